From an optimization exercise on the open Yosys and OpenROAD flow, aimed at small area, a short achievable clock period and few clock cycles; shortcuts taken in it are not production practice. RTL that was checked went through simulation tests only; none was proved equivalent to the original. Order is by start time. A run may have started before the one above it ended, and the first run may already hold edits. The series may have gaps, and a smaller design here may also do less where the tests do not look. Only the layout flow was run in run 2; the RTL was not checked for function there. No activity file was given, so power comes from the tool's default toggle rates.

### design.v
module vDFF(clk,D,Q);
  parameter n=1;
  input clk;
  input [n-1:0] D;
  output [n-1:0] Q;
  reg [n-1:0] Q;
  always @(posedge clk)
    Q <= D;
endmodule
module ALU(Ain,Bin,ALUop,out,Z,N,V);
input [15:0] Ain, Bin;
input [1:0] ALUop;
output [15:0] out;
output reg Z,N,V;
reg [15:0] out;
always@(*) begin
	case(ALUop)
		{2'b00}: out = Ain + Bin;
		{2'b01}: out = Ain - Bin;
 		{2'b10}: out = Ain & Bin;
		{2'b11}: out = ~Bin;
		default: out = {16{1'bx}};
	endcase
if (out == 16'b0000000000000000)begin
Z =1'b1;
end
else begin
Z=1'b0;
end
if(out[15]==1'b1) begin
N=1'b1;
end
else begin
N=1'b0;
end
if(ALUop===2'b00&Ain[15]===1'b0&Bin[15]===1'b0&out[15]===1'b1) begin
V=1'b1;
end 
else if(ALUop===2'b00&Ain[15]===1'b1&Bin[15]===1'b1&out[15]===1'b0) begin
V=1'b1;
end 
else if (ALUop===2'b01&Ain[15]===1'b0&Bin[15]===1'b1&out[15]===1'b1) begin
V=1'b1;
end
else if(ALUop===2'b01&Ain[15]===1'b1&Bin[15]===1'b0&out[15]===1'b0) begin
V=1'b1;
end 
else begin
V=1'b0;
end
end
endmodule
module shifter(in,shift,sout);
input [15:0] in;
input [1:0] shift;
output [15:0] sout;
reg [15:0] sout;
always@(*) begin
	case(shift)
		{2'b01}: {sout}={in[14:0], 1'b0};
		{2'b10}: {sout}={1'b0, in[15:1]};
		{2'b11}: {sout}={in[15], in[15:1]};
		{2'b00}: sout = in;
		default: sout = {16{1'bx}};
	endcase
end
endmodule
module regfile(data_in,writenum,write,readnum,clk,data_out);
input [15:0] data_in;
input [2:0] writenum, readnum;
input write, clk;
output [15:0] data_out;
wire[7:0] one_hot_write_adress,load_enables,mux_select;
wire [15:0] R0,R1,R2,R3,R4,R5,R6,R7;
DEC writing_adress_decoder(writenum,one_hot_write_adress);
DEC reading_adress_decoder(readnum,mux_select);
assign load_enables=one_hot_write_adress&{write,write,write,write,write,write,write,write};
REG #(16) reg0(clk,load_enables[0],data_in,R0);
REG #(16)reg1(clk,load_enables[1],data_in,R1);
REG #(16)reg2(clk,load_enables[2],data_in,R2);
REG #(16)reg3(clk,load_enables[3],data_in,R3);
REG #(16)reg4(clk,load_enables[4],data_in,R4);
REG #(16)reg5(clk,load_enables[5],data_in,R5);
REG #(16)reg6(clk,load_enables[6],data_in,R6);
REG #(16)reg7(clk,load_enables[7],data_in,R7);
MUX8 #(16)outputMUX(mux_select,R0,R1,R2,R3,R4,R5,R6,R7,data_out);
endmodule
module datapath(vsel,writenum,write,readnum,clk,loada,loadb,shift,asel,bsel,ALUop,loadc,loads,Z_out,N_out,V_out,datapath_out,sximm5,sximm8,PC,mdata);
input write,clk,loada,loadb,asel,bsel,loads,loadc;
input [1:0] shift,ALUop,vsel;
input [2:0] writenum,readnum;
input [8:0] PC;
input [15:0] sximm5,sximm8,mdata;
output Z_out,N_out,V_out;
output [15:0] datapath_out;
wire Z,N,V;
wire [15:0] data_in,data_out,regA_out,regB_out,Ain,Bin,sout,out;
MUX4 #(16) inputMux(vsel,datapath_out,{7'b0000000,PC},sximm8,mdata,data_in);
regfile REGFILE(data_in,writenum,write,readnum,clk,data_out);
REG #(16) regA(clk,loada,data_out,regA_out);
REG #(16) regB(clk,loadb,data_out,regB_out);
shifter shifter(regB_out,shift,sout);
MUX #(16) AinMux(asel,regA_out,16'b0,Ain);
MUX #(16) BinMux(bsel,sout,sximm5,Bin);
ALU ALU(Ain,Bin,ALUop,out,Z,N,V);
REG #(16)regC(clk,loadc,out,datapath_out);
REG regSZ(clk,loads,Z,Z_out);
REG regSN(clk,loads,N,N_out);
REG regSV(clk,loads,V,V_out);
endmodule
module DEC(in,out);
input[2:0] in;
output reg [7:0] out;
always@(in) begin
case(in)
3'b000:out=8'b00000001;
3'b001:out=8'b00000010;
3'b010:out=8'b00000100;
3'b011:out=8'b00001000;
3'b100:out=8'b00010000;
3'b101:out=8'b00100000;
3'b110:out=8'b01000000;
3'b111:out=8'b10000000;
default: out=8'bx;
endcase
end
endmodule
module REG(clk,load,in,out);
parameter n=1;
input clk,load;
input [n-1:0] in;
output reg [n-1:0] out;
wire [n-1:0] D;
wire [n-1:0] Q;
MUX #(.n(n)) LoadEnable(load,out,in,D);
vDFF #(.n(n)) RegisterFlipFlop(clk,D,Q);
always@(Q) begin
out=Q;
end
endmodule
module MUX4(sel,in0,in1,in2,in3,out);
parameter n=1;
input [1:0]sel;
input [n-1:0] in0,in1,in2,in3;
output reg [n-1:0] out;
always@(sel,in0,in1,in2,in3) begin
case(sel)
2'b00:out=in0;
2'b01:out=in1;
2'b10:out=in2;
2'b11:out=in3;
default: out=1'bx;
endcase
end
endmodule
module MUX(sel,in0,in1,out);
parameter n=1;
input sel;
input [n-1:0] in0,in1;
output reg [n-1:0] out;
always@(sel,in0,in1) begin
case(sel)
1'b1:out=in1;
1'b0:out=in0;
default: out=1'bx;
endcase
end
endmodule
module MUX8(sel,in0,in1,in2,in3,in4,in5,in6,in7,out);
parameter n=1;
input [7:0] sel;
input [n-1:0] in0,in1,in2,in3,in4,in5,in6,in7;
output reg [n-1:0] out;
always@(sel,in0,in1,in2,in3,in4,in5,in6,in7) begin
if(sel[0]==1'b1)
out=in0;
else if(sel[1]==1'b1)
out=in1;
else if(sel[2]==1'b1)
out=in2;
else if(sel[3]==1'b1)
out=in3;
else if(sel[4]==1'b1)
out=in4;
else if(sel[5]==1'b1)
out=in5;
else if(sel[6]==1'b1)
out=in6;
else if(sel[7]==1'b1)
out=in7;
else
out=16'bx;
end
endmodule
module instruction_register(load,clk,in,out);
input load,clk;
input [15:0] in;
output reg [15:0] out;
always@(posedge clk) begin
if(load==1'b1) begin
out<=in;
end
end
endmodule
module instruct_dec(instructreg, nsel, opcode, op, ALUop, sximm5, sximm8, shift, readnum, writenum);
input [15:0] instructreg;
input [2:0] nsel;
output [2:0] opcode;
output [1:0] op;
output [1:0] ALUop;
output reg [15:0] sximm5;
output reg [15:0] sximm8;
output [1:0] shift;
output [2:0] readnum;
output [2:0] writenum;
wire [4:0] imm5;
wire [7:0] imm8;
wire [2:0] Rn, Rd, Rm;
wire [2:0] mux_out;
assign shift = ((opcode==3'b011)|(opcode==3'b100))? 2'b00 :instructreg[4:3] ; 
assign Rn = instructreg[10:8];
assign Rd = instructreg[7:5];
assign Rm = instructreg[2:0];
MUX3 outputMUX(nsel, Rn, Rd, Rm, mux_out);
assign readnum=mux_out;
assign writenum = mux_out;
assign imm5 = instructreg[4:0];
assign imm8 = instructreg[7:0];
assign opcode = instructreg[15:13];
assign op = instructreg[12:11];	
assign ALUop = instructreg[12:11];
always@* begin
	if(imm5[4]== 1'b0)begin
		sximm5 = {{11{1'b0}},imm5};
	end
	else if(imm5[4]== 1'b1) begin
		sximm5 = {{11{1'b1}},imm5};
	end
	else begin
		sximm5 = {16{1'bx}};
	end
end
always @* begin 
	if(imm8[7] == 1'b0) begin
		sximm8 = {{8{1'b0}},imm8};
	end
	else if (imm8[7] == 1'b1)begin
		sximm8 = {{8{1'b1}},imm8};
	end
	else begin
	sximm8 = {16{1'bx}};
	end
end
endmodule
module MUX3(sel,in0,in1,in2,out);
input [2:0] sel;
input [2:0] in0,in1,in2;
output reg [2:0] out;
always@(sel,in0,in1,in2) begin
if(sel[0]==1'b1)
out=in0;
else if(sel[1]==1'b1)
out=in1;
else if(sel[2]==1'b1)
out=in2;
else begin
out=3'bx;
end
end
endmodule
module FSMcontroller(reset,clk,opcode,op,nsel,asel,bsel,vsel,loada,loadb,loadc,loads,write_regfile,load_pc,reset_pc,load_addr,addr_sel,mem_cmd,load_ir);
input  reset,clk;
input [2:0] opcode;
input [1:0] op;
output reg  asel,bsel,loada,loadb,loadc,loads,write_regfile,load_pc,reset_pc,load_addr,addr_sel,load_ir;
output reg [1:0] vsel,mem_cmd;
output reg [2:0] nsel;
reg[3:0] state;
reg[3:0] next_state;
always@(*) begin
case(state)
4'b1001:next_state=4'b1001;
4'b0000 : next_state = 4'b0110;
4'b0110 :next_state = 4'b0111;
4'b0111 : next_state=4'b1000;
4'b1000: next_state=4'b0001;
4'b0001: begin
if({opcode,op}==5'b11010) begin 
next_state=4'b0101;
end 
else if(opcode==3'b111) begin
next_state=4'b1001;
end
else if(({opcode,op}==5'b10111)|({opcode,op}==5'b11000)) begin
next_state=4'b0011;
end
else if( ({opcode,op}==5'b10100) | ({opcode,op}==5'b10101) | ({opcode,op}==5'b10110)|({opcode,op}==5'b01100)|({opcode,op}==5'b10000) ) begin
next_state=4'b0010;
end
else begin
next_state=4'b0000;
end
end
4'b0010:begin 
if(({opcode,op}==5'b01100)|({opcode,op}==5'b10000)) begin
next_state=4'b0100;
end
else begin
next_state=4'b0011;
end
end
4'b0011: begin 
if({opcode,op}==5'b10000) begin
next_state=4'b1100;
end
else begin
next_state=4'b0100;
end
end
4'b0100:begin
if({opcode,op}==5'b10101)  begin
next_state=4'b0110;
end
else if(({opcode,op}==5'b01100)|({opcode,op}==5'b10000)) begin
next_state=4'b1010;
end
else begin
next_state=4'b0101;
end
end
4'b0101: begin next_state=4'b0110;
end
4'b1010: begin
if({opcode,op}==5'b01100) begin
next_state=4'b1011;
end
else begin
next_state=4'b0011;
end
end
4'b1011: begin
next_state=4'b0101;
end
4'b1100: begin
next_state=4'b1101;
end
4'b1101: begin 
next_state=4'b0110;
end
default:next_state=4'bxxxx;
endcase
end
always@(posedge clk) begin
if(reset==1'b1) begin
state<=4'b0000;
end
else begin
state<=next_state;
end 
end
always@(*) begin
case(state)
4'b0000:begin
{load_pc,reset_pc,load_addr,addr_sel,mem_cmd,load_ir}={2'b11,5'b00000};
{asel,bsel,vsel,loada,loadb,loadc,loads,write_regfile,nsel}={12'b000000000000};
end
4'b1001: begin
{load_pc,reset_pc,load_addr,addr_sel,mem_cmd,load_ir}={2'b00,5'b00000};
{asel,bsel,vsel,loada,loadb,loadc,loads,write_regfile,nsel}={12'b000000000000};
end
4'b0110: begin
{asel,bsel,vsel,loada,loadb,loadc,loads,write_regfile,nsel}={12'b000000000000};
{load_pc,reset_pc,load_addr,addr_sel,mem_cmd,load_ir}={3'b000,1'b1,2'b01,1'b0};
end
4'b0111: begin
{asel,bsel,vsel,loada,loadb,loadc,loads,write_regfile,nsel}={12'b000000000000};
{load_pc,reset_pc,load_addr,addr_sel,mem_cmd,load_ir}={3'b000,1'b1,2'b01,1'b1};
end
4'b1000: begin
{asel,bsel,vsel,loada,loadb,loadc,loads,write_regfile,nsel}={12'b000000000000};
{load_pc,reset_pc,load_addr,addr_sel,mem_cmd,load_ir}={1'b1,2'b00,1'b1,2'b00,1'b0};
end
4'b0001:begin {asel,bsel,vsel,loada,loadb,loadc,loads,write_regfile,nsel}={12'b000000000000};
{load_pc,reset_pc,load_addr,addr_sel,mem_cmd,load_ir}={7'b0000000};
end
4'b0010: begin{asel,bsel,vsel,loada,loadb,loadc,loads,write_regfile,nsel}={4'b0000,1'b1,4'b0000,3'b001};
{load_pc,reset_pc,load_addr,addr_sel,mem_cmd,load_ir}=7'b0000000;
end
4'b0011:begin{asel,bsel,vsel,loada,loadb,loadc,loads,write_regfile}={5'b00000,1'b1,3'b000};
{load_pc,reset_pc,load_addr,addr_sel,mem_cmd,load_ir}=7'b0000000;
if({opcode,op}==5'b10000) begin
nsel=3'b010;
end else begin
nsel=3'b100;
end
end
4'b0100: begin {vsel,loada,loadb,loadc,write_regfile,nsel}={4'b0000,1'b1,4'b0000};
{load_pc,reset_pc,load_addr,addr_sel,mem_cmd,load_ir}=7'b0000000;
if({opcode,op}==5'b11000) begin
asel=1'b1;
loads=1'b0;
bsel=1'b0;
end
else if({opcode,op}==5'b10101)  begin
loads=1'b1;
asel=1'b0;
bsel=1'b0;
end else if(({opcode,op}==5'b01100)|({opcode,op}==5'b10000))  begin
loads=1'b0;
asel=1'b0;
bsel=1'b1;
end
else begin
asel=1'b0;
loads=1'b0;
bsel=1'b0;
end
end
4'b0101:begin {asel,bsel,loada,loadb,loadc,loads,write_regfile}={2'b00,4'b0000,1'b1};
{load_pc,reset_pc,load_addr,addr_sel,load_ir}={4'b0000,1'b0};
if({opcode,op}==5'b11010) begin
vsel=2'b10;
nsel=3'b001;
mem_cmd=2'b00;
end
else if({opcode,op}==5'b01100) begin
vsel=2'b11;
nsel=3'b010;
mem_cmd=2'b01;
end else 
begin
vsel=2'b00;
nsel=3'b010;
mem_cmd=2'b00;
end
end
4'b1010: begin
{asel,bsel,vsel,loada,loadb,loadc,loads,write_regfile,nsel}={12'b000000000000};
{load_pc,reset_pc,load_addr,addr_sel,mem_cmd,load_ir}={2'b00,2'b11,3'b000};
end
4'b1011: begin
{asel,bsel,vsel,loada,loadb,loadc,loads,write_regfile,nsel}={12'b000000000000};
{load_pc,reset_pc,load_addr,addr_sel,mem_cmd,load_ir}={4'b0000,2'b01,1'b0};
end
4'b1100: begin
{load_pc,reset_pc,load_addr,addr_sel,mem_cmd,load_ir}={2'b00,5'b00000};
{asel,bsel,vsel,loada,loadb,loadc,loads,write_regfile,nsel}={1'b1,5'b00000,1'b1,5'b00000};
end
4'b1101: begin
{load_pc,reset_pc,load_addr,addr_sel,mem_cmd,load_ir}={2'b00,2'b00,2'b10,1'b0};
{asel,bsel,vsel,loada,loadb,loadc,loads,write_regfile,nsel}={12'b000000000000};
end
default:begin {asel,bsel,vsel,loada,loadb,loadc,loads,write_regfile,nsel}={12'bxxxxxxxxxxxx};
{load_pc,reset_pc,load_addr,addr_sel,mem_cmd,load_ir}=7'bxxxxxxx;
end
endcase
end
endmodule
module cpu(clk,reset,read_data,out,N,V,Z,mem_cmd,mem_addr);
input clk, reset;
input [15:0] read_data;
output [1:0] mem_cmd;
output [8:0] mem_addr;
output [15:0] out;
output N, V, Z;
wire asel,bsel,loada,loadb,loadc,loads,write_regfile, load_ir,load_pc,reset_pc,addr_sel,load_addr;
wire [2:0] opcode,readnum,writenum,nsel;
wire[1:0] op,vsel,ALUop,shift;
wire [8:0] PC,next_pc, count_plusone, addr_out;
wire[15:0] instruction,sximm5,sximm8;
instruction_register IRREG(load_ir,clk,read_data,instruction);
instruct_dec dec(instruction, nsel, opcode, op, ALUop, sximm5, sximm8, shift, readnum, writenum);
FSMcontroller FSM(reset,clk,opcode,op,nsel,asel,bsel,vsel,loada,loadb,loadc,loads,write_regfile,load_pc,reset_pc,load_addr,addr_sel,mem_cmd,load_ir);
datapath DP(vsel,writenum,write_regfile,readnum,clk,loada,loadb,shift,asel,bsel,ALUop,loadc,loads,Z,N,V,out,sximm5,sximm8,PC,read_data);
assign count_plusone = PC + 9'b000000001;
 MUX #(9) ADDONE(reset_pc,count_plusone, 9'b000000000,  next_pc);
REG #(9) Program_Counter(clk,load_pc, next_pc, PC);
REG #(9) DATA(clk,load_addr ,out[8:0], addr_out);
MUX #(9) MEM(addr_sel, addr_out, PC, mem_addr);
endmodule
### run.sh
#!/bin/bash
# synth_recipe.tcl (not shown) runs the flow's synth.tcl, then flattens the netlist and writes it again
# the make line also repeats each setting of config.mk as NAME=value (left out here)
make -C /OpenROAD-flow-scripts/flow DESIGN_CONFIG=/design/flow/config.mk WORK_HOME=/design/flow/orfs CLKGATE_MAP_FILE= SYNTH_SCRIPT=/design/flow/synth_recipe.tcl finish
### config.mk
export PLATFORM = sky130hd
export DESIGN_NAME = cpu
export DESIGN_NICKNAME = cpu
export VERILOG_FILES = /design/flow/design.v
export SDC_FILE = /design/flow/constraint.sdc
export NUM_CORES = 4
export LEC_CHECK = 0
export CAP_MARGIN = 20
export CORE_MARGIN = 2
export CORE_UTILIZATION = 40
export SLEW_MARGIN = 20
### constraint.sdc
create_clock -name core_clock -period 6.0 [get_ports {clk}]
set_input_delay 1.2000 -clock core_clock [delete_from_list [all_inputs] [get_ports {clk}]]
set_output_delay 1.2000 -clock core_clock [all_outputs]
set_load 0.01 [all_outputs]
==> results of run 1 <==
[per-stage QoR]
step	total power [mW]	hold WS, ps	util [%]	instance area, µm²
final	5.82	477	47.3	12800
after global routing	6.14	492	47.3	12800
after floorplan	3.69	520	-	11100
after global placement	4.44	471	44.6	12100
after detailed placement	4.46	469	44.6	12100
after CTS	5.84	480	47.2	12800
[kinds of logic after synthesis]
| logic type | Yosys count | synth area share, % |
|---|---|---|
| DFF | 217 | 58.5 |
| and+or+nand+nor | 286 | 13.0 |
| AOI/OAI and AO/OA | 271 | 16.4 |
| buffers and inverters | 74 | 2.72 |
| muxes | 45 | 4.80 |
| adders and majority gates | 19 | 2.21 |
| xor gates and xnor gates | 29 | 2.42 |
[what timing repair did]
item,4_1_cts,5_1_grt
gates resized for setup,0,3
endpoints found under the setup margin,0,3
setup buffers,0,0
[critical path, delay by kind of cell (launching register included)]
| family | cells | cell delay, ps |
|---|---|---|
| adders and majority gates | 2 | 540 |
| and+or+nand+nor | 8 | 2380 |
| AOI/OAI and AO/OA | 9 | 1830 |
| DFF | 1 | 630 |
[flip-flops by register name, summed over array words and instances (netlist names), 4 cells and up]
register and count:
FSM.state 4, DP.REGFILE.reg5.RegisterFlipFlop.Q 16, DP.REGFILE.reg7.RegisterFlipFlop.Q 16, DP.REGFILE.reg4.RegisterFlipFlop.Q 16, DP.regB.RegisterFlipFlop.Q 16, DP.REGFILE.reg1.RegisterFlipFlop.Q 16, DATA.RegisterFlipFlop.Q 9, IRREG.out 16
DP.REGFILE.reg0.RegisterFlipFlop.Q 16, Program_Counter.RegisterFlipFlop.Q 9, DP.REGFILE.reg3.RegisterFlipFlop.Q 16, DP.regA.RegisterFlipFlop.Q 16, DP.REGFILE.reg6.RegisterFlipFlop.Q 16, DP.REGFILE.reg2.RegisterFlipFlop.Q 16, DP.regC.RegisterFlipFlop.Q 16
[metal layers]
layer / vias to the layer above / share of wire, % / track usage, %
met5: - / 0 / 0
met4: 0 / 2.2 / 5.39
met3: 37 / 6.5 / 3.12
met2: 275 / 46 / 33.8
met1: 4046 / 46 / 30.8
li1: 3741 / - / -
[cell usage in the layout, fill, tap and decap left out, types with 5 or more instances in the layout]
| cell | Yosys | routed |
|---|---|---|
| nand2_1 | 88 | 88 |
| a221o_1 | 12 | 12 |
| o22ai_1 | 19 | 19 |
| a22oi_1 | 8 | 8 |
| buf_4 | 0 | 33 |
| nor4_1 | 9 | 5 |
| clkinv_2 | 0 | 5 |
| ha_1 | 18 | 18 |
| xnor2_1 | 10 | 10 |
| a221oi_1 | 14 | 14 |
| clkbuf_1 | 46 | 6 |
| a21o_1 | 11 | 11 |
| o21ai_0 | 41 | 40 |
| mux2_2 | 17 | 17 |
| o21a_1 | 10 | 9 |
| nor3_1 | 21 | 18 |
| a21oi_1 | 63 | 63 |
| a211oi_1 | 15 | 15 |
| nor2b_1 | 10 | 10 |
| clkbuf_16 | 0 | 25 |
| xor2_1 | 18 | 18 |
| a31oi_1 | 21 | 21 |
| o211ai_1 | 5 | 5 |
| nand3_1 | 19 | 19 |
| nor2_1 | 66 | 66 |
| mux2i_1 | 16 | 16 |
| edfxtp_1 | 213 | 213 |
| nand2b_1 | 9 | 9 |
| and2_1 | 17 | 17 |
| nor4_2 | 1 | 5 |
| nand3b_1 | 5 | 5 |
| a41oi_1 | 5 | 5 |
| mux2_1 | 8 | 8 |
| o21ai_1 | 9 | 8 |
| inv_1 | 14 | 14 |
| clkdlybuf4s50_1 | 0 | 47 |
| and3_1 | 10 | 10 |
[power groups by stage]
stage	clock, mW	combinational [mW]	sequential [mW]
finish	1.37	2.23	2.22
CTS	1.39	2.23	2.22
global placement	0	2.20	2.24
detailed placement	0	2.22	2.24
global route	1.46	2.45	2.23
floorplan	0	1.51	2.18
[final timing paths]
kind                                                 from                                    end  depth (start not counted)
setup reg to reg                  IRREG.out[14]$_DFFE_PN_  DP.regSZ.RegisterFlipFlop.Q$_DFFE_PP_                         19
hold reg to reg   DP.regC.RegisterFlipFlop.Q[2]$_DFFE_PP_   DATA.RegisterFlipFlop.Q[2]$_DFFE_PP_                          0
setup / recovery                  IRREG.out[14]$_DFFE_PN_  DP.regSZ.RegisterFlipFlop.Q$_DFFE_PP_                         19
hold / removal    DP.regC.RegisterFlipFlop.Q[2]$_DFFE_PP_   DATA.RegisterFlipFlop.Q[2]$_DFFE_PP_                          0
[cell type report]
cell class / count / area, µm²
sequential: 217 / 6480
multi-input combinational: 650 / 4380
tap: 372 / 465
inverter: 17 / 63.8
clock inverter: 9 / 71.3
timing repair buffer: 80 / 718
fill: 2467 / 14300
clock buffer: 31 / 648
==> impl_metrics.yaml, run 1 <==
status:
  status: "timing/DRC/antenna clean"
power:
  intPower_mw: 3.71
  clock_power_share_pct: 23.6
  p_leak_nw: 4.36
  power.density_mw_per_mm2: 454
  p_switching_mw: 2.11
  vdd_ir_drop_max_v: 0.000210
  p_comb_share_pct: 38.3
  power.share.switching_pct: 36.2
  pwr-share-seq_pct: 38.1
timing:
  drv_slew: 0
  tightest_slew_ps: 955
  fin_setup_tns_ps: 0
  finClkSkew_ps: 14.0
  rsz0062_at_grt: "no"
  setup_viol_count_final: 0
  fmax_mhz: 181
  period_share_pct: 92.2
  setup_slack_ps: 469
  hold_viol: 0
  finalCriticalPeriod_ps: 5530
  slew-limit-headroom_pct: 36.0
route:
  drtPass1Iterations: 6
  vias: 8099
  wirelength_um: 30800
  routedWlPerCell_um: 22.4
  ant_nets: 0
  initialDrtViolationCount: 905
  drcViolationCount: 0
  viasPerCell: 5.89
yosys:
  yosysMostFrequentCell: "edfxtp_1"
  async_flop_share_pct: 0
  synthCells: 941
  synth-edff-count: 213
  ys_warn_count: 18
  synth_area_per_cell_um2: 11.8
  ys_top_cells_by_area: "edfxtp_1 58%, nand2_1 3.0%, a21oi_1 2.8%, nor2_1 2.2%, ha_1 2.0%"
  synth.distinct_cells: 79
  synth_area_leader_cell: "edfxtp_1"
  synth_ff_type: "edfxtp_1"
  synth_seq_cells: 217
  syn_nets: 978
  synthesis.area_mm2: 0.0111
  seq_area_frac_synth_pct: 58.5
  synthTopCellsByCount: "213 x edfxtp_1, 88 x nand2_1, 66 x nor2_1"
  synth_top_area_share_pct: 57.7
cts:
  hold_buffers: 0
  cts.reportedPaths.clkPinSlew_ps: 60
  cts_sinks: 217
  tritoncts: "yes"
  cts_root_buf: "clkbuf_16"
  cts_max_level: 1
  clk_latency_ps: 520
  cts_made_buffers: 24
  clk_path_buf_depth: 3
worst_setup_path:
  slowest_stage: "edfxtp_1"
  max_stage_delay_ps: 630
  cp.arrival_ps: 5920
  crit_fanout: 14
  cp_cell_sequence: "and3b_1 > o21ai_4 > or2_4 > o21ai_0 > ha_1 > and3_1 > nand3_1 > a211oi_1 > nor2_1 > ha_1 > a21oi_1 > o21ai_0 > o21a_1 > a311o_1 > a21oi_1 > a31oi_1 > or4b_1 > nor4_2 > and3_1"
  required_ps: 6390
  reg2reg_slack_ps: 470
  critPathLaunchType: "flip-flop"
  crit_type: "reg2reg"
  cp-end-kind: "flip-flop"
placed_design:
  numPortBuffers: 47
  dp_hpwl_um: 21800
  gp_congestion: 0.883
  dp_slack_ps: 218
  dp.cells: 1336
final_layout:
  nets: 1027
  drive_gt1_share_pct: 11.5
  final_cell_count_no_fill: 1376
  area_delta_synth_final_pct: 15.8
  antennaDiodeCount: 0
die:
  die_w_um: 170
  start_util_pct: 40.9
  core-area_mm2: 0.0271
  dieArea_mm2: 0.0290
  fp-row-count: 60
  io_pins: 48
  die_y_um: 170
global_routing:
  grt_pass1_vias: 7662
  antenna_found_initial: 1
  grt_remaining_overflow: 0
  grt_pass1_wl_um: 46800
  grt_max_degree: 43
  track_usage_pct: 21.3
flow_run:
  drv_cap: 0
worst_hold_path:
  holdCritPathClass: "reg2reg"
Testbench counts, summed over its fixed seeds: cycles 73,109.
==> run 2, diff against run 1 <==
==> design.v (replaced) <==
module cpu(clk,reset,read_data,out,N,V,Z,mem_cmd,mem_addr);
input clk, reset;
input [15:0] read_data;
output reg [1:0] mem_cmd;
output reg [8:0] mem_addr;
output reg [15:0] out;
output reg N, V, Z;
reg        c_fetch;    
reg        d_valid;    
reg        i_valid;    
reg [15:0] ir;
reg        halted;
reg  [8:0] fpc;        
reg  [8:0] xpc;        
reg        smc;        
reg        ld1_v, ld2_v, ld3_v;
reg  [2:0] ld1_rd, ld2_rd, ld3_rd;
wire is_mem  = ~ir[15] | ~(ir[14] | ir[13]);    
wire is_ldr  = ~ir[15];
wire is_str  = ir[15] & ~ir[14] & ~ir[13];
wire is_halt = ir[15] & ir[14] & ir[13];
wire is_mov  = ir[15] & ir[14] & ~ir[13];       
wire is_alu  = ir[15] & ~ir[14] & ir[13];       
wire is_cmp  = is_alu & ~ir[12] & ir[11];
wire wr_reg  = is_mov | (is_alu & ~is_cmp);
wire use_rn  = is_mem | (is_alu & ~(ir[12] & ir[11]));
wire use_rm  = (is_mov & ~ir[12]) | is_alu;
wire [2:0] rn = ir[10:8], rd = ir[7:5], rm = ir[2:0];
wire [2:0] wa = (is_mov & ir[12]) ? rn : rd;
function pend;
  input [2:0] r;
  pend = (ld1_v & (ld1_rd == r)) | (ld2_v & (ld2_rd == r));
endfunction
wire hazard = (use_rn & pend(rn)) | (use_rm & pend(rm)) | (is_str & pend(rd));
wire flush  = (i_valid & hazard) | smc;
wire exec   = i_valid & ~flush & ~halted;
reg  [15:0] rf [0:7];
wire [2:0]  rb = is_str ? rd : rm;
wire [15:0] a  = rf[rn];
wire [15:0] b  = rf[rb];
reg [15:0] sb;
always @(*) begin
  case (ir[4:3])
    2'b00: sb = b;
    2'b01: sb = {b[14:0], 1'b0};
    2'b10: sb = {1'b0, b[15:1]};
    default: sb = {b[15], b[15:1]};
  endcase
end
wire        sub = ~ir[12] & ir[11];
wire [15:0] sum = a + (sb ^ {16{sub}}) + {15'b0, sub};
wire  [8:0] ea  = a[8:0] + {{4{ir[4]}}, ir[4:0]};
reg [15:0] res;
always @(*) begin
  if (is_mov) res = ir[12] ? {{8{ir[7]}}, ir[7:0]} : sb;
  else case (ir[12:11])
    2'b10: res = a & sb;
    2'b11: res = ~sb;
    default: res = sum;
  endcase
end
wire        we_x = exec & wr_reg;
wire        we   = we_x | ld3_v;
wire  [2:0] wsel = ld3_v ? ld3_rd : wa;
wire [15:0] wd   = ld3_v ? ir : res;
integer k;
always @(posedge clk)
  for (k = 0; k < 8; k = k + 1)
    if (we && wsel == k) rf[k] <= wd;
always @(posedge clk) begin
  if (exec & is_cmp) begin
    Z <= (a == sb);
    N <= sum[15];
    V <= (a[15] ^ sb[15]) & (sum[15] ^ a[15]);
  end
end
wire [8:0] xpc1 = xpc + 9'd1;
wire [8:0] xpc2 = xpc + 9'd2;
wire       mem_x = exec & is_mem;
always @(posedge clk) out <= b;
always @(posedge clk) begin
  if (reset) begin
    mem_cmd <= 2'b01; mem_addr <= 9'd0; c_fetch <= 1'b1;
    fpc <= 9'd1; xpc <= 9'd0;
    d_valid <= 1'b0; i_valid <= 1'b0; halted <= 1'b0; smc <= 1'b0;
    ld1_v <= 1'b0; ld2_v <= 1'b0; ld3_v <= 1'b0;
  end else begin
    d_valid <= c_fetch & ~flush;
    i_valid <= d_valid & ~flush;
    smc     <= mem_x & is_str & ((ea == xpc1) | (ea == xpc2));
    if (exec) xpc <= xpc1;
    ld1_v <= mem_x & is_ldr;
    ld2_v <= ld1_v & ~(we_x & (wa == ld1_rd));
    ld3_v <= ld2_v & ~(we_x & (wa == ld2_rd));
    if (halted | (exec & is_halt)) begin
      halted <= 1'b1; mem_cmd <= 2'b00; c_fetch <= 1'b0;
    end else if (flush) begin
      mem_cmd <= 2'b01; mem_addr <= xpc; c_fetch <= 1'b1; fpc <= xpc1;
    end else if (mem_x) begin
      mem_cmd <= is_str ? 2'b10 : 2'b01; mem_addr <= ea; c_fetch <= 1'b0;
    end else begin
      mem_cmd <= 2'b01; mem_addr <= fpc; c_fetch <= 1'b1; fpc <= fpc + 9'd1;
    end
  end
end
always @(posedge clk) begin
  ir <= read_data;
  ld1_rd <= rd; ld2_rd <= ld1_rd; ld3_rd <= ld2_rd;
end
endmodule
==> run 2 against run 1 <==
Worst hold slack got worse by 20 ps. Combinational power fell by 55%. Critical path type unchanged. Critical endpoint is now rf[1][12]$_DFFE_PP_. Cell count rose by 27%. Critical path depth rose by 2. Clock skew rose by 5.0 ps. Global-route usage rose by 2.5 points. Wire length rose by 28%. Worst setup slack got worse by 150 ps.
==> impl_metrics.yaml, run 2 <==
status:
  status: "timing/DRC/antenna clean"
global_routing:
  grt_pass1_vias: 10100
  track_usage_pct: 23.8
  grt_remaining_overflow: 0
  grt_pass1_wl_um: 60900
  antenna_found_initial: 0
  grt_max_degree: 32
final_layout:
  finish.utilization_pct: 47.2
  drive_gt1_share_pct: 12.4
  nets: 1393
  multi_input_area_mm2: 0.00651
  antennaDiodeCount: 0
  reg.largest.list: "rf: 128 flops, ir: 16 flops, out: 16 flops"
  largest_register_ffs: 128
  nFillCells: 2900
  area_delta_synth_final_pct: 16.1
  regMostFlops: "rf"
  final_common_cell: "edfxtp_1"
  mostFrequentLayoutCells: "131 x edfxtp_1, 129 x nor2_1, 87 x nand2_1, 76 x dfxtp_1, 70 x buf_4"
  seq_area_mm2: 0.00550
route:
  vias: 10600
  ant_nets: 0
  initialDrtViolationCount: 1111
  wirelength_um: 39600
  drtPass1Iterations: 5
  routedWlPerCell_um: 22.7
  viasPerCell: 6.05
  drcViolationCount: 0
power:
  p_total_mw: 4.11
  vdd_ir_drop_max_v: 0.000274
  power.density_mw_per_mm2: 284
  p_leak_nw: 5.41
worst_setup_path:
  timing.rr.start: "ir[13]$_DFF_P_"
  crit_type: "reg2reg"
  required_ps: 6250
  cp-end-kind: "flip-flop"
  cp.arrival_ps: 5930
  critPathLaunchType: "flip-flop"
  critPathLaunch: "ir[13]$_DFF_P_"
  crit_fanout: 17
cts:
  cts.reportedPaths.clkPinSlew_ps: 60
  clk_latency_ps: 540
  tritoncts: "yes"
  cts_max_level: 1
  cts_sinks: 209
  cts_made_buffers: 24
  cts_root_buf: "clkbuf_16"
  clk_path_buf_depth: 3
  hold_buffers: 0
yosys:
  synth_seq_cells: 209
  seq_area_frac_synth_pct: 44.1
  synth_area_per_cell_um2: 9.81
  synthCells: 1270
  ys_top_cells_by_area: "edfxtp_1 32%, dfxtp_1 13%, mux2i_1 4.7%, ha_1 4.1%, xnor2_1 4.0%"
  synth-edff-count: 131
  ys_warn_count: 2
  synth_ff_type: "edfxtp_1"
  synth.distinct_cells: 88
  synthTopCellsByCount: "131 x edfxtp_1, 130 x nor2_1, 87 x nand2_1"
  synth_area_leader_cell: "edfxtp_1"
  synthesis.area_mm2: 0.0125
  async_flop_share_pct: 0
  synth_top_area_share_pct: 31.6
  yosysMostFrequentCell: "edfxtp_1"
  syn_nets: 1331
timing:
  rsz0062_at_grt: "no"
  finClkSkew_ps: 19.0
  hold_viol: 0
  drv_slew: 0
  tightest_slew_ps: 1020
  finalCriticalPeriod_ps: 5680
  setup_viol_count_final: 0
  period_share_pct: 94.7
  fin_setup_tns_ps: 0
  fmax_mhz: 176
  slew-limit-headroom_pct: 31.7
die:
  start_util_pct: 40.6
  io_pins: 48
  dieArea_mm2: 0.0326
  core-area_mm2: 0.0307
  die_w_um: 180
  die_y_um: 180
  fp-row-count: 64
placed_design:
  dp_hpwl_um: 29200
  gp_congestion: 0.967
  numPortBuffers: 47
worst_hold_path:
  holdCritPathClass: "reg2reg"
  hp-start: "d_valid$_SDFF_PP0_"
flow_run:
  drv_cap: 0
run 2: cell types whose count changed after synthesis, moves of 42 or more:
cell	change
nor2_1	+64
edfxtp_1	-82
xnor2_1	+47
mux2i_1	+42
dfxtp_1	+74
run 2: logic make-up (layout without fill, tap and decap cells):
family,Yosys count,after routing,synth area share [%]
AOI/OAI and AO/OA,340,340,19.0
xor gates and xnor gates,87,87,6.18
adders and majority gates,43,43,4.44
buffers and inverters,126,206,4.06
DFF,209,209,44.1
muxes,86,86,7.73
and+or+nand+nor,379,379,14.5
run 2: repair_timing:
item | CTS | global route
setup endpoints to repair | 0 | 21
resized for setup | 0 | 4
buffers inserted | 0 | 2
run 2: final timing paths:
check	to	slack (ps)	cells past startpoint
hold / removal	i_valid$_SDFF_PP0_	460	1
hold reg to reg	i_valid$_SDFF_PP0_	460	1
setup / recovery	rf[1][12]$_DFFE_PP_	320	21
setup reg to reg	rf[1][12]$_DFFE_PP_	320	21
run 2: critical path, stage by stage (launching register included):
cell	delay [ps]
dfxtp_1	400
or3b_1	480
buf_4	260
a21oi_4	190
buf_4	250
o211ai_1	130
nand4_1	160
o211ai_1	170
and2_1	230
inv_1	100
mux2_2	350
fa_1	400
a21o_1	200
a21oi_1	290
o21ai_0	160
a31o_2	250
a21o_1	210
a21oi_1	170
nor2_1	50
or3_1	320
a32o_1	290
o31a_1	350
run 2: metrics by stage:
stage / setup WS (ps) / std cells / cell area, µm² / hold WS (ps)
floorplan: 627 / 1270 / 12500 / 329
global placement: 289 / 1700 / 13600 / 447
detailed placement: 180 / 1700 / 13600 / 453
CTS: 153 / 1744 / 14400 / 460
global route: 40.3 / 1746 / 14500 / 475
finish: 321 / 1746 / 14500 / 457
run 2: cell type report:
| cell class | count | area share [%] |
|---|---|---|
| clock inverters | 10 | 0.718 |
| clock buffers | 34 | 4.56 |
| flip-flops and latches | 209 | 38.0 |
| well taps | 396 | 3.43 |
| inverters | 43 | 1.12 |
| multi-input cells | 935 | 45.0 |
| repair buffers | 119 | 7.16 |
run 2: per-layer routing:
layer | vias up | part of all wire, % | track usage (%)
met4 | 0 | 4.1 | 9.61
li1 | 4874 | - | -
met1 | 5104 | 43 | 32.4
met2 | 491 | 45 | 38.4
met5 | - | 0 | 0
met3 | 86 | 7.7 | 3.11
run 2: where the power goes:
group	switching [mW]	internal [mW]	total [mW]
clock network	0.596	0.817	1.41
registers	0.0454	1.63	1.68
logic	0.609	0.404	1.01
==> run 3, diff against run 2 <==
--- a/design.v
+++ b/design.v
@@ -9,6 +9,7 @@
 reg        d_valid;    
 reg        i_valid;    
 reg [15:0] ir;
+reg  [2:0] ir_rb;      
 reg        halted;
 reg  [8:0] fpc;        
 reg  [8:0] xpc;        
@@ -35,9 +36,8 @@
 wire flush  = (i_valid & hazard) | smc;
 wire exec   = i_valid & ~flush & ~halted;
 reg  [15:0] rf [0:7];
-wire [2:0]  rb = is_str ? rd : rm;
 wire [15:0] a  = rf[rn];
-wire [15:0] b  = rf[rb];
+wire [15:0] b  = rf[ir_rb];
 reg [15:0] sb;
 always @(*) begin
   case (ir[4:3])
@@ -105,6 +105,7 @@
 end
 always @(posedge clk) begin
   ir <= read_data;
+  ir_rb <= (read_data[15] & ~read_data[14] & ~read_data[13]) ? read_data[7:5] : read_data[2:0];
   ld1_rd <= rd; ld2_rd <= ld1_rd; ld3_rd <= ld2_rd;
 end
 endmodule
--- a/config.mk
+++ b/config.mk
@@ -8,4 +8,5 @@
 export CAP_MARGIN = 20
 export CORE_MARGIN = 2
 export CORE_UTILIZATION = 40
+export SETUP_SLACK_MARGIN = 1.5
 export SLEW_MARGIN = 20
==> run 3 against run 2 <==
Still clean on timing, DRC and antenna. First-iteration DRC count shrank 8.6%. Worst setup slack improved by 1300 ps. Sequential power about the same. Synthesized cell count decreased by 4.9%. Sequential cell count is 3 higher. Core utilization increased by 0.84 points. Fmax grew 31%. Via count fell by 7.2%. Sequential share of layout area grew 1.1 points. Clock-buffer cell count shrank 10. Wire length down 6.2%.
==> impl_metrics.yaml, run 3 <==
status:
  status: "timing/DRC/antenna clean"
timing:
  finClkSkew_ps: 22.0
  slew-limit-headroom_pct: 36.6
  rsz0062_at_grt: "no"
  hold_viol: 0
  hold_ws_ps: 455
  period_share_pct: 72.2
  setup_viol_count_final: 0
  finalCriticalPeriod_ps: 4330
  fmax_mhz: 231
  drv_slew: 0
  tightest_slew_ps: 941
  fin_setup_tns_ps: 0
yosys:
  synthesis.area_mm2: 0.0121
  synthCells: 1208
  synth_top_area_share_pct: 32.5
  ys_warn_count: 2
  synth_area_leader_cell: "edfxtp_1"
  synth_top_family_by_area: "compound AO/OA/AOI/OAI gates"
  synth.distinct_cells: 80
  synth_ff_type: "edfxtp_1"
  synth_compound_area_share_pct: 17.6
  ys_top_cells_by_area: "edfxtp_1 32%, dfxtp_1 13%, xnor2_1 5.5%, mux2i_1 5.0%, ha_1 4.2%"
  synthTopCellsByCount: "131 x edfxtp_1, 126 x nor2_1, 89 x nand2_1"
  synth_area_per_cell_um2: 10.0
  synth-xor-area-share_pct: 7.30
  synth-edff-count: 131
  synth_adder_area_share_pct: 4.56
  syn_nets: 1269
  yosysMostFrequentCell: "edfxtp_1"
  async_flop_share_pct: 0
  seq_area_frac_synth_pct: 45.8
  yosys.area_share.simple_pct: 13.2
  synth_seq_cells: 212
  synth_mux_area_share_pct: 7.47
global_routing:
  grt_max_degree: 36
  antenna_found_initial: 1
  grt_pass1_wl_um: 56200
  grt_pass1_vias: 9422
  grt_remaining_overflow: 0
  track_usage_pct: 23.4
power:
  pwr-share-seq_pct: 40.6
  p_comb_share_pct: 23.6
  power.density_mw_per_mm2: 295
  intPower_mw: 2.96
  clock_power_share_pct: 35.8
  p_switching_mw: 1.25
  power.share.switching_pct: 29.6
  vdd_ir_drop_max_v: 0.000161
  p_leak_nw: 5.27
route:
  vias: 9791
  routedWlPerCell_um: 22.3
  wirelength_um: 37100
  ant_nets: 0
  initialDrtViolationCount: 1016
  drtPass1Iterations: 6
  viasPerCell: 5.89
  drcViolationCount: 0
worst_setup_path:
  crit_fanout: 8
  reg2reg_depth: 18
  slowest_stage: "dfxtp_4"
  cpMostUsedCell: "buf_4"
  critPathTopFamily: "compound AO/OA/AOI/OAI gates"
  max_stage_delay_ps: 390
  required_ps: 6280
  cp.depth: 18
  cp-end-kind: "flip-flop"
  crit_type: "reg2reg"
  cp_cell_sequence: "buf_4 > nor2b_4 > a22oi_2 > nor2_1 > o32a_1 > mux2_2 > mux2i_4 > xnor2_1 > ha_1 > buf_4 > nand3_1 > and3b_1 > or3_1 > a41oi_2 > xnor2_1 > a2111oi_2 > a211oi_2 > buf_4"
  cp_num_buf_inv: 3
  critPathLaunchType: "flip-flop"
  cp.arrival_ps: 4610
die:
  dieArea_mm2: 0.0317
  start_util_pct: 40.8
  die_y_um: 178
  fp-row-count: 63
  core-area_mm2: 0.0297
  die_w_um: 178
  io_pins: 48
final_layout:
  area_delta_synth_final_pct: 17.7
  reg.largest.list: "rf: 128 flops, ir: 16 flops, out: 16 flops"
  largest_register_ffs: 128
  mostFrequentLayoutCells: "131 x edfxtp_1, 122 x nor2_1, 87 x nand2_1, 75 x dfxtp_1, 74 x xnor2_1"
  nets: 1317
  antennaDiodeCount: 0
  drive_gt1_share_pct: 14.5
  nFillCells: 2724
  final_common_cell: "edfxtp_1"
  regMostFlops: "rf"
worst_hold_path:
  hold_depth: 2
  holdCritPathClass: "reg2reg"
placed_design:
  dp_hpwl_um: 25700
  gp_congestion: 0.937
  numPortBuffers: 47
cts:
  tritoncts: "yes"
  cts.reportedPaths.clkPinSlew_ps: 60
  clk_path_buf_depth: 3
  cts_made_buffers: 23
  cts_root_buf: "clkbuf_16"
  cts_max_level: 1
  clk_latency_ps: 550
  cts_sinks: 212
flow_run:
  drv_cap: 0
==> run 3: changes by cell type after synthesis, sizes merged, moves of 12 or more <==
cell    before  now
o22ai       10   22
xnor2       57   77
nand3       44   24
clkbuf      61   46
a31oi       26   11
o21ai       74   60
==> run 3: worst min-delay path: stages (launching register included) <==
cell     delay, ps
dfxtp_1        310
nand2_1         50
a21oi_1         50
==> run 3: power by group through the flow <==
stage / logic [mW] / clock network [mW] / registers (mW)
floorplan: 0.636 / 0 / 1.72
detailed placement: 0.876 / 0 / 1.75
CTS: 0.918 / 1.53 / 1.71
finish: 0.993 / 1.51 / 1.71
global placement: 0.869 / 0 / 1.75
global route: 1.08 / 1.59 / 1.71
==> run 3: cells by family (layout without fill, tap and decap cells) <==
group | after synthesis | in the layout
simple gates | 344 | 344
compound gates | 314 | 314
fa+ha+maj | 43 | 43
xor+xnor | 98 | 98
flops | 212 | 212
mux | 82 | 82
buf+inv | 115 | 180
==> run 3: path summary, 6_finish.rpt <==
check / slack (ps) / to / from
max reg2reg: 1670 / rf[4][7]$_DFFE_PP_ / ir_rb[2]$_DFF_P_
min: 450 / mem_addr[4]$_SDFFE_PP0P_ / mem_addr[4]$_SDFFE_PP0P_
max: 1670 / rf[4][7]$_DFFE_PP_ / ir_rb[2]$_DFF_P_
min reg2reg: 450 / mem_addr[4]$_SDFFE_PP0P_ / mem_addr[4]$_SDFFE_PP0P_
==> run 3: cell type report <==
class	instances	area, µm²	share of cell area, %
multi-input combinational	881	6370	44.7
sequential	212	5580	39.1
timing repair buffer	97	876	6.14
clock buffer	24	579	4.06
tap	390	488	3.42
clock inverter	18	220	1.54
inverter	41	158	1.11
==> run 3: per-layer routing <==
metal / vias up / track usage, % / part of all wire [%]
met1: 4728 / 33.1 / 44
met2: 405 / 36.9 / 45
met4: 2 / 6.73 / 2.7
met5: - / 0 / 0.035
li1: 4571 / - / -
met3: 85 / 3.82 / 7.9
==> run 3: metrics by stage <==
stage / setup slack (ps) / util, % / total power, mW / cell area [µm²] / std cells
floorplan: 1740 / - / 2.36 / 12100 / 1208
global placement: 809 / 43.7 / 2.62 / 13000 / 1602
detailed placement: 603 / 43.7 / 2.62 / 13000 / 1602
CTS: 1510 / 47.1 / 4.16 / 14000 / 1657
global route: 1450 / 48.0 / 4.38 / 14300 / 1663
finish: 1670 / 48.0 / 4.21 / 14300 / 1663
==> run 3: timing repair <==
action | in CTS | in global routing
setup endpoints to repair | 107 | 91
setup buffers | 13 | 6
pin swaps | 4 | 11
hold buffers | 0 | 0
gates resized for setup | 27 | 47
Testbench counts for the RTL of run 3, summed over its fixed seeds: cycles 13,003.
==> run 4, diff against run 3 <==
==> design.v (replaced) <==
module cpu(clk,reset,read_data,out,N,V,Z,mem_cmd,mem_addr);
input clk, reset;
input [15:0] read_data;
output reg [1:0] mem_cmd;
output reg [8:0] mem_addr;
output reg [15:0] out;
output reg N, V, Z;
reg        c_fetch;    
reg        d_valid;    
reg        halted;
reg  [8:0] fpc;        
reg  [8:0] xpc;        
reg        smc;        
reg        ld1_v, ld2_v;
reg  [2:0] ld1_rd, ld2_rd;
reg        e_valid;    
reg        e_haz;      
reg        e_ldw;      
reg        e_wr;       
reg  [2:0] e_wa;
reg        e_pass;     
reg  [1:0] e_op;       
reg        e_cmp, e_ldr, e_str, e_halt;
reg  [4:0] e_imm5;
reg [15:0] a, b;
wire flush = (e_valid & e_haz) | smc;
wire exec  = e_valid & ~flush & ~halted;
wire [15:0] sum = a + (b ^ {16{e_op[0]}}) + {15'b0, e_op[0]};
reg  [15:0] res;
always @(*) begin
  if (e_pass) res = b;
  else case (e_op)
    2'b10: res = a & b;
    2'b11: res = ~b;
    default: res = sum;
  endcase
end
wire [8:0] ea = a[8:0] + {{4{e_imm5[4]}}, e_imm5};
wire       we_x = exec & e_wr;
wire       we   = we_x | e_ldw;
wire       mem_x = exec & (e_ldr | e_str);
reg  [15:0] rf [0:7];
integer k;
always @(posedge clk)
  for (k = 0; k < 8; k = k + 1)
    if (we && e_wa == k) rf[k] <= res;
always @(posedge clk) begin
  if (exec & e_cmp) begin
    Z <= (a == b);
    N <= sum[15];
    V <= (a[15] ^ b[15]) & (sum[15] ^ a[15]);
  end
end
wire [15:0] ir = read_data;
wire is_mem  = ~ir[15] | ~(ir[14] | ir[13]);    
wire is_ldr  = ~ir[15];
wire is_str  = ir[15] & ~ir[14] & ~ir[13];
wire is_halt = ir[15] & ir[14] & ir[13];
wire is_mov  = ir[15] & ir[14] & ~ir[13];       
wire is_alu  = ir[15] & ~ir[14] & ir[13];       
wire is_movi = is_mov & ir[12];
wire use_rn  = is_mem | (is_alu & ~(ir[12] & ir[11]));
wire use_rm  = (is_mov & ~ir[12]) | is_alu;
wire [2:0] rn = ir[10:8], rd = ir[7:5], rm = ir[2:0];
wire [2:0] rb = is_str ? rd : rm;
wire [1:0] sh = is_mem ? 2'b00 : ir[4:3];
function [15:0] shf;
  input [15:0] x;
  input [1:0] s;
  case (s)
    2'b00: shf = x;
    2'b01: shf = {x[14:0], 1'b0};
    2'b10: shf = {1'b0, x[15:1]};
    default: shf = {x[15], x[15:1]};
  endcase
endfunction
function pend;
  input [2:0] r;
  pend = (e_valid & e_ldr & (e_wa == r)) | (ld1_v & (ld1_rd == r));
endfunction
wire haz_d = (use_rn & pend(rn)) | (use_rm & pend(rm)) | (is_str & pend(rd));
wire fwd_a = we & (e_wa == rn);
wire fwd_b = we & (e_wa == rb);
wire [15:0] a_d = fwd_a ? res : rf[rn];
wire [15:0] b_early = ld2_v ? read_data : is_movi ? {{8{ir[7]}}, ir[7:0]} : shf(rf[rb], sh);
wire [15:0] b_d = (fwd_b & ~ld2_v & ~is_movi) ? shf(res, sh) : b_early;
always @(posedge clk) begin
  a <= a_d;
  b <= b_d;
  e_haz  <= haz_d;
  e_wr   <= is_mov | (is_alu & ~(~ir[12] & ir[11]));
  e_wa   <= ld2_v ? ld2_rd : is_movi ? rn : rd;
  e_pass <= ld2_v | is_mov;
  e_op   <= ir[12:11];
  e_cmp  <= is_alu & ~ir[12] & ir[11];
  e_ldr  <= is_ldr;
  e_str  <= is_str;
  e_halt <= is_halt;
  e_imm5 <= ir[4:0];
  ld1_rd <= e_wa; ld2_rd <= ld1_rd;
end
wire [8:0] xpc1 = xpc + 9'd1;
wire [8:0] xpc2 = xpc + 9'd2;
always @(posedge clk) out <= b;
always @(posedge clk) begin
  if (reset) begin
    mem_cmd <= 2'b01; mem_addr <= 9'd0; c_fetch <= 1'b1;
    fpc <= 9'd1; xpc <= 9'd0;
    d_valid <= 1'b0; e_valid <= 1'b0; e_ldw <= 1'b0; halted <= 1'b0; smc <= 1'b0;
    ld1_v <= 1'b0; ld2_v <= 1'b0;
  end else begin
    d_valid <= c_fetch & ~flush;
    e_valid <= d_valid & ~flush;
    smc     <= mem_x & e_str & ((ea == xpc1) | (ea == xpc2));
    if (exec) xpc <= xpc1;
    ld1_v <= mem_x & e_ldr;
    ld2_v <= ld1_v & ~(we_x & (e_wa == ld1_rd));
    e_ldw <= ld2_v & ~(we_x & (e_wa == ld2_rd));
    if (halted | (exec & e_halt)) begin
      halted <= 1'b1; mem_cmd <= 2'b00; c_fetch <= 1'b0;
    end else if (flush) begin
      mem_cmd <= 2'b01; mem_addr <= xpc; c_fetch <= 1'b1; fpc <= xpc1;
    end else if (mem_x) begin
      mem_cmd <= e_str ? 2'b10 : 2'b01; mem_addr <= ea; c_fetch <= 1'b0;
    end else begin
      mem_cmd <= 2'b01; mem_addr <= fpc; c_fetch <= 1'b1; fpc <= fpc + 9'd1;
    end
  end
end
endmodule
--- a/config.mk
+++ b/config.mk
@@ -5,8 +5,9 @@
 export SDC_FILE = /design/flow/constraint.sdc
 export NUM_CORES = 4
 export LEC_CHECK = 0
+export ABC_AREA = 1
 export CAP_MARGIN = 20
 export CORE_MARGIN = 2
 export CORE_UTILIZATION = 40
-export SETUP_SLACK_MARGIN = 1.5
+export SETUP_SLACK_MARGIN = 3.4
 export SLEW_MARGIN = 20
==> run 4 against run 3 <==
Combinational power increased by 45%. Critical endpoint is now b[14]$_DFF_P_. Highest routed layer is now met4. Via count increased by 36%. Critical path depth decreased by 4. Fmax increased by 64%. Core utilization increased by 2.8 points.
==> impl_metrics.yaml, run 4 <==
power:
  power.density_mw_per_mm2: 294
  p_comb_share_pct: 28.0
  intPower_mw: 3.42
  vdd_ir_drop_max_v: 0.000201
  pwr-share-seq_pct: 38.7
  clock_power_share_pct: 33.3
  p_leak_nw: 7.64
  p_switching_mw: 1.72
  power.share.switching_pct: 33.5
yosys:
  synth_area_per_cell_um2: 7.86
  seq_area_frac_synth_pct: 43.9
  syn_nets: 1826
  synth_seq_cells: 239
  yosysMostFrequentCell: "nand2_1"
  synth-edff-count: 131
  synthTopCellsByCount: "366 x nand2_1, 258 x inv_1, 139 x nand3_1"
  synth.distinct_cells: 52
  synth_ff_type: "edfxtp_1"
  synth_area_leader_cell: "edfxtp_1"
  async_flop_share_pct: 0
  ys_warn_count: 2
  synth_top_area_share_pct: 28.4
  ys_top_cells_by_area: "edfxtp_1 28%, dfxtp_1 16%, nand2_1 9.9%, inv_1 7.0%, nand3_1 5.0%"
  synthesis.area_mm2: 0.0139
  synthCells: 1764
status:
  status: "timing/DRC/antenna clean"
die:
  io_pins: 48
  core-area_mm2: 0.0344
  die_y_um: 190
  die_w_um: 190
  dieArea_mm2: 0.0362
  start_util_pct: 40.4
  fp-row-count: 68
cts:
  clk_path_buf_depth: 3
  hold_buffers: 0
  tritoncts: "yes"
  cts.reportedPaths.clkPinSlew_ps: 60
  cts_root_buf: "clkbuf_16"
  cts_max_level: 1
  clk_latency_ps: 560
  cts_sinks: 239
  cts_made_buffers: 27
final_layout:
  finish.utilization_pct: 50.8
  regMostFlops: "rf"
  nets: 1931
  drive_gt1_share_pct: 18.5
  antennaDiodeCount: 0
  final_common_cell: "nand2_1"
  stdcell_area_mm2: 0.0175
  nFillCells: 3250
  mostFrequentLayoutCells: "321 x nand2_1, 245 x inv_1, 131 x edfxtp_1, 108 x nor2_1, 102 x nand3_1"
  largest_register_ffs: 128
  area_delta_synth_final_pct: 26.0
timing:
  finClkSkew_ps: 20.8
  fmax_mhz: 379
  hold_viol: 0
  setup_viol_count_final: 0
  finalCriticalPeriod_ps: 2640
  period_share_pct: 44.0
  slew-limit-headroom_pct: 44.5
  tightest_slew_ps: 833
  rsz0062_at_grt: "yes"
  fin_setup_tns_ps: 0
  drv_slew: 0
worst_setup_path:
  cp_num_buf_inv: 3
  crit_fanout: 7
  max_stage_delay_ps: 250
  cp-end-kind: "flip-flop"
  required_ps: 6490
  cp_cell_sequence: "buf_12 > nor2_4 > buf_6 > buf_6 > nand3_4 > nand2_8 > nand3_4 > o21ai_0 > nor2_1 > nand2_1 > nand3_1 > nand3_2 > nand2_2 > a21oi_2"
  critPathTopFamily: "simple AND/OR/NAND/NOR gates"
  cp.arrival_ps: 3130
  critPathLaunchType: "input pin"
  slowest_stage: "nor2_4"
  crit_type: "in2reg"
placed_design:
  numPortBuffers: 47
  gp_congestion: 0.904
  place_area_mm2: 0.0147
  dp_hpwl_um: 29900
global_routing:
  grt_pass1_wl_um: 70200
  track_usage_pct: 24.9
  grt_pass1_vias: 12400
  antenna_found_initial: 0
  grt_max_degree: 42
  grt_remaining_overflow: 0
route:
  initialDrtViolationCount: 1618
  vias: 13300
  routedWlPerCell_um: 20.0
  viasPerCell: 5.67
  ant_nets: 0
  drtPass1Iterations: 9
  wirelength_um: 47000
  drcViolationCount: 0
worst_hold_path:
  holdCritPathClass: "reg2reg"
flow_run:
  drv_cap: 0
## run 4: cell types whose count changed in the layout (fill, tap and decap cells not counted), moves of 35 or more
cell             change
nand2_1            +234
inv_1              +207
nand3_1             +78
nand4_1             +64
xnor2_1             -61
mux2i_1             -58
clkdlybuf4s50_1     -45
o22ai_1             +37
nand2_2             +35
## run 4: metrics by stage
step	hold WS, ps	setup slack [ps]	std cells	total power [mW]
floorplan	329	2900	1764	2.76
global placement	414	1700	2212	3.12
detailed placement	414	1670	2212	3.14
CTS	421	3390	2304	4.95
global route	438	3320	2345	5.38
finish	424	3360	2345	5.14
## run 4: final cells by class
cell class                      instances  area [µm²]  share of cell area (%)
Inverter                              265        1030                    5.87
Clock buffer                           33         739                    4.23
Tap cell                              455         569                    3.26
Clock inverter                         17         175                    1.00
Multi-Input combinational cell       1200        7420                    42.5
Timing Repair inverter                  1        7.51                  0.0430
Sequential cell                       239        6110                    35.0
Timing Repair Buffer                  135        1430                    8.18
## run 4: power groups by stage
stage | sequential, mW | combinational, mW | clock (mW)
2_1_floorplan | 1.99 | 0.773 | 0
3_3_place_gp | 2.02 | 1.10 | 0
3_5_place_dp | 2.03 | 1.11 | 0
4_1_cts | 1.99 | 1.22 | 1.74
5_1_grt | 2.00 | 1.57 | 1.81
6_report | 1.99 | 1.44 | 1.71
## run 4: worst paths after layout
check | cells after the start | slack, ps | start | endpoint
worst max-delay path | 14 | 3360 | read_data[13] | b[14]$_DFF_P_
worst min register to register | 2 | 420 | c_fetch$_SDFF_PP1_ | d_valid$_SDFF_PP0_
worst min-delay path | 2 | 420 | c_fetch$_SDFF_PP1_ | d_valid$_SDFF_PP0_
worst max register to register | 13 | 3380 | e_op[0]$_DFF_P_ | b[3]$_DFF_P_
## run 4: repair_timing
| action | 4_1_cts | 5_1_grt |
|---|---|---|
| buffers inserted | 29 | 37 |
| resized for setup | 165 | 187 |
| endpoints found under the setup margin | 327 | 201 |
| pin swaps | 16 | 77 |
| cloned | 13 | 4 |
## run 4: worst min-delay path: stages, from the launching register on
cell and delay (ps):
dfxtp_1 290, nand2_1 50, nor2_1 40
## run 4: metal layers
metal,global-route usage [%],wire length (µm),up-vias
met5,0,0,-
met1,33.6,19600,6305
met2,41.1,21900,631
li1,-,-,6237
met4,8.94,1770,0
met3,3.29,3680,130
## run 4: logic make-up (layout without fill, tap and decap cells)
logic type / Yosys count / after routing / synth area share, %
AO/OA/AOI/OAI: 314 / 314 / 13.4
XOR/XNOR: 60 / 60 / 3.79
adder cells (fa/ha/maj): 44 / 44 / 4.08
buffers and inverters: 337 / 451 / 10.0
flip-flops: 239 / 239 / 43.9
multiplexers: 1 / 1 / 0.0812
AND/OR/NAND/NOR: 769 / 781 / 24.6
Testbench counts for the RTL of run 4, summed over its fixed seeds: cycles 13,053.
==> run 5, diff against run 4 <==
--- a/design.v
+++ b/design.v
@@ -46,18 +46,18 @@
     if (we && e_wa == k) rf[k] <= res;
 always @(posedge clk) begin
   if (exec & e_cmp) begin
-    Z <= (a == b);
+    Z <= (sum == 16'b0);
     N <= sum[15];
     V <= (a[15] ^ b[15]) & (sum[15] ^ a[15]);
   end
 end
 wire [15:0] ir = read_data;
-wire is_mem  = ~ir[15] | ~(ir[14] | ir[13]);    
-wire is_ldr  = ~ir[15];
-wire is_str  = ir[15] & ~ir[14] & ~ir[13];
-wire is_halt = ir[15] & ir[14] & ir[13];
-wire is_mov  = ir[15] & ir[14] & ~ir[13];       
-wire is_alu  = ir[15] & ~ir[14] & ir[13];       
+wire is_ldr  = ~ir[15];                         
+wire is_str  = ~(ir[14] | ir[13]);              
+wire is_mem  = is_ldr | is_str;
+wire is_halt = ir[15] & ir[14] & ir[13];        
+wire is_mov  = ir[14] & ~ir[13];                
+wire is_alu  = ~ir[14] & ir[13];                
 wire is_movi = is_mov & ir[12];
 wire use_rn  = is_mem | (is_alu & ~(ir[12] & ir[11]));
 wire use_rm  = (is_mov & ~ir[12]) | is_alu;
@@ -82,8 +82,8 @@
 wire fwd_a = we & (e_wa == rn);
 wire fwd_b = we & (e_wa == rb);
 wire [15:0] a_d = fwd_a ? res : rf[rn];
-wire [15:0] b_early = ld2_v ? read_data : is_movi ? {{8{ir[7]}}, ir[7:0]} : shf(rf[rb], sh);
-wire [15:0] b_d = (fwd_b & ~ld2_v & ~is_movi) ? shf(res, sh) : b_early;
+wire [15:0] b_sh = shf(fwd_b ? res : rf[rb], sh);
+wire [15:0] b_d = ld2_v ? read_data : is_movi ? {{8{ir[7]}}, ir[7:0]} : b_sh;
 always @(posedge clk) begin
   a <= a_d;
   b <= b_d;
@@ -100,7 +100,6 @@
   ld1_rd <= e_wa; ld2_rd <= ld1_rd;
 end
 wire [8:0] xpc1 = xpc + 9'd1;
-wire [8:0] xpc2 = xpc + 9'd2;
 always @(posedge clk) out <= b;
 always @(posedge clk) begin
   if (reset) begin
@@ -111,7 +110,7 @@
   end else begin
     d_valid <= c_fetch & ~flush;
     e_valid <= d_valid & ~flush;
-    smc     <= mem_x & e_str & ((ea == xpc1) | (ea == xpc2));
+    smc     <= mem_x & e_str & ((ea[8:6] == xpc[8:6]) | (&xpc[5:1] & (ea[8:6] == xpc[8:6] + 3'd1)));
     if (exec) xpc <= xpc1;
     ld1_v <= mem_x & e_ldr;
     ld2_v <= ld1_v & ~(we_x & (e_wa == ld1_rd));
==> run 5 against run 4 <==
Still clean. Wire length down 9.0%. Via count down 12%. Synthesized cell count down 12%. Sequential share of layout area up 2.3 points. Non-clock buffer count up 14. Core utilization up 1.0 points. Die area down 7.6%. Cell area down 6.4%.
==> impl_metrics.yaml, run 5 <==
status:
  status: "timing/DRC/antenna clean"
timing:
  finalCriticalPeriod_ps: 2820
  tightest_slew_ps: 975
  rsz0062_at_grt: "yes"
  fmax_mhz: 355
  setup_viol_count_final: 0
  slew-limit-headroom_pct: 34.7
  hold_viol: 0
  drv_slew: 0
  finClkSkew_ps: 14.1
  fin_setup_tns_ps: 0
  period_share_pct: 47.0
placed_design:
  dp.cells: 1962
  numPortBuffers: 47
  dp_hpwl_um: 26100
  gp_congestion: 0.927
final_layout:
  seq_area_mm2: 0.00610
  mostFrequentLayoutCells: "272 x nand2_1, 201 x inv_1, 143 x nor2_1, 131 x edfxtp_1, 107 x dfxtp_1"
  multi_input_area_mm2: 0.00643
  largest_register_ffs: 128
  antennaDiodeCount: 0
  nFillCells: 2875
  final_common_cell: "nand2_1"
  area_delta_synth_final_pct: 27.8
  nets: 1730
  regMostFlops: "rf"
  drive_gt1_share_pct: 20.1
  final_cell_count_no_fill: 2102
worst_setup_path:
  reg2reg_to: "a[11]$_DFF_P_"
  timing.rr.start: "e_op[0]$_DFF_P_"
  cp-end-kind: "flip-flop"
  reg2reg_slack_ps: 3320
  cp_num_buf_inv: 8
  crit_type: "in2reg"
  crit_fanout: 7
  required_ps: 6420
  max_stage_delay_ps: 220
  cp_cell_sequence: "buf_8 > nor2_4 > buf_12 > buf_12 > inv_8 > nand2_8 > nand2_8 > buf_6 > nand3_4 > buf_12 > buf_6 > buf_4 > o22ai_2 > nor2_1 > nand4_1 > nand3_1 > nand2_1 > nand2_1 > nand2_1"
  cp.arrival_ps: 3240
  reg2reg_depth: 12
  slowest_stage: "nand4_1"
  critPathTopFamily: "simple AND/OR/NAND/NOR gates"
  critPathLaunchType: "input pin"
global_routing:
  track_usage_pct: 25.2
  antenna_found_initial: 0
  grt_pass1_vias: 11300
  grt_max_degree: 31
  grt_remaining_overflow: 0
  grt_pass1_wl_um: 64700
yosys:
  synth_top_area_share_pct: 30.7
  synth.distinct_cells: 56
  synthCells: 1556
  async_flop_share_pct: 0
  synth-edff-count: 131
  synth_area_per_cell_um2: 8.23
  synth_seq_cells: 239
  synth_ff_type: "edfxtp_1"
  syn_nets: 1604
  synthesis.area_mm2: 0.0128
  ys_top_cells_by_area: "edfxtp_1 31%, dfxtp_1 17%, nand2_1 9.1%, inv_1 6.3%, nor2_1 4.5%"
  synthTopCellsByCount: "310 x nand2_1, 215 x inv_1, 152 x nor2_1"
  seq_area_frac_synth_pct: 47.6
  synth_area_leader_cell: "edfxtp_1"
  ys_warn_count: 2
  yosysMostFrequentCell: "nand2_1"
route:
  ant_nets: 0
  routedWlPerCell_um: 20.3
  viasPerCell: 5.59
  wirelength_um: 42700
  drtPass1Iterations: 6
  drcViolationCount: 0
  vias: 11800
  initialDrtViolationCount: 1293
power:
  p_leak_nw: 7.04
  power.density_mw_per_mm2: 300
  vdd_ir_drop_max_v: 0.000181
cts:
  hold_buffers: 0
  cts_root_buf: "clkbuf_16"
  cts_sinks: 239
  clk_path_buf_depth: 3
  cts.reportedPaths.clkPinSlew_ps: 70
  tritoncts: "yes"
  clk_latency_ps: 550
  cts_max_level: 1
  cts_made_buffers: 26
worst_hold_path:
  hp-start: "b[13]$_DFF_P_"
  min_to: "out[13]$_DFF_P_"
  holdCritPathClass: "reg2reg"
  hold_depth: 0
die:
  start_util_pct: 40.6
  dieArea_mm2: 0.0334
  die_w_um: 183
  core-area_mm2: 0.0316
  io_pins: 48
  die_y_um: 183
  fp-row-count: 65
flow_run:
  drv_cap: 0
-- run 5: cell count changes in the layout (fill, tap and decap cells not counted), moves of 10 or more --
| cell | previous run | this run |
|---|---|---|
| dlygate4sd2_1 | 27 | 17 |
| nand3_2 | 27 | 16 |
| nand4_1 | 74 | 13 |
| a221oi_1 | 10 | 0 |
| nor2_2 | 18 | 6 |
| clkdlybuf4s50_1 | 2 | 13 |
| nand2_1 | 321 | 272 |
| nand3_1 | 102 | 67 |
| nor2_1 | 108 | 143 |
| buf_4 | 51 | 65 |
| ha_1 | 40 | 23 |
| inv_1 | 245 | 201 |
-- run 5: final cells by class --
type,count,area share [%]
clock buffers,30,4.20
clock inverters,16,0.765
inverters,225,5.40
multi-input cells,1038,39.3
flip-flops and latches,239,37.3
well taps,402,3.07
repair buffers,149,9.84
repair inverters,3,0.138
-- run 5: per-stage QoR --
stage,power (mW),hold WS [ps],worst slack (ps),util (%),area [µm²]
5_1_grt,5.12,391,3140,51.8,16400
3_5_place_dp,3.08,387,1750,43.5,13700
6_report,4.90,371,3180,51.8,16400
3_3_place_gp,3.07,389,1810,43.5,13700
2_1_floorplan,2.72,329,2880,-,12900
4_1_cts,4.78,379,3320,50.3,15900
-- run 5: worst reg2reg max path: stages (launching register included) --
cell,delay [ps]
dfxtp_4,370
clkbuf_16,190
xor2_1,180
ha_1,370
nand2_1,160
nor2_2,190
nand3_1,170
nand4_1,140
nand3_1,130
a21boi_1,200
buf_4,200
nor2_1,70
a41oi_2,220
-- run 5: worst max-delay path by stage --
stage	endpoint	slack, ps	start	cells past startpoint
global placement	b[11]$_DFF_P_	1810	read_data[13]	15
detailed placement	b[11]$_DFF_P_	1750	read_data[13]	15
finish	b[14]$_DFF_P_	3180	read_data[13]	19
global route	b[0]$_DFF_P_	3140	read_data[13]	20
CTS	b[13]$_DFF_P_	3320	read_data[14]	18
floorplan	rf[1][0]$_DFFE_PP_	2880	e_valid$_SDFF_PP0_	9
-- run 5: cells by family (layout without fill, tap and decap cells) --
family,Yosys count,in the layout,share of synthesized area (%)
flops,239,239,47.6
simple gates,624,629,21.2
fa+ha+maj,30,30,3.05
buf+inv,284,423,8.98
compound gates,319,319,15.1
xor+xnor,60,60,4.11
-- run 5: routing by layer --
metal  global-route usage, %  part of all wire, %  vias to the layer above
met1                    31.9                   40                     5473
met3                    4.98                  8.9                      160
met2                    41.3                   46                      604
met5                       0                    0                        -
li1                        -                    -                     5522
met4                    12.0                  5.0                        0
-- run 5: report_power, final --
group	switching [mW]	internal [mW]
Clock	0.664	0.897
Combinational	0.848	0.512
Sequential	0.0895	1.89
Total	1.60	3.30
-- run 5: timing repair --
| action | in CTS | in global routing |
|---|---|---|
| setup buffers | 59 | 20 |
| endpoints found under the setup margin | 156 | 130 |
| gates cloned | 14 | 1 |
| resized for setup | 183 | 87 |
| pin swaps | 57 | 39 |
| endpoints found under the hold margin | 0 | 0 |
Testbench counts for the RTL of run 5, summed over its fixed seeds: cycles 13,053.
==> run 6, diff against run 5 <==
--- a/config.mk
+++ b/config.mk
@@ -8,6 +8,7 @@
 export ABC_AREA = 1
 export CAP_MARGIN = 20
 export CORE_MARGIN = 2
-export CORE_UTILIZATION = 40
-export SETUP_SLACK_MARGIN = 3.4
+export CORE_UTILIZATION = 65
+export PLACE_DENSITY = 0.75
+export SETUP_SLACK_MARGIN = 3.5
 export SLEW_MARGIN = 20
==> run 6 against run 5 <==
Global-route usage grew 16 points. Still clean on timing, DRC and antenna. Core utilization grew 33 points. Largest power group unchanged. Sequential cell count unchanged. Non-clock buffer count down 8. Synthesized area did not move. Die area shrank 38%. Register-to-register slack got worse by 170 ps. Cell area increased by 1.1%. Via count rose by 12%. Critical path depth did not move. Critical path type unchanged.
==> impl_metrics.yaml, run 6 <==
timing:
  finClkSkew_ps: 14.8
  finalCriticalPeriod_ps: 2970
  hold_ws_ps: 432
  fin_setup_tns_ps: 0
  setup_viol_count_final: 0
  tightest_slew_ps: 942
  hold_viol: 0
  drv_slew: 0
  slew-limit-headroom_pct: 37.1
  rsz0062_at_grt: "yes"
  fmax_mhz: 337
  period_share_pct: 49.4
yosys:
  async_flop_share_pct: 0
  synth.distinct_cells: 56
  synth_adder_area_share_pct: 3.05
  synth_ff_type: "edfxtp_1"
  synthCells: 1556
  ys_top_cells_by_area: "edfxtp_1 31%, dfxtp_1 17%, nand2_1 9.1%, inv_1 6.3%, nor2_1 4.5%"
  seq_area_frac_synth_pct: 47.6
  synth-edff-count: 131
  synthTopCellsByCount: "310 x nand2_1, 215 x inv_1, 152 x nor2_1"
  synth_area_leader_cell: "edfxtp_1"
  syn_nets: 1604
  synth_seq_cells: 239
  synth_top_family_by_area: "simple AND/OR/NAND/NOR gates"
  synthesis.area_mm2: 0.0128
  yosysMostFrequentCell: "nand2_1"
  ys_warn_count: 2
  synth_compound_area_share_pct: 15.1
  synth_area_per_cell_um2: 8.23
  yosys.area_share.simple_pct: 21.2
  synth_mux_area_share_pct: 0
  synth-xor-area-share_pct: 4.11
  synth_top_area_share_pct: 30.7
final_layout:
  mostFrequentLayoutCells: "252 x nand2_1, 201 x inv_1, 141 x nor2_1, 131 x edfxtp_1, 105 x dfxtp_1"
  area_delta_synth_final_pct: 29.2
  final_common_cell: "nand2_1"
  largest_register_ffs: 128
  nets: 1721
  drive_gt1_share_pct: 23.1
  regMostFlops: "rf"
  antennaDiodeCount: 0
  final_cell_count_no_fill: 1955
die:
  core-area_mm2: 0.0194
  dieArea_mm2: 0.0208
  die_y_um: 144
  io_pins: 48
  die_w_um: 144
  fp-row-count: 51
  start_util_pct: 66.0
worst_setup_path:
  cp-end-kind: "flip-flop"
  timing.rr.start: "e_op[0]$_DFF_P_"
  cp.arrival_ps: 3430
  reg2reg_slack_ps: 3150
  critPathLaunchType: "input pin"
  critPathLaunch: "read_data[13]"
  crit_type: "in2reg"
  reg2reg_depth: 20
  crit_fanout: 13
  reg2reg_to: "b[14]$_DFF_P_"
  required_ps: 6470
worst_hold_path:
  holdCritPathClass: "reg2reg"
  hold_depth: 0
  min_to: "out[0]$_DFF_P_"
  hp-start: "b[0]$_DFF_P_"
cts:
  cts.reportedPaths.clkPinSlew_ps: 60
  cts_root_buf: "clkbuf_16"
  cts_max_level: 1
  tritoncts: "yes"
  clk_latency_ps: 530
  clk_path_buf_depth: 3
  hold_buffers: 0
  cts_sinks: 239
  cts_made_buffers: 25
status:
  status: "timing/DRC/antenna clean"
route:
  drcViolationCount: 0
  viasPerCell: 6.73
  wirelength_um: 47300
  drtPass1Iterations: 12
  routedWlPerCell_um: 24.2
  vias: 13200
  initialDrtViolationCount: 1992
  ant_nets: 0
global_routing:
  track_usage_pct: 41.2
  antenna_found_initial: 0
  grt_remaining_overflow: 0
  grt_pass1_wl_um: 64500
  grt_pass1_vias: 11700
  grt_max_degree: 31
power:
  power.density_mw_per_mm2: 314
  vdd_ir_drop_max_v: 0.000305
  p_total_mw: 5.20
  p_leak_nw: 7.03
flow_run:
  drv_cap: 0
placed_design:
  numPortBuffers: 47
  dp_hpwl_um: 26200
  dp.cells: 1825
  gp_congestion: 1.01
==> run 6: cell counts after synthesis <==
No cell type changed its count.
==> run 6: metal layers <==
metal	vias up	track usage, %	share of wire (%)
met3	427	10.4	13
li1	5482	-	-
met2	1268	65.0	44
met1	5979	50.9	34
met4	0	25.9	9.0
met5	-	0	0
==> run 6: area by class of cell <==
type                            instances  area, µm²
Clock buffer                           32        682
Clock inverter                         12        134
Fill cell                            1063       2860
Inverter                              225        886
Multi-Input combinational cell       1038       6890
Sequential cell                       239       6100
Tap cell                              265        332
Timing Repair Buffer                  141       1500
Timing Repair inverter                  3       18.8
==> run 6: per-stage QoR <==
step                      setup WS, ps  util (%)  instance area (µm²)
after floorplan                   2880         -                12900
after global placement            1920      69.9                13600
after detailed placement          1880      69.9                13600
after CTS                         3360      80.9                15700
after global routing              2990      85.2                16500
final                             3030      85.2                16500
==> run 6: kinds of logic after synthesis <==
logic type	count (synthesis)
compound gates	319
flops	239
simple gates	624
fa+ha+maj	30
xor+xnor	60
buf+inv	284
==> run 6: repair_timing <==
item	4_1_cts	5_1_grt
gates resized for setup	188	156
pin swaps	38	49
setup endpoints to repair	240	202
setup buffers	61	12
gates cloned	12	1
==> run 6: worst max-delay path by stage <==
| stage | slack, ps | endpoint |
|---|---|---|
| global placement | 1920 | b[14]$_DFF_P_ |
| finish | 3030 | b[14]$_DFF_P_ |
| CTS | 3360 | b[1]$_DFF_P_ |
| floorplan | 2880 | rf[1][0]$_DFFE_PP_ |
| detailed placement | 1880 | b[11]$_DFF_P_ |
| global route | 2990 | b[4]$_DFF_P_ |
==> run 6: worst max-delay path, stage by stage <==
cell,delay (ps)
buf_8,100
nor2_4,160
buf_12,130
buf_16,130
nand2_2,90
o21ai_4,120
buf_4,170
nand3_4,190
o21ai_0,320
nor2_1,110
nand2_1,180
nand3_4,110
nand2_4,80
nand2_2,40
nand2_1,80
nand2_1,50
nand2_1,60
nand2_1,50
nand2_1,60
==> run 6: power breakdown <==
part | switching [mW] | total [mW] | internal, mW
logic | 1.02 | 1.62 | 0.598
clock network | 0.643 | 1.57 | 0.926
registers | 0.120 | 2.01 | 1.89
total | 1.78 | 5.20 | 3.42
==> run 7, diff against run 6 <==
--- a/config.mk
+++ b/config.mk
@@ -8,7 +8,7 @@
 export ABC_AREA = 1
 export CAP_MARGIN = 20
 export CORE_MARGIN = 2
-export CORE_UTILIZATION = 65
-export PLACE_DENSITY = 0.75
+export CORE_UTILIZATION = 55
+export PLACE_DENSITY = 0.65
 export SETUP_SLACK_MARGIN = 3.5
 export SLEW_MARGIN = 20
==> run 7 against run 6 <==
Still clean on timing, DRC and antenna. Critical path depth shrank 3. Cell area hardly changed. Worst hold slack lost 21 ps. Critical path type unchanged. First-iteration DRC count is 38% lower. Global-route usage fell by 7.1 points. Fmax increased by 11%. Highest routed layer unchanged. Non-clock buffer count rose by 6. Cell count grew 1.6%.
==> impl_metrics.yaml, run 7 <==
yosys:
  yosysMostFrequentCell: "nand2_1"
  synth_ff_type: "edfxtp_1"
  ys_warn_count: 2
  synth_area_per_cell_um2: 8.23
  synth_seq_cells: 239
  synth.distinct_cells: 56
  synth-edff-count: 131
  ys_top_cells_by_area: "edfxtp_1 31%, dfxtp_1 17%, nand2_1 9.1%, inv_1 6.3%, nor2_1 4.5%"
  synth_top_area_share_pct: 30.7
  synthesis.area_mm2: 0.0128
  syn_nets: 1604
  synthTopCellsByCount: "310 x nand2_1, 215 x inv_1, 152 x nor2_1"
  async_flop_share_pct: 0
  synth_area_leader_cell: "edfxtp_1"
  synthCells: 1556
  seq_area_frac_synth_pct: 47.6
power:
  p_leak_nw: 7.00
  p_total_mw: 5.04
  vdd_ir_drop_max_v: 0.000317
  power.density_mw_per_mm2: 305
route:
  initialDrtViolationCount: 1228
  routedWlPerCell_um: 21.7
  vias: 12100
  wirelength_um: 43100
  drcViolationCount: 0
  ant_nets: 0
  viasPerCell: 6.07
  drtPass1Iterations: 5
worst_setup_path:
  crit_type: "in2reg"
  cp_cell_sequence: "buf_8 > nor2_4 > buf_12 > buf_4 > o21ai_4 > buf_4 > nand3_4 > clkinvlp_4 > a21oi_1 > nand3_1 > o21bai_1 > nand2_1 > nand2_1 > nand3_1 > nand2_1 > nand2_1"
  timing.rr.start: "e_op[0]$_DFF_P_"
  crit_fanout: 6
  reg2reg_slack_ps: 3440
  reg2reg_depth: 21
  cp-end-kind: "flip-flop"
  cpMostUsedCell: "nand2_1"
  required_ps: 6430
  cp.arrival_ps: 3110
  critPathTopFamily: "simple AND/OR/NAND/NOR gates"
  critPathLaunchType: "input pin"
  max_stage_delay_ps: 220
  reg2reg_to: "b[14]$_DFF_P_"
  slowest_stage: "a21oi_1"
  cp_num_buf_inv: 5
die:
  core-area_mm2: 0.0227
  die_y_um: 157
  die_w_um: 157
  fp-row-count: 55
  io_pins: 48
  start_util_pct: 56.4
  dieArea_mm2: 0.0245
placed_design:
  numPortBuffers: 47
  gp_congestion: 0.962
  dp_hpwl_um: 27400
timing:
  finClkSkew_ps: 22.7
  setup_viol_count_final: 0
  fmax_mhz: 373
  finalCriticalPeriod_ps: 2680
  hold_viol: 0
  tightest_slew_ps: 893
  period_share_pct: 44.7
  drv_slew: 0
  rsz0062_at_grt: "yes"
  fin_setup_tns_ps: 0
  slew-limit-headroom_pct: 40.4
  hold_ws_ps: 412
worst_hold_path:
  hp-start: "b[12]$_DFF_P_"
  hold_depth: 0
  holdCritPathClass: "reg2reg"
  min_to: "out[12]$_DFF_P_"
final_layout:
  largest_register_ffs: 128
  mostFrequentLayoutCells: "242 x nand2_1, 200 x inv_1, 135 x nor2_1, 131 x edfxtp_1, 106 x dfxtp_1"
  regMostFlops: "rf"
  antennaDiodeCount: 0
  nets: 1729
  drive_gt1_share_pct: 24.3
  finish.utilization_pct: 72.8
  area_delta_synth_final_pct: 29.2
  final_common_cell: "nand2_1"
cts:
  clk_latency_ps: 550
  cts_sinks: 239
  clk_path_buf_depth: 3
  tritoncts: "yes"
  hold_buffers: 0
  cts_made_buffers: 27
  cts_max_level: 1
  cts.reportedPaths.clkPinSlew_ps: 70
  cts_root_buf: "clkbuf_16"
status:
  status: "timing/DRC/antenna clean"
global_routing:
  grt_remaining_overflow: 0
  grt_pass1_vias: 11000
  track_usage_pct: 34.1
  antenna_found_initial: 0
  grt_max_degree: 31
  grt_pass1_wl_um: 63600
flow_run:
  drv_cap: 0
run 7: kinds of logic (layout without fill, tap and decap cells):
group,count (synthesis),after routing,share of synthesized area [%]
simple gates,624,628,21.2
compound gates,319,319,15.1
buf+inv,284,425,8.98
flops,239,239,47.6
xor+xnor,60,60,4.11
fa+ha+maj,30,30,3.05
run 7: routing by layer:
layer	up-vias	GRT usage, %	part of all wire, %
met4	0	14.1	5.1
met5	-	0	0
met2	710	54.2	45
met3	189	5.57	9.5
li1	5514	-	-
met1	5650	46.5	40
run 7: final cells by class:
type	instances	area, µm²
repair buffers	147	1490
clock buffers	33	708
repair inverters	4	26.3
flip-flops and latches	239	6100
well taps	285	357
inverters	225	892
multi-input cells	1037	6880
fillers	1719	6170
clock inverters	16	88.8
run 7: where the power goes:
part | total [mW] | switching [mW] | leakage [nW] | internal, mW
logic | 1.53 | 0.934 | 4.55 | 0.592
registers | 2.00 | 0.111 | 2.08 | 1.89
clock network | 1.51 | 0.676 | 0.369 | 0.836
run 7: how the worst max path moves through the flow:
stage	from	to	slack [ps]	cells past startpoint
final	read_data[13]	b[11]$_DFF_P_	3320	16
after global routing	read_data[13]	b[5]$_DFF_P_	3220	18
after CTS	read_data[14]	b[14]$_DFF_P_	3380	20
after detailed placement	read_data[13]	b[2]$_DFF_P_	1850	15
after global placement	read_data[13]	b[14]$_DFF_P_	1950	18
after floorplan	e_valid$_SDFF_PP0_	rf[1][0]$_DFFE_PP_	2880	9
run 7: stage by stage:
step                      cells  worst slack (ps)  area, µm²
after floorplan            1556              2880      12900
after global placement     1844              1950      13600
after detailed placement   1844              1850      13600
after CTS                  1963              3380      15700
after global routing       1986              3220      16500
final                      1986              3320      16500
run 7: timing repair:
action,in CTS,in global routing
endpoints found under the setup margin,287,273
resized for setup,219,152
gates cloned,10,2
pin swaps,63,68
buffers inserted,60,21
run 7: worst reg2reg max path: cells and delay by family (launching register included):
kind / cells / cell delay, ps
flip-flops: 1 / 390
XOR/XNOR: 1 / 180
AO/OA/AOI/OAI: 1 / 170
AND/OR/NAND/NOR: 15 / 1140
adder cells (fa/ha/maj): 1 / 260
buffers and inverters: 3 / 390
==> run 8, diff against run 7 <==
--- a/design.v
+++ b/design.v
@@ -10,7 +10,6 @@
 reg        halted;
 reg  [8:0] fpc;        
 reg  [8:0] xpc;        
-reg        smc;        
 reg        ld1_v, ld2_v;
 reg  [2:0] ld1_rd, ld2_rd;
 reg        e_valid;    
@@ -23,9 +22,33 @@
 reg        e_cmp, e_ldr, e_str, e_halt;
 reg  [4:0] e_imm5;
 reg [15:0] a, b;
+wire smc   = mem_cmd[1] & ((mem_addr[8:6] == xpc[8:6]) | (&xpc[5:0] & (mem_addr[8:6] == xpc[8:6] + 3'd1)));
 wire flush = (e_valid & e_haz) | smc;
 wire exec  = e_valid & ~flush & ~halted;
-wire [15:0] sum = a + (b ^ {16{e_op[0]}}) + {15'b0, e_op[0]};
+function [15:0] add16;
+  input [15:0] x, y;
+  input cin;
+  reg [15:0] g, p, G, P, G2, P2;
+  integer l, i, j;
+  begin
+    g = x & y;
+    p = x ^ y;
+    G = g; P = p;
+    G[0] = g[0] | (p[0] & cin);
+    for (l = 0; l < 4; l = l + 1) begin
+      G2 = G; P2 = P;
+      for (i = 0; i < 16; i = i + 1)
+        if (i[l]) begin
+          j = ((i >> l) << l) - 1;
+          G2[i] = G[i] | (P[i] & G[j]);
+          P2[i] = P[i] & P[j];
+        end
+      G = G2; P = P2;
+    end
+    add16 = p ^ {G[14:0], cin};
+  end
+endfunction
+wire [15:0] sum = add16(a, b ^ {16{e_op[0]}}, e_op[0]);
 reg  [15:0] res;
 always @(*) begin
   if (e_pass) res = b;
@@ -46,7 +69,7 @@
     if (we && e_wa == k) rf[k] <= res;
 always @(posedge clk) begin
   if (exec & e_cmp) begin
-    Z <= (sum == 16'b0);
+    Z <= (a == b);
     N <= sum[15];
     V <= (a[15] ^ b[15]) & (sum[15] ^ a[15]);
   end
@@ -105,12 +128,11 @@
   if (reset) begin
     mem_cmd <= 2'b01; mem_addr <= 9'd0; c_fetch <= 1'b1;
     fpc <= 9'd1; xpc <= 9'd0;
-    d_valid <= 1'b0; e_valid <= 1'b0; e_ldw <= 1'b0; halted <= 1'b0; smc <= 1'b0;
+    d_valid <= 1'b0; e_valid <= 1'b0; e_ldw <= 1'b0; halted <= 1'b0;
     ld1_v <= 1'b0; ld2_v <= 1'b0;
   end else begin
     d_valid <= c_fetch & ~flush;
     e_valid <= d_valid & ~flush;
-    smc     <= mem_x & e_str & ((ea[8:6] == xpc[8:6]) | (&xpc[5:1] & (ea[8:6] == xpc[8:6] + 3'd1)));
     if (exec) xpc <= xpc1;
     ld1_v <= mem_x & e_ldr;
     ld2_v <= ld1_v & ~(we_x & (e_wa == ld1_rd));
--- a/config.mk
+++ b/config.mk
@@ -8,7 +8,6 @@
 export ABC_AREA = 1
 export CAP_MARGIN = 20
 export CORE_MARGIN = 2
-export CORE_UTILIZATION = 55
-export PLACE_DENSITY = 0.65
+export CORE_UTILIZATION = 40
 export SETUP_SLACK_MARGIN = 3.5
 export SLEW_MARGIN = 20
==> run 8 against run 7 <==
Sequential share of layout area is 0.50 points lower. Clock skew is 4.6 ps higher. Cell area is 1.4% higher. Worst hold slack hardly changed. Combinational power is 16% lower. Synthesized area is 2.6% lower. Synthesized cell count is 8.0% lower. Clock power is 9% higher. Clock-buffer cell count is 4 higher. Critical path type unchanged. Critical endpoint is now b[4]$_DFF_P_. Largest power group unchanged.
==> impl_metrics.yaml, run 8 <==
status:
  status: "timing/DRC/antenna clean"
worst_setup_path:
  critPathLaunchType: "input pin"
  critPathLaunch: "read_data[5]"
  required_ps: 6430
  crit_type: "in2reg"
  reg2reg_slack_ps: 3250
  reg2reg_depth: 17
  reg2reg_to: "b[10]$_DFF_P_"
  cp-end-kind: "flip-flop"
  timing.rr.start: "e_op[0]$_DFF_P_"
  crit_fanout: 8
  cp.arrival_ps: 3250
final_layout:
  drive_gt1_share_pct: 26.8
  regMostFlops: "rf"
  area_delta_synth_final_pct: 34.4
  nets: 1654
  final_cell_count_no_fill: 2008
  nFillCells: 2648
  final_common_cell: "inv_1"
  finish.utilization_pct: 54.7
  largest_register_ffs: 128
  mostFrequentLayoutCells: "169 x inv_1, 168 x nand2_1, 131 x edfxtp_1, 107 x nor2_1, 96 x dfxtp_1"
timing:
  setup_slack_ps: 3170
  finClkSkew_ps: 27.3
  finalCriticalPeriod_ps: 2830
  rsz0062_at_grt: "yes"
  drv_slew: 0
  hold_viol: 0
  period_share_pct: 47.1
  fin_setup_tns_ps: 0
  fmax_mhz: 354
  slew-limit-headroom_pct: 43.2
  setup_viol_count_final: 0
  tightest_slew_ps: 851
power:
  p_comb_share_pct: 26.1
  power.density_mw_per_mm2: 294
  p_switching_mw: 1.54
  p_leak_nw: 6.99
  p_total_mw: 4.93
  intPower_mw: 3.38
  clock_power_share_pct: 33.4
  pwr-share-seq_pct: 40.5
  power.share.switching_pct: 31.4
  vdd_ir_drop_max_v: 0.000247
route:
  drtPass1Iterations: 6
  wirelength_um: 42300
  routedWlPerCell_um: 21.0
  drcViolationCount: 0
  initialDrtViolationCount: 1314
  viasPerCell: 5.68
  ant_nets: 0
  vias: 11400
global_routing:
  gr-usage-met1_pct: 31.5
  grt_use_met3_pct: 4.77
  grt_pass1_vias: 10800
  grt_use_met2_pct: 39.7
  busiest_layer: "met2"
  antenna_found_initial: 1
  grt_max_degree: 25
  grt_pass1_wl_um: 62100
  grt_remaining_overflow: 0
  track_usage_pct: 24.3
yosys:
  synth_area_per_cell_um2: 8.71
  ys_top_cells_by_area: "edfxtp_1 32%, dfxtp_1 17%, nand2_1 6.4%, inv_1 5.9%, nand3_1 4.4%"
  yosysMostFrequentCell: "nand2_1"
  synthTopCellsByCount: "213 x nand2_1, 196 x inv_1, 131 x edfxtp_1"
  async_flop_share_pct: 0
  synth_ff_type: "edfxtp_1"
  synthesis.area_mm2: 0.0125
  syn_nets: 1495
  synth_seq_cells: 238
  synth_top_area_share_pct: 31.5
  synth.distinct_cells: 58
  ys_warn_count: 2
  synth-edff-count: 131
  seq_area_frac_synth_pct: 48.7
  synth_area_leader_cell: "edfxtp_1"
  synthCells: 1432
cts:
  cts_made_buffers: 27
  cts_root_buf: "clkbuf_16"
  clk_latency_ps: 560
  clk_path_buf_depth: 3
  cts.reportedPaths.clkPinSlew_ps: 60
  cts_sinks: 238
  tritoncts: "yes"
  cts_max_level: 1
placed_design:
  dp.cells: 1835
  gp_congestion: 0.917
  dp_slack_ps: 1710
  dp_hpwl_um: 25300
  numPortBuffers: 47
flow_run:
  drv_cap: 0
worst_hold_path:
  hp-start: "b[3]$_DFF_P_"
  holdCritPathClass: "reg2reg"
  hold_depth: 0
  min_to: "out[3]$_DFF_P_"
die:
  die_y_um: 181
  core-area_mm2: 0.0307
  dieArea_mm2: 0.0326
  start_util_pct: 40.7
  io_pins: 48
  fp-row-count: 64
  die_w_um: 181
[run 8: power by group through the flow]
stage / combinational [mW] / clock, mW / sequential [mW]
6_report: 1.29 / 1.65 / 1.99
5_1_grt: 1.39 / 1.73 / 2.00
4_1_cts: 1.09 / 1.66 / 1.98
3_5_place_dp: 0.913 / 0 / 2.02
3_3_place_gp: 0.898 / 0 / 2.02
2_1_floorplan: 0.628 / 0 / 1.99
[run 8: worst max path at each step]
stage                         end  slack, ps  cells past startpoint
detailed placement  b[15]$_DFF_P_       1710                     12
CTS                 b[14]$_DFF_P_       3280                     15
global placement    b[15]$_DFF_P_       1750                     12
global route        b[10]$_DFF_P_       3110                     17
finish               b[4]$_DFF_P_       3170                     16
floorplan            b[0]$_DFF_P_       3200                     14
[run 8: what timing repair did]
action | CTS | global route
setup buffers | 76 | 32
gates resized for setup | 270 | 141
endpoints found under the setup margin | 326 | 276
hold buffers | 0 | 0
pin swaps | 77 | 73
gates cloned | 11 | 4
[run 8: layer usage]
metal | routed length, µm | part of all wire, % | vias up
li1 | - | - | 5300
met1 | 17200 | 41 | 5423
met2 | 19700 | 47 | 551
met3 | 3540 | 8.4 | 132
met4 | 1820 | 4.3 | 0
met5 | 0 | 0 | -
[run 8: critical path: stages]
cell and delay [ps]:
clkdlybuf4s18_2 270, inv_1 110, nand2_4 80, o21ai_4 60, buf_12 140, buf_6 110, nand3_4 260, inv_8 80
a21oi_2 150, nand3_1 90, o22ai_2 210, nand2_2 130, nand3_1 120, nand2_1 90, nor2_1 90, nor2_1 40
[run 8: logic make-up (layout without fill, tap and decap cells)]
logic type | Yosys count | in the layout | share of synthesized area, %
AOI/OAI and AO/OA | 338 | 338 | 16.3
buffers and inverters | 260 | 435 | 8.38
other | 0 | 1 | 0
DFF | 238 | 238 | 48.7
adders and majority gates | 45 | 45 | 4.82
and+or+nand+nor | 492 | 496 | 17.5
xor gates and xnor gates | 59 | 59 | 4.20
[run 8: area by class of cell]
| cell class | instances | area [µm²] | area share, % |
|---|---|---|---|
| antenna | 1 | 2.50 | 0.0149 |
| clock buffer | 37 | 733 | 4.37 |
| clock inverter | 12 | 145 | 0.866 |
| inverter | 206 | 842 | 5.02 |
| multi-input combinational | 938 | 6530 | 38.9 |
| sequential | 238 | 6100 | 36.4 |
| tap | 396 | 495 | 2.96 |
| timing repair buffer | 174 | 1880 | 11.2 |
| timing repair inverter | 6 | 43.8 | 0.261 |
[run 8: through the flow]
| stage | cell area (µm²) | hold WS, ps |
|---|---|---|
| 6_report | 16800 | 411 |
| 5_1_grt | 16800 | 420 |
| 4_1_cts | 15900 | 418 |
| 3_5_place_dp | 13500 | 411 |
| 3_3_place_gp | 13500 | 416 |
| 2_1_floorplan | 12700 | 326 |
Testbench counts for the RTL of run 8, summed over its fixed seeds: cycles 13,053.
==> run 9, diff against run 8 <==
--- a/design.v
+++ b/design.v
@@ -8,7 +8,6 @@
 reg        c_fetch;    
 reg        d_valid;    
 reg        halted;
-reg  [8:0] fpc;        
 reg  [8:0] xpc;        
 reg        ld1_v, ld2_v;
 reg  [2:0] ld1_rd, ld2_rd;
@@ -123,11 +122,13 @@
   ld1_rd <= e_wa; ld2_rd <= ld1_rd;
 end
 wire [8:0] xpc1 = xpc + 9'd1;
+wire [1:0] inflight = {1'b0, e_valid} + {1'b0, d_valid} + {1'b0, c_fetch};
+wire [8:0] nfa = xpc + {7'b0, inflight};
 always @(posedge clk) out <= b;
 always @(posedge clk) begin
   if (reset) begin
     mem_cmd <= 2'b01; mem_addr <= 9'd0; c_fetch <= 1'b1;
-    fpc <= 9'd1; xpc <= 9'd0;
+    xpc <= 9'd0;
     d_valid <= 1'b0; e_valid <= 1'b0; e_ldw <= 1'b0; halted <= 1'b0;
     ld1_v <= 1'b0; ld2_v <= 1'b0;
   end else begin
@@ -140,11 +141,11 @@
     if (halted | (exec & e_halt)) begin
       halted <= 1'b1; mem_cmd <= 2'b00; c_fetch <= 1'b0;
     end else if (flush) begin
-      mem_cmd <= 2'b01; mem_addr <= xpc; c_fetch <= 1'b1; fpc <= xpc1;
+      mem_cmd <= 2'b01; mem_addr <= xpc; c_fetch <= 1'b1;
     end else if (mem_x) begin
       mem_cmd <= e_str ? 2'b10 : 2'b01; mem_addr <= ea; c_fetch <= 1'b0;
     end else begin
-      mem_cmd <= 2'b01; mem_addr <= fpc; c_fetch <= 1'b1; fpc <= fpc + 9'd1;
+      mem_cmd <= 2'b01; mem_addr <= nfa; c_fetch <= 1'b1;
     end
   end
 end
--- a/config.mk
+++ b/config.mk
@@ -8,6 +8,7 @@
 export ABC_AREA = 1
 export CAP_MARGIN = 20
 export CORE_MARGIN = 2
-export CORE_UTILIZATION = 40
+export CORE_UTILIZATION = 55
+export PLACE_DENSITY = 0.65
 export SETUP_SLACK_MARGIN = 3.5
 export SLEW_MARGIN = 20
==> run 9 against run 8 <==
Fmax fell by 5.1%. Synthesized area fell by 3.0%. Non-clock buffer count fell by 5. Combinational power barely moved. Wire length fell by 6.6%. Register-to-register slack got worse by 100 ps. Sequential share of layout area rose by 0.51 points. Power fell by 4.4%. Core utilization rose by 19 points. First-iteration DRC count fell by 13%. Largest power group unchanged. Clock-buffer cell count fell by 4. Sequential power fell by 4%. Critical endpoint unchanged.
==> impl_metrics.yaml, run 9 <==
status:
  status: "timing/DRC/antenna clean"
worst_setup_path:
  slowest_stage: "o21ai_2"
  crit_type: "in2reg"
  max_stage_delay_ps: 270
  cp-end-kind: "flip-flop"
  crit_fanout: 8
  cp_num_buf_inv: 5
  critPathTopFamily: "simple AND/OR/NAND/NOR gates"
  cp_cell_sequence: "buf_8 > nor2_4 > buf_12 > buf_8 > nand2_2 > o21ai_4 > nand3_2 > buf_6 > clkinvlp_4 > a21oi_1 > nand3_1 > o21ai_2 > nand2_1 > nand3_2 > nand2_2 > a21oi_2 > nor2_1"
  critPathLaunchType: "input pin"
  required_ps: 6420
  cp.arrival_ps: 3400
  reg2reg_slack_ps: 3150
yosys:
  seq_area_frac_synth_pct: 48.8
  synthTopCellsByCount: "217 x nand2_1, 204 x inv_1, 131 x edfxtp_1"
  synth_area_per_cell_um2: 8.64
  synth-edff-count: 131
  synth_seq_cells: 229
  synth_top_area_share_pct: 32.5
  synth.distinct_cells: 53
  synthCells: 1400
  syn_nets: 1466
  synth_ff_type: "edfxtp_1"
  synthesis.area_mm2: 0.0121
  synth_area_leader_cell: "edfxtp_1"
  yosysMostFrequentCell: "nand2_1"
  ys_top_cells_by_area: "edfxtp_1 33%, dfxtp_1 16%, nand2_1 6.7%, inv_1 6.3%, nand3_1 4.8%"
  async_flop_share_pct: 0
  ys_warn_count: 2
cts:
  tritoncts: "yes"
  cts_max_level: 1
  cts_made_buffers: 25
  hold_buffers: 0
  cts.reportedPaths.clkPinSlew_ps: 60
  clk_path_buf_depth: 3
  clk_latency_ps: 540
  cts_sinks: 229
  cts_root_buf: "clkbuf_16"
global_routing:
  grt_pass1_vias: 10400
  grt_pass1_wl_um: 58200
  track_usage_pct: 32.2
  grt_max_degree: 33
  antenna_found_initial: 1
  grt_remaining_overflow: 0
worst_hold_path:
  holdCritPathClass: "reg2reg"
die:
  fp-row-count: 54
  die_w_um: 152
  dieArea_mm2: 0.0232
  core-area_mm2: 0.0217
  die_y_um: 152
  start_util_pct: 55.8
  io_pins: 48
power:
  p_switching_mw: 1.48
  clock_power_share_pct: 32.0
  pwr-share-seq_pct: 40.5
  intPower_mw: 3.22
  power.density_mw_per_mm2: 294
  power.share.switching_pct: 31.5
  p_comb_share_pct: 27.5
  vdd_ir_drop_max_v: 0.000269
  p_leak_nw: 6.69
final_layout:
  drive_gt1_share_pct: 25.9
  largest_register_ffs: 128
  antennaDiodeCount: 0
  area_delta_synth_final_pct: 32.6
  regMostFlops: "rf"
  final_common_cell: "inv_1"
  nets: 1617
  mostFrequentLayoutCells: "182 x inv_1, 178 x nand2_1, 131 x edfxtp_1, 113 x nor2_1, 88 x dfxtp_1"
route:
  routedWlPerCell_um: 21.4
  drcViolationCount: 0
  wirelength_um: 39500
  vias: 11200
  viasPerCell: 6.04
  initialDrtViolationCount: 1137
  ant_nets: 0
  drtPass1Iterations: 6
timing:
  fin_setup_tns_ps: 0
  rsz0062_at_grt: "yes"
  setup_slack_ps: 3020
  slew-limit-headroom_pct: 47.1
  tightest_slew_ps: 785
  drv_slew: 0
  finClkSkew_ps: 24.8
  hold_viol: 0
  setup_viol_count_final: 0
  finalCriticalPeriod_ps: 2980
  fmax_mhz: 336
  period_share_pct: 49.7
placed_design:
  numPortBuffers: 47
  dp_slack_ps: 1750
  gp_congestion: 0.917
  dp_hpwl_um: 24800
flow_run:
  drv_cap: 0
run 9: changes by cell type after synthesis, sizes merged, moves of 8 or more:
cell / before / now
a21oi: 103 / 72
xor2: 54 / 35
o21ai: 78 / 90
o22ai: 74 / 66
dfxtp: 107 / 98
run 9: metal layers:
metal  track usage [%]  wire length, µm  vias up
li1                  -                -     5134
met4              13.6             1790        0
met1              41.3            15500     5250
met2              52.8            18400      636
met5                 0                0        -
met3              7.31             3790      150
run 9: cell families (layout without fill, tap and decap cells):
group / after synthesis / count (layout) / synth area share, %
AO/OA/AOI/OAI: 310 / 310 / 15.6
adder cells (fa/ha/maj): 48 / 48 / 5.40
flip-flops: 229 / 229 / 48.8
XOR/XNOR: 45 / 45 / 3.26
AND/OR/NAND/NOR: 506 / 508 / 18.4
buffers and inverters: 262 / 429 / 8.55
run 9: repair_timing:
item	CTS	global route
cloned	6	1
setup buffers	65	37
gates resized for setup	273	118
setup endpoints to repair	312	284
pin swaps	62	45
run 9: final cells by class:
cell class	count	area, µm²
repair inverters	2	15.0
repair buffers	169	1760
inverters	213	885
flip-flops and latches	229	5920
multi-input cells	911	6320
clock buffers	33	677
clock inverters	12	116
fillers	1586	5650
well taps	280	350
run 9: worst reg2reg max path, cell delays in order (launching register included):
cell      delay, ps
dfxtp_4         370
buf_12          150
xor2_1          160
ha_1            300
or2_4           250
and2_4          160
fa_2            530
a21oi_2          60
o211ai_1        130
o21a_2          220
inv_2            60
nand3_4         100
nand3_2          80
nand2_2          70
a21oi_2          40
nor2_1           90
run 9: path summary, 6_finish.rpt:
kind | startpoint | endpoint | depth (start not counted)
setup reg to reg | e_op[0]$_DFF_P_ | b[3]$_DFF_P_ | 15
hold reg to reg | b[0]$_DFF_P_ | out[0]$_DFF_P_ | 0
hold / removal | b[0]$_DFF_P_ | out[0]$_DFF_P_ | 0
setup / recovery | read_data[13] | b[4]$_DFF_P_ | 17
run 9: per-stage QoR:
| stage | hold WS (ps) | utilization [%] | area [µm²] | total power, mW | instances |
|---|---|---|---|---|---|
| 2_1_floorplan | 326 | - | 12400 | 2.52 | 1400 |
| 3_3_place_gp | 418 | 60.3 | 13100 | 2.81 | 1695 |
| 3_5_place_dp | 416 | 60.3 | 13100 | 2.83 | 1695 |
| 4_1_cts | 421 | 70.4 | 15300 | 4.52 | 1811 |
| 5_1_grt | 410 | 73.9 | 16000 | 4.90 | 1849 |
| 6_report | 410 | 73.9 | 16000 | 4.71 | 1849 |
run 9: power groups by stage:
stage                     registers (mW)  clock network [mW]  logic [mW]
after floorplan                     1.91                   0       0.614
after global routing                1.92                1.58        1.40
after global placement              1.93                   0       0.879
after CTS                           1.90                1.52        1.10
final                               1.91                1.51        1.30
after detailed placement            1.93                   0       0.891
Testbench counts for the RTL of run 9, summed over its fixed seeds: cycles 13,053.
==> run 10, diff against run 9 <==
--- a/design.v
+++ b/design.v
@@ -16,7 +16,6 @@
 reg        e_ldw;      
 reg        e_wr;       
 reg  [2:0] e_wa;
-reg        e_pass;     
 reg  [1:0] e_op;       
 reg        e_cmp, e_ldr, e_str, e_halt;
 reg  [4:0] e_imm5;
@@ -24,34 +23,10 @@
 wire smc   = mem_cmd[1] & ((mem_addr[8:6] == xpc[8:6]) | (&xpc[5:0] & (mem_addr[8:6] == xpc[8:6] + 3'd1)));
 wire flush = (e_valid & e_haz) | smc;
 wire exec  = e_valid & ~flush & ~halted;
-function [15:0] add16;
-  input [15:0] x, y;
-  input cin;
-  reg [15:0] g, p, G, P, G2, P2;
-  integer l, i, j;
-  begin
-    g = x & y;
-    p = x ^ y;
-    G = g; P = p;
-    G[0] = g[0] | (p[0] & cin);
-    for (l = 0; l < 4; l = l + 1) begin
-      G2 = G; P2 = P;
-      for (i = 0; i < 16; i = i + 1)
-        if (i[l]) begin
-          j = ((i >> l) << l) - 1;
-          G2[i] = G[i] | (P[i] & G[j]);
-          P2[i] = P[i] & P[j];
-        end
-      G = G2; P = P2;
-    end
-    add16 = p ^ {G[14:0], cin};
-  end
-endfunction
-wire [15:0] sum = add16(a, b ^ {16{e_op[0]}}, e_op[0]);
+wire [15:0] sum = a + (b ^ {16{e_op[0]}}) + {15'b0, e_op[0]};
 reg  [15:0] res;
 always @(*) begin
-  if (e_pass) res = b;
-  else case (e_op)
+  case (e_op)
     2'b10: res = a & b;
     2'b11: res = ~b;
     default: res = sum;
@@ -103,7 +78,8 @@
 wire haz_d = (use_rn & pend(rn)) | (use_rm & pend(rm)) | (is_str & pend(rd));
 wire fwd_a = we & (e_wa == rn);
 wire fwd_b = we & (e_wa == rb);
-wire [15:0] a_d = fwd_a ? res : rf[rn];
+wire        pass = ld2_v | is_mov;
+wire [15:0] a_d = pass ? 16'b0 : fwd_a ? res : rf[rn];
 wire [15:0] b_sh = shf(fwd_b ? res : rf[rb], sh);
 wire [15:0] b_d = ld2_v ? read_data : is_movi ? {{8{ir[7]}}, ir[7:0]} : b_sh;
 always @(posedge clk) begin
@@ -112,8 +88,7 @@
   e_haz  <= haz_d;
   e_wr   <= is_mov | (is_alu & ~(~ir[12] & ir[11]));
   e_wa   <= ld2_v ? ld2_rd : is_movi ? rn : rd;
-  e_pass <= ld2_v | is_mov;
-  e_op   <= ir[12:11];
+  e_op   <= pass ? 2'b00 : ir[12:11];
   e_cmp  <= is_alu & ~ir[12] & ir[11];
   e_ldr  <= is_ldr;
   e_str  <= is_str;
==> run 10 against run 9 <==
Core utilization rose by 4.0 points. Sequential power hardly changed. Via count is 7.1% higher. Wire length up 16%. Fmax is 3.2% higher. Register-to-register slack improved by 130 ps. Die area shrank 0.34%. Cell area grew 5.5%. Global-route usage increased by 2.9 points. Sequential cell count shrank 1. Synthesized cell count rose by 0.36%. Largest power group unchanged. Highest routed layer unchanged.
==> impl_metrics.yaml, run 10 <==
die:
  fp-row-count: 54
  die_y_um: 152
  die_w_um: 152
  dieArea_mm2: 0.0231
  start_util_pct: 55.6
  io_pins: 48
  core-area_mm2: 0.0217
worst_setup_path:
  cpMostUsedCell: "nand3_1"
  reg2reg_depth: 16
  reg2reg_slack_ps: 3280
  timing.rr.start: "e_op[0]$_SDFF_PP0_"
  cp.arrival_ps: 3310
  crit_type: "in2reg"
  reg2reg_to: "b[14]$_DFF_P_"
  max_stage_delay_ps: 230
  crit_fanout: 7
  cp_cell_sequence: "buf_8 > nor2_4 > buf_6 > nand2_4 > o21ai_4 > buf_12 > buf_12 > nor3_4 > buf_6 > clkbuf_16 > a21oi_2 > nand3_1 > o21bai_1 > nand2_1 > nand3_1 > nand3_1 > nor2_1 > nor2_1"
  required_ps: 6420
  critPathLaunchType: "input pin"
  critPathLaunch: "read_data[14]"
  cp-end-kind: "flip-flop"
  slowest_stage: "o21bai_1"
yosys:
  synth_seq_cells: 228
  async_flop_share_pct: 0
  synthTopCellsByCount: "240 x nand2_1, 181 x inv_1, 131 x edfxtp_1, 131 x nor2_1, 121 x nand3_1"
  seq_area_frac_synth_pct: 48.8
  synthesis.area_mm2: 0.0120
  syn_nets: 1469
  ys_top_cells_by_area: "edfxtp_1 33%, dfxtp_1 16%, nand2_1 7.5%, inv_1 5.6%, nand3_1 5.0%"
  synth_area_leader_cell: "edfxtp_1"
  synth_top_area_share_pct: 32.6
  synth-edff-count: 131
  synth_ff_type: "edfxtp_1"
  yosysMostFrequentCell: "nand2_1"
  synth.distinct_cells: 52
  ys_warn_count: 2
  synth_area_per_cell_um2: 8.58
  synthCells: 1405
status:
  status: "timing/DRC/antenna clean"
cts:
  cts_made_buffers: 25
  cts_sinks: 228
  clk_latency_ps: 540
  cts.reportedPaths.clkPinSlew_ps: 70
  cts_max_level: 1
  hold_buffers: 0
  clk_path_buf_depth: 3
  cts_root_buf: "clkbuf_16"
  tritoncts: "yes"
route:
  vias: 12000
  wl_met3_um: 4950
  wl_met2_um: 21200
  wirelength_um: 45800
  initialDrtViolationCount: 1412
  ant_nets: 0
  viasPerCell: 6.31
  drtPass1Iterations: 6
  wl_met1_um: 16700
  top_layer: "met4"
  drcViolationCount: 0
  routedWlPerCell_um: 24.1
final_layout:
  finish.utilization_pct: 78.0
  largest_register_ffs: 128
  mostFrequentLayoutCells: "181 x nand2_1, 139 x inv_1, 131 x edfxtp_1, 107 x nor2_1, 105 x buf_4"
  drive_gt1_share_pct: 32.2
  area_delta_synth_final_pct: 40.4
  final_common_cell: "nand2_1"
  stdcell_area_mm2: 0.0169
  regMostFlops: "rf"
  nets: 1662
timing:
  drv_slew: 0
  finClkSkew_ps: 11.4
  fin_setup_tns_ps: 0
  finalCriticalPeriod_ps: 2890
  fmax_mhz: 346
  tightest_slew_ps: 717
  setup_viol_count_final: 0
  hold_viol: 0
  rsz0062_at_grt: "yes"
  slew-limit-headroom_pct: 52.1
  period_share_pct: 48.1
placed_design:
  gp_congestion: 0.977
  place_area_mm2: 0.0131
  numPortBuffers: 47
  dp_hpwl_um: 26100
worst_hold_path:
  holdCritPathClass: "reg2reg"
  hp-start: "b[8]$_DFF_P_"
  min_to: "out[8]$_DFF_P_"
  hold_depth: 0
flow_run:
  drv_cap: 0
global_routing:
  grt_pass1_wl_um: 63200
  grt_remaining_overflow: 0
  antenna_found_initial: 0
  grt_max_degree: 18
  track_usage_pct: 35.1
  grt_pass1_vias: 11100
power:
  p_leak_nw: 7.00
  power.density_mw_per_mm2: 302
  vdd_ir_drop_max_v: 0.000320
## run 10: cell types whose count changed after synthesis, sizes merged, moves of 9 or more
| cell | before | now |
|---|---|---|
| nand2 | 224 | 241 |
| a21oi | 72 | 84 |
| o21bai | 2 | 11 |
| inv | 211 | 186 |
| o22ai | 66 | 36 |
| a31oi | 19 | 9 |
| a221oi | 2 | 21 |
| o221ai | 16 | 0 |
## run 10: kinds of logic (layout without fill, tap and decap cells)
logic type      Yosys count  count (layout)  synth area share, %
compound gates          304             304                 15.6
xor+xnor                 46              46                 3.34
fa+ha+maj                46              46                 5.03
buf+inv                 237             446                 7.75
other cells               0               1                    0
flops                   228             228                 48.8
simple gates            544             546                 19.5
## run 10: metal layers
layer / up-vias / global-route usage, %
met1: 5607 / 44.9
met5: - / 0
li1: 5243 / -
met2: 859 / 57.6
met4: 0 / 18.3
met3: 254 / 5.82
## run 10: worst max path at each step
stage / end / slack (ps) / cells past startpoint
2_1_floorplan: rf[0][0]$_DFFE_PP_ / 3130 / 13
3_3_place_gp: a[14]$_SDFF_PP0_ / 1700 / 6
3_5_place_dp: b[3]$_DFF_P_ / 1590 / 14
4_1_cts: b[5]$_DFF_P_ / 3250 / 17
5_1_grt: b[2]$_DFF_P_ / 3070 / 18
6_report: b[5]$_DFF_P_ / 3110 / 18
## run 10: repair_timing
action / 4_1_cts / 5_1_grt
pin swaps: 58 / 103
gates resized for setup: 274 / 205
cloned: 7 / 8
hold endpoints to repair: 0 / 0
endpoints found under the setup margin: 316 / 253
setup buffers: 86 / 53
## run 10: area by class of cell
cell class,instances,area [µm²]
sequential,228,5900
fill,1390,4770
timing repair inverter,2,15.0
timing repair buffer,212,2260
inverter,187,797
antenna,1,2.50
tap,280,350
clock inverter,13,97.6
clock buffer,32,746
multi-input combinational,942,6750
## run 10: per-stage QoR
stage	hold slack [ps]	std cells	total power, mW	setup slack, ps
final	420	1897	5.10	3110
after detailed placement	398	1697	2.93	1590
after global routing	419	1896	5.27	3070
after CTS	406	1835	4.76	3250
after global placement	403	1697	2.92	1700
after floorplan	326	1405	2.58	3130
## run 10: worst max-delay path: cells and delay by family
kind | cells | cell delay (ps)
AOI/OAI and AO/OA | 3 | 430
buffers and inverters | 6 | 790
and+or+nand+nor | 9 | 870
## run 10: report_power, final
| group | leakage, nW | switching, mW | internal [mW] |
|---|---|---|---|
| Sequential | 1.99 | 0.0997 | 1.83 |
| Combinational | 4.59 | 0.966 | 0.648 |
| Clock | 0.414 | 0.643 | 0.919 |
| Total | 7.00 | 1.71 | 3.39 |
Testbench counts for the RTL of run 10, summed over its fixed seeds: cycles 13,053.
==> run 11, diff against run 10 <==
--- a/design.v
+++ b/design.v
@@ -9,6 +9,7 @@
 reg        d_valid;    
 reg        halted;
 reg  [8:0] xpc;        
+reg        smc;        
 reg        ld1_v, ld2_v;
 reg  [2:0] ld1_rd, ld2_rd;
 reg        e_valid;    
@@ -16,17 +17,18 @@
 reg        e_ldw;      
 reg        e_wr;       
 reg  [2:0] e_wa;
+reg        e_pass;     
 reg  [1:0] e_op;       
 reg        e_cmp, e_ldr, e_str, e_halt;
 reg  [4:0] e_imm5;
 reg [15:0] a, b;
-wire smc   = mem_cmd[1] & ((mem_addr[8:6] == xpc[8:6]) | (&xpc[5:0] & (mem_addr[8:6] == xpc[8:6] + 3'd1)));
 wire flush = (e_valid & e_haz) | smc;
 wire exec  = e_valid & ~flush & ~halted;
 wire [15:0] sum = a + (b ^ {16{e_op[0]}}) + {15'b0, e_op[0]};
 reg  [15:0] res;
 always @(*) begin
-  case (e_op)
+  if (e_pass) res = b;
+  else case (e_op)
     2'b10: res = a & b;
     2'b11: res = ~b;
     default: res = sum;
@@ -43,7 +45,7 @@
     if (we && e_wa == k) rf[k] <= res;
 always @(posedge clk) begin
   if (exec & e_cmp) begin
-    Z <= (a == b);
+    Z <= (sum == 16'b0);
     N <= sum[15];
     V <= (a[15] ^ b[15]) & (sum[15] ^ a[15]);
   end
@@ -78,8 +80,7 @@
 wire haz_d = (use_rn & pend(rn)) | (use_rm & pend(rm)) | (is_str & pend(rd));
 wire fwd_a = we & (e_wa == rn);
 wire fwd_b = we & (e_wa == rb);
-wire        pass = ld2_v | is_mov;
-wire [15:0] a_d = pass ? 16'b0 : fwd_a ? res : rf[rn];
+wire [15:0] a_d = fwd_a ? res : rf[rn];
 wire [15:0] b_sh = shf(fwd_b ? res : rf[rb], sh);
 wire [15:0] b_d = ld2_v ? read_data : is_movi ? {{8{ir[7]}}, ir[7:0]} : b_sh;
 always @(posedge clk) begin
@@ -88,7 +89,8 @@
   e_haz  <= haz_d;
   e_wr   <= is_mov | (is_alu & ~(~ir[12] & ir[11]));
   e_wa   <= ld2_v ? ld2_rd : is_movi ? rn : rd;
-  e_op   <= pass ? 2'b00 : ir[12:11];
+  e_pass <= ld2_v | is_mov;
+  e_op   <= ir[12:11];
   e_cmp  <= is_alu & ~ir[12] & ir[11];
   e_ldr  <= is_ldr;
   e_str  <= is_str;
@@ -104,11 +106,12 @@
   if (reset) begin
     mem_cmd <= 2'b01; mem_addr <= 9'd0; c_fetch <= 1'b1;
     xpc <= 9'd0;
-    d_valid <= 1'b0; e_valid <= 1'b0; e_ldw <= 1'b0; halted <= 1'b0;
+    d_valid <= 1'b0; e_valid <= 1'b0; e_ldw <= 1'b0; halted <= 1'b0; smc <= 1'b0;
     ld1_v <= 1'b0; ld2_v <= 1'b0;
   end else begin
     d_valid <= c_fetch & ~flush;
     e_valid <= d_valid & ~flush;
+    smc     <= mem_x & e_str & ((ea[8:6] == xpc[8:6]) | (&xpc[5:1] & (ea[8:6] == xpc[8:6] + 3'd1)));
     if (exec) xpc <= xpc1;
     ld1_v <= mem_x & e_ldr;
     ld2_v <= ld1_v & ~(we_x & (e_wa == ld1_rd));
==> run 11 against run 10 <==
Cell area grew 0.22%. Combinational power grew 8%. Sequential share of layout area grew 0.10 points. Sequential cell count grew 2. Via count shrank 0.69%. Clock skew grew 1.1 ps. Critical endpoint is now b[11]$_DFF_P_. Largest power group unchanged. Die area grew 3.8%. Synthesized area grew 3.9%. First-iteration DRC count shrank 6.2%. Global-route usage shrank 1.1 points.
==> impl_metrics.yaml, run 11 <==
status:
  status: "timing/DRC/antenna clean"
power:
  vdd_ir_drop_max_v: 0.000360
  p_leak_nw: 7.15
  power.density_mw_per_mm2: 309
yosys:
  synth.distinct_cells: 58
  synth_ff_type: "edfxtp_1"
  synth_top_area_share_pct: 31.4
  synth_area_leader_cell: "edfxtp_1"
  seq_area_frac_synth_pct: 47.3
  synthCells: 1499
  syn_nets: 1550
  yosysMostFrequentCell: "nand2_1"
  synth_area_per_cell_um2: 8.35
  synth_seq_cells: 230
  ys_warn_count: 2
  async_flop_share_pct: 0
  synthTopCellsByCount: "298 x nand2_1, 206 x inv_1, 137 x nor2_1"
  synthesis.area_mm2: 0.0125
  synth-edff-count: 131
  ys_top_cells_by_area: "edfxtp_1 31%, dfxtp_1 16%, nand2_1 8.9%, inv_1 6.2%, nor2_1 4.1%"
global_routing:
  grt_max_degree: 33
  grt_pass1_vias: 11000
  track_usage_pct: 34.0
  antenna_found_initial: 1
  grt_pass1_wl_um: 62100
  grt_remaining_overflow: 0
final_layout:
  seq_area_mm2: 0.00593
  nets: 1703
  antennaDiodeCount: 0
  area_delta_synth_final_pct: 35.4
  mostFrequentLayoutCells: "225 x nand2_1, 183 x inv_1, 131 x edfxtp_1, 122 x nor2_1, 92 x dfxtp_1"
  final_common_cell: "nand2_1"
  largest_register_ffs: 128
  multi_input_area_mm2: 0.00705
  drive_gt1_share_pct: 27.8
  regMostFlops: "rf"
  nFillCells: 1560
cts:
  tritoncts: "yes"
  cts_sinks: 230
  clk_path_buf_depth: 3
  cts_made_buffers: 26
  hold_buffers: 0
  cts_max_level: 1
  clk_latency_ps: 550
  cts.reportedPaths.clkPinSlew_ps: 60
  cts_root_buf: "clkbuf_16"
worst_hold_path:
  min_to: "out[14]$_DFF_P_"
  hp-start: "b[14]$_DFF_P_"
  hold_depth: 0
  holdCritPathClass: "reg2reg"
worst_setup_path:
  cpMostUsedCell: "buf_12"
  slowest_stage: "buf_12"
  reg2reg_slack_ps: 3330
  required_ps: 6430
  cp_num_buf_inv: 7
  cp.arrival_ps: 3150
  crit_type: "in2reg"
  crit_fanout: 8
  critPathLaunchType: "input pin"
  cp-end-kind: "flip-flop"
  reg2reg_to: "b[1]$_DFF_P_"
  critPathTopFamily: "simple AND/OR/NAND/NOR gates"
  reg2reg_depth: 9
  max_stage_delay_ps: 150
  cp_cell_sequence: "buf_8 > nor2_4 > buf_12 > buf_12 > nand2_4 > o21ai_4 > buf_12 > buf_6 > nor2_4 > buf_12 > buf_16 > nand2_4 > o21ai_2 > nor2_1 > nand3_1 > nand3_2 > nand2_2 > nand2_1 > nand3_1 > nand2_1 > nand2_1"
  timing.rr.start: "e_op[1]$_DFF_P_"
timing:
  rsz0062_at_grt: "yes"
  tightest_slew_ps: 1070
  setup_viol_count_final: 0
  hold_viol: 0
  hold_ws_ps: 408
  finClkSkew_ps: 12.5
  slew-limit-headroom_pct: 28.6
  period_share_pct: 45.3
  fin_setup_tns_ps: 0
  fmax_mhz: 368
  drv_slew: 0
  finalCriticalPeriod_ps: 2720
route:
  ant_nets: 0
  drtPass1Iterations: 6
  routedWlPerCell_um: 22.5
  vias: 11900
  drcViolationCount: 0
  wirelength_um: 43900
  viasPerCell: 6.08
  initialDrtViolationCount: 1325
die:
  core-area_mm2: 0.0225
  die_y_um: 155
  fp-row-count: 55
  start_util_pct: 55.6
  dieArea_mm2: 0.0240
  io_pins: 48
  die_w_um: 155
flow_run:
  drv_cap: 0
placed_design:
  numPortBuffers: 47
  gp_congestion: 0.921
  dp_hpwl_um: 25800
[run 11: how the worst max path moves through the flow]
stage	slack, ps	endpoint	startpoint	depth (start not counted)
after floorplan	3180	b[10]$_DFF_P_	read_data[14]	17
after global placement	1570	b[14]$_DFF_P_	read_data[14]	18
after detailed placement	1520	b[14]$_DFF_P_	read_data[14]	18
after CTS	3340	b[10]$_DFF_P_	read_data[13]	21
after global routing	3170	b[10]$_DFF_P_	read_data[14]	21
final	3280	b[11]$_DFF_P_	read_data[14]	21
[run 11: worst reg2reg max path: stages, from the launching register on]
cell,delay (ps)
dfxtp_1,440
inv_1,840
a21oi_1,190
a21oi_2,570
nand2_1,140
nand2_2,110
nand2_1,50
nand2_1,80
nand2_1,60
a21oi_2,140
[run 11: layer usage]
metal / vias to the layer above / wire [µm] / track usage, %
li1: 5398 / - / -
met1: 5606 / 16700 / 43.3
met2: 708 / 20800 / 56.4
met3: 168 / 4140 / 5.40
met4: 0 / 2370 / 17.5
met5: - / 0 / 0
[run 11: power by group]
part	internal [mW]	switching [mW]
Sequential	1.82	0.117
Combinational	0.709	1.03
Clock	0.910	0.644
[run 11: cell type report]
| type | instances | share of cell area [%] |
|---|---|---|
| Clock buffer | 34 | 4.13 |
| Clock inverter | 12 | 0.812 |
| Inverter | 213 | 5.06 |
| Multi-Input combinational cell | 1002 | 41.6 |
| Sequential cell | 230 | 35.0 |
| Tap cell | 285 | 2.10 |
| Timing Repair Buffer | 172 | 11.0 |
| Timing Repair inverter | 7 | 0.280 |
[run 11: per-stage QoR]
step / cell area [µm²] / instances / total power, mW / setup slack (ps) / util [%]
after floorplan: 12600 / 1499 / 2.64 / 3180 / -
after global placement: 13300 / 1788 / 2.98 / 1570 / 59.0
after detailed placement: 13300 / 1788 / 2.99 / 1520 / 59.0
after CTS: 15800 / 1917 / 4.79 / 3340 / 70.2
after global routing: 17000 / 1955 / 5.42 / 3170 / 75.3
final: 17000 / 1955 / 5.23 / 3280 / 75.3
[run 11: kinds of logic after synthesis]
family / share of synthesized area [%]
xor+xnor: 3.64
fa+ha+maj: 3.54
buf+inv: 8.98
flops: 47.3
compound gates: 15.4
simple gates: 21.2
[run 11: repair_timing]
| action | in CTS | in global routing |
|---|---|---|
| setup buffers | 71 | 33 |
| cloned | 12 | 5 |
| pin swaps | 63 | 76 |
| endpoints found under the setup margin | 315 | 241 |
| gates resized for setup | 255 | 200 |
Testbench counts for the RTL of run 11, summed over its fixed seeds: cycles 13,053.
==> run 12, diff against run 11 <==
--- a/config.mk
+++ b/config.mk
@@ -8,7 +8,7 @@
 export ABC_AREA = 1
 export CAP_MARGIN = 20
 export CORE_MARGIN = 2
-export CORE_UTILIZATION = 55
-export PLACE_DENSITY = 0.65
+export CORE_UTILIZATION = 45
+export PLACE_DENSITY = 0.6
 export SETUP_SLACK_MARGIN = 3.5
 export SLEW_MARGIN = 20
==> run 12 against run 11 <==
Still clean. Clock skew up 6.7 ps. Clock power up 8%. Sequential power about the same. Wire length down 1.3%. Worst hold slack better by 7.1 ps.
==> impl_metrics.yaml, run 12 <==
placed_design:
  numPortBuffers: 47
  gp_congestion: 0.913
  dp_slack_ps: 1590
  dp_hpwl_um: 26300
cts:
  cts_max_level: 1
  cts_root_buf: "clkbuf_16"
  clk_path_buf_depth: 3
  hold_buffers: 0
  clk_latency_ps: 570
  cts_sinks: 230
  cts_made_buffers: 27
  cts.reportedPaths.clkPinSlew_ps: 60
  tritoncts: "yes"
global_routing:
  grt_pass1_wl_um: 63800
  busiest_layer: "met2"
  grt_max_degree: 33
  grt_pass1_vias: 11100
  track_usage_pct: 28.9
  antenna_found_initial: 0
  grt_use_met2_pct: 47.7
  grt_use_met3_pct: 5.76
  gr-usage-met1_pct: 36.3
  grt_remaining_overflow: 0
final_layout:
  antennaDiodeCount: 0
  mostFrequentLayoutCells: "225 x nand2_1, 184 x inv_1, 131 x edfxtp_1, 122 x nor2_1, 93 x dfxtp_1"
  regMostFlops: "rf"
  largest_register_ffs: 128
  area_delta_synth_final_pct: 36.5
  drive_gt1_share_pct: 28.4
  multi_input_area_mm2: 0.00695
  seq_area_mm2: 0.00593
  nFillCells: 2249
  final_common_cell: "nand2_1"
  nets: 1714
yosys:
  synth_area_leader_cell: "edfxtp_1"
  ys_top_cells_by_area: "edfxtp_1 31%, dfxtp_1 16%, nand2_1 8.9%, inv_1 6.2%, nor2_1 4.1%"
  synth_area_per_cell_um2: 8.35
  synthTopCellsByCount: "298 x nand2_1, 206 x inv_1, 137 x nor2_1"
  synth-edff-count: 131
  synthesis.area_mm2: 0.0125
  async_flop_share_pct: 0
  synth.distinct_cells: 58
  syn_nets: 1550
  ys_warn_count: 2
  seq_area_frac_synth_pct: 47.3
  synth_ff_type: "edfxtp_1"
  synth_top_area_share_pct: 31.4
  synthCells: 1499
  synth_seq_cells: 230
  yosysMostFrequentCell: "nand2_1"
power:
  vdd_ir_drop_max_v: 0.000207
  power.density_mw_per_mm2: 308
  p_leak_nw: 7.16
worst_setup_path:
  cp_cell_sequence: "buf_8 > nor2_4 > buf_12 > buf_12 > o21ai_4 > buf_12 > nand2_4 > nand2_4 > nor2_4 > nand3_4 > buf_12 > buf_12 > buf_4 > nand3_4 > nand2_2 > nand2_1 > nand3_2 > nand2_1 > nand2_1"
  reg2reg_to: "b[8]$_DFF_P_"
  reg2reg_depth: 17
  reg2reg_slack_ps: 3330
  cp_num_buf_inv: 7
  critPathLaunchType: "input pin"
  slowest_stage: "nor2_4"
  required_ps: 6440
  cp.arrival_ps: 3170
  crit_type: "in2reg"
  crit_fanout: 8
  cp-end-kind: "flip-flop"
  timing.rr.start: "e_op[0]$_DFF_P_"
  max_stage_delay_ps: 160
  critPathTopFamily: "buffers and inverters"
  cpMostUsedCell: "buf_12"
die:
  core-area_mm2: 0.0276
  die_w_um: 171
  io_pins: 48
  fp-row-count: 61
  start_util_pct: 45.4
  die_y_um: 171
  dieArea_mm2: 0.0292
timing:
  drv_slew: 0
  setup_slack_ps: 3270
  fin_setup_tns_ps: 0
  rsz0062_at_grt: "yes"
  fmax_mhz: 367
  setup_viol_count_final: 0
  tightest_slew_ps: 866
  finClkSkew_ps: 19.2
  slew-limit-headroom_pct: 42.2
  hold_viol: 0
  finalCriticalPeriod_ps: 2730
  period_share_pct: 45.4
route:
  ant_nets: 0
  wirelength_um: 43400
  viasPerCell: 5.73
  routedWlPerCell_um: 21.0
  drcViolationCount: 0
  initialDrtViolationCount: 1342
  drtPass1Iterations: 7
  vias: 11800
status:
  status: "timing/DRC/antenna clean"
worst_hold_path:
  holdCritPathClass: "reg2reg"
  min_to: "out[11]$_DFF_P_"
  hp-start: "b[11]$_DFF_P_"
  hold_depth: 0
flow_run:
  drv_cap: 0
-- run 12: cell counts after synthesis --
No cell type changed its count.
-- run 12: final cells by class --
type	instances	area share, %
sequential	230	34.7
clock buffer	29	4.00
inverter	213	4.98
timing repair buffer	183	11.4
clock inverter	21	1.27
timing repair inverter	6	0.242
tap	378	2.77
multi-input combinational	1002	40.7
-- run 12: per-layer routing --
layer | part of all wire [%] | vias up
met1 | 39 | 5545
li1 | - | 5429
met2 | 47 | 660
met3 | 8.7 | 174
met4 | 5.7 | 0
met5 | 0 | -
-- run 12: worst max path at each step --
stage | start | endpoint | depth (start not counted)
floorplan | read_data[14] | b[10]$_DFF_P_ | 17
global placement | read_data[14] | b[14]$_DFF_P_ | 18
detailed placement | read_data[14] | b[14]$_DFF_P_ | 18
CTS | read_data[13] | b[12]$_DFF_P_ | 19
global route | read_data[13] | b[5]$_DFF_P_ | 20
finish | read_data[13] | b[8]$_DFF_P_ | 19
-- run 12: where the power goes --
part	switching [mW]	internal (mW)	total (mW)
Clock	0.702	0.963	1.67
Combinational	0.975	0.692	1.67
Sequential	0.112	1.82	1.93
Total	1.79	3.48	5.27
-- run 12: kinds of logic after synthesis --
| family | Yosys count | synth area share [%] |
|---|---|---|
| buffers and inverters | 271 | 8.98 |
| adders and majority gates | 33 | 3.54 |
| and+or+nand+nor | 602 | 21.2 |
| AOI/OAI and AO/OA | 311 | 15.4 |
| xor gates and xnor gates | 52 | 3.64 |
| DFF | 230 | 47.3 |
-- run 12: what timing repair did --
| action | in CTS | in global routing |
|---|---|---|
| gates resized for setup | 247 | 170 |
| buffers inserted | 77 | 40 |
| setup endpoints to repair | 324 | 256 |
| pin swaps | 61 | 65 |
| cloned | 13 | 1 |
-- run 12: metrics by stage --
stage | instances | cell area (µm²) | utilization [%] | power, mW | hold slack (ps)
after floorplan | 1499 | 12600 | - | 2.64 | 329
after global placement | 1881 | 13400 | 48.7 | 2.98 | 380
after detailed placement | 1881 | 13400 | 48.7 | 2.99 | 382
after CTS | 2021 | 16000 | 58.1 | 4.89 | 389
after global routing | 2062 | 17100 | 62.0 | 5.47 | 415
final | 2062 | 17100 | 62.0 | 5.27 | 416
==> run 13, diff against run 12 <==
--- a/config.mk
+++ b/config.mk
@@ -8,7 +8,9 @@
 export ABC_AREA = 1
 export CAP_MARGIN = 20
 export CORE_MARGIN = 2
-export CORE_UTILIZATION = 45
-export PLACE_DENSITY = 0.6
-export SETUP_SLACK_MARGIN = 3.5
+export CORE_UTILIZATION = 55
+export CTS_CLUSTER_DIAMETER = 100
+export CTS_CLUSTER_SIZE = 25
+export PLACE_DENSITY = 0.65
+export SETUP_SLACK_MARGIN = 3.2
 export SLEW_MARGIN = 20
==> run 13 against run 12 <==
Still clean. Worst setup slack got worse by 61 ps. Critical path depth shrank 1. Non-clock buffer count is 58 lower. Power down 22%. Cell count shrank 9.0%. Worst hold slack got worse by 8.0 ps. Wire length decreased by 11%. Combinational power decreased by 25%. Critical path type unchanged. Highest routed layer unchanged.
==> impl_metrics.yaml, run 13 <==
status:
  status: "timing/DRC/antenna clean"
final_layout:
  drive_gt1_share_pct: 17.1
  final_common_cell: "nand2_1"
  largest_register_ffs: 128
  antennaDiodeCount: 0
  seq_area_mm2: 0.00592
  nFillCells: 1883
  finish.utilization_pct: 66.3
  nets: 1637
  area_delta_synth_final_pct: 19.2
  stdcell_area_mm2: 0.0149
  regMostFlops: "rf"
  multi_input_area_mm2: 0.00610
  mostFrequentLayoutCells: "270 x nand2_1, 193 x inv_1, 131 x edfxtp_1, 131 x nor2_1, 98 x dfxtp_1"
worst_hold_path:
  min_to: "out[2]$_DFF_P_"
  hp-start: "b[2]$_DFF_P_"
  hold_depth: 0
  holdCritPathClass: "reg2reg"
flow_run:
  drv_cap: 0
yosys:
  synth_area_per_cell_um2: 8.35
  synth_area_leader_cell: "edfxtp_1"
  synth_top_area_share_pct: 31.4
  synthTopCellsByCount: "298 x nand2_1, 206 x inv_1, 137 x nor2_1"
  synthCells: 1499
  syn_nets: 1550
  synth_ff_type: "edfxtp_1"
  synth.distinct_cells: 58
  ys_top_cells_by_area: "edfxtp_1 31%, dfxtp_1 16%, nand2_1 8.9%, inv_1 6.2%, nor2_1 4.1%"
  seq_area_frac_synth_pct: 47.3
  synthesis.area_mm2: 0.0125
  synth-edff-count: 131
  async_flop_share_pct: 0
  ys_warn_count: 2
  synth_seq_cells: 230
  yosysMostFrequentCell: "nand2_1"
timing:
  setup_viol_count_final: 0
  period_share_pct: 46.5
  slew-limit-headroom_pct: 46.6
  tightest_slew_ps: 798
  drv_slew: 0
  fmax_mhz: 359
  hold_viol: 0
  fin_setup_tns_ps: 0
  finClkSkew_ps: 19.8
  finalCriticalPeriod_ps: 2790
  rsz0062_at_grt: "yes"
cts:
  hold_buffers: 0
  cts_max_level: 1
  tritoncts: "yes"
  clk_latency_ps: 490
  clk_path_buf_depth: 3
  cts_made_buffers: 13
  cts_sinks: 230
  cts_root_buf: "clkbuf_16"
  cts.reportedPaths.clkPinSlew_ps: 100
worst_setup_path:
  timing.rr.start: "e_op[0]$_DFF_P_"
  cp-end-kind: "flip-flop"
  reg2reg_depth: 17
  cp.arrival_ps: 3160
  reg2reg_to: "a[14]$_DFF_P_"
  crit_fanout: 8
  crit_type: "in2reg"
  required_ps: 6370
  critPathLaunchType: "input pin"
  reg2reg_slack_ps: 3300
placed_design:
  numPortBuffers: 47
  place_area_mm2: 0.0132
  gp_congestion: 0.912
  dp_hpwl_um: 25800
die:
  start_util_pct: 55.6
  core-area_mm2: 0.0225
  fp-row-count: 55
  die_w_um: 155
  die_y_um: 155
  dieArea_mm2: 0.0240
  io_pins: 48
route:
  ant_nets: 0
  wirelength_um: 38600
  drtPass1Iterations: 5
  routedWlPerCell_um: 20.6
  viasPerCell: 5.89
  initialDrtViolationCount: 1093
  drcViolationCount: 0
  vias: 11000
global_routing:
  grt_remaining_overflow: 0
  grt_pass1_vias: 10300
  grt_pass1_wl_um: 58600
  antenna_found_initial: 0
  track_usage_pct: 31.7
  grt_max_degree: 27
power:
  p_leak_nw: 6.26
  vdd_ir_drop_max_v: 0.000288
  power.density_mw_per_mm2: 276
==> run 13: layout make-up <==
| cell class | instances | area share [%] |
|---|---|---|
| Multi-Input combinational cell | 1000 | 40.9 |
| Sequential cell | 230 | 39.7 |
| Inverter | 213 | 5.63 |
| Tap cell | 285 | 2.39 |
| Clock inverter | 3 | 0.168 |
| Clock buffer | 17 | 2.42 |
| Timing Repair inverter | 3 | 0.134 |
| Timing Repair Buffer | 125 | 8.73 |
==> run 13: power breakdown <==
group | switching, mW | total (mW) | internal [mW]
Clock | 0.516 | 0.952 | 0.436
Combinational | 0.793 | 1.26 | 0.470
Sequential | 0.0889 | 1.91 | 1.82
==> run 13: repair_timing <==
action / CTS / global route
pin swaps: 15 / 23
cloned: 6 / 2
setup buffers: 35 / 21
setup endpoints to repair: 275 / 123
resized for setup: 94 / 110
==> run 13: cells by family (layout without fill, tap and decap cells) <==
kind of cell             count (synthesis)  count (layout)  share of synthesized area (%)
buffers and inverters                  271             361                           8.98
XOR/XNOR                                52              52                           3.64
flip-flops                             230             230                           47.3
adder cells (fa/ha/maj)                 33              33                           3.54
AND/OR/NAND/NOR                        602             604                           21.2
AO/OA/AOI/OAI                          311             311                           15.4
==> run 13: how the worst max path moves through the flow <==
stage | startpoint | to | cells after the start
after global placement | read_data[13] | b[14]$_DFF_P_ | 18
after global routing | read_data[13] | b[14]$_DFF_P_ | 21
after detailed placement | read_data[13] | b[14]$_DFF_P_ | 18
final | read_data[13] | b[14]$_DFF_P_ | 18
after floorplan | e_valid$_SDFF_PP0_ | rf[1][0]$_DFFE_PP_ | 9
after CTS | e_op[0]$_DFF_P_ | b[8]$_DFF_P_ | 18
==> run 13: per-layer routing <==
layer | track usage, % | up-vias | wire length [µm]
met5 | 0 | - | 0
met4 | 12.7 | 0 | 1570
met3 | 4.74 | 101 | 3020
met2 | 52.6 | 478 | 18400
met1 | 42.1 | 5221 | 15600
li1 | - | 5243 | -
==> run 13: critical path, cell delays in order <==
cell and delay (ps):
buf_8 100, nor2_4 130, buf_12 140, buf_8 120, o21ai_4 70, buf_6 150
nand3_2 220, nor2_1 70, nor3_1 260, nand2_1 110, nand2_1 150, nand2_1 110
nand2_1 80, nand2_1 50, nand2_1 50, nand2_1 50, nand2_1 50, nand2_1 50
==> run 13: per-stage QoR <==
step / power [mW] / hold WS [ps] / std cells / worst slack (ps)
after floorplan: 2.63 / 329 / 1499 / 2800
after global placement: 2.98 / 387 / 1792 / 1730
after detailed placement: 2.99 / 387 / 1792 / 1700
after CTS: 4.00 / 401 / 1853 / 3190
after global routing: 4.32 / 415 / 1876 / 3110
final: 4.12 / 408 / 1876 / 3210
==> run 14, diff against run 13 <==
--- a/design.v
+++ b/design.v
@@ -8,6 +8,7 @@
 reg        c_fetch;    
 reg        d_valid;    
 reg        halted;
+reg  [8:0] fpc;        
 reg  [8:0] xpc;        
 reg        smc;        
 reg        ld1_v, ld2_v;
@@ -99,13 +100,11 @@
   ld1_rd <= e_wa; ld2_rd <= ld1_rd;
 end
 wire [8:0] xpc1 = xpc + 9'd1;
-wire [1:0] inflight = {1'b0, e_valid} + {1'b0, d_valid} + {1'b0, c_fetch};
-wire [8:0] nfa = xpc + {7'b0, inflight};
 always @(posedge clk) out <= b;
 always @(posedge clk) begin
   if (reset) begin
     mem_cmd <= 2'b01; mem_addr <= 9'd0; c_fetch <= 1'b1;
-    xpc <= 9'd0;
+    fpc <= 9'd1; xpc <= 9'd0;
     d_valid <= 1'b0; e_valid <= 1'b0; e_ldw <= 1'b0; halted <= 1'b0; smc <= 1'b0;
     ld1_v <= 1'b0; ld2_v <= 1'b0;
   end else begin
@@ -119,11 +118,11 @@
     if (halted | (exec & e_halt)) begin
       halted <= 1'b1; mem_cmd <= 2'b00; c_fetch <= 1'b0;
     end else if (flush) begin
-      mem_cmd <= 2'b01; mem_addr <= xpc; c_fetch <= 1'b1;
+      mem_cmd <= 2'b01; mem_addr <= xpc; c_fetch <= 1'b1; fpc <= xpc1;
     end else if (mem_x) begin
       mem_cmd <= e_str ? 2'b10 : 2'b01; mem_addr <= ea; c_fetch <= 1'b0;
     end else begin
-      mem_cmd <= 2'b01; mem_addr <= nfa; c_fetch <= 1'b1;
+      mem_cmd <= 2'b01; mem_addr <= fpc; c_fetch <= 1'b1; fpc <= fpc + 9'd1;
     end
   end
 end
--- a/config.mk
+++ b/config.mk
@@ -12,5 +12,5 @@
 export CTS_CLUSTER_DIAMETER = 100
 export CTS_CLUSTER_SIZE = 25
 export PLACE_DENSITY = 0.65
-export SETUP_SLACK_MARGIN = 3.2
+export SETUP_SLACK_MARGIN = 3.5
 export SLEW_MARGIN = 20
==> run 14 against run 13 <==
Clock power increased by 0.9%. Sequential cell count increased by 9. Fmax increased by 1.6%. Critical endpoint is now b[2]$_DFF_P_. Highest routed layer unchanged.
==> impl_metrics.yaml, run 14 <==
route:
  vias: 12000
  wirelength_um: 43900
  drcViolationCount: 0
  viasPerCell: 6.13
  ant_nets: 0
  initialDrtViolationCount: 1337
  drtPass1Iterations: 6
  routedWlPerCell_um: 22.4
die:
  fp-row-count: 55
  core-area_mm2: 0.0227
  start_util_pct: 56.4
  die_w_um: 157
  die_y_um: 157
  io_pins: 48
  dieArea_mm2: 0.0245
timing:
  slew-limit-headroom_pct: 34.9
  fin_setup_tns_ps: 0
  setup_viol_count_final: 0
  setup_slack_ps: 3260
  fmax_mhz: 364
  finClkSkew_ps: 36.3
  hold_viol: 0
  finalCriticalPeriod_ps: 2740
  period_share_pct: 45.7
  drv_slew: 0
  rsz0062_at_grt: "yes"
  tightest_slew_ps: 975
global_routing:
  antenna_found_initial: 0
  grt_remaining_overflow: 0
  track_usage_pct: 34.4
  grt_max_degree: 31
  grt_pass1_vias: 11000
  grt_pass1_wl_um: 63900
worst_setup_path:
  crit_fanout: 7
  slowest_stage: "nand3_4"
  cp-end-kind: "flip-flop"
  cp_cell_sequence: "buf_8 > nor2_4 > buf_12 > buf_6 > o21ai_4 > buf_12 > nand2_4 > nand2_4 > nor2_4 > buf_6 > nand3_4 > o21ai_2 > inv_1 > nand2_2 > nand2_2 > nand2_1 > nand2_1 > nor2_1 > nor2_1"
  max_stage_delay_ps: 200
  crit_type: "in2reg"
  required_ps: 6400
  critPathLaunchType: "input pin"
  cp.arrival_ps: 3150
flow_run:
  drv_cap: 0
yosys:
  synth-edff-count: 131
  synth_ff_type: "edfxtp_1"
  synth_seq_cells: 239
  ys_warn_count: 2
  synthCells: 1556
  ys_top_cells_by_area: "edfxtp_1 31%, dfxtp_1 17%, nand2_1 9.1%, inv_1 6.3%, nor2_1 4.5%"
  synth_top_area_share_pct: 30.7
  synth.distinct_cells: 56
  synthTopCellsByCount: "310 x nand2_1, 215 x inv_1, 152 x nor2_1"
  async_flop_share_pct: 0
  syn_nets: 1604
  yosysMostFrequentCell: "nand2_1"
  seq_area_frac_synth_pct: 47.6
  synthesis.area_mm2: 0.0128
  synth_area_leader_cell: "edfxtp_1"
  synth_area_per_cell_um2: 8.23
power:
  power.density_mw_per_mm2: 280
  pwr-share-seq_pct: 43.6
  clock_power_share_pct: 20.9
  p_total_mw: 4.60
  vdd_ir_drop_max_v: 0.000307
  p_switching_mw: 1.65
  power.share.switching_pct: 36.0
  intPower_mw: 2.95
  p_comb_share_pct: 35.5
  p_leak_nw: 6.84
cts:
  cts_made_buffers: 13
  cts_root_buf: "clkbuf_16"
  cts_max_level: 1
  cts.reportedPaths.clkPinSlew_ps: 100
  hold_buffers: 0
  cts_sinks: 239
  clk_latency_ps: 510
  clk_path_buf_depth: 3
  tritoncts: "yes"
final_layout:
  area_delta_synth_final_pct: 28.2
  antennaDiodeCount: 0
  regMostFlops: "rf"
  drive_gt1_share_pct: 24.9
  final_cell_count_no_fill: 1965
  nets: 1722
  finish.utilization_pct: 72.2
  largest_register_ffs: 128
  mostFrequentLayoutCells: "234 x nand2_1, 198 x inv_1, 134 x nor2_1, 131 x edfxtp_1, 106 x dfxtp_1"
  final_common_cell: "nand2_1"
placed_design:
  numPortBuffers: 47
  gp_congestion: 0.962
  dp.cells: 1844
  dp_slack_ps: 1850
  dp_hpwl_um: 27400
worst_hold_path:
  holdCritPathClass: "reg2reg"
status:
  status: "timing/DRC/antenna clean"
[run 14: cell count changes after synthesis, sizes merged, moves of 12 or more]
cell / previous run / this run
o22ai: 49 / 73
a221oi: 15 / 1
nor2: 143 / 157
inv: 210 / 222
[run 14: power groups by stage]
stage | Sequential, mW | Clock, mW | Combinational [mW]
after floorplan | 1.99 | 0 | 0.734
after global placement | 2.02 | 0 | 1.06
after detailed placement | 2.02 | 0 | 1.06
after CTS | 1.99 | 0.972 | 1.30
after global routing | 2.01 | 1.02 | 1.74
final | 2.00 | 0.961 | 1.63
[run 14: per-layer routing]
layer | part of all wire, % | vias up | GRT usage, %
met5 | 0 | - | 0
met3 | 8.8 | 184 | 4.93
met4 | 5.6 | 0 | 15.9
met2 | 46 | 712 | 55.3
met1 | 40 | 5647 | 46.2
li1 | - | 5496 | -
[run 14: logic make-up (layout without fill, tap and decap cells)]
| family | after synthesis | count (layout) | share of synthesized area [%] |
|---|---|---|---|
| AOI/OAI and AO/OA | 319 | 319 | 15.1 |
| xor gates and xnor gates | 60 | 60 | 4.11 |
| adders and majority gates | 30 | 30 | 3.05 |
| buffers and inverters | 284 | 400 | 8.98 |
| DFF | 239 | 239 | 47.6 |
| and+or+nand+nor | 624 | 632 | 21.2 |
[run 14: final timing paths]
| kind | startpoint | to | slack [ps] | cells after the start |
|---|---|---|---|---|
| max | read_data[13] | b[2]$_DFF_P_ | 3260 | 19 |
| min | d_valid$_SDFF_PP0_ | e_valid$_SDFF_PP0_ | 430 | 2 |
| max reg2reg | e_op[0]$_DFF_P_ | b[14]$_DFF_P_ | 3380 | 20 |
| min reg2reg | d_valid$_SDFF_PP0_ | e_valid$_SDFF_PP0_ | 430 | 2 |
[run 14: area by class of cell]
cell class	count	area [µm²]
Multi-Input combinational cell	1041	7150
Fill cell	1716	6300
Sequential cell	239	6100
Timing Repair Buffer	150	1490
Inverter	225	906
Tap cell	285	357
Clock buffer	19	348
Clock inverter	2	25.0
Timing Repair inverter	4	23.8
[run 14: critical path, delay by kind of cell]
| kind | cells | cell delay (ps) |
|---|---|---|
| AND/OR/NAND/NOR | 11 | 1050 |
| buffers and inverters | 6 | 680 |
| AO/OA/AOI/OAI | 2 | 190 |
[run 14: per-stage QoR]
step                area (µm²)  hold slack, ps
global placement         13600             389
floorplan                12900             329
detailed placement       13600             385
finish                   16400             429
global route             16400             443
CTS                      15400             401
[run 14: timing repair]
action	CTS	global route
buffers inserted	63	21
resized for setup	252	162
setup endpoints to repair	281	134
pin swaps	53	76
cloned	14	2
Testbench counts for the RTL of run 14, summed over its fixed seeds: cycles 13,053.
==> run 15, diff against run 14 <==
--- a/design.v
+++ b/design.v
@@ -8,7 +8,6 @@
 reg        c_fetch;    
 reg        d_valid;    
 reg        halted;
-reg  [8:0] fpc;        
 reg  [8:0] xpc;        
 reg        smc;        
 reg        ld1_v, ld2_v;
@@ -100,11 +99,13 @@
   ld1_rd <= e_wa; ld2_rd <= ld1_rd;
 end
 wire [8:0] xpc1 = xpc + 9'd1;
+wire [1:0] inflight = {1'b0, e_valid} + {1'b0, d_valid} + {1'b0, c_fetch};
+wire [8:0] nfa = xpc + {7'b0, inflight};
 always @(posedge clk) out <= b;
 always @(posedge clk) begin
   if (reset) begin
     mem_cmd <= 2'b01; mem_addr <= 9'd0; c_fetch <= 1'b1;
-    fpc <= 9'd1; xpc <= 9'd0;
+    xpc <= 9'd0;
     d_valid <= 1'b0; e_valid <= 1'b0; e_ldw <= 1'b0; halted <= 1'b0; smc <= 1'b0;
     ld1_v <= 1'b0; ld2_v <= 1'b0;
   end else begin
@@ -118,11 +119,11 @@
     if (halted | (exec & e_halt)) begin
       halted <= 1'b1; mem_cmd <= 2'b00; c_fetch <= 1'b0;
     end else if (flush) begin
-      mem_cmd <= 2'b01; mem_addr <= xpc; c_fetch <= 1'b1; fpc <= xpc1;
+      mem_cmd <= 2'b01; mem_addr <= xpc; c_fetch <= 1'b1;
     end else if (mem_x) begin
       mem_cmd <= e_str ? 2'b10 : 2'b01; mem_addr <= ea; c_fetch <= 1'b0;
     end else begin
-      mem_cmd <= 2'b01; mem_addr <= fpc; c_fetch <= 1'b1; fpc <= fpc + 9'd1;
+      mem_cmd <= 2'b01; mem_addr <= nfa; c_fetch <= 1'b1;
     end
   end
 end
--- a/config.mk
+++ b/config.mk
@@ -12,5 +12,5 @@
 export CTS_CLUSTER_DIAMETER = 100
 export CTS_CLUSTER_SIZE = 25
 export PLACE_DENSITY = 0.65
-export SETUP_SLACK_MARGIN = 3.5
+export SETUP_SLACK_MARGIN = 2.9
 export SLEW_MARGIN = 20
==> run 15 against run 14 <==
Sequential cell count shrank 9. Sequential share of layout area increased by 4.6 points. Critical endpoint is now a[13]$_DFF_P_. Worst setup slack got worse by 260 ps. Cell count decreased by 5.6%.
==> impl_metrics.yaml, run 15 <==
status:
  status: "timing/DRC/antenna clean"
global_routing:
  grt_max_degree: 30
  track_usage_pct: 31.6
  grt_pass1_vias: 10200
  antenna_found_initial: 0
  grt_remaining_overflow: 0
  grt_pass1_wl_um: 58100
placed_design:
  dp_hpwl_um: 26100
  dp.cells: 1789
  gp_congestion: 0.915
  numPortBuffers: 47
yosys:
  synth_area_per_cell_um2: 8.35
  synth-edff-count: 131
  synth_area_leader_cell: "edfxtp_1"
  synthesis.area_mm2: 0.0125
  synth_ff_type: "edfxtp_1"
  synth_seq_cells: 230
  synth_adder_area_share_pct: 3.54
  synth-xor-area-share_pct: 3.64
  synth_mux_area_share_pct: 0
  async_flop_share_pct: 0
  seq_area_frac_synth_pct: 47.3
  yosys.area_share.simple_pct: 21.2
  synth_compound_area_share_pct: 15.4
  synthTopCellsByCount: "298 x nand2_1, 206 x inv_1, 137 x nor2_1"
  ys_top_cells_by_area: "edfxtp_1 31%, dfxtp_1 16%, nand2_1 8.9%, inv_1 6.2%, nor2_1 4.1%"
  synth.distinct_cells: 58
  synth_top_family_by_area: "simple AND/OR/NAND/NOR gates"
  yosysMostFrequentCell: "nand2_1"
  synthCells: 1499
  ys_warn_count: 2
  synth_top_area_share_pct: 31.4
  syn_nets: 1550
route:
  initialDrtViolationCount: 1126
  viasPerCell: 5.86
  drtPass1Iterations: 5
  ant_nets: 0
  vias: 10900
  routedWlPerCell_um: 20.7
  drcViolationCount: 0
  wirelength_um: 38300
timing:
  finClkSkew_ps: 34.8
  setup_viol_count_final: 0
  slew-limit-headroom_pct: 22.6
  hold_viol: 0
  period_share_pct: 50.1
  fin_setup_tns_ps: 0
  rsz0062_at_grt: "yes"
  drv_slew: 0
  finalCriticalPeriod_ps: 3010
  tightest_slew_ps: 1160
  fmax_mhz: 333
worst_setup_path:
  critPathLaunchType: "input pin"
  cp.arrival_ps: 3420
  crit_type: "in2reg"
  reg2reg_slack_ps: 3080
  required_ps: 6410
  cp-end-kind: "flip-flop"
  crit_fanout: 25
final_layout:
  largest_register_ffs: 128
  final_common_cell: "nand2_1"
  nets: 1615
  area_delta_synth_final_pct: 13.3
  antennaDiodeCount: 0
  drive_gt1_share_pct: 10.4
  mostFrequentLayoutCells: "296 x nand2_1, 200 x inv_1, 133 x nor2_1, 131 x edfxtp_1, 97 x dfxtp_1"
  final_cell_count_no_fill: 1855
  regMostFlops: "rf"
die:
  start_util_pct: 55.6
  io_pins: 48
  dieArea_mm2: 0.0240
  die_y_um: 155
  die_w_um: 155
  fp-row-count: 55
  core-area_mm2: 0.0225
power:
  intPower_mw: 2.63
  pwr-share-seq_pct: 48.1
  p_leak_nw: 6.01
  power.share.switching_pct: 34.1
  p_switching_mw: 1.36
  p_comb_share_pct: 28.2
  vdd_ir_drop_max_v: 0.000269
  clock_power_share_pct: 23.7
  power.density_mw_per_mm2: 281
cts:
  cts_root_buf: "clkbuf_16"
  cts_sinks: 230
  clk_latency_ps: 500
  clk_path_buf_depth: 3
  tritoncts: "yes"
  cts_max_level: 1
  cts.reportedPaths.clkPinSlew_ps: 110
  cts_made_buffers: 13
flow_run:
  drv_cap: 0
worst_hold_path:
  holdCritPathClass: "reg2reg"
run 15: cell count changes after synthesis, moves of 5 or more:
cell / delta
xor2_1: -9
dfxtp_1: -9
o211ai_1: -5
inv_1: -9
a41oi_1: +6
nor3_1: +7
o22ai_1: -24
a221oi_1: +14
o32ai_1: -5
o221ai_1: -5
nand2_1: -12
nor2_1: -15
run 15: cell families (layout without fill, tap and decap cells):
logic type / count (synthesis) / in the layout
AO/OA/AOI/OAI: 311 / 311
flip-flops: 230 / 230
AND/OR/NAND/NOR: 602 / 604
buffers and inverters: 271 / 340
XOR/XNOR: 52 / 52
adder cells (fa/ha/maj): 33 / 33
run 15: cell type report:
| cell class | instances | area [µm²] |
|---|---|---|
| fillers | 1959 | 8320 |
| flip-flops and latches | 230 | 5920 |
| multi-input cells | 1000 | 5710 |
| repair buffers | 104 | 991 |
| inverters | 213 | 820 |
| well taps | 285 | 357 |
| clock buffers | 19 | 348 |
| clock inverters | 2 | 23.8 |
| repair inverters | 2 | 12.5 |
run 15: stage by stage:
step	instance area, µm²	power [mW]	util (%)	setup WS (ps)	hold slack (ps)
after floorplan	12500	2.63	-	2800	329
after global placement	13200	2.97	58.7	1670	377
after detailed placement	13200	2.99	58.7	1630	372
after CTS	14000	3.95	62.1	2900	388
after global routing	14200	4.17	63.0	2860	395
final	14200	3.98	63.0	2990	383
run 15: power groups by stage:
stage          Sequential, mW  Combinational, mW  Clock, mW
6_report                 1.91               1.12      0.946
5_1_grt                  1.92               1.24       1.00
4_1_cts                  1.91               1.08      0.958
3_5_place_dp             1.95               1.04          0
3_3_place_gp             1.95               1.02          0
2_1_floorplan            1.91              0.716          0
run 15: metal layers:
metal | up-vias | track usage (%) | wire length (µm)
met5 | - | 0 | 0
met4 | 0 | 11.2 | 1350
met3 | 103 | 3.87 | 2870
met2 | 471 | 53.1 | 18100
met1 | 5097 | 42.6 | 16000
li1 | 5205 | - | -
run 15: critical path: stages:
cell and delay (ps):
clkdlybuf4s50_1 450, buf_4 350, clkinvlp_4 300, nor3_4 440
buf_4 300, a221oi_1 110, a41oi_1 240
run 15: what timing repair did:
action                                  CTS  global route
endpoints found under the setup margin  139            57
pin swaps                                10             6
setup buffers                            27            13
resized for setup                        32            28
hold buffers                              0             0
gates cloned                              3             2
run 15: final timing paths:
path / startpoint / endpoint / depth (start not counted)
min reg2reg: b[11]$_DFF_P_ / out[11]$_DFF_P_ / 0
max: read_data[8] / a[13]$_DFF_P_ / 7
max reg2reg: e_op[0]$_DFF_P_ / b[6]$_DFF_P_ / 18
min: b[11]$_DFF_P_ / out[11]$_DFF_P_ / 0
Testbench counts for the RTL of run 15, summed over its fixed seeds: cycles 13,053.
==> run 16, diff against run 15 <==
--- a/design.v
+++ b/design.v
@@ -8,6 +8,7 @@
 reg        c_fetch;    
 reg        d_valid;    
 reg        halted;
+reg  [8:0] fpc;        
 reg  [8:0] xpc;        
 reg        smc;        
 reg        ld1_v, ld2_v;
@@ -99,13 +100,11 @@
   ld1_rd <= e_wa; ld2_rd <= ld1_rd;
 end
 wire [8:0] xpc1 = xpc + 9'd1;
-wire [1:0] inflight = {1'b0, e_valid} + {1'b0, d_valid} + {1'b0, c_fetch};
-wire [8:0] nfa = xpc + {7'b0, inflight};
 always @(posedge clk) out <= b;
 always @(posedge clk) begin
   if (reset) begin
     mem_cmd <= 2'b01; mem_addr <= 9'd0; c_fetch <= 1'b1;
-    xpc <= 9'd0;
+    fpc <= 9'd1; xpc <= 9'd0;
     d_valid <= 1'b0; e_valid <= 1'b0; e_ldw <= 1'b0; halted <= 1'b0; smc <= 1'b0;
     ld1_v <= 1'b0; ld2_v <= 1'b0;
   end else begin
@@ -119,11 +118,11 @@
     if (halted | (exec & e_halt)) begin
       halted <= 1'b1; mem_cmd <= 2'b00; c_fetch <= 1'b0;
     end else if (flush) begin
-      mem_cmd <= 2'b01; mem_addr <= xpc; c_fetch <= 1'b1;
+      mem_cmd <= 2'b01; mem_addr <= xpc; c_fetch <= 1'b1; fpc <= xpc1;
     end else if (mem_x) begin
       mem_cmd <= e_str ? 2'b10 : 2'b01; mem_addr <= ea; c_fetch <= 1'b0;
     end else begin
-      mem_cmd <= 2'b01; mem_addr <= nfa; c_fetch <= 1'b1;
+      mem_cmd <= 2'b01; mem_addr <= fpc; c_fetch <= 1'b1; fpc <= fpc + 9'd1;
     end
   end
 end
--- a/config.mk
+++ b/config.mk
@@ -12,5 +12,5 @@
 export CTS_CLUSTER_DIAMETER = 100
 export CTS_CLUSTER_SIZE = 25
 export PLACE_DENSITY = 0.65
-export SETUP_SLACK_MARGIN = 2.9
+export SETUP_SLACK_MARGIN = 3.2
 export SLEW_MARGIN = 20
==> run 16 against run 15 <==
Sequential power increased by 4%. Combinational power up 13%. Cell area up 6.3%. Clock-buffer cell count did not move. Core utilization increased by 3.4 points. First-iteration DRC count increased by 13%. Die area is 2.2% higher. Via count up 6.1%.
==> impl_metrics.yaml, run 16 <==
status:
  status: "timing/DRC/antenna clean"
route:
  drcViolationCount: 0
  routedWlPerCell_um: 21.0
  vias: 11500
  viasPerCell: 5.97
  initialDrtViolationCount: 1268
  ant_nets: 0
  wirelength_um: 40500
  drtPass1Iterations: 6
yosys:
  synth_area_per_cell_um2: 8.23
  synth_area_leader_cell: "edfxtp_1"
  yosysMostFrequentCell: "nand2_1"
  seq_area_frac_synth_pct: 47.6
  synth-edff-count: 131
  synthCells: 1556
  synthesis.area_mm2: 0.0128
  async_flop_share_pct: 0
  synthTopCellsByCount: "310 x nand2_1, 215 x inv_1, 152 x nor2_1"
  synth_ff_type: "edfxtp_1"
  synth_top_area_share_pct: 30.7
  ys_top_cells_by_area: "edfxtp_1 31%, dfxtp_1 17%, nand2_1 9.1%, inv_1 6.3%, nor2_1 4.5%"
  syn_nets: 1604
  synth_seq_cells: 239
  synth.distinct_cells: 56
  ys_warn_count: 2
die:
  die_y_um: 157
  die_w_um: 157
  core-area_mm2: 0.0227
  io_pins: 48
  fp-row-count: 55
  start_util_pct: 56.4
  dieArea_mm2: 0.0245
timing:
  setup_viol_count_final: 0
  tightest_slew_ps: 949
  period_share_pct: 46.2
  slew-limit-headroom_pct: 36.5
  fmax_mhz: 361
  finalCriticalPeriod_ps: 2770
  drv_slew: 0
  finClkSkew_ps: 21.0
  hold_viol: 0
  rsz0062_at_grt: "yes"
  fin_setup_tns_ps: 0
worst_setup_path:
  reg2reg_slack_ps: 3320
  critPathLaunch: "read_data[14]"
  cp-end-kind: "flip-flop"
  critPathLaunchType: "input pin"
  reg2reg_to: "a[14]$_DFF_P_"
  crit_end: "b[4]$_DFF_P_"
  timing.rr.start: "e_valid$_SDFF_PP0_"
  cp.arrival_ps: 3160
  required_ps: 6390
  crit_fanout: 5
  crit_type: "in2reg"
  reg2reg_depth: 12
cts:
  cts_max_level: 1
  cts_root_buf: "clkbuf_16"
  tritoncts: "yes"
  cts.reportedPaths.clkPinSlew_ps: 100
  clk_latency_ps: 490
  clk_path_buf_depth: 3
  cts_sinks: 239
  hold_buffers: 0
  cts_made_buffers: 13
final_layout:
  area_delta_synth_final_pct: 17.8
  final_cell_count_no_fill: 1932
  largest_register_ffs: 128
  drive_gt1_share_pct: 14.6
  final_common_cell: "nand2_1"
  antennaDiodeCount: 0
  nets: 1689
  regMostFlops: "rf"
  mostFrequentLayoutCells: "289 x nand2_1, 205 x inv_1, 148 x nor2_1, 131 x edfxtp_1, 106 x dfxtp_1"
power:
  p_comb_share_pct: 30.1
  p_total_mw: 4.20
  power.share.switching_pct: 33.8
  intPower_mw: 2.78
  p_switching_mw: 1.42
  clock_power_share_pct: 22.6
  vdd_ir_drop_max_v: 0.000292
  power.density_mw_per_mm2: 278
  p_leak_nw: 6.42
  pwr-share-seq_pct: 47.3
global_routing:
  antenna_found_initial: 2
  grt_max_degree: 31
  grt_pass1_wl_um: 59900
  grt_remaining_overflow: 0
  track_usage_pct: 31.9
  grt_pass1_vias: 10400
placed_design:
  numPortBuffers: 47
  gp_congestion: 0.973
  dp.cells: 1845
  dp_hpwl_um: 26600
worst_hold_path:
  holdCritPathClass: "reg2reg"
flow_run:
  drv_cap: 0
-- run 16: layer usage --
| metal | global-route usage [%] | vias up | share of wire [%] |
|---|---|---|---|
| li1 | - | 5408 | - |
| met2 | 51.4 | 628 | 46 |
| met3 | 4.18 | 124 | 9.0 |
| met4 | 11.2 | 0 | 3.9 |
| met5 | 0 | - | 0 |
| met1 | 44.5 | 5374 | 41 |
-- run 16: cell families (layout without fill, tap and decap cells) --
group / count (synthesis) / in the layout / synth area share [%]
fa+ha+maj: 30 / 30 / 3.05
buf+inv: 284 / 372 / 8.98
simple gates: 624 / 627 / 21.2
compound gates: 319 / 319 / 15.1
flops: 239 / 239 / 47.6
xor+xnor: 60 / 60 / 4.11
-- run 16: worst min-delay path by stage --
stage / cells past startpoint / start / endpoint
finish: 0 / b[12]$_DFF_P_ / out[12]$_DFF_P_
global route: 0 / b[12]$_DFF_P_ / out[12]$_DFF_P_
CTS: 0 / b[3]$_DFF_P_ / out[3]$_DFF_P_
detailed placement: 0 / b[12]$_DFF_P_ / out[12]$_DFF_P_
global placement: 0 / b[12]$_DFF_P_ / out[12]$_DFF_P_
floorplan: 0 / e_wa[1]$_DFF_P_ / ld1_rd[1]$_DFF_P_
-- run 16: through the flow --
step / instance area, µm² / setup slack, ps / hold WS [ps] / utilization, %
after floorplan: 12800 / 2880 / 329 / -
after global placement: 13500 / 1820 / 390 / 59.4
after detailed placement: 13500 / 1770 / 387 / 59.4
after CTS: 14400 / 3180 / 396 / 63.5
after global routing: 15100 / 3120 / 404 / 66.4
final: 15100 / 3230 / 398 / 66.4
-- run 16: critical path, stage by stage --
cell and delay [ps]:
buf_8 100, nor2_4 170, buf_6 170, buf_6 110
o21ai_4 100, buf_6 140, nand3_4 90, clkinvlp_4 200
buf_4 190, a21oi_1 130, nand2_1 90, nand2_2 110
nand2_2 80, nand2_1 60, nand2_1 60, nor2_1 100
nor2_1 50
-- run 16: power groups by stage --
stage	registers, mW	logic [mW]	clock network [mW]
2_1_floorplan	1.99	0.722	0
4_1_cts	1.98	1.12	0.961
6_report	1.99	1.26	0.948
3_5_place_dp	2.02	1.05	0
3_3_place_gp	2.02	1.04	0
5_1_grt	2.00	1.38	1.01
-- run 16: area by class of cell --
class,count,area (µm²)
clock buffers,19,358
clock inverters,2,12.5
fillers,1900,7630
inverters,225,883
multi-input cells,1036,6100
flip-flops and latches,239,6100
well taps,285,357
repair buffers,123,1250
repair inverters,3,21.3
-- run 16: repair_timing --
item	4_1_cts	5_1_grt
hold endpoints to repair	0	0
gates cloned	2	5
pin swaps	11	26
setup endpoints to repair	165	68
resized for setup	80	112
buffers inserted	31	28
Testbench counts for the RTL of run 16, summed over its fixed seeds: cycles 13,053.
==> run 17, diff against run 16 <==
--- a/design.v
+++ b/design.v
@@ -8,7 +8,6 @@
 reg        c_fetch;    
 reg        d_valid;    
 reg        halted;
-reg  [8:0] fpc;        
 reg  [8:0] xpc;        
 reg        smc;        
 reg        ld1_v, ld2_v;
@@ -100,11 +99,13 @@
   ld1_rd <= e_wa; ld2_rd <= ld1_rd;
 end
 wire [8:0] xpc1 = xpc + 9'd1;
+wire [1:0] inflight = {1'b0, e_valid} + {1'b0, d_valid} + {1'b0, c_fetch};
+wire [8:0] nfa = xpc + {7'b0, inflight};
 always @(posedge clk) out <= b;
 always @(posedge clk) begin
   if (reset) begin
     mem_cmd <= 2'b01; mem_addr <= 9'd0; c_fetch <= 1'b1;
-    fpc <= 9'd1; xpc <= 9'd0;
+    xpc <= 9'd0;
     d_valid <= 1'b0; e_valid <= 1'b0; e_ldw <= 1'b0; halted <= 1'b0; smc <= 1'b0;
     ld1_v <= 1'b0; ld2_v <= 1'b0;
   end else begin
@@ -118,11 +119,11 @@
     if (halted | (exec & e_halt)) begin
       halted <= 1'b1; mem_cmd <= 2'b00; c_fetch <= 1'b0;
     end else if (flush) begin
-      mem_cmd <= 2'b01; mem_addr <= xpc; c_fetch <= 1'b1; fpc <= xpc1;
+      mem_cmd <= 2'b01; mem_addr <= xpc; c_fetch <= 1'b1;
     end else if (mem_x) begin
       mem_cmd <= e_str ? 2'b10 : 2'b01; mem_addr <= ea; c_fetch <= 1'b0;
     end else begin
-      mem_cmd <= 2'b01; mem_addr <= fpc; c_fetch <= 1'b1; fpc <= fpc + 9'd1;
+      mem_cmd <= 2'b01; mem_addr <= nfa; c_fetch <= 1'b1;
     end
   end
 end
--- a/config.mk
+++ b/config.mk
@@ -12,5 +12,6 @@
 export CTS_CLUSTER_DIAMETER = 100
 export CTS_CLUSTER_SIZE = 25
 export PLACE_DENSITY = 0.65
-export SETUP_SLACK_MARGIN = 3.2
+export SETUP_SLACK_MARGIN = 3.3
 export SLEW_MARGIN = 20
+export TNS_END_PERCENT = 30
==> run 17 against run 16 <==
Clock power about the same. Clock skew grew 10 ps. Worst setup slack got worse by 8.9 ps. Core utilization rose by 2.2 points. Fmax down 0.32%. Synthesized cell count is 3.7% lower. Register-to-register slack gained 30 ps. Power rose by 1.5%.
==> impl_metrics.yaml, run 17 <==
placed_design:
  gp_congestion: 0.915
  numPortBuffers: 47
  dp_hpwl_um: 26100
  dp_slack_ps: 1630
worst_setup_path:
  crit_fanout: 8
  cpMostUsedCell: "buf_12"
  cp-end-kind: "flip-flop"
  slowest_stage: "o21ai_2"
  crit_type: "in2reg"
  critPathTopFamily: "simple AND/OR/NAND/NOR gates"
  max_stage_delay_ps: 230
  cp_num_buf_inv: 5
  cp_cell_sequence: "buf_8 > nor2_4 > buf_12 > o21ai_4 > buf_12 > buf_12 > nand3_4 > inv_1 > a21oi_2 > nand3_1 > o21ai_2 > nand2_2 > nand2_1 > nand3_1 > nor2_1 > nor2_1"
  cp.arrival_ps: 3180
  required_ps: 6400
  critPathLaunchType: "input pin"
yosys:
  async_flop_share_pct: 0
  ys_warn_count: 2
  synth_area_per_cell_um2: 8.35
  synthesis.area_mm2: 0.0125
  synthTopCellsByCount: "298 x nand2_1, 206 x inv_1, 137 x nor2_1"
  synth_ff_type: "edfxtp_1"
  synthCells: 1499
  synth_seq_cells: 230
  synth_top_area_share_pct: 31.4
  synth.distinct_cells: 58
  ys_top_cells_by_area: "edfxtp_1 31%, dfxtp_1 16%, nand2_1 8.9%, inv_1 6.2%, nor2_1 4.1%"
  synth-edff-count: 131
  synth_area_leader_cell: "edfxtp_1"
  seq_area_frac_synth_pct: 47.3
  yosysMostFrequentCell: "nand2_1"
  syn_nets: 1550
timing:
  fmax_mhz: 360
  fin_setup_tns_ps: 0
  tightest_slew_ps: 821
  drv_slew: 0
  hold_ws_ps: 385
  finalCriticalPeriod_ps: 2780
  finClkSkew_ps: 31.1
  period_share_pct: 46.3
  slew-limit-headroom_pct: 45.2
  rsz0062_at_grt: "yes"
  setup_slack_ps: 3220
  setup_viol_count_final: 0
  hold_viol: 0
final_layout:
  largest_register_ffs: 128
  area_delta_synth_final_pct: 23.3
  regMostFlops: "rf"
  mostFrequentLayoutCells: "248 x nand2_1, 192 x inv_1, 131 x edfxtp_1, 129 x nor2_1, 95 x dfxtp_1"
  drive_gt1_share_pct: 21.5
  antennaDiodeCount: 0
  nets: 1673
  final_common_cell: "nand2_1"
  nFillCells: 1781
cts:
  tritoncts: "yes"
  cts.reportedPaths.clkPinSlew_ps: 110
  clk_path_buf_depth: 3
  cts_made_buffers: 13
  cts_sinks: 230
  clk_latency_ps: 500
  cts_max_level: 1
  cts_root_buf: "clkbuf_16"
route:
  viasPerCell: 6.04
  routedWlPerCell_um: 22.0
  initialDrtViolationCount: 1341
  drtPass1Iterations: 7
  wirelength_um: 42000
  ant_nets: 0
  vias: 11600
  drcViolationCount: 0
global_routing:
  grt_pass1_vias: 10600
  grt_pass1_wl_um: 60300
  track_usage_pct: 32.9
  grt_max_degree: 27
  antenna_found_initial: 0
  grt_remaining_overflow: 0
worst_hold_path:
  holdCritPathClass: "reg2reg"
power:
  p_comb_share_pct: 32.8
  power.density_mw_per_mm2: 276
  power.share.switching_pct: 34.8
  pwr-share-seq_pct: 45.1
  clock_power_share_pct: 22.2
  intPower_mw: 2.78
  p_switching_mw: 1.48
  vdd_ir_drop_max_v: 0.000270
  p_leak_nw: 6.48
die:
  die_y_um: 155
  start_util_pct: 55.6
  core-area_mm2: 0.0225
  io_pins: 48
  dieArea_mm2: 0.0240
  die_w_um: 155
  fp-row-count: 55
flow_run:
  drv_cap: 0
status:
  status: "timing/DRC/antenna clean"
## run 17: changes by cell type after synthesis, moves of 12 or more
cell / before / now
nand2_1: 310 / 298
a221oi_1: 1 / 15
nor2_1: 152 / 137
o22ai_1: 73 / 49
## run 17: power groups by stage
stage | clock network, mW | logic (mW) | registers (mW)
after floorplan | 0 | 0.716 | 1.91
after global placement | 0 | 1.02 | 1.95
after detailed placement | 0 | 1.04 | 1.95
after CTS | 0.958 | 1.13 | 1.91
after global routing | 1.00 | 1.51 | 1.93
final | 0.945 | 1.40 | 1.92
## run 17: metrics by stage
stage | std cells | power [mW] | util, % | instance area [µm²]
CTS | 1867 | 4.00 | 64.1 | 14400
detailed placement | 1789 | 2.99 | 58.7 | 13200
global route | 1913 | 4.44 | 68.6 | 15400
global placement | 1789 | 2.97 | 58.7 | 13200
floorplan | 1499 | 2.63 | - | 12500
finish | 1913 | 4.26 | 68.6 | 15400
## run 17: final cells by class
class                      instances  area [µm²]  share of cell area, %
multi-input combinational       1006        6360                   41.2
sequential                       230        5920                   38.4
timing repair buffer             153        1550                   10.1
inverter                         213         838                   5.43
tap                              285         357                   2.31
clock buffer                      19         348                   2.25
timing repair inverter             5        36.3                  0.235
clock inverter                     2        23.8                  0.154
## run 17: path summary, 6_finish.rpt
kind                        start              end  slack (ps)  depth (start not counted)
hold / removal      b[11]$_DFF_P_  out[11]$_DFF_P_         380                          0
setup reg to reg  e_op[0]$_DFF_P_      Z$_DFFE_PP_        3350                         15
hold reg to reg     b[11]$_DFF_P_  out[11]$_DFF_P_         380                          0
setup / recovery    read_data[14]     b[2]$_DFF_P_        3220                         16
## run 17: cells by family after synthesis
kind of cell	after synthesis	share of synthesized area, %
XOR/XNOR	52	3.64
AND/OR/NAND/NOR	602	21.2
flip-flops	230	47.3
AO/OA/AOI/OAI	311	15.4
buffers and inverters	271	8.98
adder cells (fa/ha/maj)	33	3.54
## run 17: layer usage
| layer | track usage, % | vias up | wire [µm] |
|---|---|---|---|
| li1 | - | 5332 | - |
| met3 | 4.99 | 185 | 3860 |
| met2 | 54.2 | 666 | 19300 |
| met5 | 0 | - | 0 |
| met4 | 15.8 | 0 | 2310 |
| met1 | 42.8 | 5378 | 16600 |
## run 17: timing repair
item,4_1_cts,5_1_grt
pin swaps,27,66
setup endpoints to repair,285,230
hold buffers,0,0
buffers inserted,49,38
gates resized for setup,114,159
cloned,8,8
Testbench counts for the RTL of run 17, summed over its fixed seeds: cycles 13,053.
==> run 18, diff against run 17 <==
--- a/design.v
+++ b/design.v
@@ -24,7 +24,30 @@
 reg [15:0] a, b;
 wire flush = (e_valid & e_haz) | smc;
 wire exec  = e_valid & ~flush & ~halted;
-wire [15:0] sum = a + (b ^ {16{e_op[0]}}) + {15'b0, e_op[0]};
+function [15:0] add16;
+  input [15:0] x, y;
+  input cin;
+  reg [15:0] g, p, G, P, G2, P2;
+  integer l, i, j;
+  begin
+    g = x & y;
+    p = x ^ y;
+    G = g; P = p;
+    G[0] = g[0] | (p[0] & cin);
+    for (l = 0; l < 4; l = l + 1) begin
+      G2 = G; P2 = P;
+      for (i = 0; i < 16; i = i + 1)
+        if (i[l]) begin
+          j = ((i >> l) << l) - 1;
+          G2[i] = G[i] | (P[i] & G[j]);
+          P2[i] = P[i] & P[j];
+        end
+      G = G2; P = P2;
+    end
+    add16 = p ^ {G[14:0], cin};
+  end
+endfunction
+wire [15:0] sum = add16(a, b ^ {16{e_op[0]}}, e_op[0]);
 reg  [15:0] res;
 always @(*) begin
   if (e_pass) res = b;
--- a/config.mk
+++ b/config.mk
@@ -12,6 +12,5 @@
 export CTS_CLUSTER_DIAMETER = 100
 export CTS_CLUSTER_SIZE = 25
 export PLACE_DENSITY = 0.65
-export SETUP_SLACK_MARGIN = 3.3
+export SETUP_SLACK_MARGIN = 3.2
 export SLEW_MARGIN = 20
-export TNS_END_PERCENT = 30
==> run 18 against run 17 <==
First-iteration DRC count down 4.2%. Die area fell by 3.0%. Core utilization grew 0.78 points. Sequential cell count did not move. Clock-buffer cell count down 4. Cell area decreased by 2.2%. Synthesized area is 3.1% lower. Fmax decreased by 12%. Worst setup slack worse by 370 ps. Critical path type is now reg2reg.
==> impl_metrics.yaml, run 18 <==
status:
  status: "timing/DRC/antenna clean"
yosys:
  synth.distinct_cells: 53
  synth_top_area_share_pct: 32.4
  synth_ff_type: "edfxtp_1"
  seq_area_frac_synth_pct: 48.8
  synthesis.area_mm2: 0.0121
  ys_top_cells_by_area: "edfxtp_1 32%, dfxtp_1 16%, nand2_1 8.0%, inv_1 6.0%, nor2_1 4.9%"
  synthCells: 1426
  syn_nets: 1478
  synth_area_leader_cell: "edfxtp_1"
  synth_seq_cells: 230
  ys_warn_count: 2
  synth_area_per_cell_um2: 8.51
  yosysMostFrequentCell: "nand2_1"
  synth-edff-count: 131
  async_flop_share_pct: 0
  synthTopCellsByCount: "259 x nand2_1, 193 x inv_1, 159 x nor2_1"
global_routing:
  grt_max_degree: 26
  grt_remaining_overflow: 0
  antenna_found_initial: 0
  grt_pass1_vias: 10300
  grt_pass1_wl_um: 58100
  track_usage_pct: 32.0
die:
  fp-row-count: 54
  core-area_mm2: 0.0218
  dieArea_mm2: 0.0233
  die_w_um: 153
  die_y_um: 153
  io_pins: 48
  start_util_pct: 55.8
worst_setup_path:
  slowest_stage: "fa_2"
  max_stage_delay_ps: 440
  crit_type: "reg2reg"
  required_ps: 6300
  cp.arrival_ps: 3450
  cp_cell_sequence: "buf_4 > xor2_4 > ha_2 > nand2_1 > nor2_2 > nand3_2 > nand2_4 > fa_2 > or3_4 > nor4_4 > nand4_1 > a2111oi_2"
  critPathLaunchType: "flip-flop"
  cp-end-kind: "flip-flop"
  crit_fanout: 6
route:
  routedWlPerCell_um: 21.5
  wirelength_um: 39400
  viasPerCell: 6.00
  drtPass1Iterations: 6
  ant_nets: 0
  drcViolationCount: 0
  vias: 11000
  initialDrtViolationCount: 1285
final_layout:
  final_cell_count_no_fill: 1832
  final_common_cell: "nand2_1"
  antennaDiodeCount: 0
  nets: 1601
  drive_gt1_share_pct: 20.8
  stdcell_area_mm2: 0.0151
  mostFrequentLayoutCells: "224 x nand2_1, 185 x inv_1, 148 x nor2_1, 131 x edfxtp_1, 98 x dfxtp_1"
  largest_register_ffs: 128
  regMostFlops: "rf"
  finish.utilization_pct: 69.4
  area_delta_synth_final_pct: 24.4
timing:
  setup_viol_count_final: 0
  setup_slack_ps: 2850
  slew-limit-headroom_pct: 48.2
  finClkSkew_ps: 23.7
  drv_slew: 0
  finalCriticalPeriod_ps: 3150
  rsz0062_at_grt: "yes"
  hold_ws_ps: 383
  tightest_slew_ps: 777
  hold_viol: 0
  fin_setup_tns_ps: 0
  period_share_pct: 52.5
  fmax_mhz: 317
cts:
  cts.reportedPaths.clkPinSlew_ps: 100
  cts_max_level: 1
  cts_made_buffers: 13
  hold_buffers: 0
  cts_sinks: 230
  clk_path_buf_depth: 3
  tritoncts: "yes"
  clk_latency_ps: 500
  cts_root_buf: "clkbuf_16"
power:
  power.density_mw_per_mm2: 283
  p_leak_nw: 6.26
  p_total_mw: 4.27
  vdd_ir_drop_max_v: 0.000231
placed_design:
  place_area_mm2: 0.0129
  dp.cells: 1720
  dp_slack_ps: 1660
  gp_congestion: 0.932
  numPortBuffers: 47
  dp_hpwl_um: 24400
worst_hold_path:
  holdCritPathClass: "reg2reg"
flow_run:
  drv_cap: 0
[run 18: final timing paths]
kind	start	end	slack, ps	depth (start not counted)
worst max-delay path	e_op[0]$_DFF_P_	Z$_DFFE_PP_	2850	12
worst min-delay path	b[11]$_DFF_P_	out[11]$_DFF_P_	380	0
worst max register to register	e_op[0]$_DFF_P_	Z$_DFFE_PP_	2850	12
worst min register to register	b[11]$_DFF_P_	out[11]$_DFF_P_	380	0
[run 18: logic make-up after synthesis]
family,after synthesis,synth area share [%]
adder cells (fa/ha/maj),34,3.94
buffers and inverters,256,8.62
flip-flops,230,48.8
XOR/XNOR,49,3.54
AO/OA/AOI/OAI,303,15.5
AND/OR/NAND/NOR,554,19.6
[run 18: layout make-up]
| type | count | area, µm² |
|---|---|---|
| tap | 280 | 350 |
| sequential | 230 | 5920 |
| fill | 1649 | 6660 |
| clock inverter | 3 | 28.8 |
| clock buffer | 15 | 343 |
| timing repair buffer | 155 | 1530 |
| inverter | 205 | 798 |
| multi-input combinational | 942 | 6110 |
| timing repair inverter | 2 | 13.8 |
[run 18: routing by layer]
metal / GRT usage, % / wire (µm)
met5: 0 / 0
met4: 13.8 / 1940
met3: 4.89 / 3580
met2: 51.7 / 18300
met1: 43.1 / 15600
[run 18: power breakdown]
part           total (mW)  internal, mW  switching [mW]
combinational        1.40         0.587           0.809
sequential           1.92          1.82          0.0997
clock               0.945         0.420           0.525
[run 18: critical path: cells and delay by family (launching register included)]
family,cells,cell delay (ps)
AOI/OAI and AO/OA,1,280
xor gates and xnor gates,1,190
adders and majority gates,2,780
buffers and inverters,1,170
DFF,1,400
and+or+nand+nor,7,1130
[run 18: repair_timing]
action	in CTS	in global routing
gates cloned	5	1
resized for setup	120	141
buffers inserted	56	32
pin swaps	39	54
setup endpoints to repair	258	95
Testbench counts for the RTL of run 18, summed over its fixed seeds: cycles 13,053.
==> run 19, diff against run 18 <==
--- a/design.v
+++ b/design.v
@@ -8,6 +8,7 @@
 reg        c_fetch;    
 reg        d_valid;    
 reg        halted;
+reg  [8:0] fpc;        
 reg  [8:0] xpc;        
 reg        smc;        
 reg        ld1_v, ld2_v;
@@ -24,30 +25,7 @@
 reg [15:0] a, b;
 wire flush = (e_valid & e_haz) | smc;
 wire exec  = e_valid & ~flush & ~halted;
-function [15:0] add16;
-  input [15:0] x, y;
-  input cin;
-  reg [15:0] g, p, G, P, G2, P2;
-  integer l, i, j;
-  begin
-    g = x & y;
-    p = x ^ y;
-    G = g; P = p;
-    G[0] = g[0] | (p[0] & cin);
-    for (l = 0; l < 4; l = l + 1) begin
-      G2 = G; P2 = P;
-      for (i = 0; i < 16; i = i + 1)
-        if (i[l]) begin
-          j = ((i >> l) << l) - 1;
-          G2[i] = G[i] | (P[i] & G[j]);
-          P2[i] = P[i] & P[j];
-        end
-      G = G2; P = P2;
-    end
-    add16 = p ^ {G[14:0], cin};
-  end
-endfunction
-wire [15:0] sum = add16(a, b ^ {16{e_op[0]}}, e_op[0]);
+wire [15:0] sum = a + (b ^ {16{e_op[0]}}) + {15'b0, e_op[0]};
 reg  [15:0] res;
 always @(*) begin
   if (e_pass) res = b;
@@ -122,13 +100,11 @@
   ld1_rd <= e_wa; ld2_rd <= ld1_rd;
 end
 wire [8:0] xpc1 = xpc + 9'd1;
-wire [1:0] inflight = {1'b0, e_valid} + {1'b0, d_valid} + {1'b0, c_fetch};
-wire [8:0] nfa = xpc + {7'b0, inflight};
 always @(posedge clk) out <= b;
 always @(posedge clk) begin
   if (reset) begin
     mem_cmd <= 2'b01; mem_addr <= 9'd0; c_fetch <= 1'b1;
-    xpc <= 9'd0;
+    fpc <= 9'd1; xpc <= 9'd0;
     d_valid <= 1'b0; e_valid <= 1'b0; e_ldw <= 1'b0; halted <= 1'b0; smc <= 1'b0;
     ld1_v <= 1'b0; ld2_v <= 1'b0;
   end else begin
@@ -142,11 +118,11 @@
     if (halted | (exec & e_halt)) begin
       halted <= 1'b1; mem_cmd <= 2'b00; c_fetch <= 1'b0;
     end else if (flush) begin
-      mem_cmd <= 2'b01; mem_addr <= xpc; c_fetch <= 1'b1;
+      mem_cmd <= 2'b01; mem_addr <= xpc; c_fetch <= 1'b1; fpc <= xpc1;
     end else if (mem_x) begin
       mem_cmd <= e_str ? 2'b10 : 2'b01; mem_addr <= ea; c_fetch <= 1'b0;
     end else begin
-      mem_cmd <= 2'b01; mem_addr <= nfa; c_fetch <= 1'b1;
+      mem_cmd <= 2'b01; mem_addr <= fpc; c_fetch <= 1'b1; fpc <= fpc + 9'd1;
     end
   end
 end
--- a/config.mk
+++ b/config.mk
@@ -12,5 +12,5 @@
 export CTS_CLUSTER_DIAMETER = 100
 export CTS_CLUSTER_SIZE = 25
 export PLACE_DENSITY = 0.65
-export SETUP_SLACK_MARGIN = 3.2
+export SETUP_SLACK_MARGIN = 3.1
 export SLEW_MARGIN = 20
==> run 19 against run 18 <==
Fmax is 8.8% higher. Global-route usage is 0.24 points higher. Still clean on timing, DRC and antenna. Sequential cell count is 9 higher. Highest routed layer is now met5. Register-to-register slack better by 370 ps. Cell area is 1.7% lower. Die area is 5.4% higher. Largest power group unchanged. Sequential share of layout area is 1.9 points higher. First-iteration DRC count is 5.6% higher.
==> impl_metrics.yaml, run 19 <==
placed_design:
  place_area_mm2: 0.0135
  dp.cells: 1845
  dp_slack_ps: 1770
  gp_congestion: 0.973
  dp_hpwl_um: 26600
  numPortBuffers: 47
final_layout:
  regMostFlops: "rf"
  area_delta_synth_final_pct: 16.0
  final_common_cell: "nand2_1"
  stdcell_area_mm2: 0.0148
  mostFrequentLayoutCells: "293 x nand2_1, 206 x inv_1, 148 x nor2_1, 131 x edfxtp_1, 106 x dfxtp_1"
  largest_register_ffs: 128
  drive_gt1_share_pct: 13.2
  final_cell_count_no_fill: 1925
  nets: 1681
status:
  status: "timing/DRC/antenna clean"
yosys:
  synth_compound_area_share_pct: 15.1
  seq_area_frac_synth_pct: 47.6
  synth-edff-count: 131
  synth_ff_type: "edfxtp_1"
  synth_area_leader_cell: "edfxtp_1"
  yosys.area_share.simple_pct: 21.2
  yosysMostFrequentCell: "nand2_1"
  ys_top_cells_by_area: "edfxtp_1 31%, dfxtp_1 17%, nand2_1 9.1%, inv_1 6.3%, nor2_1 4.5%"
  synth_top_family_by_area: "simple AND/OR/NAND/NOR gates"
  synth_mux_area_share_pct: 0
  syn_nets: 1604
  synth_adder_area_share_pct: 3.05
  ys_warn_count: 2
  synthTopCellsByCount: "310 x nand2_1, 215 x inv_1, 152 x nor2_1"
  synth.distinct_cells: 56
  async_flop_share_pct: 0
  synth_seq_cells: 239
  synthCells: 1556
  synth-xor-area-share_pct: 4.11
  synth_top_area_share_pct: 30.7
  synthesis.area_mm2: 0.0128
  synth_area_per_cell_um2: 8.23
global_routing:
  grt_pass1_vias: 10500
  grt_remaining_overflow: 0
  grt_pass1_wl_um: 60400
  antenna_found_initial: 3
  grt_max_degree: 31
  track_usage_pct: 32.2
worst_setup_path:
  cp_cell_sequence: "clkdlybuf4s15_2 > inv_1 > o21ai_4 > buf_4 > nand3_4 > o21ai_0 > nor2_1 > nand2_1 > nand3_1 > nand2_1 > nand2_1 > nand2_1 > nand2_1 > nand2_1 > nand2_1 > nand2_1"
  cpMostUsedCell: "nand2_1"
  cp_num_buf_inv: 3
  slowest_stage: "clkdlybuf4s15_2"
  cp-end-kind: "flip-flop"
  crit_fanout: 7
  critPathTopFamily: "simple AND/OR/NAND/NOR gates"
  critPathLaunchType: "input pin"
  crit_type: "in2reg"
  max_stage_delay_ps: 340
  required_ps: 6430
  cp.arrival_ps: 3330
die:
  core-area_mm2: 0.0227
  start_util_pct: 56.4
  die_w_um: 157
  dieArea_mm2: 0.0245
  die_y_um: 157
  fp-row-count: 55
  io_pins: 48
route:
  drcViolationCount: 0
  viasPerCell: 5.99
  wirelength_um: 40600
  wl_met2_um: 18600
  wl_met3_um: 3670
  vias: 11500
  ant_nets: 0
  top_layer: "met5"
  wl_met1_um: 16800
  routedWlPerCell_um: 21.1
  drtPass1Iterations: 5
  initialDrtViolationCount: 1357
cts:
  cts_root_buf: "clkbuf_16"
  cts_sinks: 239
  tritoncts: "yes"
  hold_buffers: 0
  cts_made_buffers: 13
  clk_latency_ps: 490
  clk_path_buf_depth: 3
  cts.reportedPaths.clkPinSlew_ps: 100
  cts_max_level: 1
timing:
  setup_viol_count_final: 0
  rsz0062_at_grt: "yes"
  hold_viol: 0
  tightest_slew_ps: 908
  slew-limit-headroom_pct: 39.2
  setup_slack_ps: 3100
  period_share_pct: 48.3
  finClkSkew_ps: 21.3
  fmax_mhz: 345
  finalCriticalPeriod_ps: 2900
  drv_slew: 0
  fin_setup_tns_ps: 0
power:
  vdd_ir_drop_max_v: 0.000296
  power.density_mw_per_mm2: 280
  p_leak_nw: 6.35
flow_run:
  drv_cap: 0
worst_hold_path:
  holdCritPathClass: "reg2reg"
[run 19: cell count changes in the layout (fill, tap and decap cells not counted), moves of 8 or more]
cell      before  now
nand2_1      224  293
o22ai_1       43   71
buf_4         73   47
xor2_1        22   45
inv_1        185  206
nand3_1       60   81
a221oi_1      13    1
nand2_2       31   20
buf_6         21   11
o21ai_0       56   65
dfxtp_1       98  106
ha_1          19   27
[run 19: routing by layer]
layer / up-vias / GRT usage, %
met5: - / 0
met4: 2 / 11.8
met3: 138 / 4.60
met2: 645 / 51.5
met1: 5337 / 44.8
li1: 5401 / -
[run 19: kinds of logic after synthesis]
logic type               Yosys count
AO/OA/AOI/OAI                    319
flip-flops                       239
AND/OR/NAND/NOR                  624
XOR/XNOR                          60
adder cells (fa/ha/maj)           30
buffers and inverters            284
[run 19: worst paths after layout]
check | startpoint | depth (start not counted) | slack (ps) | end
hold / removal | b[12]$_DFF_P_ | 0 | 410 | out[12]$_DFF_P_
setup reg to reg | e_op[0]$_DFF_P_ | 14 | 3220 | a[8]$_DFF_P_
hold reg to reg | b[12]$_DFF_P_ | 0 | 410 | out[12]$_DFF_P_
setup / recovery | read_data[1] | 16 | 3100 | b[14]$_DFF_P_
[run 19: metrics by stage]
| step | total power, mW | utilization [%] | hold slack (ps) |
|---|---|---|---|
| final | 4.16 | 65.4 | 405 |
| after global routing | 4.34 | 65.4 | 404 |
| after CTS | 4.05 | 63.2 | 396 |
| after detailed placement | 3.07 | 59.4 | 387 |
| after global placement | 3.06 | 59.4 | 390 |
| after floorplan | 2.71 | - | 329 |
[run 19: cell type report]
class,count,area (µm²)
timing repair buffer,115,1120
clock buffer,19,358
multi-input combinational,1037,6000
sequential,239,6100
fill,1929,7870
timing repair inverter,2,16.3
inverter,225,877
tap,285,357
clock inverter,2,12.5
antenna,1,2.50
[run 19: what timing repair did]
item / CTS / global route
setup endpoints to repair: 125 / 72
buffers inserted: 25 / 25
cloned: 3 / 5
resized for setup: 65 / 86
pin swaps: 10 / 19
[run 19: where the power goes]
part           internal, mW  leakage [nW]  switching [mW]  total [mW]
Clock                 0.422         0.182           0.531       0.953
Sequential             1.89          2.08          0.0931        1.98
Combinational         0.441          4.09           0.783        1.22
Total                  2.75          6.35            1.41        4.16
Testbench counts for the RTL of run 19, summed over its fixed seeds: cycles 13,053.
==> run 20, diff against run 19 <==
--- a/design.v
+++ b/design.v
@@ -46,18 +46,18 @@
     if (we && e_wa == k) rf[k] <= res;
 always @(posedge clk) begin
   if (exec & e_cmp) begin
-    Z <= (sum == 16'b0);
+    Z <= (a == b);
     N <= sum[15];
     V <= (a[15] ^ b[15]) & (sum[15] ^ a[15]);
   end
 end
 wire [15:0] ir = read_data;
-wire is_ldr  = ~ir[15];                         
-wire is_str  = ~(ir[14] | ir[13]);              
-wire is_mem  = is_ldr | is_str;
-wire is_halt = ir[15] & ir[14] & ir[13];        
-wire is_mov  = ir[14] & ~ir[13];                
-wire is_alu  = ~ir[14] & ir[13];                
+wire is_mem  = ~ir[15] | ~(ir[14] | ir[13]);    
+wire is_ldr  = ~ir[15];
+wire is_str  = ir[15] & ~ir[14] & ~ir[13];
+wire is_halt = ir[15] & ir[14] & ir[13];
+wire is_mov  = ir[15] & ir[14] & ~ir[13];       
+wire is_alu  = ir[15] & ~ir[14] & ir[13];       
 wire is_movi = is_mov & ir[12];
 wire use_rn  = is_mem | (is_alu & ~(ir[12] & ir[11]));
 wire use_rm  = (is_mov & ~ir[12]) | is_alu;
@@ -82,8 +82,8 @@
 wire fwd_a = we & (e_wa == rn);
 wire fwd_b = we & (e_wa == rb);
 wire [15:0] a_d = fwd_a ? res : rf[rn];
-wire [15:0] b_sh = shf(fwd_b ? res : rf[rb], sh);
-wire [15:0] b_d = ld2_v ? read_data : is_movi ? {{8{ir[7]}}, ir[7:0]} : b_sh;
+wire [15:0] b_early = ld2_v ? read_data : is_movi ? {{8{ir[7]}}, ir[7:0]} : shf(rf[rb], sh);
+wire [15:0] b_d = (fwd_b & ~ld2_v & ~is_movi) ? shf(res, sh) : b_early;
 always @(posedge clk) begin
   a <= a_d;
   b <= b_d;
@@ -100,6 +100,7 @@
   ld1_rd <= e_wa; ld2_rd <= ld1_rd;
 end
 wire [8:0] xpc1 = xpc + 9'd1;
+wire [8:0] xpc2 = xpc + 9'd2;
 always @(posedge clk) out <= b;
 always @(posedge clk) begin
   if (reset) begin
@@ -110,7 +111,7 @@
   end else begin
     d_valid <= c_fetch & ~flush;
     e_valid <= d_valid & ~flush;
-    smc     <= mem_x & e_str & ((ea[8:6] == xpc[8:6]) | (&xpc[5:1] & (ea[8:6] == xpc[8:6] + 3'd1)));
+    smc     <= mem_x & e_str & ((ea == xpc1) | (ea == xpc2));
     if (exec) xpc <= xpc1;
     ld1_v <= mem_x & e_ldr;
     ld2_v <= ld1_v & ~(we_x & (e_wa == ld1_rd));
--- a/config.mk
+++ b/config.mk
@@ -12,5 +12,5 @@
 export CTS_CLUSTER_DIAMETER = 100
 export CTS_CLUSTER_SIZE = 25
 export PLACE_DENSITY = 0.65
-export SETUP_SLACK_MARGIN = 3.1
+export SETUP_SLACK_MARGIN = 3.2
 export SLEW_MARGIN = 20
==> run 20 against run 19 <==
Non-clock buffer count up 1. Still clean. Synthesized area up 8.4%. Clock skew up 10 ps. Worst setup slack better by 150 ps. Sequential power about the same. Worst hold slack better by 23 ps. Core utilization down 0.54 points. Fmax up 5.5%. First-iteration DRC count up 22%.
==> impl_metrics.yaml, run 20 <==
status:
  status: "timing/DRC/antenna clean"
final_layout:
  mostFrequentLayoutCells: "341 x nand2_1, 247 x inv_1, 131 x edfxtp_1, 126 x nand3_1, 119 x nor2_1"
  area_delta_synth_final_pct: 16.6
  antennaDiodeCount: 0
  nets: 1902
  final_common_cell: "nand2_1"
  nFillCells: 2151
  largest_register_ffs: 128
  final_cell_count_no_fill: 2178
  finish.utilization_pct: 64.8
  regMostFlops: "rf"
  seq_area_mm2: 0.00610
  multi_input_area_mm2: 0.00707
  drive_gt1_share_pct: 12.0
  stdcell_area_mm2: 0.0162
yosys:
  synthesis.area_mm2: 0.0139
  ys_warn_count: 2
  synthTopCellsByCount: "366 x nand2_1, 258 x inv_1, 139 x nand3_1"
  synth-xor-area-share_pct: 3.79
  synth_adder_area_share_pct: 4.08
  async_flop_share_pct: 0
  yosysMostFrequentCell: "nand2_1"
  synth_area_leader_cell: "edfxtp_1"
  synth_ff_type: "edfxtp_1"
  syn_nets: 1826
  synth_area_per_cell_um2: 7.86
  synth-edff-count: 131
  synth_compound_area_share_pct: 13.4
  synth_mux_area_share_pct: 0.0812
  synth_top_area_share_pct: 28.4
  synth_top_family_by_area: "simple AND/OR/NAND/NOR gates"
  synthCells: 1764
  seq_area_frac_synth_pct: 43.9
  yosys.area_share.simple_pct: 24.6
  synth.distinct_cells: 52
  ys_top_cells_by_area: "edfxtp_1 28%, dfxtp_1 16%, nand2_1 9.9%, inv_1 7.0%, nand3_1 5.0%"
  synth_seq_cells: 239
cts:
  cts_root_buf: "clkbuf_16"
  cts_made_buffers: 14
  clk_latency_ps: 510
  cts_max_level: 1
  clk_path_buf_depth: 3
  cts.reportedPaths.clkPinSlew_ps: 100
  cts_sinks: 239
  tritoncts: "yes"
timing:
  period_share_pct: 45.8
  tightest_slew_ps: 777
  hold_viol: 0
  drv_slew: 0
  finalCriticalPeriod_ps: 2750
  rsz0062_at_grt: "yes"
  fmax_mhz: 364
  slew-limit-headroom_pct: 48.1
  hold_ws_ps: 428
  setup_viol_count_final: 0
  finClkSkew_ps: 31.5
  fin_setup_tns_ps: 0
flow_run:
  drv_cap: 0
global_routing:
  antenna_found_initial: 0
  track_usage_pct: 33.5
  grt_max_degree: 32
  grt_remaining_overflow: 0
  grt_pass1_vias: 12000
  grt_pass1_wl_um: 68800
die:
  die_w_um: 163
  start_util_pct: 55.6
  fp-row-count: 58
  io_pins: 48
  core-area_mm2: 0.0250
  die_y_um: 163
  dieArea_mm2: 0.0265
worst_setup_path:
  critPathLaunchType: "input pin"
  cp.arrival_ps: 3160
  crit_fanout: 15
  crit_type: "in2reg"
  required_ps: 6410
  cp-end-kind: "flip-flop"
route:
  routedWlPerCell_um: 20.7
  initialDrtViolationCount: 1651
  drtPass1Iterations: 6
  drcViolationCount: 0
  viasPerCell: 6.04
  vias: 13200
  wirelength_um: 45100
  ant_nets: 0
worst_hold_path:
  holdCritPathClass: "reg2reg"
placed_design:
  place_area_mm2: 0.0145
  gp_congestion: 0.943
  dp_hpwl_um: 29400
  dp.cells: 2087
  numPortBuffers: 47
power:
  vdd_ir_drop_max_v: 0.000312
  power.density_mw_per_mm2: 269
  p_leak_nw: 7.05
## run 20: cell type report
| class | instances | area share, % |
|---|---|---|
| multi-input cells | 1203 | 43.7 |
| flip-flops and latches | 239 | 37.7 |
| repair buffers | 116 | 6.89 |
| inverters | 265 | 6.33 |
| well taps | 330 | 2.55 |
| clock buffers | 21 | 2.52 |
| clock inverters | 3 | 0.255 |
| repair inverters | 1 | 0.0309 |
## run 20: layer usage
metal / vias up / part of all wire [%] / global-route usage, %
met5: - / 0 / 0
met4: 0 / 4.8 / 14.0
met3: 159 / 8.8 / 4.84
met2: 717 / 46 / 54.6
met1: 6105 / 41 / 44.9
li1: 6173 / - / -
## run 20: critical path, cell delays in order
cell      delay (ps)
clkbuf_4         280
inv_2            100
nor3_2           270
nand2_4          120
nand2_2          210
inv_4            130
nand3_2          160
nor2_4            80
inv_2             70
nand2_2          120
a21oi_1          220
nand2_1           80
nand2_1           60
inv_1             30
## run 20: worst paths after layout
check	startpoint	endpoint	slack [ps]	cells after the start
worst max-delay path	read_data[15]	b[15]$_DFF_P_	3250	14
worst min-delay path	d_valid$_SDFF_PP0_	e_valid$_SDFF_PP0_	430	2
worst max register to register	b[2]$_DFF_P_	a[15]$_DFF_P_	3320	16
worst min register to register	d_valid$_SDFF_PP0_	e_valid$_SDFF_PP0_	430	2
## run 20: timing repair
| item | CTS | global route |
|---|---|---|
| pin swaps | 15 | 11 |
| setup endpoints to repair | 146 | 239 |
| resized for setup | 103 | 64 |
| hold buffers | 0 | 0 |
| setup buffers | 32 | 19 |
| gates cloned | 13 | 3 |
## run 20: logic make-up (layout without fill, tap and decap cells)
family,count (synthesis),count (layout)
AOI/OAI and AO/OA,314,319
xor gates and xnor gates,60,60
adders and majority gates,44,44
buffers and inverters,337,406
DFF,239,239
muxes,1,1
and+or+nand+nor,769,779
## run 20: where the power goes
group | switching (mW) | leakage [nW] | total, mW | internal (mW)
combinational | 0.846 | 4.75 | 1.31 | 0.463
sequential | 0.107 | 2.08 | 1.99 | 1.88
clock | 0.568 | 0.219 | 1.06 | 0.491
total | 1.52 | 7.05 | 4.36 | 2.84
## run 20: per-stage QoR
step / power [mW] / setup WS (ps)
floorplan: 2.76 / 2900
global placement: 3.12 / 1500
detailed placement: 3.14 / 1460
CTS: 4.26 / 3170
global route: 4.56 / 3150
finish: 4.36 / 3250
Testbench counts for the RTL of run 20, summed over its fixed seeds: cycles 13,053.
==> run 21, diff against run 20 <==
--- a/design.v
+++ b/design.v
@@ -46,18 +46,18 @@
     if (we && e_wa == k) rf[k] <= res;
 always @(posedge clk) begin
   if (exec & e_cmp) begin
-    Z <= (a == b);
+    Z <= (sum == 16'b0);
     N <= sum[15];
     V <= (a[15] ^ b[15]) & (sum[15] ^ a[15]);
   end
 end
 wire [15:0] ir = read_data;
-wire is_mem  = ~ir[15] | ~(ir[14] | ir[13]);    
-wire is_ldr  = ~ir[15];
-wire is_str  = ir[15] & ~ir[14] & ~ir[13];
-wire is_halt = ir[15] & ir[14] & ir[13];
-wire is_mov  = ir[15] & ir[14] & ~ir[13];       
-wire is_alu  = ir[15] & ~ir[14] & ir[13];       
+wire is_ldr  = ~ir[15];                         
+wire is_str  = ~(ir[14] | ir[13]);              
+wire is_mem  = is_ldr | is_str;
+wire is_halt = ir[15] & ir[14] & ir[13];        
+wire is_mov  = ir[14] & ~ir[13];                
+wire is_alu  = ~ir[14] & ir[13];                
 wire is_movi = is_mov & ir[12];
 wire use_rn  = is_mem | (is_alu & ~(ir[12] & ir[11]));
 wire use_rm  = (is_mov & ~ir[12]) | is_alu;
@@ -82,8 +82,8 @@
 wire fwd_a = we & (e_wa == rn);
 wire fwd_b = we & (e_wa == rb);
 wire [15:0] a_d = fwd_a ? res : rf[rn];
-wire [15:0] b_early = ld2_v ? read_data : is_movi ? {{8{ir[7]}}, ir[7:0]} : shf(rf[rb], sh);
-wire [15:0] b_d = (fwd_b & ~ld2_v & ~is_movi) ? shf(res, sh) : b_early;
+wire [15:0] b_sh = shf(fwd_b ? res : rf[rb], sh);
+wire [15:0] b_d = ld2_v ? read_data : is_movi ? {{8{ir[7]}}, ir[7:0]} : b_sh;
 always @(posedge clk) begin
   a <= a_d;
   b <= b_d;
@@ -100,7 +100,6 @@
   ld1_rd <= e_wa; ld2_rd <= ld1_rd;
 end
 wire [8:0] xpc1 = xpc + 9'd1;
-wire [8:0] xpc2 = xpc + 9'd2;
 always @(posedge clk) out <= b;
 always @(posedge clk) begin
   if (reset) begin
@@ -111,7 +110,7 @@
   end else begin
     d_valid <= c_fetch & ~flush;
     e_valid <= d_valid & ~flush;
-    smc     <= mem_x & e_str & ((ea == xpc1) | (ea == xpc2));
+    smc     <= mem_x & e_str & ((ea[8:6] == xpc[8:6]) | (&xpc[5:1] & (ea[8:6] == xpc[8:6] + 3'd1)));
     if (exec) xpc <= xpc1;
     ld1_v <= mem_x & e_ldr;
     ld2_v <= ld1_v & ~(we_x & (e_wa == ld1_rd));
--- a/config.mk
+++ b/config.mk
@@ -8,9 +8,9 @@
 export ABC_AREA = 1
 export CAP_MARGIN = 20
 export CORE_MARGIN = 2
-export CORE_UTILIZATION = 55
+export CORE_UTILIZATION = 50
 export CTS_CLUSTER_DIAMETER = 100
 export CTS_CLUSTER_SIZE = 25
-export PLACE_DENSITY = 0.65
-export SETUP_SLACK_MARGIN = 3.2
+export PLACE_DENSITY = 0.62
+export SETUP_SLACK_MARGIN = 3.25
 export SLEW_MARGIN = 20
==> run 21 against run 20 <==
Still clean. Via count fell by 13%. Sequential cell count did not move. Global-route usage fell by 4.9 points. Sequential power barely moved. Combinational power barely moved. Non-clock buffer count fell by 3. Clock-buffer cell count fell by 2. Worst hold slack got worse by 27 ps. Register-to-register slack improved by 40 ps. Largest cell class unchanged. Largest power group unchanged.
==> impl_metrics.yaml, run 21 <==
timing:
  tightest_slew_ps: 942
  fmax_mhz: 348
  rsz0062_at_grt: "yes"
  finClkSkew_ps: 26.1
  finalCriticalPeriod_ps: 2870
  drv_slew: 0
  period_share_pct: 47.8
  hold_ws_ps: 401
  hold_viol: 0
  slew-limit-headroom_pct: 37.0
  fin_setup_tns_ps: 0
  setup_viol_count_final: 0
die:
  start_util_pct: 50.8
  die_y_um: 164
  dieArea_mm2: 0.0269
  fp-row-count: 58
  die_w_um: 164
  core-area_mm2: 0.0252
  io_pins: 48
final_layout:
  mostFrequentLayoutCells: "277 x nand2_1, 203 x inv_1, 147 x nor2_1, 131 x edfxtp_1, 107 x dfxtp_1"
  largest_register_ffs: 128
  regMostFlops: "rf"
  nets: 1678
  nFillCells: 2191
  area_delta_synth_final_pct: 18.5
  drive_gt1_share_pct: 15.4
  finish.utilization_pct: 60.2
  final_cell_count_no_fill: 1966
  final_common_cell: "nand2_1"
  antennaDiodeCount: 0
cts:
  cts_root_buf: "clkbuf_16"
  tritoncts: "yes"
  cts_max_level: 1
  cts_sinks: 239
  cts_made_buffers: 13
  clk_path_buf_depth: 3
  clk_latency_ps: 510
  cts.reportedPaths.clkPinSlew_ps: 100
  hold_buffers: 0
yosys:
  synth_area_per_cell_um2: 8.23
  synth_adder_area_share_pct: 3.05
  synthTopCellsByCount: "310 x nand2_1, 215 x inv_1, 152 x nor2_1"
  synth_seq_cells: 239
  syn_nets: 1604
  synthCells: 1556
  ys_warn_count: 2
  synthesis.area_mm2: 0.0128
  synth_top_area_share_pct: 30.7
  synth-edff-count: 131
  synth_compound_area_share_pct: 15.1
  yosys.area_share.simple_pct: 21.2
  seq_area_frac_synth_pct: 47.6
  ys_top_cells_by_area: "edfxtp_1 31%, dfxtp_1 17%, nand2_1 9.1%, inv_1 6.3%, nor2_1 4.5%"
  synth_mux_area_share_pct: 0
  synth_ff_type: "edfxtp_1"
  synth.distinct_cells: 56
  synth_top_family_by_area: "simple AND/OR/NAND/NOR gates"
  synth_area_leader_cell: "edfxtp_1"
  yosysMostFrequentCell: "nand2_1"
  synth-xor-area-share_pct: 4.11
  async_flop_share_pct: 0
global_routing:
  grt_max_degree: 31
  antenna_found_initial: 0
  grt_pass1_wl_um: 58900
  grt_pass1_vias: 10200
  grt_remaining_overflow: 0
  track_usage_pct: 28.6
route:
  routedWlPerCell_um: 20.4
  wirelength_um: 40200
  ant_nets: 0
  vias: 11500
  drtPass1Iterations: 5
  drcViolationCount: 0
  initialDrtViolationCount: 1415
  viasPerCell: 5.84
placed_design:
  dp_hpwl_um: 26500
  gp_congestion: 0.942
  numPortBuffers: 47
  dp.cells: 1888
worst_setup_path:
  crit_end: "b[14]$_DFF_P_"
  critPathLaunchType: "input pin"
  crit_type: "in2reg"
  reg2reg_to: "a[12]$_DFF_P_"
  critPathLaunch: "read_data[14]"
  reg2reg_depth: 13
  reg2reg_slack_ps: 3360
  cp-end-kind: "flip-flop"
  crit_fanout: 13
  required_ps: 6440
  cp.arrival_ps: 3310
  timing.rr.start: "e_op[0]$_DFF_P_"
worst_hold_path:
  holdCritPathClass: "reg2reg"
power:
  vdd_ir_drop_max_v: 0.000283
  power.density_mw_per_mm2: 281
  p_leak_nw: 6.41
flow_run:
  drv_cap: 0
status:
  status: "timing/DRC/antenna clean"
-- run 21: cell count changes in the layout (fill, tap and decap cells not counted), sizes merged, moves of 5 or more --
cell,before,now
a221oi,10,1
nand4,74,13
inv,259,216
nor2,142,157
o211ai,19,13
o22ai,58,73
nand2,381,317
a21oi,93,85
o21a,5,0
nand3,142,96
or2,4,14
ha,42,28
a41oi,1,9
-- run 21: repair_timing --
item	in CTS	in global routing
pin swaps	21	37
gates resized for setup	106	112
setup endpoints to repair	131	79
cloned	3	7
buffers inserted	33	14
-- run 21: how the worst min path moves through the flow --
stage	start	to	slack, ps	depth (start not counted)
after CTS	b[1]$_DFF_P_	out[1]$_DFF_P_	400	0
final	b[12]$_DFF_P_	out[12]$_DFF_P_	400	0
after detailed placement	b[12]$_DFF_P_	out[12]$_DFF_P_	380	0
after floorplan	e_wa[1]$_DFF_P_	ld1_rd[1]$_DFF_P_	330	0
after global placement	b[12]$_DFF_P_	out[12]$_DFF_P_	380	0
after global routing	b[12]$_DFF_P_	out[12]$_DFF_P_	400	0
-- run 21: final cells by class --
type | instances | area (µm²) | area share, %
repair inverters | 4 | 25.0 | 0.165
inverters | 225 | 903 | 5.96
clock buffers | 19 | 379 | 2.50
multi-input cells | 1034 | 6140 | 40.5
flip-flops and latches | 239 | 6100 | 40.2
clock inverters | 2 | 16.3 | 0.107
well taps | 330 | 413 | 2.72
repair buffers | 113 | 1180 | 7.81
-- run 21: where the power goes --
part	leakage [nW]	internal (mW)	switching [mW]
clock	0.189	0.449	0.543
sequential	2.08	1.89	0.103
combinational	4.14	0.469	0.812
total	6.41	2.81	1.46
-- run 21: cell families (layout without fill, tap and decap cells) --
family | after synthesis | in the layout
adder cells (fa/ha/maj) | 30 | 30
AND/OR/NAND/NOR | 624 | 625
buffers and inverters | 284 | 363
XOR/XNOR | 60 | 60
flip-flops | 239 | 239
AO/OA/AOI/OAI | 319 | 319
-- run 21: per-stage QoR --
step	power, mW	instance area [µm²]	worst slack (ps)
final	4.27	15200	3130
after global routing	4.46	15200	2990
after CTS	4.13	14600	3240
after detailed placement	3.07	13500	1400
after global placement	3.06	13500	1480
after floorplan	2.71	12800	2880
-- run 21: critical path, cell delays in order --
cell and delay [ps]:
buf_8 110, nor2_4 110, buf_12 150, buf_8 120
nand2_2 60, o21ai_4 120, nand3_4 290, o21ai_0 340
nor2_1 90, nand2_1 70, nand3_1 160, nand2_2 140
nand2_1 50, nand2_1 70, nand2_1 40, nand2_1 60
nand2_1 50, nand2_1 50
-- run 21: per-layer routing --
layer / routed length, µm / track usage, % / vias up
met5: 0 / 0 / -
met4: 1770 / 10.2 / 0
met3: 3520 / 4.75 / 128
met2: 18500 / 47.1 / 567
met1: 16400 / 38.3 / 5401
li1: - / - / 5389
Testbench counts for the RTL of run 21, summed over its fixed seeds: cycles 13,053.

afterwards: timing with drivers on the ports:
The results above use ideal ports. As a check the final layouts listed here were re-extracted and re-timed, cells and wires unchanged.
Step 1: set_driving_cell puts a clkbuf_16 on clk and a buf_2 on each other input, an assumption about the parent block.
Step 2 adds t to the input delays and takes it off the output delays; t is the mean of the earliest and latest rising clock arrival at the registers after step 1. Input paths then give back, and output paths get back, about the clock's delay inside the block.
Three values: ideal, step 1, step 2; two values: the first two.
| run | t (ns) | slack for setup (ns) | clock arrival spread, ns |
|---|---|---|---|
| run 1 | 0.562 | 0.469 / 0.469 / 0.469 | 0.014 / 0.014 |
| run 2 | 0.581 | 0.321 / 0.321 / 0.321 | 0.020 / 0.020 |
| run 3 | 0.586 | 1.669 / 1.669 / 1.669 | 0.022 / 0.022 |
| run 4 | 0.605 | 3.359 / 3.359 / 2.754 | 0.021 / 0.022 |
| run 5 | 0.595 | 3.183 / 3.190 / 2.595 | 0.015 / 0.014 |
| run 6 | 0.571 | 3.034 / 3.038 / 2.467 | 0.018 / 0.018 |
| run 7 | 0.584 | 3.321 / 3.305 / 2.721 | 0.023 / 0.024 |
| run 8 | 0.595 | 3.172 / 3.182 / 2.587 | 0.027 / 0.028 |
| run 9 | 0.577 | 3.020 / 3.017 / 2.439 | 0.025 / 0.025 |
| run 10 | 0.578 | 3.113 / 3.121 / 2.543 | 0.013 / 0.012 |
| run 11 | 0.598 | 3.280 / 3.293 / 2.695 | 0.013 / 0.012 |
| run 12 | 0.607 | 3.273 / 3.283 / 2.675 | 0.019 / 0.019 |
| run 13 | 0.534 | 3.212 / 3.217 / 2.684 | 0.022 / 0.021 |
| run 14 | 0.546 | 3.256 / 3.249 / 2.702 | 0.043 / 0.043 |
| run 15 | 0.530 | 2.995 / 3.016 / 2.487 | 0.035 / 0.035 |
| run 16 | 0.530 | 3.229 / 3.235 / 2.705 | 0.027 / 0.027 |
| run 17 | 0.530 | 3.220 / 3.228 / 2.699 | 0.032 / 0.031 |
| run 18 | 0.539 | 2.848 / 2.848 / 2.635 | 0.024 / 0.024 |
| run 19 | 0.532 | 3.102 / 3.120 / 2.588 | 0.026 / 0.026 |
| run 20 | 0.539 | 3.252 / 3.277 / 2.738 | 0.032 / 0.032 |
| run 21 | 0.539 | 3.130 / 3.138 / 2.599 | 0.027 / 0.028 |
After both steps setup and hold are still met in every run listed. The setup slack of run 4, which loses most, moves by 0.000 ns with the drivers and by -0.605 ns with both steps.
